Context: an optimization exercise on an open-source flow, tuned for a short achievable clock period and few clock cycles. The choices shown serve that exercise and are no tape-out recipe. RTL that was checked went through simulation tests only; none was proved equivalent to the original. The runs stand in the order in which they began. Some may have run side by side, so a run need not build on the results above it, and the first need not be the original design. Some runs may be left out. An edit can pass the tests and still lose a function that they never use. Only the layout flow was run in runs 1 to 6, 8, 9 and 11 to 13; the RTL was not checked for function there. Power figures rest on the tool's default switching activity, not on a simulated workload.

### design.v
`timescale 1ns/100ps
`default_nettype none
module BUF    (input wire I, output wire O); assign O = I; endmodule
module INV    (input wire I, output wire O); assign O = ~I; endmodule
module AND2   (input wire I0, I1, output wire O); assign O = I0 & I1; endmodule
module AND2B1 (input wire I0, I1, output wire O); assign O = ~I0 & I1; endmodule
module AND4   (input wire I0, I1, I2, I3, output wire O); assign O = I0 & I1 & I2 & I3; endmodule
module AND4B1 (input wire I0, I1, I2, I3, output wire O); assign O = ~I0 & I1 & I2 & I3; endmodule
module AND4B2 (input wire I0, I1, I2, I3, output wire O); assign O = ~I0 & ~I1 & I2 & I3; endmodule
module AND4B3 (input wire I0, I1, I2, I3, output wire O); assign O = ~I0 & ~I1 & ~I2 & I3; endmodule
module OR2    (input wire I0, I1, output wire O); assign O = I0 | I1; endmodule
module OR2B1  (input wire I0, I1, output wire O); assign O = ~I0 | I1; endmodule
module OR3    (input wire I0, I1, I2, output wire O); assign O = I0 | I1 | I2; endmodule
module OR4    (input wire I0, I1, I2, I3, output wire O); assign O = I0 | I1 | I2 | I3; endmodule
module FDC (input wire C, CLR, D, output reg Q);
  always @(posedge C or posedge CLR)
    if (CLR) Q <= 1'b0;
    else     Q <= D;
endmodule
`default_nettype wire
`timescale 1ns/100ps
`default_nettype none
module MU0_Alu (
               input  wire [15:0]  X, 
               input  wire [15:0]  Y, 
               input  wire [1:0]   M, 
               output reg  [15:0]  Q
	       );
always @ (*)
begin
    case(M)
        2'b00: Q <= Y;   
        2'b01: Q <= X + Y;  
        2'b10: Q <= X + 1;   
        2'b11: Q <= X + (~Y) + 1;  
        default: Q <= 16'hxxxx;
    endcase
end
endmodule 
`default_nettype wire
`timescale 1ns/100ps
`default_nettype none
module MU0_Flags (
input  wire [15:0]  Acc, 
output reg          N, 
output reg          Z
);
always @(*)
 begin
   Z = ~|Acc;      
   N = Acc[15];    
 end
endmodule 
`default_nettype wire
`timescale 1ns/100ps
`default_nettype none
module MU0_Mux12 (
input  wire [11:0] A, 
input  wire [11:0] B, 
input  wire        S, 
output reg  [11:0] Q);
always @ (*)
begin
    case(S)
        0: Q <= A;   
        1: Q <= B;   
        default: Q <= 12'dx;     
    endcase
end
endmodule 
`default_nettype wire
`timescale 1ns/100ps
`default_nettype none
module MU0_Mux16 (
input  wire  [15:0] A, 
input  wire  [15:0] B, 
input  wire         S, 
output reg  [15:0]  Q
);
always @ (*)
begin
    case(S)
        0: Q <= A;   
        1: Q <= B;   
        default: Q <= 16'dx;
    endcase
end
endmodule 
`default_nettype wire
`timescale 1ns/100ps
`default_nettype none
module MU0_Reg12 (
input  wire        Clk, 
input  wire        Reset,     
input  wire        En, 
input  wire [11:0] D, 
output reg  [11:0] Q
);
always @ (posedge Clk, posedge Reset)
begin
    if(Reset)
        Q <= 12'h000;    
    else if(En)
        Q <= D;  
end
endmodule 
`default_nettype wire
`timescale 1ns/100ps
`default_nettype none
module MU0_Reg16 (
input  wire        Clk, 
input  wire        Reset,     
input  wire        En, 
input  wire [15:0] D, 
output reg  [15:0] Q
 );
always @ (posedge Clk, posedge Reset)
begin
    if(Reset)
        Q <= 16'h0000;   
    else if(En)
        Q <= D;  
end
endmodule 
`default_nettype wire
`timescale 1ns/100ps
`default_nettype none
module MU0_Datapath(
input  wire        Clk,
input  wire        Reset,
input  wire [15:0] Din,
input  wire        X_sel,
input  wire        Y_sel,
input  wire        Addr_sel,
input  wire        PC_En,
input  wire        IR_En,
input  wire        Acc_En,
input  wire [1:0]  M,
output wire [3:0]  F,			 
output wire [11:0] Address,
output wire [15:0] Dout,
output wire        N,
output wire        Z,
output wire [15:0] PC,
output wire [15:0] Acc);
wire [15:0] X;
wire [15:0] Y;
wire [15:0] ALU;
wire [15:0] IR;
MU0_Reg12 PCReg(.D(ALU[11:0]), .En(PC_En), .Reset(Reset), .Clk(Clk), .Q(PC[11:0]));  
MU0_Reg16 ACCReg(.D(ALU), .En(Acc_En), .Reset(Reset), .Clk(Clk), .Q(Acc));  
MU0_Reg16 IRReg(.D(Din), .En(IR_En), .Reset(Reset), .Clk(Clk), .Q(IR));  
MU0_Mux12 AddrMux(.S(Addr_sel), .A(PC[11:0]), .B(IR[11:0]), .Q(Address));    
MU0_Mux16 XMux(.S(X_sel), .A(Acc), .B(PC), .Q(X));   
MU0_Mux16 YMux(.S(Y_sel), .A(Din), .B(IR), .Q(Y));   
MU0_Alu MU0_ALU(.X(X), .Y(Y), .M(M), .Q(ALU));
MU0_Flags FLAGS(.Acc(Acc), .N(N), .Z(Z));
assign Dout = X;
assign F = IR[15:12];
assign PC[15:12] = 4'b0;
endmodule 
`default_nettype wire
`timescale 1ns/100ps
`default_nettype none
module MU0_Control(
                   input  wire         Clk,       
                   input  wire         Reset,     
                   input  wire  [3:0]  F,         
                   input  wire         N,         
                   input  wire         Z,         
                   output wire          fetch,     
                   output wire          PC_En,     
                   output wire          IR_En,     
                   output wire          Acc_En,    
                   output wire          X_sel,     
                   output wire          Y_sel,     
                   output wire          Addr_sel,  
                   output wire   [1:0]  M,         
                   output wire          Rd,        
                   output wire          Wr,        
                   output wire          Halted);   
wire net103, net110, net120, net123, net126;
wire lda, sta, add, sub, jmp, jge, jne, stp; 
wire execute;
AND4B3  ID4 ( .I0(F[2]), .I1(F[1]), .I2(F[0]), .I3(execute), .O(lda));
AND4B1  ID1 ( .I0(F[0]), .I1(F[2]), .I2(F[1]), .I3(execute), .O(jne));
AND4B1  ID2 ( .I0(F[1]), .I1(F[2]), .I2(F[0]), .I3(execute), .O(jge));
AND4B1  ID7 ( .I0(F[2]), .I1(F[1]), .I2(F[0]), .I3(execute), .O(sub));
AND4    ID0 ( .I0(F[2]), .I1(F[1]), .I2(F[0]), .I3(execute), .O(stp));
AND4B2  ID3 ( .I0(F[1]), .I1(F[0]), .I2(F[2]), .I3(execute), .O(jmp));
AND4B2  ID5 ( .I0(F[2]), .I1(F[1]), .I2(F[0]), .I3(execute), .O(sta));
AND4B2  ID6 ( .I0(F[2]), .I1(F[0]), .I2(F[1]), .I3(execute), .O(add));
BUF     ID8 ( .I(execute), .O(Addr_sel));
BUF  I10 ( .I(F[2]), .O(Y_sel));
BUF  I8 ( .I(stp), .O(Halted));
FDC  I0 ( .C(Clk), .CLR(Reset), .Q(execute), .D(net110));
AND2  I12 ( .I0(net120), .I1(execute), .O(M[0]));
AND2  I9 ( .I0(net103), .I1(execute), .O(Acc_En));
AND2  I4 ( .I0(sta), .I1(execute), .O(Wr));
INV  I3 ( .I(execute), .O(X_sel));
INV  I11 ( .I(execute), .O(IR_En));
INV  I5 ( .I(execute), .O(fetch));
AND2B1  I15 ( .I0(Z), .I1(jne), .O(net123));
AND2B1  I17 ( .I0(N), .I1(jge), .O(net126));
OR4  I16 ( .I0(net123), .I1(net126), .I2(jmp), .I3(fetch), .O(PC_En));
OR2B1  I14 ( .I0(execute), .I1(sub), .O(M[1]));
OR2B1  I1 ( .I0(execute), .I1(stp), .O(net110));
OR2B1  I6 ( .I0(execute), .I1(net103), .O(Rd));
OR2  I13 ( .I0(sub), .I1(add), .O(net120));
OR3  I7 ( .I0(add), .I1(sub), .I2(lda), .O(net103));
endmodule 
`default_nettype wire
`timescale 1ns/100ps
`default_nettype none
module MU0 (
           input  wire         Clk,
           input  wire         Reset,
           input  wire [15:0]  Din,
           output wire         Rd,
           output wire         Wr,
           output wire [11:0]  Addr,
           output wire [15:0]  Dout,
           output wire         Halted
	   );
wire N;
wire Z;
wire fetch;
wire [3:0] F;
wire IR_En;
wire PC_En;
wire Acc_En;
wire X_sel;
wire Y_sel;
wire Addr_sel;
wire [1:0] M;
wire [15:0] PC;
wire [15:0] Acc;
MU0_Datapath Datapath (.Clk(Clk), .Reset(Reset), .Din(Din), .X_sel(X_sel),
  			.Y_sel(Y_sel), .Addr_sel(Addr_sel), .PC_En(PC_En),
			.IR_En(IR_En), .Acc_En(Acc_En), .M(M), .F(F),
                        .Address(Addr), .Dout(Dout), .N(N), .Z(Z), .PC(PC), .Acc(Acc));
MU0_Control Control (.Clk(Clk), .Reset(Reset), .F(F),  .N(N), .Z(Z),
                      .fetch(fetch), .PC_En(PC_En), .IR_En(IR_En), .Acc_En(Acc_En),
                      .X_sel(X_sel), .Y_sel(Y_sel), .Addr_sel(Addr_sel),
                      .M(M), .Rd(Rd), .Wr(Wr), .Halted(Halted));
endmodule 
`default_nettype wire
### run.sh
#!/bin/bash
# synth_recipe.tcl (not shown) runs the flow's synth.tcl, then flattens the netlist and writes it again
# the make line also repeats each setting of config.mk as NAME=value (left out here)
make -C /OpenROAD-flow-scripts/flow DESIGN_CONFIG=/design/flow/config.mk WORK_HOME=/design/flow/orfs CLKGATE_MAP_FILE= SYNTH_SCRIPT=/design/flow/synth_recipe.tcl finish
### config.mk
export PLATFORM = sky130hd
export DESIGN_NAME = MU0
export DESIGN_NICKNAME = MU0
export VERILOG_FILES = /design/flow/design.v
export SDC_FILE = /design/flow/constraint.sdc
export NUM_CORES = 4
export LEC_CHECK = 0
export CAP_MARGIN = 20
export CORE_MARGIN = 2
export CORE_UTILIZATION = 40
export SLEW_MARGIN = 20
### constraint.sdc
create_clock -name core_clock -period 4.0 [get_ports {Clk}]
set_input_delay 0.8000 -clock core_clock [delete_from_list [all_inputs] [get_ports {Clk}]]
set_output_delay 0.8000 -clock core_clock [all_outputs]
set_load 0.01 [all_outputs]
==> summary.md, run 1 <==
| Metric | Value |
|---|---|
| Outcome | timing/DRC/antenna clean |
| Latest clock arrival within the worst-skew pair | 310 ps |
| Largest net degree at the start of global routing | 46 |
| Top cells by area, synth | dfrtp_1 (27%), ha_1 (9.8%), nand2_1 (7.6%) |
| Post-DR vias/cell | 5.62 |
| Mapped Area | 4100 sq um |
| Reg-to-Reg Start | Datapath.IRReg.Q[13]$_DFFE_PP0N_ |
| Root Buffer | clkbuf_8 |
| Post-route ant nets | 0 |
| Initial antenna violation count | 0 |
| Post-Syn Instances | 503 |
| Fin Clk Skew | 8.55 ps |
| Actual slew at the worst max-slew pin | 1010 ps |
| Worst setup startpoint | Datapath.IRReg.Q[13]$_DFFE_PP0N_ |
| Total Routed Length | 12,000 microns |
| WP depth | 14 |
| Clk sinks | 45 |
| Fmax | 277 MHz |
| Die H | 105 microns |
| Pre-Repair DR Iteration Count | 5 |
| Hold path startpoint | Datapath.ACCReg.Q[1]$_DFFE_PP0P_ |
| # port buffers | 48 |
| Synth Register Bits | 45 |
| Largest family of logic cells by synthesized area | compound AO/OA/AOI/OAI gates |
| Final setup violation count | 0 |
| Layout cells sized above 1 | 0.0936 |
| Top Family by Delay on Critical Path | compound AO/OA/AOI/OAI gates |
| Number of synthesized flops with an enable pin | 0 |
| Final net count | 596 |
| Area of placed instances | 4710 sq um |
| Yosys warns | 7 |
| Final Cell Area | 4820 sq um |
| Post-synthesis async set-or-reset flop share | 1.00 |
| Mux contribution to synthesized area | 0.0965 |
| M3 GR Usage | 0.0324 |
| Detailed Place HPWL | 9180 microns |
| Max stage delay on crit path | 470 ps |
| Routed vias | 3,812 |
| Post-synthesis compound-gate area fraction | 0.213 |
| Die ar. | 11,100 sq um |
| Simple-Gate Fraction of Synth Area | 0.209 |
| Bufs and invs on worst path | 1 |
| Drc violations | 0 |
| R2R depth | 14 |
| Register area share after synthesis | 0.275 |
| Share of the synthesized area in the top cell type | 0.275 |
| Initial core utilization | 0.415 |
| Core area | 9860 sq um |
| Leading area contributor after synthesis | dfrtp_1 |
| Synth Area in Adders | 0.108 |
| Final GP Congestion | 0.958 |
| CP arrival | 3760 ps |
| Busiest metal layer after global routing | met2 |
| Clock Tree Buf Depth | 2 |
| CTS resizes | 0 |
| Global Route met2 Usage | 0.403 |
| TritonCTS clock tree | done |
| Htree depth | 2 |
| First-pass GRT wire length | 19,800 microns |
| Crit-path cells | and2b_1, nand2_1, nand2_1, ha_1, or2_2, inv_1, ha_1, a211oi_1, o211a_1, o31ai_4, o211ai_1, o31ai_1, a2111oi_0, a311oi_1 |
| Final setup TNS | 0 ps |
| Initial DRC count | 176 |
| CP Max Fanout | 8 |
| Required time worst endpoint | 4150 ps |
| Crit start category | flop |
| Wire length per cell | 17.8 microns |
| FILL cells | 955 |
| CP endpoint kind | flop |
| Clock transition at path regs | 100 ps |
| Max_slew headroom | 0.325 |
| Total track usage | 0.224 |
| Slew Limit Fails | 0 |
| Max stage delay cell, worst path | dfrtp_1 |
| Worst Hold Depth | 2 |
| Gr ovfl total | 0 |
| Rows | 36 |
| N_diodes | 0 |
| Area grow syn2layout | 17.7% |
| Die W | 105 microns |
| Synth unique cells | 61 |
| Ports | 49 |
| Kind of critical path | flop to flop |
| Worst Hold Class | flop to flop |
| Synth Flop Type | dfrtp_1 |
| Inserted Clock Buffers | 5 |
| Post-CTS Hold Buffers | 0 |
| Vias in the first global route | 3,804 |
| RSZ-0062 raised after global routing | no |
| Global routing usage on met1 | 0.279 |
| XOR/XNOR Fraction of Synth Area | 0.0492 |
| Final hold vios | 0 |
| Max-cap violations | 0 |
| Post-Syn Nets | 555 |
| Synthesized area per cell | 8.14 sq um |
| Postcts setup bufs | 0 |
| Final min period | 3610 ps |
| Final period utilization | 0.903 |
area by class of cell:
cell class,instances,area [sq um],share of cell area
Multi-Input combinational cell,408,2770,0.574
Sequential cell,45,1130,0.234
Timing Repair Buffer,56,541,0.112
Tap cell,133,166,0.0345
Inverter,28,106,0.0221
Clock buffer,6,72.6,0.0151
Clock inverter,2,38.8,0.00805
cell families (layout without fill, tap and decap cells):
family,count (synthesis),in the layout
buffers and inverters,50,92
AO/OA/AOI/OAI,128,128
multiplexers,37,37
flip-flops,45,45
AND/OR/NAND/NOR,186,186
adder cells (fa/ha/maj),34,34
XOR/XNOR,23,23
Yosys cell counts, types with 2 or more instances:
| cell type | instances |
|---|---|
| a211oi_1 | 4 |
| a21o_1 | 2 |
| a21oi_1 | 31 |
| a21oi_2 | 3 |
| a221oi_1 | 6 |
| a22oi_1 | 2 |
| a31oi_1 | 8 |
| a31oi_2 | 2 |
| a41oi_1 | 3 |
| and2_1 | 8 |
| and3b_1 | 2 |
| buf_2 | 5 |
| buf_4 | 2 |
| clkbuf_1 | 14 |
| clkinv_1 | 2 |
| dfrtp_1 | 45 |
| fa_1 | 2 |
| ha_1 | 32 |
| inv_1 | 26 |
| mux2_2 | 20 |
| mux2i_1 | 17 |
| nand2_1 | 83 |
| nand2b_1 | 18 |
| nand3_1 | 7 |
| nand3b_1 | 2 |
| nand4_1 | 3 |
| nor2_1 | 40 |
| nor2b_1 | 4 |
| nor3_1 | 4 |
| nor4_1 | 8 |
| o211ai_1 | 5 |
| o21a_1 | 6 |
| o21ai_0 | 31 |
| o21ai_1 | 3 |
| o22ai_1 | 2 |
| o31ai_1 | 3 |
| o31ai_4 | 2 |
| or2_2 | 2 |
| xnor2_1 | 15 |
| xor2_1 | 8 |
layer usage:
metal,vias up,part of all wire
li1,1870,-
met1,1814,0.44
met2,107,0.50
met3,21,0.038
met4,0,0.021
met5,-,0
flip-flops by register name, summed over array words and instances (netlist names):
name               count
Control.I0.Q           1
Datapath.ACCReg.Q     16
Datapath.IRReg.Q      16
Datapath.PCReg.Q      12
metrics by stage:
stage	hold slack, ps	utilization	setup WS (ps)	instances
after global placement	486	0.477	211	670
after CTS	516	0.488	377	678
after detailed placement	493	0.477	184	670
after global routing	533	0.488	218	678
final	515	0.488	390	678
after floorplan	468	-	658	503
placed cells by master (no fill, tap or decap), types with 4 or more instances in the layout:
cell type,Yosys,layout
a221oi_1,6,6
dfrtp_1,45,44
nor2b_1,4,4
a21oi_1,31,31
o211ai_1,5,5
clkbuf_8,0,5
xnor2_1,15,15
ha_1,32,32
nor3_1,4,4
a211oi_1,4,4
nand3_1,7,7
and2_1,8,8
nor2_1,40,40
xor2_1,8,8
nand2b_1,18,18
o21ai_0,31,31
nor4_1,8,8
mux2i_1,17,17
o21a_1,6,6
clkdlybuf4s50_1,0,48
nand2_1,83,83
a31oi_1,8,8
inv_1,26,25
buf_4,2,8
mux2_2,20,20
worst paths after layout:
kind	slack, ps	end
setup / recovery	390	Datapath.ACCReg.Q[13]$_DFFE_PP0P_
min in group asynchronous	950	Datapath.IRReg.Q[3]$_DFFE_PP0N_
max in group asynchronous	2520	Control.I0.Q$_DFF_PP0_
hold reg to reg	510	Datapath.ACCReg.Q[1]$_DFFE_PP0P_
setup reg to reg	390	Datapath.ACCReg.Q[13]$_DFFE_PP0P_
hold / removal	510	Datapath.ACCReg.Q[1]$_DFFE_PP0P_
worst min-delay path, delay by kind of cell (launching register included):
family        cells  cell delay, ps
simple gates      2             120
flops             1             370
Power of run 1 is left out: the tool's default activity adds up to more than one toggle a clock period on the data nets, which glitch-free logic cannot reach.
==> run 2: changes to the inputs <==
==> design.v (replaced) <==
`timescale 1ns/100ps
`default_nettype none
module MU0 (
           input  wire         Clk,
           input  wire         Reset,
           input  wire [15:0]  Din,
           output wire         Rd,
           output wire         Wr,
           output wire [11:0]  Addr,
           output wire [15:0]  Dout,
           output wire         Halted
	   );
localparam S_FETCH = 2'd0;   
localparam S_OPER  = 2'd1;   
localparam S_STORE = 2'd2;   
localparam S_HALT  = 2'd3;   
reg [1:0]  state;
reg [11:0] pc;        
reg [11:0] addr_r;
reg        rd_r, wr_r, halted_r;
reg [15:0] acc;
reg        op_lda, op_sub;   
wire [2:0]  op = Din[14:12];
wire [11:0] s  = Din[11:0];
wire [11:0] pc_inc = pc + 12'd1;
wire taken = (op == 3'd4) |
             (op == 3'd5 & ~acc[15]) |
             (op == 3'd6 & (|acc));
wire [15:0] sum = acc + (Din ^ {16{op_sub}}) + {15'd0, op_sub};
always @(posedge Clk or posedge Reset)
  if (Reset) begin
    state    <= S_FETCH;
    pc       <= 12'd0;
    addr_r   <= 12'd0;
    rd_r     <= 1'b1;
    wr_r     <= 1'b0;
    halted_r <= 1'b0;
    acc      <= 16'd0;
    op_lda   <= 1'b0;
    op_sub   <= 1'b0;
  end else begin
    case (state)
      S_FETCH: begin
        op_lda <= (op == 3'd0);
        op_sub <= (op == 3'd3);
        case (op)
          3'd0, 3'd2, 3'd3: begin
            state  <= S_OPER;
            addr_r <= s;
            pc     <= pc_inc;
            rd_r   <= 1'b1;
            wr_r   <= 1'b0;
          end
          3'd1: begin
            state  <= S_STORE;
            addr_r <= s;
            pc     <= pc_inc;
            rd_r   <= 1'b0;
            wr_r   <= 1'b1;
          end
          3'd7: begin
            state    <= S_HALT;
            rd_r     <= 1'b0;
            wr_r     <= 1'b0;
            halted_r <= 1'b1;
          end
          default: begin
            addr_r <= taken ? s : pc_inc;
            pc     <= taken ? s : pc_inc;
            rd_r   <= 1'b1;
            wr_r   <= 1'b0;
          end
        endcase
      end
      S_OPER: begin
        acc    <= op_lda ? Din : sum;
        state  <= S_FETCH;
        addr_r <= pc;
        rd_r   <= 1'b1;
        wr_r   <= 1'b0;
      end
      S_STORE: begin
        state  <= S_FETCH;
        addr_r <= pc;
        rd_r   <= 1'b1;
        wr_r   <= 1'b0;
      end
      default: ;
    endcase
  end
assign Addr   = addr_r;
assign Rd     = rd_r;
assign Wr     = wr_r;
assign Dout   = acc;
assign Halted = halted_r;
endmodule
`default_nettype wire
--- a/config.mk
+++ b/config.mk
@@ -5,7 +5,9 @@
 export SDC_FILE = /design/flow/constraint.sdc
 export NUM_CORES = 4
 export LEC_CHECK = 0
+export ABC_CLOCK_PERIOD_IN_PS = 1000
 export CAP_MARGIN = 20
 export CORE_MARGIN = 2
 export CORE_UTILIZATION = 40
+export SETUP_SLACK_MARGIN = 2.5
 export SLEW_MARGIN = 20
==> run 2 against run 1 <==
  * Sequential share of layout area increased by 0.61 points
  * Routed wire length decreased by 11%
  * Die area decreased by 16%
  * Register-to-register slack improved by 700 ps
  * Via count decreased by 7.0%
  * Sequential cell count increased by 2
  * Critical path type is now input port to flop
  * Highest routed layer unchanged
==> summary.md, run 2 <==
| Metric | Value |
|---|---|
| Final setup violation count | 0 (unchanged) |
| Synth Register Bits | 47 (+4.4%) |
| Die H | 96.5 microns (-8.2%) |
| CP endpoint kind | flop |
| Initial antenna violation count | 0 (unchanged) |
| Largest Register | acc |
| Hold path startpoint | halted_r$_DFFE_PP0P_ |
| Final period utilization | 0.735 (-0.168) |
| Worst Hold Class | flop to flop |
| First-pass GRT wire length | 16,500 microns (-17%) |
| Total Routed Length | 10,700 microns (-11%) |
| Post-Syn Instances | 424 (-16%) |
| Slew Limit Fails | 0 (unchanged) |
| Actual slew at the worst max-slew pin | 837 ps (-174 ps) |
| Flop2flop setup slack | 1090 ps (+700 ps) |
| Register area share after synthesis | 0.344 (+0.0690) |
| Required time worst endpoint | 4200 ps (+50 ps) |
| Number of synthesized flops with an enable pin | 0 (unchanged) |
| Total track usage | 0.229 (+0.00418) |
| Final GP Congestion | 0.865 (-9.7%) |
| N_diodes | 0 (unchanged) |
| Yosys warns | 1 (-6) |
| Crit start category | input port |
| Share of the synthesized area in the top cell type | 0.336 (+0.0613) |
| Layout cells sized above 1 | 0.336 (+0.243) |
| Initial DRC count | 190 (+8.0%) |
| Clock Tree Buf Depth | 2 (unchanged) |
| Top cells by area, synth | dfrtp_1 (34%), a21oi_1 (7.9%), ha_1 (7.3%) |
| Core area | 8260 sq um (-16%) |
| CP Max Fanout | 2 (-6) |
| Post-synthesis async set-or-reset flop share | 1.00 (unchanged) |
| Post-Syn Nets | 463 (-17%) |
| Latest clock arrival within the worst-skew pair | 310 ps (about the same) |
| RSZ-0062 raised after global routing | yes |
| Synth Flop Type | dfrtp_1 |
| Top-count cell post-synth | a21oi_1 |
| Leading area contributor after synthesis | dfrtp_1 |
| Wire length per cell | 16.6 microns (-6.4%) |
| Fmax | 340 MHz (+23%) |
| WHS | 468 ps (-47.1 ps) |
| Kind of critical path | input port to flop |
| # port buffers | 48 (unchanged) |
| Detailed Place HPWL | 6750 microns (-26%) |
| Initial core utilization | 0.415 (-0.000599) |
| Worst setup startpoint | Din[3] |
| Die W | 96.5 microns (-8.2%) |
| Final hold vios | 0 (unchanged) |
| Top cells by instance count after synthesis | a21oi_1 (54), nor2_1 (48), dfrtp_1 (46), nand2_1 (33), o21ai_0 (31) |
| Gr ovfl total | 0 (unchanged) |
| Drc violations | 0 (unchanged) |
| Routed vias | 3,547 (-7.0%) |
| Max-cap violations | 0 (unchanged) |
| Fin Clk Skew | 11.4 ps (+2.84 ps) |
| Synthesized area per cell | 8.07 sq um (-0.83%) |
| Post-DR vias/cell | 5.52 (-1.9%) |
| Clk sinks | 47 (+4.4%) |
| Pre-CTS setup slack | 226 ps (+41.9 ps) |
| Clock transition at path regs | 100 ps (about the same) |
| Area grow syn2layout | 44.2% |
| Synth unique cells | 44 (-28%) |
| Die ar. | 9310 sq um (-16%) |
| CP arrival | 3140 ps (-620 ps) |
| Inserted Clock Buffers | 5 (unchanged) |
| Worst Hold Depth | 1 (-1) |
| R2R depth | 12 (-2) |
| Commonest non-fill, non-tap cell in the layout | buf_4 |
| Final setup TNS | 0 ps (unchanged) |
| Vias in the first global route | 3,319 (-13%) |
| Post-route setup slack | 1060 ps (+670 ps) |
| Outcome | timing/DRC/antenna clean |
| Core Util, Final | 0.598 (+0.109) |
| Htree depth | 2 (unchanged) |
| Ports | 49 (unchanged) |
| Root Buffer | clkbuf_8 |
| Largest net degree at the start of global routing | 36 (-22%) |
| Post-route ant nets | 0 (unchanged) |
| TritonCTS clock tree | done |
| Mapped Area | 3420 sq um (-16%) |
| Final min period | 2940 ps (-670 ps) |
| Max FFs per register | 16 |
| Reg-to-Reg Start | op_sub$_DFFE_PP0P_ |
| Most frequent cells in the layout | buf_4 (58), a21oi_1 (48), nor2_1 (47), dfrtp_1 (40), buf_6 (37) |
| Max_slew headroom | 0.442 (+0.117) |
| Final net count | 576 (-3.4%) |
| Post-CTS Hold Buffers | 0 (unchanged) |
| Rows | 33 (-8.3%) |
| Pre-Repair DR Iteration Count | 4 (-1) |
run 2: cell types whose count changed after synthesis, sizes merged, moves of 12 or more:
| cell | before | now |
|---|---|---|
| a21oi | 34 | 54 |
| ha | 32 | 20 |
| inv | 26 | 10 |
| mux2 | 20 | 4 |
| nand2 | 83 | 33 |
| nand2b | 18 | 5 |
| nand3 | 7 | 26 |
run 2: layout make-up:
class | instances | area (sq um)
fill | 765 | 3320
inverter | 11 | 45.0
timing repair inverter | 1 | 5.00
timing repair buffer | 131 | 1120
clock buffer | 5 | 68.8
multi-input combinational | 340 | 2360
clock inverter | 3 | 18.8
tap | 105 | 131
sequential | 47 | 1180
run 2: per-stage QoR:
step                      instances  cell area [sq um]
after floorplan                 424               3570
after CTS                       624               4700
after global placement          568               4130
final                           643               4930
after global routing            643               4930
after detailed placement        569               4150
run 2: logic make-up (layout without fill, tap and decap cells):
family / Yosys count / after routing / share of synthesized area
simple gates: 144 / 144 / 0.196
xor+xnor: 28 / 28 / 0.0716
fa+ha+maj: 21 / 21 / 0.0789
flops: 47 / 47 / 0.344
compound gates: 134 / 134 / 0.229
buf+inv: 37 / 151 / 0.0413
mux: 13 / 13 / 0.0395
run 2: critical path, cell delays in order:
cell and delay, ps:
buf_2 120, xor2_1 160, ha_1 350, nor3_2 60, o311a_1 380, a2111oi_4 220, a211oi_2 100, a221oi_2 350
xnor2_2 160, buf_4 150, mux2i_1 190, nand4b_1 100
run 2: final timing paths:
check / endpoint
max reg2reg: acc[15]$_DFFE_PP0N_
min in group asynchronous: pc[2]$_DFFE_PP0P_
min: halted_r$_DFFE_PP0P_
min reg2reg: halted_r$_DFFE_PP0P_
max: acc[15]$_DFFE_PP0N_
max in group asynchronous: rd_r$_DFFE_PP1P_
run 2: per-layer routing:
metal	vias to the layer above	GRT usage	wire, microns
met5	-	0	0
met4	0	0.0880	317
met3	25	0.0318	368
met2	87	0.380	5140
met1	1691	0.301	4860
li1	1744	-	-
run 2: repair_timing:
action,4_1_cts,5_1_grt
pin swaps,30,21
gates resized for setup,203,26
cloned,0,1
hold endpoints to repair,0,0
setup buffers,47,18
endpoints found under the setup margin,78,102
Power of run 2 is not shown: the default activity estimate is doubtful for this run.
==> run 3: changes to the inputs <==
==> config.mk (replaced) <==
export PLATFORM = sky130hd
export DESIGN_NAME = MU0
export DESIGN_NICKNAME = MU0
export VERILOG_FILES = /design/flow/design.v
export SDC_FILE = /design/flow/constraint.sdc
export NUM_CORES = 4
export LEC_CHECK = 0
export CAP_MARGIN = 20
export CORE_MARGIN = 2
export CORE_UTILIZATION = 40
export SLEW_MARGIN = 20
==> run 3 against run 2 <==
  * Still clean
  * Die area unchanged
  * Count of clock-buffer cells in the layout increased by 1
  * Design area is 15% lower
  * Area after synthesis did not move
  * Synthesized cell count is the same
  * Critical path type unchanged
  * Largest cell class unchanged
==> summary.md, run 3 <==
| Metric | Value |
|---|---|
| Outcome | timing/DRC/antenna clean |
| Final GP Congestion | 0.894 (+3.4%) |
| Top-count cell post-synth | a21oi_1 |
| Register area share after synthesis | 0.344 (unchanged) |
| Synth Flop Type | dfrtp_1 |
| Synth unique cells | 44 (unchanged) |
| Final min period | 3560 ps (+624 ps) |
| Max stage delay cell, worst path | clkdlybuf4s50_1 |
| Synthesized area per cell | 8.07 sq um (unchanged) |
| Latest clock arrival within the worst-skew pair | 310 ps (about the same) |
| N_diodes | 0 (unchanged) |
| Gr ovfl total | 0 (unchanged) |
| Flop2flop setup slack | 860 ps (-230 ps) |
| Initial DRC count | 243 (+28%) |
| Clk sinks | 47 (unchanged) |
| Final hold vios | 0 (unchanged) |
| R2R depth | 11 (-1) |
| Max FFs per register | 16 (unchanged) |
| Initial antenna violation count | 0 (unchanged) |
| Crit-path cells | clkdlybuf4s50_1, xor2_1, ha_1, nand2_1, o311a_1, a2111oi_2, a211oi_1, buf_4, a221oi_2, xnor2_1, or4_1, nand4b_1 |
| Core area | 8260 sq um (unchanged) |
| Die H | 96.5 microns (unchanged) |
| Post-Syn Instances | 424 (unchanged) |
| Synth Register Bits | 47 (unchanged) |
| Largest Register | acc |
| Final setup TNS | 0 ps (unchanged) |
| Initial core utilization | 0.415 (unchanged) |
| Clock Tree Buf Depth | 2 (unchanged) |
| Share of the synthesized area in the top cell type | 0.336 (unchanged) |
| Max_slew headroom | 0.413 (-0.0296) |
| CP arrival | 3810 ps (+670 ps) |
| Largest net degree at the start of global routing | 48 (+33%) |
| Final setup violation count | 0 (unchanged) |
| Routed vias | 3,240 (-8.7%) |
| Crit start category | input port |
| Drc violations | 0 (unchanged) |
| Top cells by area, synth | dfrtp_1 (34%), a21oi_1 (7.9%), ha_1 (7.3%) |
| Bufs and invs on worst path | 2 (unchanged) |
| Reg-to-Reg Start | op_sub$_DFFE_PP0P_ |
| Total track usage | 0.211 (-0.0177) |
| Vias in the first global route | 3,011 (-9.3%) |
| Kind of critical path | input port to flop |
| R2R Path End | acc[15]$_DFFE_PP0N_ |
| TritonCTS clock tree | done |
| Post-CTS Hold Buffers | 0 (unchanged) |
| Detailed Place HPWL | 6790 microns (+0.52%) |
| Yosys warns | 1 (unchanged) |
| Final net count | 511 (-11%) |
| Crit path capture | acc[15]$_DFFE_PP0N_ |
| Root Buffer | clkbuf_8 |
| CP Max Fanout | 4 (+2) |
| Die ar. | 9310 sq um (unchanged) |
| Layout cells sized above 1 | 0.0782 (-0.258) |
| FILL cells | 831 (+8.6%) |
| Post-route ant nets | 0 (unchanged) |
| Clock transition at path regs | 100 ps (about the same) |
| Max stage delay on crit path | 430 ps (+50 ps) |
| Leading area contributor after synthesis | dfrtp_1 |
| Top cells by instance count after synthesis | a21oi_1 (54), nor2_1 (48), dfrtp_1 (46), nand2_1 (33), o21ai_0 (31) |
| WP depth | 12 (unchanged) |
| Post-DR vias/cell | 5.61 (+1.6%) |
| Ports | 49 (unchanged) |
| Worst setup startpoint | Din[6] |
| Fmax | 281 MHz (-18%) |
| # port buffers | 48 (unchanged) |
| Number of synthesized flops with an enable pin | 0 (unchanged) |
| CTS resizes | 0 (-100%) |
| Commonest non-fill, non-tap cell in the layout | a21oi_1 |
| Area grow syn2layout | 22.0% |
| Top Family by Delay on Critical Path | compound AO/OA/AOI/OAI gates |
| Inserted Clock Buffers | 5 (unchanged) |
| Mapped Area | 3420 sq um (unchanged) |
| Most frequent cells in the layout | a21oi_1 (54), nor2_1 (48), clkdlybuf4s50_1 (48), dfrtp_1 (46), nand2_1 (33) |
| Required time worst endpoint | 4250 ps (+50 ps) |
| Actual slew at the worst max-slew pin | 880 ps (+43.3 ps) |
| Htree depth | 2 (unchanged) |
| Post-synthesis async set-or-reset flop share | 1.00 (unchanged) |
| Pre-Repair DR Iteration Count | 5 (+1) |
| Postcts setup bufs | 0 (-100%) |
| CP endpoint kind | flop |
| Final period utilization | 0.891 (+0.156) |
| Worst Hold Class | flop to flop |
| Slew Limit Fails | 0 (unchanged) |
| First-pass GRT wire length | 15,100 microns (-8.3%) |
| Max-cap violations | 0 (unchanged) |
| RSZ-0062 raised after global routing | no |
| Post-Syn Nets | 463 (unchanged) |
| Fin Clk Skew | 7.31 ps (-4.07 ps) |
| Die W | 96.5 microns (unchanged) |
| Total Routed Length | 9390 microns (-12%) |
| Rows | 33 (unchanged) |
| Wire length per cell | 16.2 microns (-2.3%) |
[run 3: cell counts after synthesis]
No cell type changed its count.
[run 3: metrics by stage]
stage | area [sq um] | utilization | hold slack, ps | std cells | setup slack [ps]
6_report | 4180 | 0.506 | 471 | 578 | 436
2_1_floorplan | 3420 | - | 472 | 424 | 804
4_1_cts | 4180 | 0.506 | 478 | 578 | 439
5_1_grt | 4180 | 0.506 | 493 | 578 | 249
3_3_place_gp | 4080 | 0.494 | 449 | 570 | 215
3_5_place_dp | 4080 | 0.494 | 454 | 570 | 124
[run 3: layer usage]
layer | GRT usage | vias to the layer above | routed length [microns] | part of all wire
met5 | 0 | - | 0 | 0
met4 | 0.0587 | 0 | 132 | 0.014
met3 | 0.0310 | 11 | 363 | 0.039
met2 | 0.338 | 75 | 4360 | 0.46
met1 | 0.297 | 1531 | 4530 | 0.48
li1 | - | 1623 | - | -
[run 3: final cells by class]
| type | count | area, sq um | area share |
|---|---|---|---|
| multi-input combinational | 340 | 2100 | 0.504 |
| sequential | 47 | 1180 | 0.282 |
| timing repair buffer | 67 | 623 | 0.149 |
| tap | 105 | 131 | 0.0314 |
| clock buffer | 6 | 82.6 | 0.0198 |
| inverter | 11 | 42.5 | 0.0102 |
| clock inverter | 2 | 16.3 | 0.00389 |
[run 3: how the worst min path moves through the flow]
stage / start / end / slack [ps] / cells past startpoint
4_1_cts: halted_r$_DFFE_PP0P_ / halted_r$_DFFE_PP0P_ / 480 / 1
3_5_place_dp: halted_r$_DFFE_PP0P_ / halted_r$_DFFE_PP0P_ / 450 / 1
2_1_floorplan: rd_r$_DFFE_PP1P_ / rd_r$_DFFE_PP1P_ / 470 / 2
3_3_place_gp: halted_r$_DFFE_PP0P_ / halted_r$_DFFE_PP0P_ / 450 / 1
5_1_grt: rd_r$_DFFE_PP1P_ / rd_r$_DFFE_PP1P_ / 490 / 2
6_report: halted_r$_DFFE_PP0P_ / halted_r$_DFFE_PP0P_ / 470 / 1
[run 3: kinds of logic (layout without fill, tap and decap cells)]
| group | after synthesis | in the layout | share of synthesized area |
|---|---|---|---|
| and+or+nand+nor | 144 | 144 | 0.196 |
| AOI/OAI and AO/OA | 134 | 134 | 0.229 |
| DFF | 47 | 47 | 0.344 |
| buffers and inverters | 37 | 86 | 0.0413 |
| xor gates and xnor gates | 28 | 28 | 0.0716 |
| adders and majority gates | 21 | 21 | 0.0789 |
| muxes | 13 | 13 | 0.0395 |
Power of run 3 is not shown: the default activity estimate is doubtful for this run.
==> run 4: changes to the inputs <==
--- a/design.v
+++ b/design.v
@@ -26,7 +26,42 @@
 wire taken = (op == 3'd4) |
              (op == 3'd5 & ~acc[15]) |
              (op == 3'd6 & (|acc));
-wire [15:0] sum = acc + (Din ^ {16{op_sub}}) + {15'd0, op_sub};
+wire [15:0] x = op_lda ? 16'd0 : (acc ^ {16{op_sub}});
+wire [15:0] g0 = x & Din;
+wire [15:0] p0 = x ^ Din;
+wire [15:0] g1, p1, g2, p2, g3, p3, g4;
+genvar i;
+generate
+  for (i = 0; i < 16; i = i + 1) begin : pfx
+    if (i >= 1) begin
+      assign g1[i] = g0[i] | (p0[i] & g0[i-1]);
+      assign p1[i] = p0[i] & p0[i-1];
+    end else begin
+      assign g1[i] = g0[i];
+      assign p1[i] = p0[i];
+    end
+    if (i >= 2) begin
+      assign g2[i] = g1[i] | (p1[i] & g1[i-2]);
+      assign p2[i] = p1[i] & p1[i-2];
+    end else begin
+      assign g2[i] = g1[i];
+      assign p2[i] = p1[i];
+    end
+    if (i >= 4) begin
+      assign g3[i] = g2[i] | (p2[i] & g2[i-4]);
+      assign p3[i] = p2[i] & p2[i-4];
+    end else begin
+      assign g3[i] = g2[i];
+      assign p3[i] = p2[i];
+    end
+    if (i >= 8) begin
+      assign g4[i] = g3[i] | (p3[i] & g3[i-8]);
+    end else begin
+      assign g4[i] = g3[i];
+    end
+  end
+endgenerate
+wire [15:0] sum = p0 ^ {g4[14:0], 1'b0};
 always @(posedge Clk or posedge Reset)
   if (Reset) begin
     state    <= S_FETCH;
@@ -73,7 +108,7 @@
         endcase
       end
       S_OPER: begin
-        acc    <= op_lda ? Din : sum;
+        acc    <= sum ^ {16{op_sub}};
         state  <= S_FETCH;
         addr_r <= pc;
         rd_r   <= 1'b1;
--- a/config.mk
+++ b/config.mk
@@ -5,7 +5,9 @@
 export SDC_FILE = /design/flow/constraint.sdc
 export NUM_CORES = 4
 export LEC_CHECK = 0
+export ABC_CLOCK_PERIOD_IN_PS = 1000
 export CAP_MARGIN = 20
 export CORE_MARGIN = 2
 export CORE_UTILIZATION = 40
+export SETUP_SLACK_MARGIN = 2.5
 export SLEW_MARGIN = 20
==> run 4 against run 3 <==
  * Count of clock-buffer cells in the layout stayed put
  * Via count increased by 15%
  * Synthesized cell count increased by 2.1%
  * Sequential cell count unchanged
  * Final cell count up 12%
  * Setup slack better by 590 ps
  * Maximum frequency up 20%
==> summary.md, run 4 <==
| Metric | Value |
|---|---|
| Largest Register | acc |
| Vias in the first global route | 3,711 (+23%) |
| Clock transition at path regs | 100 ps (about the same) |
| Area of placed instances | 4270 sq um (+4.7%) |
| Root Buffer | clkbuf_8 |
| Number of synthesized flops with an enable pin | 0 (unchanged) |
| Actual slew at the worst max-slew pin | 664 ps (-217 ps) |
| Share of the synthesized area in the top cell type | 0.311 (-0.0249) |
| Rows | 35 (+6.1%) |
| Routed vias | 3,725 (+15%) |
| Final net count | 575 (+13%) |
| Yosys warns | 1 (unchanged) |
| Synth Area in Adders | 0.0697 (-0.00924) |
| Final setup TNS | 0 ps (unchanged) |
| Post-Syn Nets | 471 (+1.7%) |
| R2R Path End | acc[15]$_DFFE_PP0N_ |
| Leading area contributor after synthesis | dfrtp_1 |
| Final min period | 2970 ps (-594 ps) |
| Post-synthesis async set-or-reset flop share | 1.00 (unchanged) |
| Final period utilization | 0.742 (-0.149) |
| Slew Limit Fails | 0 (unchanged) |
| Wire length per cell | 17.9 microns (+10%) |
| Post-route ant nets | 0 (unchanged) |
| Gr ovfl total | 0 (unchanged) |
| Post-CTS Hold Buffers | 0 (unchanged) |
| Initial DRC count | 270 (+11%) |
| Simple-Gate Fraction of Synth Area | 0.166 (-0.0301) |
| Max FFs per register | 16 (unchanged) |
| Max-cap violations | 0 (unchanged) |
| Pre-CTS setup slack | 507 ps (+383 ps) |
| Total Routed Length | 11,600 microns (+23%) |
| Initial antenna violation count | 0 (unchanged) |
| Crit start category | flop |
| Synthesized area per cell | 8.54 sq um (+5.8%) |
| Most frequent cells in the layout | a21oi_1 (40), buf_4 (38), nor2_1 (37), dfrtp_1 (36), buf_6 (34) |
| N_diodes | 0 (unchanged) |
| Detailed Place HPWL | 6520 microns (-4.0%) |
| Required time worst endpoint | 4200 ps (-50 ps) |
| XOR/XNOR Fraction of Synth Area | 0.114 (+0.0421) |
| CP Max Fanout | 6 (+2) |
| Top-count cell post-synth | a21oi_1 |
| Drc violations | 0 (unchanged) |
| Fin Clk Skew | 4.63 ps (-2.68 ps) |
| Mux contribution to synthesized area | 0.0403 (+0.000797) |
| Total track usage | 0.223 (+0.0124) |
| Mapped Area | 3700 sq um (+8.0%) |
| Final GP Congestion | 0.936 (+4.7%) |
| Post-Syn Instances | 433 (+2.1%) |
| Final hold vios | 0 (unchanged) |
| Latest clock arrival within the worst-skew pair | 310 ps (about the same) |
| Post-DR vias/cell | 5.74 (+2.4%) |
| Max_slew headroom | 0.555 (+0.143) |
| Pre-Repair DR Iteration Count | 5 (unchanged) |
| Largest net degree at the start of global routing | 33 (-31%) |
| Ports | 49 (unchanged) |
| Top cells by instance count after synthesis | a21oi_1 (58), dfrtp_1 (46), nor2_1 (44), xnor2_1 (41), o21ai_0 (33) |
| Die H | 100 microns (+3.8%) |
| Worst Hold Class | flop to flop |
| Area grow syn2layout | 50.6% |
| Kind of critical path | flop to flop |
| Inserted Clock Buffers | 5 (unchanged) |
| Core area | 9110 sq um (+10%) |
| Post-synthesis compound-gate area fraction | 0.229 (+0.000302) |
| Outcome | timing/DRC/antenna clean |
| FILL cells | 745 (-10%) |
| Clock Tree Buf Depth | 2 (unchanged) |
| CP endpoint kind | flop |
| RSZ-0062 raised after global routing | yes |
| Flop2flop setup slack | 1030 ps (+170 ps) |
| Reg area | 1190 sq um (+1.3%) |
| Final Cell Area | 5570 sq um (+33%) |
| Multi-input logic area | 2940 sq um (+40%) |
| Layout cells sized above 1 | 0.424 (+0.346) |
| Worst Hold Depth | 2 (+1) |
| Clk sinks | 47 (unchanged) |
| Top cells by area, synth | dfrtp_1 (31%), xnor2_1 (9.7%), a21oi_1 (7.9%) |
| Reg-to-Reg Start | op_sub$_DFFE_PP0P_ |
| TritonCTS clock tree | done |
| Post-route setup slack | 1030 ps (+594 ps) |
| Final setup violation count | 0 (unchanged) |
| Die W | 100 microns (+3.8%) |
| Synth Flop Type | dfrtp_1 |
| # port buffers | 48 (unchanged) |
| Htree depth | 2 (unchanged) |
| R2R depth | 12 (+1) |
| Die ar. | 10,000 sq um (+7.7%) |
| Initial core utilization | 0.406 (-0.00864) |
| Synth Register Bits | 47 (unchanged) |
| Largest family of logic cells by synthesized area | compound AO/OA/AOI/OAI gates |
| Hold path startpoint | addr_r[11]$_DFFE_PP0P_ |
| Register area share after synthesis | 0.318 (-0.0255) |
| First-pass GRT wire length | 18,100 microns (+19%) |
| Hold endpoint | addr_r[11]$_DFFE_PP0P_ |
| CP arrival | 3170 ps (-640 ps) |
| Fmax | 337 MHz (+20%) |
| Synth unique cells | 64 (+45%) |
| Commonest non-fill, non-tap cell in the layout | a21oi_1 |
run 4: cell count changes after synthesis, sizes merged, moves of 6 or more:
cell | before | now
xor2 | 18 | 7
o21ai | 31 | 38
xnor2 | 10 | 41
a31oi | 16 | 4
clkbuf | 19 | 13
nand3 | 26 | 14
and3 | 11 | 3
run 4: per-layer routing:
layer	up-vias	share of wire	GRT usage	routed length, microns
met4	0	0.028	0.0875	326
met3	30	0.047	0.0265	549
met1	1809	0.43	0.286	4950
li1	1760	-	-	-
met5	-	0	0	0
met2	126	0.50	0.385	5780
run 4: area by class of cell:
type,count,share of cell area
multi-input cells,349,0.528
flip-flops and latches,47,0.214
repair buffers,119,0.198
well taps,111,0.0249
clock buffers,6,0.0130
clock inverters,2,0.0108
inverters,13,0.00944
repair inverters,2,0.00225
run 4: worst max path at each step:
stage | endpoint | from | slack (ps)
floorplan | acc[15]$_DFFE_PP0N_ | op_sub$_DFFE_PP0P_ | 1000
global placement | acc[15]$_DFFE_PP0N_ | Din[11] | 550
detailed placement | acc[15]$_DFFE_PP0N_ | Din[6] | 510
CTS | acc[15]$_DFFE_PP0N_ | op_sub$_DFFE_PP0P_ | 1120
global route | acc[15]$_DFFE_PP0N_ | op_sub$_DFFE_PP0P_ | 950
finish | acc[15]$_DFFE_PP0N_ | op_sub$_DFFE_PP0P_ | 1030
run 4: logic make-up after synthesis:
family | Yosys count
compound gates | 140
xor+xnor | 48
fa+ha+maj | 20
buf+inv | 40
flops | 47
mux | 14
simple gates | 124
run 4: per-stage QoR:
| stage | utilization | cells | hold slack [ps] |
|---|---|---|---|
| 4_1_cts | 0.559 | 634 | 494 |
| 3_5_place_dp | 0.469 | 571 | 456 |
| 2_1_floorplan | - | 433 | 470 |
| 6_report | 0.611 | 649 | 489 |
| 3_3_place_gp | 0.469 | 571 | 453 |
| 5_1_grt | 0.611 | 649 | 510 |
run 4: worst max-delay path: stages (launching register included):
cell	delay, ps
dfrtp_4	510
buf_12	160
buf_12	130
xnor2_2	110
nor2_1	60
ha_1	340
o21a_1	170
o21a_4	150
o21ai_4	80
o41a_2	490
o311ai_2	90
mux2_1	350
o221a_2	220
run 4: repair_timing:
item,4_1_cts,5_1_grt
cloned,4,1
setup endpoints to repair,125,85
setup buffers,51,14
pin swaps,41,54
resized for setup,215,79
Power of run 4 is not shown: the default activity estimate is doubtful for this run.
==> run 5: changes to the inputs <==
--- a/design.v
+++ b/design.v
@@ -19,14 +19,14 @@
 reg [11:0] addr_r;
 reg        rd_r, wr_r, halted_r;
 reg [15:0] acc;
-reg        op_lda, op_sub;   
 wire [2:0]  op = Din[14:12];
 wire [11:0] s  = Din[11:0];
 wire [11:0] pc_inc = pc + 12'd1;
 wire taken = (op == 3'd4) |
              (op == 3'd5 & ~acc[15]) |
              (op == 3'd6 & (|acc));
-wire [15:0] x = op_lda ? 16'd0 : (acc ^ {16{op_sub}});
+reg  [15:0] x_r, y_r;
+wire [15:0] x = x_r;
 wire [15:0] g0 = x & Din;
 wire [15:0] p0 = x ^ Din;
 wire [15:0] g1, p1, g2, p2, g3, p3, g4;
@@ -61,7 +61,11 @@
     end
   end
 endgenerate
-wire [15:0] sum = p0 ^ {g4[14:0], 1'b0};
+wire [15:0] sum = y_r ^ Din ^ {g4[14:0], 1'b0};
+always @(posedge Clk) begin
+  x_r <= (op == 3'd0) ? 16'd0 : (op == 3'd3) ? ~acc : acc;
+  y_r <= (op == 3'd0) ? 16'd0 : acc;
+end
 always @(posedge Clk or posedge Reset)
   if (Reset) begin
     state    <= S_FETCH;
@@ -71,13 +75,9 @@
     wr_r     <= 1'b0;
     halted_r <= 1'b0;
     acc      <= 16'd0;
-    op_lda   <= 1'b0;
-    op_sub   <= 1'b0;
   end else begin
     case (state)
       S_FETCH: begin
-        op_lda <= (op == 3'd0);
-        op_sub <= (op == 3'd3);
         case (op)
           3'd0, 3'd2, 3'd3: begin
             state  <= S_OPER;
@@ -108,7 +108,7 @@
         endcase
       end
       S_OPER: begin
-        acc    <= sum ^ {16{op_sub}};
+        acc    <= sum;
         state  <= S_FETCH;
         addr_r <= pc;
         rd_r   <= 1'b1;
==> run 5 against run 4 <==
  * Clock skew is 9.1 ps higher
  * First-iteration DRC count decreased by 55%
  * Count of clock-buffer cells in the layout rose by 6
  * Non-clock buffer count is 17 higher
  * Global-route usage shrank 0.90 points
  * Critical path depth decreased by 4
  * Utilization is 1.2 points higher
  * Die area grew 15%
==> summary.md, run 5 <==
| Metric | Value |
|---|---|
| Outcome | timing/DRC/antenna clean |
| Layout cells sized above 1 | 0.425 (+0.000866) |
| Mapped Area | 4270 sq um (+15%) |
| P_leak | 2.67 nW |
| Reg area | 1770 sq um (+48%) |
| Total track usage | 0.214 (-0.00901) |
| Die H | 107 microns (+7.1%) |
| Core area | 10,300 sq um (+13%) |
| Initial antenna violation count | 0 (unchanged) |
| Yosys warns | 1 (unchanged) |
| Top cells by instance count after synthesis | dfrtp_1 (44), nor2_1 (38), nand2_1 (37), dfxtp_1 (31), xor2_1 (28) |
| Actual slew at the worst max-slew pin | 623 ps (-40.4 ps) |
| Total Routed Length | 12,500 microns (+7.8%) |
| CP arrival | 2250 ps (-920 ps) |
| Clk sinks | 76 (+62%) |
| Crit-path cells | buf_6, ha_4, and3_4, o221ai_4, buf_12, a211oi_4, a311o_1, o221ai_1 |
| Synth unique cells | 61 (-4.7%) |
| Largest net degree at the start of global routing | 28 (-15%) |
| Area of placed instances | 5130 sq um (+20%) |
| Die W | 107 microns (+7.1%) |
| Multi-input logic area | 2890 sq um (-1.7%) |
| Gr ovfl total | 0 (unchanged) |
| Die ar. | 11,500 sq um (+15%) |
| Fin Clk Skew | 13.7 ps (+9.05 ps) |
| Max-cap violations | 0 (unchanged) |
| Inserted Clock Buffers | 9 (+4) |
| Final min period | 2030 ps (-937 ps) |
| Post-DR vias/cell | 5.29 (-7.9%) |
| Final setup TNS | 0 ps (unchanged) |
| Initial DRC count | 121 (-55%) |
| Vias in the first global route | 3,709 (-0.054%) |
| RSZ-0062 raised after global routing | yes |
| Wire length per cell | 17.4 microns (-2.8%) |
| Worst Hold Class | flop to flop |
| TritonCTS clock tree | done |
| Final GP Congestion | 0.783 (-16%) |
| Final period utilization | 0.508 (-0.234) |
| Most frequent cells in the layout | buf_4 (64), nor2_1 (37), nand2_1 (34), buf_6 (32), dfxtp_1 (31) |
| Max_slew headroom | 0.582 (+0.0271) |
| FILL cells | 865 (+16%) |
| Initial core utilization | 0.413 (+0.00738) |
| Synth Register Bits | 76 (+62%) |
| Core Util, Final | 0.623 (+0.0117) |
| PwrDens | 845 nW/um^2 |
| Crit start category | input port |
| Final hold vios | 0 (unchanged) |
| Htree depth | 3 (+1) |
| Post-Syn Instances | 453 (+4.6%) |
| Final net count | 615 (+7.0%) |
| CP Max Fanout | 6 (unchanged) |
| Top cells by area, synth | dfrtp_1 (26%), dfxtp_1 (15%), xor2_1 (5.7%) |
| Post-route ant nets | 0 (unchanged) |
| Top-count cell post-synth | dfrtp_1 |
| Max stage delay cell, worst path | ha_4 |
| VDD IR max | 0.337 mV |
| Final setup violation count | 0 (unchanged) |
| Detailed Place HPWL | 7420 microns (+14%) |
| First-pass GRT wire length | 19,200 microns (+6.3%) |
| Pre-Repair DR Iteration Count | 4 (-1) |
| Root Buffer | clkbuf_8 |
| Slew Limit Fails | 0 (unchanged) |
| Required time worst endpoint | 4210 ps (about the same) |
| Leading area contributor after synthesis | dfrtp_1 |
| Latest clock arrival within the worst-skew pair | 350 ps (+40 ps) |
| Number of synthesized flops with an enable pin | 0 (unchanged) |
| Final Cell Area | 6430 sq um (+16%) |
| Clock Tree Buf Depth | 2 (unchanged) |
| Clock transition at path regs | 90 ps (about the same) |
| CP endpoint kind | flop |
| Rows | 37 (+5.7%) |
| Top Family by Delay on Critical Path | compound AO/OA/AOI/OAI gates |
| Synthesized area per cell | 9.42 sq um (+10%) |
| Drc violations | 0 (unchanged) |
| Routed vias | 3,807 (+2.2%) |
| Post-synthesis async set-or-reset flop share | 0.592 (-0.408) |
| Max stage delay on crit path | 280 ps (-230 ps) |
| Synth Flop Type | dfrtp_1 |
| Register area share after synthesis | 0.410 (+0.0912) |
| Share of the synthesized area in the top cell type | 0.258 (-0.0533) |
| Bufs and invs on worst path | 2 (unchanged) |
| Fmax | 492 MHz (+46%) |
| Ports | 49 (unchanged) |
| Kind of critical path | input port to flop |
| Area grow syn2layout | 50.7% (about the same) |
| Post-Syn Nets | 489 (+3.8%) |
| Commonest non-fill, non-tap cell in the layout | buf_4 |
| # port buffers | 48 (unchanged) |
| N_diodes | 0 (unchanged) |
-- run 5: cell count changes after synthesis, sizes merged, moves of 6 or more --
cell	delta
xnor2	-20
nor2b	+16
o211ai	+11
xor2	+21
nor3	+6
a21oi	-34
dfxtp	+31
mux2i	+16
nand3	+7
o21ai	-18
nor2	-6
mux2	-6
-- run 5: worst paths after layout --
| path | to | depth (start not counted) | startpoint | slack (ps) |
|---|---|---|---|---|
| setup / recovery | acc[15]$_DFFE_PP0N_ | 8 | Din[4] | 1970 |
| hold / removal | halted_r$_DFFE_PP0P_ | 1 | halted_r$_DFFE_PP0P_ | 470 |
| setup reg to reg | pc[2]$_DFFE_PP0P_ | 7 | acc[10]$_DFFE_PP0N_ | 1970 |
| hold reg to reg | halted_r$_DFFE_PP0P_ | 1 | halted_r$_DFFE_PP0P_ | 470 |
| max in group asynchronous | rd_r$_DFFE_PP1P_ | 2 | Reset | 2580 |
| min in group asynchronous | acc[0]$_DFFE_PP0N_ | 2 | Reset | 990 |
-- run 5: cell type report --
class                           instances  share of cell area
Multi-Input combinational cell        337               0.449
Sequential cell                        76               0.275
Timing Repair Buffer                  136               0.199
Tap cell                              136              0.0265
Clock buffer                           12              0.0226
Clock inverter                          4              0.0152
Inverter                               17              0.0117
Timing Repair inverter                  2             0.00195
-- run 5: logic make-up (layout without fill, tap and decap cells) --
family          after synthesis  after routing  synth area share
compound gates               95             95             0.152
xor+xnor                     49             49             0.101
fa+ha+maj                    18             18            0.0528
mux                          24             24            0.0575
flops                        76             76             0.410
buf+inv                      40            171            0.0496
simple gates                151            151             0.178
-- run 5: per-layer routing --
layer	up-vias	track usage	wire length (microns)
met2	69	0.361	6280
met3	13	0.0291	615
met1	1879	0.287	5480
li1	1846	-	-
met4	0	0.0631	129
met5	-	0	0
-- run 5: power by group --
part	switching, mW	internal, mW
registers	0.297	1.16
clock network	0.298	0.433
logic	1.56	1.68
-- run 5: what timing repair did --
item                       4_1_cts  5_1_grt
setup buffers                   48       33
pin swaps                       37       47
resized for setup              267       52
cloned                           1        3
hold buffers                     0        0
setup endpoints to repair      151       88
-- run 5: stage by stage --
step / instances / hold slack (ps) / power, mW / worst slack, ps
2_1_floorplan: 453 / 470 / 3.14 / 1910
6_report: 720 / 465 / 5.44 / 1970
4_1_cts: 684 / 472 / 4.96 / 1990
3_5_place_dp: 619 / 451 / 3.81 / 811
3_3_place_gp: 619 / 450 / 3.78 / 878
5_1_grt: 720 / 488 / 5.80 / 1920
==> run 6: changes to the inputs <==
==> design.v (replaced) <==
`timescale 1ns/100ps
`default_nettype none
module MU0 (
           input  wire         Clk,
           input  wire         Reset,
           input  wire [15:0]  Din,
           output wire         Rd,
           output wire         Wr,
           output wire [11:0]  Addr,
           output wire [15:0]  Dout,
           output wire         Halted
	   );
localparam S_FETCH = 2'd0;   
localparam S_OPER  = 2'd1;   
localparam S_STORE = 2'd2;   
localparam S_HALT  = 2'd3;   
reg [1:0]  state;
reg [11:0] addr_r;    
reg [11:0] ret_r;     
reg        rd_r, wr_r, halted_r;
reg [15:0] acc;
reg        nz_r;      
wire [2:0]  op = Din[14:12];
wire [11:0] s  = Din[11:0];
wire [11:0] addr_inc = addr_r + 12'd1;
wire to_s = ~op[2] | (op == 3'd4) |
            (op == 3'd5 & ~acc[15]) |
            (op == 3'd6 & nz_r);
reg  [15:0] x_r, y_r;
wire [15:0] g0 = x_r & Din;
wire [15:0] p0 = x_r ^ Din;
wire [15:0] g1, p1, g2, p2, g3, p3, g4;
genvar i;
generate
  for (i = 0; i < 16; i = i + 1) begin : pfx
    if (i >= 1) begin
      assign g1[i] = g0[i] | (p0[i] & g0[i-1]);
      assign p1[i] = p0[i] & p0[i-1];
    end else begin
      assign g1[i] = g0[i];
      assign p1[i] = p0[i];
    end
    if (i >= 2) begin
      assign g2[i] = g1[i] | (p1[i] & g1[i-2]);
      assign p2[i] = p1[i] & p1[i-2];
    end else begin
      assign g2[i] = g1[i];
      assign p2[i] = p1[i];
    end
    if (i >= 4) begin
      assign g3[i] = g2[i] | (p2[i] & g2[i-4]);
      assign p3[i] = p2[i] & p2[i-4];
    end else begin
      assign g3[i] = g2[i];
      assign p3[i] = p2[i];
    end
    if (i >= 8) begin
      assign g4[i] = g3[i] | (p3[i] & g3[i-8]);
    end else begin
      assign g4[i] = g3[i];
    end
  end
endgenerate
wire [15:0] h   = y_r ^ Din;
wire [15:0] sum = h ^ {g4[14:0], 1'b0};
wire [14:0] carry_ok;
generate
  for (i = 0; i < 15; i = i + 1) begin : zchk
    assign carry_ok[i] = h[i+1] == ((x_r[i] & Din[i]) | (x_r[i] & h[i]) | (Din[i] & h[i]));
  end
endgenerate
wire sum_zero = ~h[0] & (&carry_ok);
always @(posedge Clk) begin
  x_r   <= (op == 3'd0) ? 16'd0 : (op == 3'd3) ? ~acc : acc;
  y_r   <= (op == 3'd0) ? 16'd0 : acc;
  ret_r <= addr_inc;
end
always @(posedge Clk or posedge Reset)
  if (Reset) begin
    state    <= S_FETCH;
    addr_r   <= 12'd0;
    rd_r     <= 1'b1;
    wr_r     <= 1'b0;
    halted_r <= 1'b0;
    acc      <= 16'd0;
    nz_r     <= 1'b0;
  end else begin
    case (state)
      S_FETCH: begin
        addr_r   <= to_s ? s : addr_inc;
        state    <= (op == 3'd1) ? S_STORE :
                    ~op[2]       ? S_OPER  :
                    (op == 3'd7) ? S_HALT  : S_FETCH;
        rd_r     <= ~((op == 3'd1) | (op == 3'd7));
        wr_r     <= (op == 3'd1);
        halted_r <= (op == 3'd7);
      end
      S_OPER: begin
        acc    <= sum;
        nz_r   <= ~sum_zero;
        state  <= S_FETCH;
        addr_r <= ret_r;
        rd_r   <= 1'b1;
        wr_r   <= 1'b0;
      end
      S_STORE: begin
        state  <= S_FETCH;
        addr_r <= ret_r;
        rd_r   <= 1'b1;
        wr_r   <= 1'b0;
      end
      default: ;
    endcase
  end
assign Addr   = addr_r;
assign Rd     = rd_r;
assign Wr     = wr_r;
assign Dout   = acc;
assign Halted = halted_r;
endmodule
`default_nettype wire
==> run 6 against run 5 <==
  * Still clean
  * Utilization decreased by 3.2 points
  * Combinational power decreased by 14%
  * Area after synthesis decreased by 2.7%
  * Routed wire length decreased by 7.6%
  * Critical path depth unchanged
  * Total power decreased by 9.7%
  * Non-clock buffer count decreased by 24
  * First-iteration DRC count decreased by 9.9%
  * Register-to-register slack about the same
  * Synthesized cell count decreased by 5.7%
  * Critical endpoint is now acc[13]$_DFFE_PP0N_
  * Largest cell class unchanged
==> summary.md, run 6 <==
| Metric | Value |
|---|---|
| Outcome | timing/DRC/antenna clean |
| Synth unique cells | 56 (-8.2%) |
| Post-DR vias/cell | 5.09 (-3.7%) |
| Final setup violation count | 0 (unchanged) |
| Max stage delay on crit path | 350 ps (+70 ps) |
| Multi-input logic area | 2810 sq um (-2.6%) |
| Fmax | 458 MHz (-7.0%) |
| Total track usage | 0.195 (-0.0198) |
| Max-cap violations | 0 (unchanged) |
| Latest clock arrival within the worst-skew pair | 350 ps (about the same) |
| Total Routed Length | 11,600 microns (-7.6%) |
| Fin Clk Skew | 11.4 ps (-2.24 ps) |
| Routed vias | 3,438 (-9.7%) |
| P_leak | 2.57 nW (-3.6%) |
| Rows | 37 (unchanged) |
| Post-synthesis async set-or-reset flop share | 0.442 (-0.151) |
| Largest net degree at the start of global routing | 37 (+32%) |
| Clock transition at path regs | 90 ps (about the same) |
| # port buffers | 48 (unchanged) |
| Max_slew headroom | 0.634 (+0.0519) |
| Synth Flop Type | dfxtp_1 |
| Pre-Repair DR Iteration Count | 5 (+1) |
| Clk pwr share | 0.132 (-0.002) |
| Crit-path cells | buf_4, ha_4, a21oi_4, a21oi_1, a211o_1, a41oi_4, o21ai_2, a221o_1 |
| Post-CTS Hold Buffers | 0 (unchanged) |
| CP arrival | 2420 ps (+170 ps) |
| Worst Hold Class | flop to flop |
| Gr ovfl total | 0 (unchanged) |
| Final setup TNS | 0 ps (unchanged) |
| Layout cells sized above 1 | 0.404 (-0.0202) |
| Final min period | 2180 ps (+153 ps) |
| Max stage delay cell, worst path | a41oi_4 |
| Actual slew at the worst max-slew pin | 549 ps (-74.4 ps) |
| Post-Syn Instances | 427 (-5.7%) |
| Final hold vios | 0 (unchanged) |
| Top cells by area, synth | dfxtp_1 (21%), dfrtp_1 (20%), xor2_1 (6.7%) |
| Crit start category | input port |
| Mapped Area | 4150 sq um (-2.7%) |
| Die H | 106 microns (-1.3%) |
| Clock Tree Buf Depth | 2 (unchanged) |
| Commonest non-fill, non-tap cell in the layout | buf_4 |
| Die ar. | 11,200 sq um (-2.6%) |
| Inserted Clock Buffers | 9 (unchanged) |
| Global Route met2 Usage | 0.312 (-0.0488) |
| Final GP Congestion | 0.839 (+7.1%) |
| Area grow syn2layout | 45.0% |
| Drc violations | 0 (unchanged) |
| Synth Register Bits | 77 (+1.3%) |
| Sw Ratio | 0.392 (-0.00477) |
| VDD IR max | 0.300 mV (-11%) |
| Internal power | 2.98 mW (-9.0%) |
| Vias in the first global route | 3,290 (-11%) |
| Flop pwr share | 0.296 (+0.028) |
| Leading area contributor after synthesis | dfxtp_1 |
| Initial antenna violation count | 0 (unchanged) |
| Post-Syn Nets | 463 (-5.3%) |
| Number of synthesized flops with an enable pin | 0 (unchanged) |
| Htree depth | 3 (unchanged) |
| WHS | 477 ps (+12.0 ps) |
| CP endpoint kind | flop |
| Required time worst endpoint | 4240 ps (+30 ps) |
| Die W | 106 microns (-1.3%) |
| Final period utilization | 0.546 (+0.0382) |
| Post-route ant nets | 0 (unchanged) |
| CP Max Fanout | 6 (unchanged) |
| Share of the synthesized area in the top cell type | 0.207 (-0.0508) |
| Share of total power in combinational logic | 0.573 (-0.025) |
| N_diodes | 0 (unchanged) |
| Yosys warns | 1 (unchanged) |
| Wire length per cell | 17.1 microns (-1.5%) |
| Initial DRC count | 109 (-9.9%) |
| Slew Limit Fails | 0 (unchanged) |
| Register area share after synthesis | 0.412 (+0.00280) |
| Reg area | 1730 sq um (-2.2%) |
| Top cells by instance count after synthesis | dfxtp_1 (43), dfrtp_1 (33), nor2_1 (32), xor2_1 (32), xnor2_1 (30) |
| Final net count | 570 (-7.3%) |
| M3 GR Usage | 0.0392 (+0.0102) |
| PwrDens | 815 nW/um^2 (-3.6%) |
| Synthesized area per cell | 9.73 sq um (+3.3%) |
| Ports | 49 (unchanged) |
| Core area | 10,200 sq um (-1.3%) |
| Most frequent cells in the layout | buf_4 (46), dfxtp_1 (43), buf_6 (32), nor2_1 (31), xor2_1 (27) |
| TritonCTS clock tree | done |
| Busiest metal layer after global routing | met2 |
| First-pass GRT wire length | 17,000 microns (-11%) |
| FILL cells | 902 (+4.3%) |
| Clk sinks | 77 (+1.3%) |
| Top-count cell post-synth | dfxtp_1 |
| Detailed Place HPWL | 6740 microns (-9.2%) |
| Kind of critical path | input port to flop |
| Sw Pwr | 1.93 mW (-11%) |
| Root Buffer | clkbuf_8 |
| Initial core utilization | 0.408 (-0.00554) |
| Global routing usage on met1 | 0.274 (-0.0138) |
| RSZ-0062 raised after global routing | yes |
[run 6: cell types whose count changed after synthesis, moves of 11 or more]
cell,change
dfrtp_1,-11
dfxtp_1,+12
mux2_2,+13
nand3_1,-11
o21ai_0,+11
o21ai_1,-12
[run 6: final cells by class]
class                           instances  area share
Clock buffer                           10      0.0212
Clock inverter                          6      0.0143
Inverter                               15     0.00998
Multi-Input combinational cell        318       0.467
Sequential cell                        77       0.287
Tap cell                              136      0.0283
Timing Repair Buffer                  112       0.171
Timing Repair inverter                  1     0.00125
[run 6: cells by family (layout without fill, tap and decap cells)]
group	count (synthesis)	after routing	synth area share
adders and majority gates	18	18	0.0542
DFF	77	77	0.412
muxes	34	34	0.0862
AOI/OAI and AO/OA	84	84	0.137
buffers and inverters	33	144	0.0362
xor gates and xnor gates	62	62	0.131
and+or+nand+nor	119	120	0.143
[run 6: what timing repair did]
item / 4_1_cts / 5_1_grt
endpoints found under the hold margin: 0 / 0
pin swaps: 44 / 36
setup endpoints to repair: 96 / 116
gates cloned: 1 / 3
gates resized for setup: 261 / 52
buffers inserted: 41 / 16
[run 6: routing by layer]
metal / vias to the layer above / part of all wire
li1: 1697 / -
met1: 1676 / 0.48
met2: 55 / 0.47
met3: 10 / 0.036
met4: 0 / 0.011
met5: - / 0
[run 6: power groups by stage]
stage / Clock, mW / Combinational, mW / Sequential [mW]
after floorplan: 0 / 1.38 / 1.51
after global placement: 0 / 1.98 / 1.52
after detailed placement: 0 / 2.02 / 1.53
after CTS: 0.662 / 2.47 / 1.44
after global routing: 0.696 / 3.04 / 1.50
final: 0.646 / 2.81 / 1.45
[run 6: final timing paths]
kind / start / endpoint / slack [ps] / cells past startpoint
hold reg to reg: rd_r$_DFFE_PP1P_ / rd_r$_DFFE_PP1P_ / 480 / 2
setup reg to reg: x_r[6]$_SDFF_PN0_ / acc[13]$_DFFE_PP0N_ / 1980 / 8
min in group asynchronous: Reset / addr_r[9]$_DFFE_PP0P_ / 940 / 2
max in group asynchronous: Reset / acc[10]$_DFFE_PP0N_ / 2690 / 2
hold / removal: rd_r$_DFFE_PP1P_ / rd_r$_DFFE_PP1P_ / 480 / 2
setup / recovery: Din[7] / acc[13]$_DFFE_PP0N_ / 1820 / 8
[run 6: metrics by stage]
stage	setup WS (ps)	util	power, mW	area (sq um)	instances
after CTS	1750	0.554	4.57	5640	656
final	1820	0.591	4.91	6020	675
after global placement	917	0.484	3.50	4930	598
after detailed placement	843	0.484	3.54	4930	598
after global routing	1770	0.591	5.23	6020	675
after floorplan	1700	-	2.89	4410	427
[run 6: worst max-delay path, delay by kind of cell]
kind                       cells  cell delay, ps
AOI/OAI and AO/OA              6            1230
adders and majority gates      1             240
buffers and inverters          1             150
==> run 7: changes to the inputs <==
--- a/design.v
+++ b/design.v
@@ -1,3 +1,12 @@
+`timescale 1ns/100ps
+`default_nettype none
+module MU0_inv   (input wire a, output wire y);           assign y = ~a; endmodule
+module MU0_nand2 (input wire a, b, output wire y);        assign y = ~(a & b); endmodule
+module MU0_nor2  (input wire a, b, output wire y);        assign y = ~(a | b); endmodule
+module MU0_aoi21 (input wire a1, a2, b1, output wire y);  assign y = ~((a1 & a2) | b1); endmodule
+module MU0_oai21 (input wire a1, a2, b1, output wire y);  assign y = ~((a1 | a2) & b1); endmodule
+module MU0_mux2  (input wire a0, a1, s, output wire y);   assign y = s ? a1 : a0; endmodule
+`default_nettype wire
 `timescale 1ns/100ps
 `default_nettype none
 module MU0 (
@@ -27,42 +36,61 @@
             (op == 3'd5 & ~acc[15]) |
             (op == 3'd6 & nz_r);
 reg  [15:0] x_r, y_r;
-wire [15:0] g0 = x_r & Din;
-wire [15:0] p0 = x_r ^ Din;
-wire [15:0] g1, p1, g2, p2, g3, p3, g4;
+wire [15:0] gn0, pn0, g1, p1, gn2, pn2, g3, p3, gn4;
 genvar i;
 generate
   for (i = 0; i < 16; i = i + 1) begin : pfx
-    if (i >= 1) begin
-      assign g1[i] = g0[i] | (p0[i] & g0[i-1]);
-      assign p1[i] = p0[i] & p0[i-1];
-    end else begin
-      assign g1[i] = g0[i];
-      assign p1[i] = p0[i];
+    MU0_nand2 l0g (.a(x_r[i]), .b(Din[i]), .y(gn0[i]));
+    MU0_nor2  l0p (.a(x_r[i]), .b(Din[i]), .y(pn0[i]));
+    if (i >= 1) begin : l1
+      MU0_oai21 g (.a1(pn0[i]), .a2(gn0[i-1]), .b1(gn0[i]), .y(g1[i]));
+    end else begin : l1
+      MU0_inv   g (.a(gn0[i]), .y(g1[i]));
     end
-    if (i >= 2) begin
-      assign g2[i] = g1[i] | (p1[i] & g1[i-2]);
-      assign p2[i] = p1[i] & p1[i-2];
-    end else begin
-      assign g2[i] = g1[i];
-      assign p2[i] = p1[i];
+    if (i >= 2) begin : l1p
+      MU0_nor2  p (.a(pn0[i]), .b(pn0[i-1]), .y(p1[i]));
+    end else begin : l1p
+      assign p1[i] = 1'b0;
     end
-    if (i >= 4) begin
-      assign g3[i] = g2[i] | (p2[i] & g2[i-4]);
-      assign p3[i] = p2[i] & p2[i-4];
-    end else begin
-      assign g3[i] = g2[i];
-      assign p3[i] = p2[i];
+    if (i >= 2) begin : l2
+      MU0_aoi21 g (.a1(p1[i]), .a2(g1[i-2]), .b1(g1[i]), .y(gn2[i]));
+    end else begin : l2
+      MU0_inv   g (.a(g1[i]), .y(gn2[i]));
     end
-    if (i >= 8) begin
-      assign g4[i] = g3[i] | (p3[i] & g3[i-8]);
-    end else begin
-      assign g4[i] = g3[i];
+    if (i >= 4) begin : l2p
+      MU0_nand2 p (.a(p1[i]), .b(p1[i-2]), .y(pn2[i]));
+    end else begin : l2p
+      assign pn2[i] = 1'b1;
+    end
+    if (i >= 4) begin : l3
+      MU0_oai21 g (.a1(pn2[i]), .a2(gn2[i-4]), .b1(gn2[i]), .y(g3[i]));
+    end else begin : l3
+      MU0_inv   g (.a(gn2[i]), .y(g3[i]));
+    end
+    if (i >= 8) begin : l3p
+      MU0_nor2  p (.a(pn2[i]), .b(pn2[i-4]), .y(p3[i]));
+    end else begin : l3p
+      assign p3[i] = 1'b0;
+    end
+    if (i >= 8) begin : l4
+      MU0_aoi21 g (.a1(p3[i]), .a2(g3[i-8]), .b1(g3[i]), .y(gn4[i]));
+    end else begin : l4
+      MU0_inv   g (.a(g3[i]), .y(gn4[i]));
     end
   end
 endgenerate
 wire [15:0] h   = y_r ^ Din;
-wire [15:0] sum = h ^ {g4[14:0], 1'b0};
+wire [15:0] sum = h ^ ~{gn4[14:0], 1'b1};
+wire        en = (state == S_OPER);
+wire [15:0] nc = en ? h  : acc;    
+wire [15:0] wc = en ? ~h : acc;    
+wire [15:0] acc_next;
+assign acc_next[0] = nc[0];
+generate
+  for (i = 1; i < 16; i = i + 1) begin : fin
+    MU0_mux2 m (.a0(wc[i]), .a1(nc[i]), .s(gn4[i-1]), .y(acc_next[i]));
+  end
+endgenerate
 wire [14:0] carry_ok;
 generate
   for (i = 0; i < 15; i = i + 1) begin : zchk
@@ -85,6 +113,7 @@
     acc      <= 16'd0;
     nz_r     <= 1'b0;
   end else begin
+    acc <= acc_next;
     case (state)
       S_FETCH: begin
         addr_r   <= to_s ? s : addr_inc;
@@ -96,7 +125,6 @@
         halted_r <= (op == 3'd7);
       end
       S_OPER: begin
-        acc    <= sum;
         nz_r   <= ~sum_zero;
         state  <= S_FETCH;
         addr_r <= ret_r;
--- a/config.mk
+++ b/config.mk
@@ -5,9 +5,10 @@
 export SDC_FILE = /design/flow/constraint.sdc
 export NUM_CORES = 4
 export LEC_CHECK = 0
-export ABC_CLOCK_PERIOD_IN_PS = 1000
 export CAP_MARGIN = 20
 export CORE_MARGIN = 2
 export CORE_UTILIZATION = 40
 export SETUP_SLACK_MARGIN = 2.5
 export SLEW_MARGIN = 20
+export SYNTH_HIERARCHICAL = 1
+export SYNTH_MINIMUM_KEEP_SIZE = 0
==> run 7 against run 6 <==
  * Area after synthesis rose by 5.1%
  * Via count rose by 22%
  * Count of clock-buffer cells in the layout rose by 2
  * Die area rose by 4.9%
  * Critical path depth fell by 2
  * Clock skew fell by 3.4 ps
  * Critical endpoint is now nz_r$_DFFE_PP0N_
  * Largest cell class unchanged
  * Register-to-register slack improved by 190 ps
  * Hold slack improved by 6.3 ps
==> summary.md, run 7 <==
| Metric | Value |
|---|---|
| Synth Register Bits | 77 (unchanged) |
| Final Power | 5.65 mW (+15%) |
| Kind of critical path | input port to flop |
| Hold endpoint | rd_r$_DFFE_PP1P_ |
| Max stage delay on crit path | 500 ps (+150 ps) |
| Rows | 38 (+2.7%) |
| Wire length per cell | 18.1 microns (+5.8%) |
| Initial antenna violation count | 0 (unchanged) |
| Inserted Clock Buffers | 9 (unchanged) |
| Number of synthesized flops with an enable pin | 0 (unchanged) |
| Clk sinks | 77 (unchanged) |
| Htree depth | 3 (unchanged) |
| Fmax | 523 MHz (+14%) |
| Final setup violation count | 0 (unchanged) |
| Top cells by instance count after synthesis | nand2_1 (64), nor2_1 (56), dfxtp_1 (43), inv_1 (41), xnor2_1 (35) |
| Required time worst endpoint | 4250 ps (about the same) |
| CP Max Fanout | 4 (-2) |
| Initial DRC count | 200 (+83%) |
| Reg-to-Reg Start | y_r[14]$_SDFF_PN0_ |
| Gr ovfl total | 0 (unchanged) |
| VDD IR max | 0.373 mV (+24%) |
| Met3 Routed Length | 603 microns (+44%) |
| PwrDens | 826 nW/um^2 (+1.3%) |
| Most frequent cells in the layout | buf_4 (59), nand2_1 (41), dfxtp_1 (40), nor2_4 (29), buf_6 (29) |
| Flop2flop setup slack | 2170 ps (+190 ps) |
| Post-route ant nets | 0 (unchanged) |
| R2R Path End | nz_r$_DFFE_PP0N_ |
| Worst Hold Depth | 2 (unchanged) |
| Crit-path cells | buf_12, xnor2_4, xnor2_2, nand4_1, or4_1, o32a_1 |
| Layout cells sized above 1 | 0.511 (+0.106) |
| Die ar. | 11,800 sq um (+4.9%) |
| Final setup TNS | 0 ps (unchanged) |
| RSZ-0062 raised after global routing | yes |
| Core area | 10,700 sq um (+5.5%) |
| Largest net degree at the start of global routing | 31 (-16%) |
| Final period utilization | 0.478 (-0.0685) |
| Max-cap violations | 0 (unchanged) |
| Max stage delay cell, worst path | or4_1 |
| Max_slew headroom | 0.630 (-0.00454) |
| Mapped Area | 4360 sq um (+5.1%) |
| Post-DR vias/cell | 5.35 (+5.1%) |
| Commonest non-fill, non-tap cell in the layout | buf_4 |
| Fin Clk Skew | 8.02 ps (-3.42 ps) |
| First-pass GRT wire length | 21,300 microns (+25%) |
| Post-synthesis async set-or-reset flop share | 0.442 (unchanged) |
| Final GP Congestion | 0.890 (+6.1%) |
| TritonCTS clock tree | done |
| R2R depth | 5 (-3) |
| Met2 Routed Length | 6870 microns (+27%) |
| Die W | 108 microns (+2.4%) |
| Register area share after synthesis | 0.392 (-0.0200) |
| Actual slew at the worst max-slew pin | 554 ps (+5.65 ps) |
| Initial core utilization | 0.406 (-0.00159) |
| Pre-Repair DR Iteration Count | 4 (-1) |
| # port buffers | 48 (unchanged) |
| N_diodes | 0 (unchanged) |
| Slew Limit Fails | 0 (unchanged) |
| Worst Hold Class | flop to flop |
| Met1 Wirelength | 6510 microns (+17%) |
| Highest metal used | met4 |
| Leading area contributor after synthesis | dfxtp_1 |
| Total Routed Length | 14,200 microns (+23%) |
| Post-Syn Nets | 539 (+16%) |
| Drc violations | 0 (unchanged) |
| Post-Syn Instances | 517 (+21%) |
| Latest clock arrival within the worst-skew pair | 360 ps (about the same) |
| Die H | 108 microns (+2.4%) |
| Area grow syn2layout | 56.8% |
| Synthesized area per cell | 8.44 sq um (-13%) |
| Final net count | 663 (+16%) |
| Synth unique cells | 47 (-16%) |
| Final min period | 1910 ps (-274 ps) |
| Top cells by area, synth | dfxtp_1 (20%), dfrtp_1 (19%), xnor2_1 (7.0%) |
| Detailed Place HPWL | 8500 microns (+26%) |
| Routed vias | 4,206 (+22%) |
| Final hold vios | 0 (unchanged) |
| Top-count cell post-synth | nand2_1 |
| Share of the synthesized area in the top cell type | 0.197 (-0.0100) |
| Outcome | timing/DRC/antenna clean |
| Synth Flop Type | dfxtp_1 |
| Clock Tree Buf Depth | 2 (unchanged) |
| P_leak | 2.89 nW (+12%) |
| CP endpoint kind | flop |
| Crit start category | input port |
| Hold path startpoint | rd_r$_DFFE_PP1P_ |
| Vias in the first global route | 4,026 (+22%) |
| CP arrival | 2160 ps (-260 ps) |
| Yosys warns | 7 (+6) |
| Ports | 49 (unchanged) |
| Clock transition at path regs | 80 ps (about the same) |
| Total track usage | 0.239 (+0.0444) |
| Root Buffer | clkbuf_8 |
| Bufs and invs on worst path | 1 (unchanged) |
| Top Family by Delay on Critical Path | simple AND/OR/NAND/NOR gates |
run 7: cell count changes after synthesis, sizes merged, moves of 5 or more:
cell and change:
xnor2 +5, nor2 +24, mux2i -7, o21a +11, ha -14, a21oi +16
nand3 -7, nand2 +37, xor2 -25, inv +26, o21ai +36, nor2b -7
run 7: routing by layer:
layer	global-route usage	vias to the layer above
met5	0	-
li1	-	2023
met4	0.0641	0
met1	0.334	2075
met3	0.0392	17
met2	0.383	91
run 7: cell families (layout without fill, tap and decap cells):
logic type               Yosys count  count (layout)  share of synthesized area
multiplexers                      30              30                     0.0866
adder cells (fa/ha/maj)            4               4                     0.0115
XOR/XNOR                          42              42                     0.0843
AO/OA/AOI/OAI                    147             148                      0.216
flip-flops                        77              77                      0.392
buffers and inverters             61             188                     0.0539
AND/OR/NAND/NOR                  156             157                      0.155
run 7: per-module statistics from Yosys (local to each module, per instance):
module	cells inside	flip-flops and latches	times used
MU0_mux2	1	0	15
MU0_nor2	1	0	34
MU0_aoi21	1	0	20
MU0_nand2	1	0	26
MU0_inv	1	0	15
MU0_oai21	1	0	25
MU0	382	77	1
run 7: metrics by stage:
step / hold WS, ps / instances / utilization / setup WS, ps / cell area, sq um
3_5_place_dp: 466 / 690 / 0.492 / 949 / 5290
2_1_floorplan: 460 / 517 / - / 1930 / 4750
3_3_place_gp: 468 / 690 / 0.492 / 963 / 5290
6_report: 483 / 786 / 0.637 / 2090 / 6840
4_1_cts: 489 / 772 / 0.588 / 2110 / 6320
5_1_grt: 512 / 786 / 0.637 / 2080 / 6840
run 7: area by class of cell:
cell class              count  area (sq um)
repair buffers            130          1220
multi-input cells         381          3350
clock buffers              12           135
flip-flops and latches     77          1720
repair inverters            1          7.51
inverters                  41           164
clock inverters             4          72.6
well taps                 140           175
fillers                   906          3900
run 7: what timing repair did:
item                       4_1_cts  5_1_grt
gates resized for setup        324       97
setup endpoints to repair      129       95
pin swaps                       57       45
hold buffers                     0        0
buffers inserted                62       13
gates cloned                     4        1
run 7: where the power goes:
part	leakage (nW)	switching, mW	total, mW	internal (mW)
Clock	0.101	0.302	0.653	0.352
Sequential	0.755	0.339	1.51	1.17
Combinational	2.04	1.72	3.49	1.77
Total	2.89	2.36	5.65	3.29
run 7: worst max path at each step:
stage	to	cells past startpoint	slack [ps]	start
after floorplan	nz_r$_DFFE_PP0N_	5	1930	Din[4]
after global placement	nz_r$_DFFE_PP0N_	6	960	Din[14]
after detailed placement	nz_r$_DFFE_PP0N_	6	950	Din[12]
after CTS	nz_r$_DFFE_PP0N_	6	2110	Din[1]
after global routing	nz_r$_DFFE_PP0N_	7	2080	Din[13]
final	nz_r$_DFFE_PP0N_	6	2090	Din[1]
run 7: worst reg2reg max path, delay by kind of cell (launching register included):
kind / cells / cell delay (ps)
AOI/OAI and AO/OA: 1 / 330
xor gates and xnor gates: 1 / 170
muxes: 1 / 270
DFF: 1 / 420
and+or+nand+nor: 2 / 530
Testbench counts for the RTL of run 7, summed over its fixed seeds: cycles 83,782.
==> run 8: changes to the inputs <==
--- a/design.v
+++ b/design.v
@@ -19,23 +19,24 @@
            output wire [15:0]  Dout,
            output wire         Halted
 	   );
-localparam S_FETCH = 2'd0;   
-localparam S_OPER  = 2'd1;   
-localparam S_STORE = 2'd2;   
-localparam S_HALT  = 2'd3;   
-reg [1:0]  state;
+reg        oper_r, store_r, halt_r;
 reg [11:0] addr_r;    
 reg [11:0] ret_r;     
-reg        rd_r, wr_r, halted_r;
+reg        nrd_r, wr_r;
 reg [15:0] acc;
 reg        nz_r;      
+reg        lda_r;     
+reg [15:0] x_r;       
+reg [15:0] k_r;       
 wire [2:0]  op = Din[14:12];
 wire [11:0] s  = Din[11:0];
 wire [11:0] addr_inc = addr_r + 12'd1;
+wire        is_lda = (op == 3'd0);
+wire        is_sub = (op == 3'd3);
+wire        fetch  = ~(oper_r | store_r | halt_r);
 wire to_s = ~op[2] | (op == 3'd4) |
             (op == 3'd5 & ~acc[15]) |
             (op == 3'd6 & nz_r);
-reg  [15:0] x_r, y_r;
 wire [15:0] gn0, pn0, g1, p1, gn2, pn2, g3, p3, gn4;
 genvar i;
 generate
@@ -79,11 +80,9 @@
     end
   end
 endgenerate
-wire [15:0] h   = y_r ^ Din;
-wire [15:0] sum = h ^ ~{gn4[14:0], 1'b1};
-wire        en = (state == S_OPER);
-wire [15:0] nc = en ? h  : acc;    
-wire [15:0] wc = en ? ~h : acc;    
+wire [15:0] h = acc ^ Din;
+wire [15:0] nc = ~oper_r ? acc : lda_r ? Din : h;    
+wire [15:0] wc = ~oper_r ? acc : lda_r ? Din : ~h;   
 wire [15:0] acc_next;
 assign acc_next[0] = nc[0];
 generate
@@ -91,59 +90,47 @@
     MU0_mux2 m (.a0(wc[i]), .a1(nc[i]), .s(gn4[i-1]), .y(acc_next[i]));
   end
 endgenerate
-wire [14:0] carry_ok;
-generate
-  for (i = 0; i < 15; i = i + 1) begin : zchk
-    assign carry_ok[i] = h[i+1] == ((x_r[i] & Din[i]) | (x_r[i] & h[i]) | (Din[i] & h[i]));
-  end
-endgenerate
-wire sum_zero = ~h[0] & (&carry_ok);
+wire        res_nz = |(Din ^ k_r);
+wire [15:0] acc_neg = ~acc + 16'd1;
 always @(posedge Clk) begin
-  x_r   <= (op == 3'd0) ? 16'd0 : (op == 3'd3) ? ~acc : acc;
-  y_r   <= (op == 3'd0) ? 16'd0 : acc;
+  x_r   <= acc ^ {16{is_sub}};
+  k_r   <= is_lda ? 16'd0 : is_sub ? acc : acc_neg;
+  lda_r <= fetch & is_lda;
   ret_r <= addr_inc;
 end
 always @(posedge Clk or posedge Reset)
   if (Reset) begin
-    state    <= S_FETCH;
-    addr_r   <= 12'd0;
-    rd_r     <= 1'b1;
-    wr_r     <= 1'b0;
-    halted_r <= 1'b0;
-    acc      <= 16'd0;
-    nz_r     <= 1'b0;
+    oper_r  <= 1'b0;
+    store_r <= 1'b0;
+    halt_r  <= 1'b0;
+    addr_r  <= 12'd0;
+    nrd_r   <= 1'b0;
+    wr_r    <= 1'b0;
+    acc     <= 16'd0;
+    nz_r    <= 1'b0;
   end else begin
     acc <= acc_next;
-    case (state)
-      S_FETCH: begin
-        addr_r   <= to_s ? s : addr_inc;
-        state    <= (op == 3'd1) ? S_STORE :
-                    ~op[2]       ? S_OPER  :
-                    (op == 3'd7) ? S_HALT  : S_FETCH;
-        rd_r     <= ~((op == 3'd1) | (op == 3'd7));
-        wr_r     <= (op == 3'd1);
-        halted_r <= (op == 3'd7);
-      end
-      S_OPER: begin
-        nz_r   <= ~sum_zero;
-        state  <= S_FETCH;
-        addr_r <= ret_r;
-        rd_r   <= 1'b1;
-        wr_r   <= 1'b0;
-      end
-      S_STORE: begin
-        state  <= S_FETCH;
-        addr_r <= ret_r;
-        rd_r   <= 1'b1;
-        wr_r   <= 1'b0;
-      end
-      default: ;
-    endcase
+    if (oper_r)
+      nz_r <= res_nz;
+    if (fetch) begin
+      addr_r  <= to_s ? s : addr_inc;
+      oper_r  <= ~op[2] & (op != 3'd1);
+      store_r <= (op == 3'd1);
+      halt_r  <= (op == 3'd7);
+      nrd_r   <= (op == 3'd1) | (op == 3'd7);
+      wr_r    <= (op == 3'd1);
+    end else if (~halt_r) begin
+      addr_r  <= ret_r;
+      oper_r  <= 1'b0;
+      store_r <= 1'b0;
+      nrd_r   <= 1'b0;
+      wr_r    <= 1'b0;
+    end
   end
 assign Addr   = addr_r;
-assign Rd     = rd_r;
+assign Rd     = ~nrd_r;
 assign Wr     = wr_r;
 assign Dout   = acc;
-assign Halted = halted_r;
+assign Halted = halt_r;
 endmodule
 `default_nettype wire
==> run 8 against run 7 <==
  * Still clean on timing, DRC and antenna
  * Count of clock-buffer cells in the layout fell by 3
  * Register-to-register slack got worse by 110 ps
  * Routed wire length rose by 16%
  * Clock skew fell by 1.1 ps
  * Maximum frequency fell by 1.4%
  * Design area rose by 7.1%
  * Final cell count rose by 5.7%
  * Utilization rose by 0.78 points
  * Global-route usage fell by 0.20 points
  * Area after synthesis rose by 6.5%
  * Sequential power barely moved
  * Largest power group unchanged
==> summary.md, run 8 <==
| Metric | Value |
|---|---|
| Kind of critical path | flop to flop |
| FILL cells | 904 (-0.22%) |
| Crit start category | flop |
| Die ar. | 12,500 sq um (+6.3%) |
| Fin cells | 831 (+5.7%) |
| Crit path capture | k_r[14]$_SDFF_PN0_ |
| Layout cells sized above 1 | 0.496 (-0.0152) |
| Worst setup startpoint | acc[10]$_DFF_PP0_ |
| Clock Tree Buf Depth | 2 (unchanged) |
| Top-count cell post-synth | nor2_1 |
| Post-synthesis compound-gate area fraction | 0.231 (+0.0145) |
| Mux contribution to synthesized area | 0.0657 (-0.0209) |
| Root Buffer | clkbuf_16 |
| Max stage delay cell, worst path | or4_4 |
| Clk sinks | 77 (unchanged) |
| Final Cell Area | 7330 sq um (+7.1%) |
| Final net count | 703 (+6.0%) |
| Rows | 39 (+2.6%) |
| Sw Ratio | 0.416 (-0.00185) |
| Final min period | 1940 ps (+27.8 ps) |
| Simple-Gate Fraction of Synth Area | 0.176 (+0.0207) |
| Sw Pwr | 2.52 mW (+6.9%) |
| Max-cap violations | 0 (unchanged) |
| Commonest non-fill, non-tap cell in the layout | buf_4 |
| Bufs and invs on worst path | 1 (unchanged) |
| Area grow syn2layout | 57.7% |
| Core area | 11,400 sq um (+5.8%) |
| Synthesized area per cell | 8.33 sq um (-1.3%) |
| Top cells by instance count after synthesis | nor2_1 (57), o21ai_0 (56), xnor2_1 (47), dfxtp_1 (44), nand2_1 (42) |
| Register area share after synthesis | 0.367 (-0.0253) |
| Share of total power in combinational logic | 0.626 (+0.008) |
| R2R Path End | k_r[14]$_SDFF_PN0_ |
| Clk pwr share | 0.127 (+0.011) |
| P_leak | 3.00 nW (+3.7%) |
| Share of the synthesized area in the top cell type | 0.190 (-0.00775) |
| Post-route ant nets | 0 (unchanged) |
| Total Routed Length | 16,500 microns (+16%) |
| Flop pwr share | 0.247 (-0.020) |
| Post-Syn Instances | 558 (+7.9%) |
| Slew Limit Fails | 0 (unchanged) |
| Clock transition at path regs | 60 ps (-20 ps) |
| Die H | 112 microns (+3.1%) |
| CP arrival | 2180 ps (+20 ps) |
| Die W | 112 microns (+3.1%) |
| Latest clock arrival within the worst-skew pair | 340 ps (-20 ps) |
| Synth Register Bits | 77 (unchanged) |
| Synth Area in Adders | 0.00538 (-0.00608) |
| WP depth | 6 (unchanged) |
| Final setup TNS | 0 ps (unchanged) |
| CP endpoint kind | flop |
| XOR/XNOR Fraction of Synth Area | 0.102 (+0.0175) |
| Final period utilization | 0.485 (+0.00696) |
| Largest family of logic cells by synthesized area | compound AO/OA/AOI/OAI gates |
| Post-CTS Hold Buffers | 0 (unchanged) |
| Initial core utilization | 0.409 (+0.00268) |
| Reg-to-Reg Start | acc[10]$_DFF_PP0_ |
| Drc violations | 0 (unchanged) |
| Mapped Area | 4650 sq um (+6.5%) |
| Leading area contributor after synthesis | dfxtp_1 |
| Ports | 49 (unchanged) |
| Required time worst endpoint | 4240 ps (about the same) |
| R2R depth | 6 (+1) |
| Internal power | 3.54 mW (+7.7%) |
| Synth unique cells | 44 (-6.4%) |
| Outcome | timing/DRC/antenna clean |
| Area of placed instances | 5420 sq um (+2.4%) |
| First-pass GRT wire length | 23,400 microns (+9.6%) |
| Detailed Place HPWL | 8740 microns (+2.9%) |
| Wire length per cell | 19.8 microns (+9.5%) |
| Max stage delay on crit path | 530 ps (+30 ps) |
| Crit-path cells | buf_6, or4_4, or4_4, o21ai_2, xor2_1, nor2_1 |
| Initial DRC count | 340 (+70%) |
| CP most frequent cell | or4_4 |
| Flop2flop setup slack | 2060 ps (-110 ps) |
| Final Power | 6.07 mW (+7.4%) |
| Post-synthesis async set-or-reset flop share | 0.429 (-0.0130) |
| PwrDens | 828 nW/um^2 (+0.25%) |
| CP Max Fanout | 2 (-2) |
| Fmax | 516 MHz (-1.4%) |
| Inserted Clock Buffers | 9 (unchanged) |
| TritonCTS clock tree | done |
| Largest net degree at the start of global routing | 63 (+100%) |
| Yosys warns | 7 (unchanged) |
| Number of synthesized flops with an enable pin | 0 (unchanged) |
| Htree depth | 3 (unchanged) |
| Total track usage | 0.237 (-0.00204) |
| Vias in the first global route | 4,373 (+8.6%) |
| RSZ-0062 raised after global routing | yes |
| Top cells by area, synth | dfxtp_1 (19%), dfrtp_1 (18%), xnor2_1 (8.9%) |
| Most frequent cells in the layout | buf_4 (63), buf_6 (52), o21ai_0 (47), dfxtp_1 (44), xnor2_1 (35) |
| Worst Hold Class | flop to flop |
| Synth Flop Type | dfxtp_1 |
| Post-DR vias/cell | 5.72 (+7.0%) |
| Final setup violation count | 0 (unchanged) |
| Actual slew at the worst max-slew pin | 535 ps (-19.5 ps) |
| N_diodes | 0 (unchanged) |
| Routed vias | 4,757 (+13%) |
| WHS | 521 ps (+38.1 ps) |
| # port buffers | 48 (unchanged) |
| Post-Syn Nets | 578 (+7.2%) |
| VDD IR max | 0.469 mV (+26%) |
| Max_slew headroom | 0.643 (+0.0130) |
| Final GP Congestion | 0.920 (+3.4%) |
| Pre-Repair DR Iteration Count | 5 (+1) |
| Initial antenna violation count | 0 (unchanged) |
| Final hold vios | 0 (unchanged) |
| Number of instances in the placed design | 714 (+3.5%) |
| Top Family by Delay on Critical Path | simple AND/OR/NAND/NOR gates |
| Fin Clk Skew | 6.97 ps (-1.05 ps) |
| Gr ovfl total | 0 (unchanged) |
run 8: modules after synthesis (local to each module, per instance):
module,cells inside,flops+latches,area [sq um]
MU0,423,77,3840
MU0_nand2,1,0,3.75
MU0_inv,1,0,3.75
MU0_oai21,1,0,5.00
MU0_aoi21,1,0,8.76
MU0_nor2,1,0,3.75
MU0_mux2,1,0,15.0
run 8: per-stage QoR:
step | worst slack (ps) | utilization
2_1_floorplan | 2080 | -
3_3_place_gp | 1190 | 0.476
3_5_place_dp | 1150 | 0.476
4_1_cts | 2070 | 0.570
5_1_grt | 2000 | 0.645
6_report | 2060 | 0.645
run 8: timing repair:
action	in CTS	in global routing
endpoints found under the setup margin	96	124
gates resized for setup	344	102
setup buffers	61	32
hold endpoints to repair	0	0
gates cloned	1	7
pin swaps	30	61
run 8: layout make-up:
cell class                      instances  area, sq um  area share
Multi-Input combinational cell        420         3380       0.461
Clock buffer                            9          225      0.0307
Sequential cell                        77         1740       0.237
Clock inverter                          7         51.3     0.00700
Tap cell                              143          179      0.0244
Inverter                               21         92.6      0.0126
Timing Repair Buffer                  152         1650       0.225
Timing Repair inverter                  2         15.0     0.00205
run 8: layer usage:
layer	share of wire	global-route usage
met1	0.41	0.300
met2	0.51	0.414
met3	0.047	0.0408
met4	0.030	0.0700
met5	0	0
run 8: kinds of logic after synthesis:
family,after synthesis
xor+xnor,54
mux,23
simple gates,170
fa+ha+maj,2
compound gates,171
flops,77
buf+inv,61
run 8: worst min path at each step:
stage                      start                      to  slack [ps]  cells after the start
2_1_floorplan  nrd_r$_DFFE_PP0P_       nrd_r$_DFFE_PP0P_         460                      1
4_1_cts         ret_r[6]$_DFF_P_   addr_r[6]$_DFFE_PP0P_         520                      2
3_5_place_dp    ret_r[6]$_DFF_P_   addr_r[6]$_DFFE_PP0P_         500                      2
3_3_place_gp    ret_r[7]$_DFF_P_   addr_r[7]$_DFFE_PP0P_         480                      2
6_report        ret_r[6]$_DFF_P_   addr_r[6]$_DFFE_PP0P_         520                      2
5_1_grt        ret_r[11]$_DFF_P_  addr_r[11]$_DFFE_PP0P_         560                      2
run 8: worst reg2reg max path: cells and delay by family (launching register included):
kind / cells / cell delay, ps
AOI/OAI and AO/OA: 1 / 140
and+or+nand+nor: 3 / 1020
xor gates and xnor gates: 1 / 160
buffers and inverters: 1 / 120
DFF: 1 / 400
run 8: power by group through the flow:
stage	registers [mW]	logic, mW	clock network (mW)
2_1_floorplan	1.51	1.89	0
3_3_place_gp	1.67	2.37	0
3_5_place_dp	1.69	2.42	0
4_1_cts	1.47	3.24	0.779
5_1_grt	1.53	4.06	0.815
6_report	1.50	3.80	0.769
==> run 9: changes to the inputs <==
--- a/design.v
+++ b/design.v
@@ -24,6 +24,7 @@
 reg [11:0] ret_r;     
 reg        nrd_r, wr_r;
 reg [15:0] acc;
+reg [15:0] dout_r;    
 reg        nz_r;      
 reg        lda_r;     
 reg [15:0] x_r;       
@@ -91,7 +92,32 @@
   end
 endgenerate
 wire        res_nz = |(Din ^ k_r);
-wire [15:0] acc_neg = ~acc + 16'd1;
+wire [15:0] on1, o2, on3, o4;
+generate
+  for (i = 0; i < 16; i = i + 1) begin : nor_pfx
+    if (i >= 1) begin : l1
+      MU0_nor2  g (.a(acc[i]), .b(acc[i-1]), .y(on1[i]));
+    end else begin : l1
+      MU0_inv   g (.a(acc[i]), .y(on1[i]));
+    end
+    if (i >= 2) begin : l2
+      MU0_nand2 g (.a(on1[i]), .b(on1[i-2]), .y(o2[i]));
+    end else begin : l2
+      MU0_inv   g (.a(on1[i]), .y(o2[i]));
+    end
+    if (i >= 4) begin : l3
+      MU0_nor2  g (.a(o2[i]), .b(o2[i-4]), .y(on3[i]));
+    end else begin : l3
+      MU0_inv   g (.a(o2[i]), .y(on3[i]));
+    end
+    if (i >= 8) begin : l4
+      MU0_nand2 g (.a(on3[i]), .b(on3[i-8]), .y(o4[i]));
+    end else begin : l4
+      MU0_inv   g (.a(on3[i]), .y(o4[i]));
+    end
+  end
+endgenerate
+wire [15:0] acc_neg = acc ^ {o4[14:0], 1'b0};
 always @(posedge Clk) begin
   x_r   <= acc ^ {16{is_sub}};
   k_r   <= is_lda ? 16'd0 : is_sub ? acc : acc_neg;
@@ -107,9 +133,11 @@
     nrd_r   <= 1'b0;
     wr_r    <= 1'b0;
     acc     <= 16'd0;
+    dout_r  <= 16'd0;
     nz_r    <= 1'b0;
   end else begin
-    acc <= acc_next;
+    acc    <= acc_next;
+    dout_r <= acc_next;
     if (oper_r)
       nz_r <= res_nz;
     if (fetch) begin
@@ -130,7 +158,7 @@
 assign Addr   = addr_r;
 assign Rd     = ~nrd_r;
 assign Wr     = wr_r;
-assign Dout   = acc;
+assign Dout   = dout_r;
 assign Halted = halt_r;
 endmodule
 `default_nettype wire
==> run 9 against run 8 <==
  * Sequential share of layout area shrank 0.11 points
  * Non-clock buffer count shrank 16
  * Design area up 0.63%
  * Via count about the same
  * Sequential cell count unchanged
  * Total power rose by 2.1%
  * Utilization shrank 2.5 points
  * Clock power grew 9.6%
  * Clock skew rose by 0.51 ps
  * Register-to-register slack better by 330 ps
  * Area after synthesis rose by 3.9%
  * Sequential power about the same
  * Critical path type is now input port to flop
  * Critical endpoint is now acc[15]$_DFF_PP0_
==> summary.md, run 9 <==
| Metric | Value |
|---|---|
| Reg area | 1740 sq um (+0.14%) |
| Max_slew headroom | 0.646 (+0.00329) |
| Detailed Place HPWL | 9610 microns (+9.9%) |
| Crit start category | input port |
| Core area | 11,900 sq um (+4.8%) |
| Post-DR vias/cell | 5.46 (-4.5%) |
| Leading area contributor after synthesis | dfxtp_1 |
| Final period utilization | 0.454 (-0.0306) |
| CP Max Fanout | 4 (+2) |
| Inserted Clock Buffers | 9 (unchanged) |
| Final setup TNS | 0 ps (unchanged) |
| Clk pwr share | 0.136 (+0.009) |
| Post-synthesis async set-or-reset flop share | 0.429 (unchanged) |
| Final hold vios | 0 (unchanged) |
| PwrDens | 840 nW/um^2 (+1.5%) |
| Initial DRC count | 282 (-17%) |
| Worst Hold Depth | 2 (unchanged) |
| Synthesized area per cell | 8.11 sq um (-2.7%) |
| P_leak | 3.07 nW (+2.4%) |
| CP endpoint kind | flop |
| Top-count cell post-synth | nor2_1 |
| Multi-input logic area | 3550 sq um (+5.0%) |
| R2R Path End | acc[12]$_DFF_PP0_ |
| Initial antenna violation count | 0 (unchanged) |
| Share of total power in combinational logic | 0.623 (-0.003) |
| Initial core utilization | 0.406 (-0.00326) |
| Final setup violation count | 0 (unchanged) |
| Number of synthesized flops with an enable pin | 0 (unchanged) |
| Yosys warns | 7 (unchanged) |
| N_diodes | 0 (unchanged) |
| Die ar. | 13,000 sq um (+3.8%) |
| Kind of critical path | input port to flop |
| Post-Syn Instances | 596 (+6.8%) |
| RSZ-0062 raised after global routing | yes |
| FILL cells | 976 (+8.0%) |
| Worst Hold Class | flop to flop |
| Reg-to-Reg Start | x_r[5]$_DFF_P_ |
| Commonest non-fill, non-tap cell in the layout | buf_4 |
| First-pass GRT wire length | 23,600 microns (+0.86%) |
| Synth Flop Type | dfxtp_1 |
| Fmax | 551 MHz (+6.7%) |
| Rows | 40 (+2.6%) |
| Root Buffer | clkbuf_16 |
| Vias in the first global route | 4,525 (+3.5%) |
| Routed vias | 4,760 (+0.063%) |
| Area grow syn2layout | 52.7% |
| XOR/XNOR Fraction of Synth Area | 0.0995 (-0.00229) |
| Outcome | timing/DRC/antenna clean |
| Synth unique cells | 45 (+2.3%) |
| Gr ovfl total | 0 (unchanged) |
| Total Routed Length | 15,900 microns (-3.5%) |
| Clk sinks | 77 (unchanged) |
| Drc violations | 0 (unchanged) |
| Final GP Congestion | 0.964 (+4.8%) |
| Hold path startpoint | nz_r$_DFFE_PP0P_ |
| Flop2flop setup slack | 2390 ps (+330 ps) |
| Area of placed instances | 5590 sq um (+3.3%) |
| Top cells by area, synth | dfxtp_1 (18%), dfrtp_1 (17%), xnor2_1 (6.3%) |
| Final Cell Area | 7370 sq um (+0.63%) |
| Final net count | 738 (+5.0%) |
| Register area share after synthesis | 0.353 (-0.0139) |
| Mapped Area | 4830 sq um (+3.9%) |
| Post-Syn Nets | 615 (+6.4%) |
| VDD IR max | 0.341 mV (-27%) |
| Clock transition at path regs | 60 ps (about the same) |
| Die H | 114 microns (+1.9%) |
| Most frequent cells in the layout | buf_4 (60), buf_6 (47), dfxtp_1 (44), nand2_1 (43), nor2_1 (41) |
| Ports | 49 (unchanged) |
| Share of the synthesized area in the top cell type | 0.182 (-0.00717) |
| Latest clock arrival within the worst-skew pair | 340 ps (about the same) |
| Largest family of logic cells by synthesized area | compound AO/OA/AOI/OAI gates |
| Largest net degree at the start of global routing | 63 (unchanged) |
| Flop pwr share | 0.241 (-0.006) |
| Actual slew at the worst max-slew pin | 530 ps (-4.93 ps) |
| TritonCTS clock tree | done |
| Final min period | 1820 ps (-123 ps) |
| Fin Clk Skew | 7.48 ps (+0.512 ps) |
| Htree depth | 3 (unchanged) |
| Required time worst endpoint | 4220 ps (-20 ps) |
| Simple-Gate Fraction of Synth Area | 0.211 (+0.0353) |
| Post-synthesis compound-gate area fraction | 0.216 (-0.0149) |
| Total track usage | 0.235 (-0.00174) |
| Mux contribution to synthesized area | 0.0632 (-0.00248) |
| Internal power | 3.60 mW (+1.6%) |
| Sw Pwr | 2.59 mW (+2.8%) |
| Top cells by instance count after synthesis | nor2_1 (81), nand2_1 (74), dfxtp_1 (44), o21ai_0 (40) |
| Hold endpoint | nz_r$_DFFE_PP0P_ |
| Clock Tree Buf Depth | 2 (unchanged) |
| Pre-Repair DR Iteration Count | 6 (+1) |
| Max-cap violations | 0 (unchanged) |
| Post-route ant nets | 0 (unchanged) |
| Layout cells sized above 1 | 0.481 (-0.0150) |
| R2R depth | 6 (unchanged) |
| Synth Area in Adders | 0.00259 (-0.00279) |
| CP arrival | 2040 ps (-140 ps) |
| Synth Register Bits | 77 (unchanged) |
| Slew Limit Fails | 0 (unchanged) |
| Wire length per cell | 18.2 microns (-8.0%) |
| # port buffers | 48 (unchanged) |
| Sw Ratio | 0.419 (+0.00271) |
| Die W | 114 microns (+1.9%) |
## run 9: cell count changes after synthesis, sizes merged, moves of 12 or more
| cell | change |
|---|---|
| nor2 | +24 |
| nand2 | +32 |
| clkbuf | -18 |
| inv | +14 |
| xnor2 | -12 |
| xor2 | +12 |
## run 9: critical path: stages
cell     delay (ps)
buf_12          110
nor2_4          170
o21ai_4          90
a21oi_2         210
o21ai_2         130
a21oi_2         210
mux2_4          320
## run 9: metrics by stage
stage	power [mW]	hold WS [ps]	worst slack [ps]	cells	util
after global routing	6.55	548	2180	871	0.619
final	6.19	525	2180	871	0.619
after CTS	5.75	527	2220	844	0.567
after floorplan	3.49	463	2210	596	-
after detailed placement	4.30	486	1070	769	0.470
after global placement	4.23	487	1120	769	0.470
## run 9: per-layer routing
metal	global-route usage	share of wire
met1	0.284	0.41
met5	0	0
met4	0.0951	0.024
met2	0.420	0.52
met3	0.0340	0.040
## run 9: worst max path at each step
stage	start	to	slack [ps]
after detailed placement	Din[12]	acc[13]$_DFF_PP0_	1070
after CTS	Din[4]	acc[15]$_DFF_PP0_	2220
after floorplan	Din[4]	acc[15]$_DFF_PP0_	2210
after global placement	Din[12]	acc[13]$_DFF_PP0_	1120
final	Din[4]	acc[15]$_DFF_PP0_	2180
after global routing	Din[4]	acc[15]$_DFF_PP0_	2180
## run 9: final cells by class
cell class | instances | share of cell area
Timing Repair Buffer | 136 | 0.196
Clock buffer | 12 | 0.0348
Timing Repair inverter | 2 | 0.00204
Tap cell | 147 | 0.0249
Inverter | 35 | 0.0188
Multi-Input combinational cell | 458 | 0.481
Sequential cell | 77 | 0.236
Clock inverter | 4 | 0.00645
## run 9: modules after synthesis (local to each module, per instance)
module,cells,copies in the design,flip-flops and latches,cell area [sq um]
MU0_oai21,1,25,0,5.00
MU0_nand2,1,46,0,3.75
MU0_inv,1,30,0,3.75
MU0_nor2,1,59,0,3.75
MU0_mux2,1,15,0,15.0
MU0_aoi21,1,20,0,8.76
MU0,401,1,77,3800
## run 9: power groups by stage
stage          clock, mW  combinational (mW)  sequential (mW)
3_5_place_dp           0                2.61             1.69
5_1_grt            0.887                4.14             1.53
2_1_floorplan          0                1.86             1.62
6_report           0.843                3.86             1.49
4_1_cts            0.855                3.42             1.47
3_3_place_gp           0                2.55             1.68
## run 9: cells by family (layout without fill, tap and decap cells)
kind of cell               count (synthesis)  in the layout
muxes                                     23             23
xor gates and xnor gates                  54             54
DFF                                       77             77
buffers and inverters                     62            189
AOI/OAI and AO/OA                        158            158
adders and majority gates                  1              1
and+or+nand+nor                          221            222
## run 9: what timing repair did
item / 4_1_cts / 5_1_grt
endpoints found under the setup margin: 96 / 109
buffers inserted: 55 / 23
pin swaps: 38 / 61
cloned: 4 / 4
hold buffers: 0 / 0
gates resized for setup: 364 / 94
==> run 10: changes to the inputs <==
--- a/design.v
+++ b/design.v
@@ -5,6 +5,7 @@
 module MU0_nor2  (input wire a, b, output wire y);        assign y = ~(a | b); endmodule
 module MU0_aoi21 (input wire a1, a2, b1, output wire y);  assign y = ~((a1 & a2) | b1); endmodule
 module MU0_oai21 (input wire a1, a2, b1, output wire y);  assign y = ~((a1 | a2) & b1); endmodule
+module MU0_xnor2 (input wire a, b, output wire y);        assign y = ~(a ^ b); endmodule
 module MU0_mux2  (input wire a0, a1, s, output wire y);   assign y = s ? a1 : a0; endmodule
 `default_nettype wire
 `timescale 1ns/100ps
@@ -22,7 +23,7 @@
 reg        oper_r, store_r, halt_r;
 reg [11:0] addr_r;    
 reg [11:0] ret_r;     
-reg        nrd_r, wr_r;
+reg        rd_r, wr_r;
 reg [15:0] acc;
 reg [15:0] dout_r;    
 reg        nz_r;      
@@ -82,13 +83,12 @@
   end
 endgenerate
 wire [15:0] h = acc ^ Din;
-wire [15:0] nc = ~oper_r ? acc : lda_r ? Din : h;    
-wire [15:0] wc = ~oper_r ? acc : lda_r ? Din : ~h;   
+wire [15:0] a = ~oper_r ? acc : lda_r ? Din : h;
 wire [15:0] acc_next;
-assign acc_next[0] = nc[0];
+assign acc_next[0] = a[0];
 generate
   for (i = 1; i < 16; i = i + 1) begin : fin
-    MU0_mux2 m (.a0(wc[i]), .a1(nc[i]), .s(gn4[i-1]), .y(acc_next[i]));
+    MU0_xnor2 x (.a(a[i]), .b(gn4[i-1]), .y(acc_next[i]));
   end
 endgenerate
 wire        res_nz = |(Din ^ k_r);
@@ -119,44 +119,49 @@
 endgenerate
 wire [15:0] acc_neg = acc ^ {o4[14:0], 1'b0};
 always @(posedge Clk) begin
-  x_r   <= acc ^ {16{is_sub}};
-  k_r   <= is_lda ? 16'd0 : is_sub ? acc : acc_neg;
-  lda_r <= fetch & is_lda;
-  ret_r <= addr_inc;
+  k_r    <= is_lda ? 16'd0 : is_sub ? acc : acc_neg;
+  lda_r  <= fetch & is_lda;
+  ret_r  <= addr_inc;
+  dout_r <= acc;
+end
+always @(posedge Clk) begin
+  x_r <= (~Reset & fetch & ~op[2] & op[1]) ? acc ^ {16{is_sub}} : 16'd0;
+  if (Reset) begin
+    addr_r <= 12'd0;
+    rd_r   <= 1'b1;
+  end else if (fetch) begin
+    addr_r <= to_s ? s : addr_inc;
+    rd_r   <= ~((op == 3'd1) | (op == 3'd7));
+  end else if (~halt_r) begin
+    addr_r <= ret_r;
+    rd_r   <= 1'b1;
+  end
 end
 always @(posedge Clk or posedge Reset)
   if (Reset) begin
     oper_r  <= 1'b0;
     store_r <= 1'b0;
     halt_r  <= 1'b0;
-    addr_r  <= 12'd0;
-    nrd_r   <= 1'b0;
     wr_r    <= 1'b0;
     acc     <= 16'd0;
-    dout_r  <= 16'd0;
     nz_r    <= 1'b0;
   end else begin
-    acc    <= acc_next;
-    dout_r <= acc_next;
+    acc <= acc_next;
     if (oper_r)
       nz_r <= res_nz;
     if (fetch) begin
-      addr_r  <= to_s ? s : addr_inc;
       oper_r  <= ~op[2] & (op != 3'd1);
       store_r <= (op == 3'd1);
       halt_r  <= (op == 3'd7);
-      nrd_r   <= (op == 3'd1) | (op == 3'd7);
       wr_r    <= (op == 3'd1);
     end else if (~halt_r) begin
-      addr_r  <= ret_r;
       oper_r  <= 1'b0;
       store_r <= 1'b0;
-      nrd_r   <= 1'b0;
       wr_r    <= 1'b0;
     end
   end
 assign Addr   = addr_r;
-assign Rd     = ~nrd_r;
+assign Rd     = rd_r;
 assign Wr     = wr_r;
 assign Dout   = dout_r;
 assign Halted = halt_r;
==> run 10 against run 9 <==
  * Still clean on timing, DRC and antenna
  * Utilization is 0.66 points lower
  * Design area shrank 4.8%
  * Sequential cell count rose by 16
  * Count of clock-buffer cells in the layout decreased by 3
  * Sequential power up 4%
  * Global-route usage shrank 0.43 points
  * Sequential share of layout area grew 5.1 points
  * Critical path depth decreased by 6
  * Hold slack got worse by 13 ps
  * First-iteration DRC count is 2.5% lower
  * Setup slack better by 130 ps
  * Largest power group is now registers
==> summary.md, run 10 <==
| Metric | Value |
|---|---|
| Worst Hold Depth | 0 (-2) |
| Synth unique cells | 48 (+6.7%) |
| Root Buffer | clkbuf_16 |
| VDD IR max | 0.415 mV (+22%) |
| Final net count | 687 (-6.9%) |
| Register area share after synthesis | 0.414 (+0.0608) |
| Gr ovfl total | 0 (unchanged) |
| Layout cells sized above 1 | 0.421 (-0.0602) |
| Top Family by Delay on Critical Path | flip-flops |
| Initial core utilization | 0.413 (+0.00764) |
| Yosys warns | 7 (unchanged) |
| Synth Register Bits | 93 (+21%) |
| Post-DR vias/cell | 5.38 (-1.6%) |
| Total Routed Length | 15,200 microns (-4.5%) |
| Post-route ant nets | 0 (unchanged) |
| Fin Clk Skew | 4.23 ps (-3.25 ps) |
| Initial antenna violation count | 0 (unchanged) |
| Final min period | 1680 ps (-132 ps) |
| Vias in the first global route | 4,184 (-7.5%) |
| Worst Hold Class | flop to flop |
| Post-route setup slack | 2320 ps (+132 ps) |
| CP endpoint kind | output pin |
| Final GP Congestion | 0.842 (-13%) |
| Bufs and invs on worst path | 1 (unchanged) |
| Post-CTS Hold Buffers | 0 (unchanged) |
| Ports | 49 (unchanged) |
| Final period utilization | 0.421 (-0.0331) |
| Clock Tree Buf Depth | 2 (unchanged) |
| Drc violations | 0 (unchanged) |
| Pre-Repair DR Iteration Count | 5 (-1) |
| Max-cap violations | 0 (unchanged) |
| Max_slew headroom | 0.596 (-0.0502) |
| N_diodes | 0 (unchanged) |
| # port buffers | 48 (unchanged) |
| WHS | 512 ps (-12.9 ps) |
| Area of placed instances | 5580 sq um (-0.31%) |
| RSZ-0062 raised after global routing | yes |
| Top cells by instance count after synthesis | nor2_1 (98), dfxtp_1 (73), nand2_1 (67), inv_1 (43), xnor2_1 (38) |
| Fin cells | 816 (-6.3%) |
| Slew Limit Fails | 0 (unchanged) |
| Post-synthesis async set-or-reset flop share | 0.215 (-0.214) |
| R2R depth | 6 (unchanged) |
| Die ar. | 12,700 sq um (-1.8%) |
| Die H | 113 microns (-0.93%) |
| Number of instances in the placed design | 745 (-3.1%) |
| Leading area contributor after synthesis | dfxtp_1 |
| Required time worst endpoint | 3200 ps (-1020 ps) |
| Clk sinks | 93 (+21%) |
| Crit-path cells | buf_2 |
| Synthesized area per cell | 8.28 sq um (+2.2%) |
| Number of synthesized flops with an enable pin | 0 (unchanged) |
| Latest clock arrival within the worst-skew pair | 350 ps (about the same) |
| CP Max Fanout | 2 (-2) |
| CP arrival | 880 ps (-1160 ps) |
| Core area | 11,500 sq um (-3.7%) |
| Most frequent cells in the layout | nor2_1 (64), dfxtp_1 (53), nand2_1 (43), inv_1 (39), buf_4 (37) |
| Largest net degree at the start of global routing | 33 (-48%) |
| WP depth | 1 (-6) |
| Detailed Place HPWL | 9410 microns (-2.1%) |
| Area grow syn2layout | 48.2% |
| Final setup TNS | 0 ps (unchanged) |
| PwrDens | 539 nW/um^2 (-36%) |
| Kind of critical path | flop to output pin |
| Actual slew at the worst max-slew pin | 604 ps (+74.4 ps) |
| Pre-CTS setup slack | 1030 ps (-39.2 ps) |
| Routed vias | 4,387 (-7.8%) |
| Final Cell Area | 7020 sq um (-4.8%) |
| TritonCTS clock tree | done |
| Crit start category | flop |
| Wire length per cell | 18.6 microns (+2.0%) |
| Final setup violation count | 0 (unchanged) |
| Mapped Area | 4740 sq um (-1.9%) |
| Top-count cell post-synth | nor2_1 |
| Rows | 39 (-2.5%) |
| Max stage delay cell, worst path | dfrtp_1 |
| Die W | 113 microns (-0.93%) |
| Initial DRC count | 275 (-2.5%) |
| Post-Syn Nets | 591 (-3.9%) |
| Max stage delay on crit path | 390 ps (+70 ps) |
| Post-Syn Instances | 572 (-4.0%) |
| Synth Flop Type | dfxtp_1 |
| Final hold vios | 0 (unchanged) |
| Inserted Clock Buffers | 9 (unchanged) |
| Share of the synthesized area in the top cell type | 0.308 (+0.126) |
| Clock transition at path regs | 70 ps (about the same) |
| P_leak | 2.86 nW (-7.0%) |
| Outcome | timing/DRC/antenna clean |
| Htree depth | 3 (unchanged) |
| Total track usage | 0.231 (-0.00433) |
| First-pass GRT wire length | 22,700 microns (-3.8%) |
| Fmax | 594 MHz (+7.9%) |
| Commonest non-fill, non-tap cell in the layout | nor2_1 |
| Top cells by area, synth | dfxtp_1 (31%), dfrtp_1 (11%), nor2_1 (7.8%) |
-- run 10: cell types whose count changed in the layout (fill, tap and decap cells not counted), sizes merged, moves of 13 or more --
cell and delta:
dfxtp +29, dfrtp -13, nor2 +18, xor2 +15, o21ai -32, mux2 -14, buf -32
-- run 10: final timing paths --
| check | from | to | slack, ps |
|---|---|---|---|
| min in group asynchronous | Reset | oper_r$_DFFE_PP0P_ | 600 |
| worst max-delay path | halt_r$_DFFE_PP0P_ | Halted | 2320 |
| worst min register to register | acc[2]$_DFF_PP0_ | dout_r[2]$_DFF_P_ | 510 |
| worst max register to register | halt_r$_DFFE_PP0P_ | addr_r[9]$_SDFFE_PP0P_ | 2340 |
| worst min-delay path | acc[2]$_DFF_PP0_ | dout_r[2]$_DFF_P_ | 510 |
| max in group asynchronous | Reset | acc[2]$_DFF_PP0_ | 3120 |
-- run 10: area by class of cell --
| class | count | area, sq um |
|---|---|---|
| clock buffer | 9 | 225 |
| clock inverter | 7 | 83.8 |
| fill | 974 | 4440 |
| inverter | 43 | 165 |
| multi-input combinational | 414 | 3190 |
| sequential | 93 | 2010 |
| tap | 143 | 179 |
| timing repair buffer | 107 | 1170 |
-- run 10: kinds of logic (layout without fill, tap and decap cells) --
| family | after synthesis | count (layout) | share of synthesized area |
|---|---|---|---|
| compound gates | 109 | 109 | 0.172 |
| xor+xnor | 72 | 72 | 0.133 |
| fa+ha+maj | 1 | 1 | 0.00264 |
| buf+inv | 65 | 166 | 0.0560 |
| flops | 93 | 93 | 0.414 |
| mux | 2 | 2 | 0.00449 |
| simple gates | 230 | 230 | 0.218 |
-- run 10: through the flow --
stage | power, mW | util
2_1_floorplan | 2.27 | -
3_3_place_gp | 2.71 | 0.486
3_5_place_dp | 2.72 | 0.486
4_1_cts | 3.64 | 0.558
5_1_grt | 4.00 | 0.613
6_report | 3.79 | 0.613
-- run 10: what timing repair did --
item | in CTS | in global routing
resized for setup | 311 | 104
setup endpoints to repair | 117 | 90
setup buffers | 35 | 13
pin swaps | 40 | 49
gates cloned | 2 | 5
-- run 10: per-module statistics from Yosys (local to each module, per instance) --
module     flops+latches  area, sq um  cells  copies in the design
MU0_nor2               0         3.75      1                    59
MU0_aoi21              0         8.76      1                    20
MU0_inv                0         3.75      1                    30
MU0                   93         3800    377                     1
MU0_xnor2              0         8.76      1                    15
MU0_oai21              0         5.00      1                    25
MU0_nand2              0         3.75      1                    46
-- run 10: where the power goes --
group / switching (mW) / internal, mW / total [mW]
sequential: 0.334 / 1.22 / 1.55
combinational: 0.664 / 0.685 / 1.35
clock: 0.394 / 0.494 / 0.888
total: 1.39 / 2.39 / 3.79
-- run 10: per-layer routing --
layer,wire (microns),GRT usage
met5,0,0
met4,377,0.0650
met3,857,0.0370
met2,7740,0.406
met1,6200,0.294
Testbench counts for the RTL of run 10, summed over its fixed seeds: cycles 83,782.
==> run 11: changes to the inputs <==
--- a/design.v
+++ b/design.v
@@ -20,7 +20,8 @@
            output wire [15:0]  Dout,
            output wire         Halted
 	   );
-reg        oper_r, store_r, halt_r;
+reg        fetch_r, oper_r, stop_r;
+reg        halt_r;
 reg [11:0] addr_r;    
 reg [11:0] ret_r;     
 reg        rd_r, wr_r;
@@ -35,7 +36,7 @@
 wire [11:0] addr_inc = addr_r + 12'd1;
 wire        is_lda = (op == 3'd0);
 wire        is_sub = (op == 3'd3);
-wire        fetch  = ~(oper_r | store_r | halt_r);
+wire        fetch  = fetch_r;
 wire to_s = ~op[2] | (op == 3'd4) |
             (op == 3'd5 & ~acc[15]) |
             (op == 3'd6 & nz_r);
@@ -132,15 +133,23 @@
   end else if (fetch) begin
     addr_r <= to_s ? s : addr_inc;
     rd_r   <= ~((op == 3'd1) | (op == 3'd7));
-  end else if (~halt_r) begin
+  end else if (~stop_r) begin
     addr_r <= ret_r;
     rd_r   <= 1'b1;
   end
 end
+always @(posedge Clk)
+  if (Reset) begin
+    fetch_r <= 1'b1;
+    oper_r  <= 1'b0;
+    stop_r  <= 1'b0;
+  end else begin
+    fetch_r <= fetch_r ? (op[2] & (op != 3'd7)) : ~stop_r;
+    oper_r  <= fetch_r & ~op[2] & (op != 3'd1);
+    stop_r  <= stop_r | (fetch_r & (op == 3'd7));
+  end
 always @(posedge Clk or posedge Reset)
   if (Reset) begin
-    oper_r  <= 1'b0;
-    store_r <= 1'b0;
     halt_r  <= 1'b0;
     wr_r    <= 1'b0;
     acc     <= 16'd0;
@@ -149,16 +158,8 @@
     acc <= acc_next;
     if (oper_r)
       nz_r <= res_nz;
-    if (fetch) begin
-      oper_r  <= ~op[2] & (op != 3'd1);
-      store_r <= (op == 3'd1);
-      halt_r  <= (op == 3'd7);
-      wr_r    <= (op == 3'd1);
-    end else if (~halt_r) begin
-      oper_r  <= 1'b0;
-      store_r <= 1'b0;
-      wr_r    <= 1'b0;
-    end
+    wr_r   <= fetch & (op == 3'd1);
+    halt_r <= halt_r | (fetch & (op == 3'd7));
   end
 assign Addr   = addr_r;
 assign Rd     = rd_r;
==> run 11 against run 10 <==
  * Via count increased by 1.3%
  * Hold slack got worse by 75 ps
  * Critical path depth unchanged
  * Combinational power increased by 3%
  * Utilization increased by 1.8 points
  * Clock skew increased by 3.9 ps
  * Setup slack improved by 16 ps
  * Register-to-register slack improved by 60 ps
  * Maximum frequency increased by 0.95%
  * Global-route usage decreased by 0.26 points
  * Design area increased by 3.3%
==> summary.md, run 11 <==
| Metric | Value |
|---|---|
| Outcome | timing/DRC/antenna clean |
| First-pass GRT wire length | 22,500 microns (-0.82%) |
| Post-Syn Nets | 597 (+1.0%) |
| Number of synthesized flops with an enable pin | 0 (unchanged) |
| Reg-to-Reg Start | addr_r[3]$_SDFFE_PP0P_ |
| Root Buffer | clkbuf_16 |
| CP endpoint kind | output pin |
| Drc violations | 0 (unchanged) |
| R2R Path End | addr_r[7]$_SDFFE_PP0P_ |
| Post-route ant nets | 0 (unchanged) |
| Bufs and invs on worst path | 1 (unchanged) |
| Max stage delay on crit path | 370 ps (-20 ps) |
| Core Util, Final | 0.630 (+0.0177) |
| Final setup violation count | 0 (unchanged) |
| Pre-CTS setup slack | 1260 ps (+229 ps) |
| Commonest non-fill, non-tap cell in the layout | nor2_1 |
| WHS | 438 ps (-74.9 ps) |
| Htree depth | 3 (unchanged) |
| CP Max Fanout | 2 (unchanged) |
| Post-DR vias/cell | 5.34 (-0.65%) |
| Flop2flop setup slack | 2400 ps (+60 ps) |
| VDD IR max | 0.330 mV (-20%) |
| Mapped Area | 4770 sq um (+0.63%) |
| Layout cells sized above 1 | 0.448 (+0.0280) |
| Die W | 113 microns (+0.30%) |
| FILL cells | 953 (-2.2%) |
| Share of the synthesized area in the top cell type | 0.319 (+0.0107) |
| Top cells by instance count after synthesis | nor2_1 (94), nand2_1 (82), dfxtp_1 (76), inv_1 (37), xnor2_1 (36) |
| Most frequent cells in the layout | nor2_1 (64), dfxtp_1 (56), buf_4 (50), nand2_1 (47), inv_1 (34) |
| Synth unique cells | 44 (-8.3%) |
| Final net count | 703 (+2.3%) |
| Max_slew headroom | 0.659 (+0.0629) |
| Pre-Repair DR Iteration Count | 16 (+11) |
| Synth Flop Type | dfxtp_1 |
| Final GP Congestion | 0.933 (+11%) |
| Initial antenna violation count | 0 (unchanged) |
| Post-synthesis async set-or-reset flop share | 0.200 (-0.0151) |
| Required time worst endpoint | 3200 ps (about the same) |
| Final setup TNS | 0 ps (unchanged) |
| Synth Register Bits | 95 (+2.2%) |
| R2R depth | 6 (unchanged) |
| Slew Limit Fails | 0 (unchanged) |
| Initial DRC count | 297 (+8.0%) |
| Final hold vios | 0 (unchanged) |
| Latest clock arrival within the worst-skew pair | 360 ps (about the same) |
| Detailed Place HPWL | 9670 microns (+2.8%) |
| Crit-path cells | buf_2 |
| Leading area contributor after synthesis | dfxtp_1 |
| Routed vias | 4,444 (+1.3%) |
| Inserted Clock Buffers | 9 (unchanged) |
| Worst Hold Class | input port to async pin |
| TritonCTS clock tree | done |
| Kind of critical path | flop to output pin |
| Initial core utilization | 0.414 (+0.000857) |
| Vias in the first global route | 4,231 (+1.1%) |
| Max stage delay cell, worst path | dfrtp_1 |
| Wire length per cell | 18.0 microns (-3.4%) |
| Post-Syn Instances | 578 (+1.0%) |
| Post-CTS Hold Buffers | 0 (unchanged) |
| Largest net degree at the start of global routing | 35 (+6.1%) |
| Yosys warns | 7 (unchanged) |
| Crit start category | flop |
| PwrDens | 560 nW/um^2 (+3.8%) |
| Final period utilization | 0.417 (-0.00397) |
| P_leak | 2.98 nW (+4.2%) |
| Total Routed Length | 15,000 microns (-1.5%) |
| Die H | 113 microns (+0.30%) |
| Top-count cell post-synth | nor2_1 |
| Actual slew at the worst max-slew pin | 512 ps (-92.4 ps) |
| Area grow syn2layout | 52.2% |
| CP arrival | 870 ps (about the same) |
| Ports | 49 (unchanged) |
| Top cells by area, synth | dfxtp_1 (32%), dfrtp_1 (10%), nor2_1 (7.4%) |
| Final min period | 1670 ps (-15.9 ps) |
| Clock transition at path regs | 70 ps (about the same) |
| Core area | 11,500 sq um (+0.43%) |
| Top Family by Delay on Critical Path | flip-flops |
| Gr ovfl total | 0 (unchanged) |
| Clk sinks | 95 (+2.2%) |
| Fmax | 600 MHz (+0.95%) |
| Total track usage | 0.228 (-0.00259) |
| Synthesized area per cell | 8.25 sq um (-0.41%) |
| Max-cap violations | 0 (unchanged) |
| Clock Tree Buf Depth | 2 (unchanged) |
| Fin Clk Skew | 8.16 ps (+3.93 ps) |
| Post-route setup slack | 2330 ps (+15.9 ps) |
| Die ar. | 12,800 sq um (+0.60%) |
| # port buffers | 48 (unchanged) |
| N_diodes | 0 (unchanged) |
| Rows | 39 (unchanged) |
| RSZ-0062 raised after global routing | yes |
| Register area share after synthesis | 0.419 (+0.00474) |
-- run 11: report_power, final --
part	total, mW	switching (mW)	internal, mW
clock network	1.09	0.381	0.708
registers	1.59	0.326	1.26
logic	1.39	0.642	0.743
-- run 11: metal layers --
layer	wire length, microns	share of wire	track usage	up-vias
met5	0	0	0	-
met4	381	0.025	0.100	0
met3	674	0.045	0.0332	25
met2	7610	0.51	0.379	121
met1	6290	0.42	0.296	2154
li1	-	-	-	2144
-- run 11: worst max-delay path by stage --
stage / slack [ps] / depth (start not counted) / startpoint / endpoint
4_1_cts: 2320 / 1 / halt_r$_DFF_PP0_ / Halted
5_1_grt: 2310 / 1 / halt_r$_DFF_PP0_ / Halted
2_1_floorplan: 2110 / 5 / Din[13] / addr_r[10]$_SDFFE_PP0P_
6_report: 2330 / 1 / halt_r$_DFF_PP0_ / Halted
3_3_place_gp: 1280 / 5 / Din[13] / addr_r[10]$_SDFFE_PP0P_
3_5_place_dp: 1260 / 5 / Din[13] / addr_r[10]$_SDFFE_PP0P_
-- run 11: worst reg2reg max path, delay by kind of cell (launching register included) --
kind                   cells  cell delay, ps
AND/OR/NAND/NOR            3             660
flip-flops                 1             360
buffers and inverters      2             300
AO/OA/AOI/OAI              1             190
-- run 11: through the flow --
step / instance area [sq um] / power, mW / instances
after detailed placement: 5630 / 2.69 / 752
after CTS: 6540 / 3.82 / 806
after global routing: 7260 / 4.27 / 832
after floorplan: 5100 / 2.26 / 578
final: 7260 / 4.06 / 832
after global placement: 5630 / 2.67 / 752
-- run 11: Yosys stat by module, one instance, submodules excluded --
module     times used  flops+latches  cells inside
MU0                 1             95           383
MU0_aoi21          20              0             1
MU0_xnor2          15              0             1
MU0_oai21          25              0             1
MU0_inv            30              0             1
MU0_nand2          46              0             1
MU0_nor2           59              0             1
-- run 11: cell type report --
cell class                      count  area, sq um  area share
Clock buffer                       11          253      0.0348
Clock inverter                      5          128      0.0176
Inverter                           38          155      0.0214
Multi-Input combinational cell    424         3330       0.459
Sequential cell                    95         2060       0.284
Tap cell                          143          179      0.0247
Timing Repair Buffer              115         1150       0.158
Timing Repair inverter              1         8.76     0.00121
-- run 11: cell families after synthesis --
logic type | share of synthesized area
AOI/OAI and AO/OA | 0.158
buffers and inverters | 0.0496
adders and majority gates | 0.00262
DFF | 0.419
and+or+nand+nor | 0.225
xor gates and xnor gates | 0.127
muxes | 0.0197
-- run 11: repair_timing --
item                                    in CTS  in global routing
endpoints found under the setup margin      98                 75
gates resized for setup                    325                106
pin swaps                                   49                 53
gates cloned                                 3                  3
buffers inserted                            35                 23
==> run 12: changes to the inputs <==
--- a/config.mk
+++ b/config.mk
@@ -7,7 +7,8 @@
 export LEC_CHECK = 0
 export CAP_MARGIN = 20
 export CORE_MARGIN = 2
-export CORE_UTILIZATION = 40
+export CORE_UTILIZATION = 65
+export PLACE_DENSITY = 0.75
 export SETUP_SLACK_MARGIN = 2.5
 export SLEW_MARGIN = 20
 export SYNTH_HIERARCHICAL = 1
==> run 12 against run 11 <==
  * Area after synthesis unchanged
  * Synthesized cell count unchanged
  * The flow now stops in global routing
==> summary.md, run 12 <==
| Metric | Value |
|---|---|
| Top-count cell post-synth | nor2_1 |
| Top cells by instance count after synthesis | nor2_1 (94), nand2_1 (82), dfxtp_1 (76), inv_1 (37), xnor2_1 (36) |
| Clock Tree Buf Depth | 2 (unchanged) |
| Die W | 89.7 microns (-21%) |
| Top cells by area, synth | dfxtp_1 (32%), dfrtp_1 (10%), nor2_1 (7.4%) |
| Inserted Clock Buffers | 9 (unchanged) |
| Post-Syn Instances | 578 (unchanged) |
| Leading area contributor after synthesis | dfxtp_1 |
| Synth Flop Type | dfxtp_1 |
| Post-synthesis async set-or-reset flop share | 0.200 (unchanged) |
| Worst EP Category | output port |
| # port buffers | 48 (unchanged) |
| Synthesized area per cell | 8.25 sq um (unchanged) |
| Number of instances in the placed design | 705 (-6.3%) |
| Post-Syn Nets | 597 (unchanged) |
| Initial core utilization | 0.665 (+0.250) |
| Yosys warns | 7 (unchanged) |
| Post-CTS Hold Buffers | 0 (unchanged) |
| Gr ovfl total | 373 |
| Die H | 89.7 microns (-21%) |
| Synth unique cells | 44 (unchanged) |
| Htree depth | 3 (unchanged) |
| Error message | [ERROR GRT-0232] Routing congestion too high. Check the congestion heatmap in the GUI. |
| Total track usage | 0.886 |
| Detailed Place HPWL | 9170 microns (-5.1%) |
| Last step reached | global routing |
| Register area share after synthesis | 0.419 (unchanged) |
| Final GP Congestion | 0.958 (+2.7%) |
| Largest net degree at the start of global routing | 35 |
| Synth Register Bits | 95 (unchanged) |
| Mapped Area | 4770 sq um (unchanged) |
| Worst_ep grt | Halted |
| Area of placed instances | 5560 sq um (-1.4%) |
| Rows | 31 (-21%) |
| Root Buffer | clkbuf_8 |
| Number of synthesized flops with an enable pin | 0 (unchanged) |
| Ports | 49 (unchanged) |
| Outcome | did not finish |
| Clk sinks | 95 (unchanged) |
| Share of the synthesized area in the top cell type | 0.319 (unchanged) |
-- run 12: routing by layer --
metal / GRT usage / GRT overflow
met1: 0.835 / 1
met2: 1.13 / 261
met3: 0.642 / 3
met4: 1.03 / 108
met5: 0.117 / 0
-- run 12: stage by stage --
stage	setup WS, ps	utilization
detailed placement	1070	0.774
CTS	2320	0.842
global placement	1130	0.774
floorplan	2110	-
-- run 12: what timing repair did --
item / CTS
pin swaps: 22
setup buffers: 26
gates resized for setup: 291
endpoints found under the setup margin: 98
hold endpoints to repair: 0
-- run 12: logic make-up after synthesis --
logic type	count (synthesis)	synth area share
compound gates	106	0.158
xor+xnor	69	0.127
fa+ha+maj	1	0.00262
buf+inv	60	0.0496
flops	95	0.419
mux	9	0.0197
simple gates	238	0.225
-- run 12: worst max path at each step --
stage	slack, ps	end	cells past startpoint	startpoint
3_3_place_gp	1130	addr_r[10]$_SDFFE_PP0P_	5	Din[14]
3_5_place_dp	1070	addr_r[10]$_SDFFE_PP0P_	5	Din[14]
4_1_cts	2320	Halted	1	halt_r$_DFF_PP0_
2_1_floorplan	2110	addr_r[10]$_SDFFE_PP0P_	5	Din[13]
-- run 12: per-module statistics from Yosys (local to each module, per instance) --
module,cells,flip-flops and latches,copies in the design,cell area (sq um)
MU0_aoi21,1,0,20,8.76
MU0_inv,1,0,30,3.75
MU0,383,95,1,3830
MU0_nand2,1,0,46,3.75
MU0_xnor2,1,0,15,8.76
MU0_nor2,1,0,59,3.75
MU0_oai21,1,0,25,5.00
==> run 13: changes to the inputs <==
--- a/config.mk
+++ b/config.mk
@@ -7,8 +7,9 @@
 export LEC_CHECK = 0
 export CAP_MARGIN = 20
 export CORE_MARGIN = 2
-export CORE_UTILIZATION = 65
-export PLACE_DENSITY = 0.75
+export CORE_UTILIZATION = 40
+export CTS_CLUSTER_DIAMETER = 150
+export CTS_CLUSTER_SIZE = 40
 export SETUP_SLACK_MARGIN = 2.5
 export SLEW_MARGIN = 20
 export SYNTH_HIERARCHICAL = 1
==> run 13 against run 12 <==
  * The run now finishes clean
  * Synthesized cell count unchanged
  * Area after synthesis unchanged
==> summary.md, run 13 <==
| Metric | Value |
|---|---|
| N_diodes | 0 |
| Drc violations | 0 |
| Pre-Repair DR Iteration Count | 16 |
| CP endpoint kind | output pin |
| Reg area | 2060 sq um |
| Actual slew at the worst max-slew pin | 512 ps |
| Clk sinks | 95 (unchanged) |
| Max stage delay on crit path | 370 ps |
| Post-Syn Nets | 597 (unchanged) |
| Routed vias | 4,444 |
| Clock Tree Buf Depth | 2 (unchanged) |
| Post-Syn Instances | 578 (unchanged) |
| Required time worst endpoint | 3200 ps |
| Share of the synthesized area in the top cell type | 0.319 (unchanged) |
| Crit start category | flop |
| Top cells by area, synth | dfxtp_1 (32%), dfrtp_1 (10%), nor2_1 (7.4%) |
| Max stage delay cell, worst path | dfrtp_1 |
| Max-cap violations | 0 |
| Root Buffer | clkbuf_16 |
| Inserted Clock Buffers | 9 (unchanged) |
| Final net count | 703 |
| Final hold vios | 0 |
| CP arrival | 870 ps |
| Most frequent cells in the layout | nor2_1 (64), dfxtp_1 (56), buf_4 (50), nand2_1 (47), inv_1 (34) |
| Die W | 113 microns (+26%) |
| Top cells by instance count after synthesis | nor2_1 (94), nand2_1 (82), dfxtp_1 (76), inv_1 (37), xnor2_1 (36) |
| Commonest non-fill, non-tap cell in the layout | nor2_1 |
| Slew Limit Fails | 0 |
| Core area | 11,500 sq um |
| Layout cells sized above 1 | 0.448 |
| Initial core utilization | 0.414 (-0.250) |
| Top-count cell post-synth | nor2_1 |
| P_leak | 2.98 nW |
| Synth unique cells | 44 (unchanged) |
| Ports | 49 (unchanged) |
| Final min period | 1670 ps |
| Wire length per cell | 18.0 microns |
| PwrDens | 560 nW/um^2 |
| Register area share after synthesis | 0.419 (unchanged) |
| Post-CTS Hold Buffers | 0 (unchanged) |
| Total track usage | 0.228 |
| Die H | 113 microns (+26%) |
| Clock transition at path regs | 70 ps |
| Detailed Place HPWL | 9670 microns (+5.4%) |
| Rows | 39 (+26%) |
| Top Family by Delay on Critical Path | flip-flops |
| Post-DR vias/cell | 5.34 |
| Post-route ant nets | 0 |
| Leading area contributor after synthesis | dfxtp_1 |
| Largest net degree at the start of global routing | 35 |
| Fmax | 600 MHz |
| Yosys warns | 7 (unchanged) |
| Synth Register Bits | 95 (unchanged) |
| Crit-path cells | buf_2 |
| Post-synthesis async set-or-reset flop share | 0.200 (unchanged) |
| Vias in the first global route | 4,231 |
| Number of synthesized flops with an enable pin | 0 (unchanged) |
| Kind of critical path | flop to output pin |
| Outcome | timing/DRC/antenna clean |
| Max_slew headroom | 0.659 |
| Final period utilization | 0.417 |
| Area grow syn2layout | 52.2% |
| Initial DRC count | 297 |
| Pre-CTS setup slack | 1260 ps (+187 ps) |
| Bufs and invs on worst path | 1 |
| FILL cells | 953 |
| Synth Flop Type | dfxtp_1 |
| Die ar. | 12,800 sq um |
| Fin Clk Skew | 8.16 ps |
| Final GP Congestion | 0.933 (-2.6%) |
| Final setup TNS | 0 ps |
| CP Max Fanout | 2 |
| Total Routed Length | 15,000 microns |
| Mapped Area | 4770 sq um (unchanged) |
| RSZ-0062 raised after global routing | yes |
| Synthesized area per cell | 8.25 sq um (unchanged) |
| VDD IR max | 0.330 mV |
| Final setup violation count | 0 |
| Multi-input logic area | 3330 sq um |
| # port buffers | 48 (unchanged) |
| Htree depth | 3 (unchanged) |
| Latest clock arrival within the worst-skew pair | 360 ps |
| First-pass GRT wire length | 22,500 microns |
| Initial antenna violation count | 0 |
| Gr ovfl total | 0 |
| Worst Hold Class | input port to async pin |
| Post-route setup slack | 2330 ps |
| TritonCTS clock tree | done |
-- run 13: power breakdown --
part,internal [mW],switching (mW),total (mW)
Combinational,0.743,0.642,1.39
Sequential,1.26,0.326,1.59
Clock,0.708,0.381,1.09
Total,2.71,1.35,4.06
-- run 13: metal layers --
metal	vias to the layer above	track usage	wire length, microns
li1	2144	-	-
met1	2154	0.296	6290
met2	121	0.379	7610
met3	25	0.0332	674
met4	0	0.100	381
met5	-	0	0
-- run 13: cell type report --
class,count,share of cell area
clock buffers,11,0.0348
clock inverters,5,0.0176
inverters,38,0.0214
multi-input cells,424,0.459
flip-flops and latches,95,0.284
well taps,143,0.0247
repair buffers,115,0.158
repair inverters,1,0.00121
-- run 13: path summary, 6_finish.rpt --
| path | endpoint | startpoint | slack [ps] | depth (start not counted) |
|---|---|---|---|---|
| worst max-delay path | Halted | halt_r$_DFF_PP0_ | 2330 | 1 |
| worst max register to register | addr_r[7]$_SDFFE_PP0P_ | addr_r[3]$_SDFFE_PP0P_ | 2400 | 6 |
| max in group asynchronous | acc[6]$_DFF_PP0_ | Reset | 3370 | 2 |
| min in group core_clock | halt_r$_DFF_PP0_ | halt_r$_DFF_PP0_ | 470 | 1 |
| worst min register to register | halt_r$_DFF_PP0_ | halt_r$_DFF_PP0_ | 470 | 1 |
| worst min-delay path | acc[14]$_DFF_PP0_ | Reset | 440 | 2 |
-- run 13: repair_timing --
| action | in CTS | in global routing |
|---|---|---|
| gates cloned | 3 | 3 |
| buffers inserted | 35 | 23 |
| pin swaps | 49 | 53 |
| resized for setup | 325 | 106 |
| endpoints found under the setup margin | 98 | 75 |
-- run 13: kinds of logic after synthesis --
| family | share of synthesized area |
|---|---|
| flip-flops | 0.419 |
| AND/OR/NAND/NOR | 0.225 |
| XOR/XNOR | 0.127 |
| multiplexers | 0.0197 |
| AO/OA/AOI/OAI | 0.158 |
| buffers and inverters | 0.0496 |
| adder cells (fa/ha/maj) | 0.00262 |
-- run 13: modules after synthesis, one instance, submodules excluded --
module | area, sq um | times used
MU0 | 3830 | 1
MU0_aoi21 | 8.76 | 20
MU0_xnor2 | 8.76 | 15
MU0_oai21 | 5.00 | 25
MU0_inv | 3.75 | 30
MU0_nand2 | 3.75 | 46
MU0_nor2 | 3.75 | 59
-- run 13: metrics by stage --
stage / utilization / cells / power, mW / cell area [sq um] / hold WS, ps
6_report: 0.630 / 832 / 4.06 / 7260 / 438
5_1_grt: 0.630 / 832 / 4.27 / 7260 / 440
4_1_cts: 0.568 / 806 / 3.82 / 6540 / 424
3_5_place_dp: 0.489 / 752 / 2.69 / 5630 / 443
3_3_place_gp: 0.489 / 752 / 2.67 / 5630 / 434
2_1_floorplan: - / 578 / 2.26 / 5100 / 425
==> run 14: changes to the inputs <==
--- a/design.v
+++ b/design.v
@@ -23,6 +23,7 @@
 reg        fetch_r, oper_r, stop_r;
 reg        halt_r;
 reg [11:0] addr_r;    
+reg [11:0] pc_r;      
 reg [11:0] ret_r;     
 reg        rd_r, wr_r;
 reg [15:0] acc;
@@ -33,13 +34,16 @@
 reg [15:0] k_r;       
 wire [2:0]  op = Din[14:12];
 wire [11:0] s  = Din[11:0];
-wire [11:0] addr_inc = addr_r + 12'd1;
+wire [11:0] addr_inc = pc_r + 12'd1;
 wire        is_lda = (op == 3'd0);
 wire        is_sub = (op == 3'd3);
 wire        fetch  = fetch_r;
-wire to_s = ~op[2] | (op == 3'd4) |
+wire to_s;
+wire [11:0] addr_next;
+assign to_s = ~op[2] | (op == 3'd4) |
             (op == 3'd5 & ~acc[15]) |
             (op == 3'd6 & nz_r);
+assign addr_next = fetch ? (to_s ? s : addr_inc) : ret_r;
 wire [15:0] gn0, pn0, g1, p1, gn2, pn2, g3, p3, gn4;
 genvar i;
 generate
@@ -130,27 +134,29 @@
   if (Reset) begin
     addr_r <= 12'd0;
     rd_r   <= 1'b1;
-  end else if (fetch) begin
-    addr_r <= to_s ? s : addr_inc;
-    rd_r   <= ~((op == 3'd1) | (op == 3'd7));
-  end else if (~stop_r) begin
-    addr_r <= ret_r;
-    rd_r   <= 1'b1;
+    halt_r <= 1'b0;
+  end else begin
+    if (~stop_r)
+      addr_r <= addr_next;
+    if (fetch)
+      rd_r <= ~((op == 3'd1) | (op == 3'd7));
+    else if (~stop_r)
+      rd_r <= 1'b1;
+    halt_r <= halt_r | (fetch & (op == 3'd7));
   end
 end
 always @(posedge Clk)
   if (Reset) begin
     fetch_r <= 1'b1;
     oper_r  <= 1'b0;
-    stop_r  <= 1'b0;
   end else begin
     fetch_r <= fetch_r ? (op[2] & (op != 3'd7)) : ~stop_r;
     oper_r  <= fetch_r & ~op[2] & (op != 3'd1);
-    stop_r  <= stop_r | (fetch_r & (op == 3'd7));
   end
 always @(posedge Clk or posedge Reset)
   if (Reset) begin
-    halt_r  <= 1'b0;
+    stop_r  <= 1'b0;
+    pc_r    <= 12'd0;
     wr_r    <= 1'b0;
     acc     <= 16'd0;
     nz_r    <= 1'b0;
@@ -159,7 +165,9 @@
     if (oper_r)
       nz_r <= res_nz;
     wr_r   <= fetch & (op == 3'd1);
-    halt_r <= halt_r | (fetch & (op == 3'd7));
+    stop_r <= stop_r | (fetch & (op == 3'd7));
+    if (~stop_r)
+      pc_r <= addr_next;
   end
 assign Addr   = addr_r;
 assign Rd     = rd_r;
--- a/config.mk
+++ b/config.mk
@@ -8,9 +8,8 @@
 export CAP_MARGIN = 20
 export CORE_MARGIN = 2
 export CORE_UTILIZATION = 40
-export CTS_CLUSTER_DIAMETER = 150
-export CTS_CLUSTER_SIZE = 40
-export SETUP_SLACK_MARGIN = 2.5
+export SETUP_SLACK_MARGIN = 3.0
 export SLEW_MARGIN = 20
 export SYNTH_HIERARCHICAL = 1
 export SYNTH_MINIMUM_KEEP_SIZE = 0
+export TNS_END_PERCENT = 100
==> run 14 against run 13 <==
  * Synthesized cell count grew 11%
  * Via count increased by 17%
  * Largest cell class unchanged
  * Highest routed layer unchanged
  * Hold slack better by 32 ps
  * Combinational power hardly changed
  * Critical path type unchanged
==> summary.md, run 14 <==
| Metric | Value |
|---|---|
| Crit-path cells | buf_2 |
| Rows | 42 (+7.7%) |
| Kind of critical path | flop to output pin |
| VDD IR max | 0.346 mV (+4.9%) |
| Share of the synthesized area in the top cell type | 0.284 (-0.0351) |
| Detailed Place HPWL | 10,900 microns (+12%) |
| Die H | 120 microns (+5.8%) |
| Pre-CTS setup slack | 987 ps (-270 ps) |
| PwrDens | 457 nW/um^2 (-18%) |
| Fmax | 604 MHz (+0.80%) |
| Synthesized area per cell | 8.33 sq um (+1.0%) |
| Die W | 120 microns (+5.8%) |
| Clock transition at path regs | 70 ps (about the same) |
| Post-Syn Nets | 662 (+11%) |
| Final setup TNS | 0 ps (unchanged) |
| Top cells by instance count after synthesis | nor2_1 (105), nand2_1 (86), dfxtp_1 (76), inv_1 (38), xnor2_1 (36) |
| Clock Tree Buf Depth | 2 (unchanged) |
| Most frequent cells in the layout | nor2_1 (68), buf_6 (62), nand2_1 (53), buf_4 (49), dfxtp_1 (43) |
| Core area | 13,100 sq um (+14%) |
| CP arrival | 850 ps (-20 ps) |
| Gr ovfl total | 0 (unchanged) |
| Post-DR vias/cell | 5.47 (+2.3%) |
| Synth unique cells | 62 (+41%) |
| Final period utilization | 0.414 (-0.00332) |
| Yosys warns | 7 (unchanged) |
| Layout cells sized above 1 | 0.530 (+0.0817) |
| Worst Hold Class | input port to async pin |
| Top-count cell post-synth | nor2_1 |
| Actual slew at the worst max-slew pin | 458 ps (-54.1 ps) |
| Ports | 49 (unchanged) |
| TritonCTS clock tree | done |
| RSZ-0062 raised after global routing | yes |
| Final min period | 1650 ps (-13.3 ps) |
| Total track usage | 0.268 (+0.0397) |
| Synth Flop Type | dfxtp_1 |
| Fin Clk Skew | 10.5 ps (+2.36 ps) |
| Vias in the first global route | 5,089 (+20%) |
| Initial antenna violation count | 0 (unchanged) |
| Leading area contributor after synthesis | dfxtp_1 |
| Largest net degree at the start of global routing | 33 (-5.7%) |
| Die ar. | 14,300 sq um (+12%) |
| CP Max Fanout | 1 (-1) |
| Drc violations | 0 (unchanged) |
| Clk sinks | 107 (+13%) |
| Sw Ratio | 0.346 (+0.0136) |
| Share of total power in combinational logic | 0.345 (+0.004) |
| Synth Register Bits | 107 (+13%) |
| Top Family by Delay on Critical Path | flip-flops |
| CP endpoint kind | output pin |
| Register area share after synthesis | 0.429 (+0.00998) |
| Post-synthesis async set-or-reset flop share | 0.290 (+0.0897) |
| Sw Pwr | 1.37 mW (+1.6%) |
| Max stage delay on crit path | 360 ps (about the same) |
| Root Buffer | clkbuf_16 |
| Number of synthesized flops with an enable pin | 0 (unchanged) |
| Post-Syn Instances | 643 (+11%) |
| Max stage delay cell, worst path | dfrtp_1 |
| # port buffers | 48 (unchanged) |
| Internal power | 2.59 mW (-4.4%) |
| Crit start category | flop |
| Clk pwr share | 0.230 (-0.038) |
| Wire length per cell | 20.0 microns (+11%) |
| Flop pwr share | 0.425 (+0.034) |
| Initial core utilization | 0.408 (-0.00625) |
| Final setup violation count | 0 (unchanged) |
| Routed vias | 5,220 (+17%) |
| Bufs and invs on worst path | 1 (unchanged) |
| Outcome | timing/DRC/antenna clean |
| Required time worst endpoint | 3200 ps (about the same) |
| Commonest non-fill, non-tap cell in the layout | nor2_1 |
| Top cells by area, synth | dfxtp_1 (28%), dfrtp_1 (14%), nor2_1 (7.4%) |
| Post-route setup slack | 2350 ps (+13.3 ps) |
| Final GP Congestion | 0.889 (-4.7%) |
| Total Routed Length | 19,100 microns (+28%) |
| Pre-Repair DR Iteration Count | 5 (-11) |
| Latest clock arrival within the worst-skew pair | 360 ps (about the same) |
| Final Power | 3.96 mW (-2.4%) |
| N_diodes | 0 (unchanged) |
| Final net count | 794 (+13%) |
| First-pass GRT wire length | 28,800 microns (+28%) |
| Final hold vios | 0 (unchanged) |
| Mapped Area | 5360 sq um (+12%) |
| Initial DRC count | 366 (+23%) |
| Max-cap violations | 0 (unchanged) |
| Slew Limit Fails | 0 (unchanged) |
| Htree depth | 3 (unchanged) |
| P_leak | 3.50 nW (+17%) |
| Post-route ant nets | 0 (unchanged) |
| Inserted Clock Buffers | 9 (unchanged) |
| Core Util, Final | 0.660 (+0.0299) |
| Max_slew headroom | 0.692 (+0.0332) |
| Area grow syn2layout | 61.9% |
run 14: worst paths after layout:
check                                   from                    to  slack (ps)  cells past startpoint
max                           wr_r$_DFF_PP0_                    Wr        2350                      1
min                                    Reset  pc_r[11]$_DFFE_PP0N_         470                      2
max reg2reg                acc[15]$_DFF_PP0_   pc_r[1]$_DFFE_PP0N_        2450                      5
min reg2reg                halt_r$_SDFF_PP0_     halt_r$_SDFF_PP0_         470                      2
max in group asynchronous              Reset   pc_r[2]$_DFFE_PP0N_        3260                      2
min in group core_clock    halt_r$_SDFF_PP0_     halt_r$_SDFF_PP0_         470                      2
run 14: what timing repair did:
| action | 4_1_cts | 5_1_grt |
|---|---|---|
| pin swaps | 88 | 52 |
| gates resized for setup | 425 | 89 |
| hold buffers | 0 | 0 |
| gates cloned | 7 | 0 |
| buffers inserted | 61 | 23 |
| endpoints found under the setup margin | 149 | 119 |
run 14: metal layers:
| layer | GRT usage | part of all wire | vias up |
|---|---|---|---|
| met3 | 0.0575 | 0.049 | 43 |
| li1 | - | - | 2432 |
| met2 | 0.446 | 0.48 | 152 |
| met1 | 0.340 | 0.43 | 2593 |
| met5 | 0 | 0 | - |
| met4 | 0.103 | 0.039 | 0 |
run 14: per-module statistics from Yosys, one instance, submodules excluded:
module	cell area, sq um	cells
MU0	4420	448
MU0_aoi21	8.76	1
MU0_inv	3.75	1
MU0_nand2	3.75	1
MU0_nor2	3.75	1
MU0_oai21	5.00	1
MU0_xnor2	8.76	1
run 14: power by group through the flow:
stage | clock network, mW | logic, mW | registers (mW)
after global routing | 0.971 | 1.47 | 1.72
after CTS | 0.922 | 1.19 | 1.68
after detailed placement | 0 | 1.01 | 1.67
after global placement | 0 | 0.994 | 1.67
after floorplan | 0 | 0.683 | 1.60
final | 0.911 | 1.37 | 1.69
run 14: per-stage QoR:
stage                     area [sq um]  hold slack [ps]  std cells
after floorplan                   5870              443        643
after global placement            6390              437        849
after detailed placement          6390              455        849
after CTS                         8090              447        932
after global routing              8670              461        955
final                             8670              469        955
run 14: final cells by class:
type | count | area (sq um)
Fill cell | 1014 | 4460
Multi-Input combinational cell | 474 | 3900
Sequential cell | 107 | 2370
Timing Repair Buffer | 142 | 1680
Clock buffer | 11 | 243
Tap cell | 176 | 220
Inverter | 39 | 191
Clock inverter | 4 | 52.6
Timing Repair inverter | 2 | 17.5
run 14: kinds of logic (layout without fill, tap and decap cells):
family,after synthesis,after routing,synth area share
buf+inv,62,198,0.0474
simple gates,270,270,0.231
xor+xnor,67,67,0.110
fa+ha+maj,1,1,0.00233
flops,107,107,0.429
compound gates,134,134,0.177
mux,2,2,0.00397
Testbench counts for the RTL of run 14, summed over its fixed seeds: cycles 83,782.
==> run 15: changes to the inputs <==
--- a/config.mk
+++ b/config.mk
@@ -8,8 +8,7 @@
 export CAP_MARGIN = 20
 export CORE_MARGIN = 2
 export CORE_UTILIZATION = 40
-export SETUP_SLACK_MARGIN = 3.0
+export SETUP_SLACK_MARGIN = 2.5
 export SLEW_MARGIN = 20
 export SYNTH_HIERARCHICAL = 1
 export SYNTH_MINIMUM_KEEP_SIZE = 0
-export TNS_END_PERCENT = 100
==> run 15 against run 14 <==
  * Still clean on timing, DRC and antenna
  * Hold slack lost 20 ps
  * Final cell count decreased by 4.7%
  * Via count fell by 5.8%
  * Sequential share of layout area is 3.4 points higher
  * Non-clock buffer count shrank 47
  * Count of clock-buffer cells in the layout fell by 1
  * Combinational power down 23%
  * Routed wire length shrank 13%
  * Sequential power barely moved
  * Clock power barely moved
  * Design area fell by 12%
  * Critical path type unchanged
==> summary.md, run 15 <==
| Metric | Value |
|---|---|
| Max stage delay cell, worst path | dfrtp_1 |
| Total track usage | 0.230 (-0.0382) |
| Initial DRC count | 407 (+11%) |
| Detailed Place HPWL | 10,400 microns (-4.5%) |
| Fin cells | 910 (-4.7%) |
| Ports | 49 (unchanged) |
| FILL cells | 1,141 (+13%) |
| Actual slew at the worst max-slew pin | 520 ps (+62.7 ps) |
| Drc violations | 0 (unchanged) |
| CP endpoint kind | output pin |
| Total Routed Length | 16,600 microns (-13%) |
| Gr ovfl total | 0 (unchanged) |
| TritonCTS clock tree | done |
| Core Util, Final | 0.580 (-0.0800) |
| Slew Limit Fails | 0 (unchanged) |
| PwrDens | 477 nW/um^2 (+4.3%) |
| WHS | 449 ps (-19.8 ps) |
| Area grow syn2layout | 42.3% |
| Bufs and invs on worst path | 1 (unchanged) |
| Rows | 42 (unchanged) |
| Post-Syn Nets | 662 (unchanged) |
| Number of synthesized flops with an enable pin | 0 (unchanged) |
| Wire length per cell | 18.2 microns (-8.9%) |
| Fin Clk Skew | 6.74 ps (-3.78 ps) |
| Pre-Repair DR Iteration Count | 5 (unchanged) |
| Core area | 13,100 sq um (unchanged) |
| Leading area contributor after synthesis | dfxtp_1 |
| Die W | 120 microns (unchanged) |
| Most frequent cells in the layout | nor2_1 (77), nand2_1 (58), dfxtp_1 (56), inv_1 (34), buf_4 (34) |
| Initial antenna violation count | 0 (unchanged) |
| Largest net degree at the start of global routing | 35 (+6.1%) |
| Post-route ant nets | 0 (unchanged) |
| Share of total power in combinational logic | 0.293 (-0.052) |
| Yosys warns | 7 (unchanged) |
| Clk sinks | 107 (unchanged) |
| Worst Hold Class | input port to async pin |
| VDD IR max | 0.540 mV (+56%) |
| Final setup TNS | 0 ps (unchanged) |
| Top Family by Delay on Critical Path | flip-flops |
| Crit-path cells | buf_2 |
| Post-synthesis async set-or-reset flop share | 0.290 (unchanged) |
| # port buffers | 48 (unchanged) |
| Synthesized area per cell | 8.33 sq um (unchanged) |
| Post-CTS Hold Buffers | 0 (unchanged) |
| Flop pwr share | 0.457 (+0.032) |
| P_leak | 3.09 nW (-12%) |
| Top cells by area, synth | dfxtp_1 (28%), dfrtp_1 (14%), nor2_1 (7.4%) |
| First-pass GRT wire length | 25,200 microns (-12%) |
| CP Max Fanout | 1 (unchanged) |
| Post-DR vias/cell | 5.40 (-1.1%) |
| Htree depth | 3 (unchanged) |
| Final net count | 748 (-5.8%) |
| Sw Ratio | 0.345 (-0.00114) |
| Outcome | timing/DRC/antenna clean |
| Mapped Area | 5360 sq um (unchanged) |
| R2R Path End | addr_r[11]$_SDFFE_PP0N_ |
| Crit start category | flop |
| Layout cells sized above 1 | 0.411 (-0.119) |
| CP arrival | 850 ps (about the same) |
| Die ar. | 14,300 sq um (unchanged) |
| Commonest non-fill, non-tap cell in the layout | nor2_1 |
| Latest clock arrival within the worst-skew pair | 350 ps (about the same) |
| Synth Register Bits | 107 (unchanged) |
| Clk pwr share | 0.250 (+0.020) |
| N_diodes | 0 (unchanged) |
| Number of instances in the placed design | 848 (-0.12%) |
| Register area share after synthesis | 0.429 (unchanged) |
| Top cells by instance count after synthesis | nor2_1 (105), nand2_1 (86), dfxtp_1 (76), inv_1 (38), xnor2_1 (36) |
| Kind of critical path | flop to output pin |
| Final min period | 1650 ps (-6.95 ps) |
| Post-Syn Instances | 643 (unchanged) |
| Initial core utilization | 0.408 (unchanged) |
| Final hold vios | 0 (unchanged) |
| Inserted Clock Buffers | 9 (unchanged) |
| Clock Tree Buf Depth | 2 (unchanged) |
| RSZ-0062 raised after global routing | yes |
| Final setup violation count | 0 (unchanged) |
| Max_slew headroom | 0.653 (-0.0390) |
| Clock transition at path regs | 70 ps (about the same) |
| Share of the synthesized area in the top cell type | 0.284 (unchanged) |
| Top-count cell post-synth | nor2_1 |
| Sw Pwr | 1.25 mW (-8.7%) |
| Final period utilization | 0.412 (-0.00174) |
| Reg-to-Reg Start | pc_r[1]$_DFFE_PP0N_ |
| Final GP Congestion | 0.872 (-2.0%) |
| Max stage delay on crit path | 360 ps (about the same) |
| Internal power | 2.38 mW (-8.2%) |
| Synth unique cells | 62 (unchanged) |
| Synth Flop Type | dfxtp_1 |
| Fmax | 607 MHz (+0.42%) |
| Flop2flop setup slack | 2490 ps (+40 ps) |
| Max-cap violations | 0 (unchanged) |
| Die H | 120 microns (unchanged) |
| Root Buffer | clkbuf_16 |
| Routed vias | 4,917 (-5.8%) |
| R2R depth | 6 (+1) |
| Required time worst endpoint | 3200 ps (about the same) |
| Vias in the first global route | 4,720 (-7.3%) |
-- run 15: cells by family (layout without fill, tap and decap cells) --
kind of cell / Yosys count / in the layout / synth area share
DFF: 107 / 107 / 0.429
adders and majority gates: 1 / 1 / 0.00233
muxes: 2 / 2 / 0.00397
and+or+nand+nor: 270 / 271 / 0.231
AOI/OAI and AO/OA: 134 / 134 / 0.177
buffers and inverters: 62 / 152 / 0.0474
xor gates and xnor gates: 67 / 67 / 0.110
-- run 15: what timing repair did --
action | in CTS | in global routing
resized for setup | 317 | 92
pin swaps | 44 | 49
buffers inserted | 21 | 18
gates cloned | 3 | 4
endpoints found under the setup margin | 145 | 93
-- run 15: power by group through the flow --
stage	clock (mW)	sequential (mW)	combinational (mW)
after CTS	0.933	1.65	0.987
after floorplan	0	1.58	0.677
after global placement	0	1.66	0.982
after detailed placement	0	1.66	0.998
final	0.909	1.66	1.06
after global routing	0.973	1.70	1.18
-- run 15: per-stage QoR --
stage | area (sq um) | power (mW) | setup WS (ps)
6_report | 7620 | 3.63 | 2350
3_5_place_dp | 6260 | 2.66 | 1090
3_3_place_gp | 6260 | 2.64 | 1130
4_1_cts | 7000 | 3.57 | 2330
2_1_floorplan | 5730 | 2.26 | 2280
5_1_grt | 7620 | 3.85 | 2330
-- run 15: cell type report --
class / instances / area, sq um / share of cell area
multi-input combinational: 475 / 3580 / 0.469
clock inverter: 6 / 63.8 / 0.00837
sequential: 107 / 2340 / 0.307
timing repair buffer: 95 / 986 / 0.129
inverter: 39 / 176 / 0.0231
clock buffer: 10 / 239 / 0.0314
tap: 176 / 220 / 0.0289
timing repair inverter: 2 / 17.5 / 0.00230
-- run 15: metal layers --
layer,up-vias,part of all wire,routed length (microns),track usage
met1,2412,0.43,7100,0.293
met2,147,0.50,8250,0.391
met4,0,0.026,430,0.0662
li1,2329,-,-,-
met5,-,0,0,0
met3,29,0.049,807,0.0509
-- run 15: Yosys stat by module (local to each module, per instance) --
module	cells	flops+latches	cell area [sq um]	copies in the design
MU0_aoi21	1	0	8.76	20
MU0_nor2	1	0	3.75	59
MU0	448	107	4420	1
MU0_nand2	1	0	3.75	46
MU0_xnor2	1	0	8.76	15
MU0_inv	1	0	3.75	30
MU0_oai21	1	0	5.00	25
-- run 15: worst max-delay path by stage --
stage / from / to / slack, ps / depth (start not counted)
after floorplan: Din[13] / addr_r[2]$_SDFFE_PP0N_ / 2280 / 4
after global placement: Din[13] / addr_r[0]$_SDFFE_PP0N_ / 1130 / 5
after detailed placement: Din[13] / addr_r[1]$_SDFFE_PP0N_ / 1090 / 5
after CTS: wr_r$_DFF_PP0_ / Wr / 2330 / 1
after global routing: wr_r$_DFF_PP0_ / Wr / 2330 / 1
final: wr_r$_DFF_PP0_ / Wr / 2350 / 1
==> run 16: changes to the inputs <==
--- a/config.mk
+++ b/config.mk
@@ -10,5 +10,3 @@
 export CORE_UTILIZATION = 40
 export SETUP_SLACK_MARGIN = 2.5
 export SLEW_MARGIN = 20
-export SYNTH_HIERARCHICAL = 1
-export SYNTH_MINIMUM_KEEP_SIZE = 0
==> run 16 against run 15 <==
  * Still clean
  * Setup slack lost 690 ps
  * Sequential cell count did not move
  * Combinational power increased by 62%
  * Final cell count shrank 11%
  * Critical endpoint is now acc[15]$_DFF_PP0_
==> summary.md, run 16 <==
| Metric | Value |
|---|---|
| Final Power | 4.29 mW (+18%) |
| Fmax | 428 MHz (-30%) |
| Top-count cell post-synth | dfxtp_1 |
| Required time worst endpoint | 4240 ps (+1040 ps) |
| Wire length per cell | 17.7 microns (-3.0%) |
| Die ar. | 13,000 sq um (-9.0%) |
| Die W | 114 microns (-4.6%) |
| FILL cells | 929 (-19%) |
| Top cells by instance count after synthesis | dfxtp_1 (76), nor2_1 (70), xnor2_1 (56), a21oi_1 (51), dfrtp_1 (31) |
| Worst Hold Class | flop to flop |
| Core area | 11,900 sq um (-9.3%) |
| Ports | 49 (unchanged) |
| Root Buffer | clkbuf_16 |
| Inserted Clock Buffers | 9 (unchanged) |
| Gr ovfl total | 0 (unchanged) |
| Clock transition at path regs | 80 ps (about the same) |
| Most frequent cells in the layout | nor2_1 (60), dfxtp_1 (60), buf_4 (60), buf_6 (49) |
| Synthesized area per cell | 9.04 sq um (+8.4%) |
| Post-route setup slack | 1660 ps (-691 ps) |
| Fin cells | 808 (-11%) |
| Clk sinks | 107 (unchanged) |
| Outcome | timing/DRC/antenna clean |
| Pre-CTS setup slack | 582 ps (-507 ps) |
| Number of synthesized flops with an enable pin | 0 (unchanged) |
| Synth Register Bits | 107 (unchanged) |
| Share of the synthesized area in the top cell type | 0.313 (+0.0290) |
| Core Util, Final | 0.635 (+0.0552) |
| Pre-Repair DR Iteration Count | 4 (-1) |
| RSZ-0062 raised after global routing | yes |
| Fin Clk Skew | 8.67 ps (+1.93 ps) |
| Final setup TNS | 0 ps (unchanged) |
| First-pass GRT wire length | 21,400 microns (-15%) |
| Final period utilization | 0.585 (+0.173) |
| Actual slew at the worst max-slew pin | 491 ps (-29.4 ps) |
| CP arrival | 2580 ps (+1730 ps) |
| Post-Syn Nets | 558 (-16%) |
| Initial core utilization | 0.408 (about the same) |
| # port buffers | 48 (unchanged) |
| Max_slew headroom | 0.673 (+0.0196) |
| Final setup violation count | 0 (unchanged) |
| Slew Limit Fails | 0 (unchanged) |
| Routed vias | 4,312 (-12%) |
| Total Routed Length | 14,300 microns (-14%) |
| CP Max Fanout | 4 (+3) |
| Kind of critical path | input port to flop |
| Final min period | 2340 ps (+691 ps) |
| Latest clock arrival within the worst-skew pair | 360 ps (about the same) |
| Initial antenna violation count | 0 (unchanged) |
| Layout cells sized above 1 | 0.492 (+0.0802) |
| Final GP Congestion | 0.862 (-1.2%) |
| TritonCTS clock tree | done |
| Largest net degree at the start of global routing | 33 (-5.7%) |
| Post-route ant nets | 0 (unchanged) |
| Crit start category | input port |
| CP endpoint kind | flop |
| Post-synthesis async set-or-reset flop share | 0.290 (unchanged) |
| VDD IR max | 0.322 mV (-40%) |
| PwrDens | 567 nW/um^2 (+19%) |
| Total track usage | 0.215 (-0.0146) |
| Register area share after synthesis | 0.473 (+0.0438) |
| Synth Flop Type | dfxtp_1 |
| Vias in the first global route | 4,132 (-12%) |
| Htree depth | 3 (unchanged) |
| P_leak | 3.04 nW (-1.5%) |
| Post-Syn Instances | 538 (-16%) |
| Synth unique cells | 47 (-24%) |
| Area grow syn2layout | 55.7% |
| Initial DRC count | 208 (-49%) |
| Top cells by area, synth | dfxtp_1 (31%), dfrtp_1 (16%), xnor2_1 (10%) |
| Drc violations | 0 (unchanged) |
| Max-cap violations | 0 (unchanged) |
| Die H | 114 microns (-4.6%) |
| Final hold vios | 0 (unchanged) |
| WHS | 464 ps (+14.4 ps) |
| Leading area contributor after synthesis | dfxtp_1 |
| Mapped Area | 4860 sq um (-9.3%) |
| Number of instances in the placed design | 701 (-17%) |
| Detailed Place HPWL | 8300 microns (-20%) |
| Clock Tree Buf Depth | 2 (unchanged) |
| Final net count | 676 (-9.6%) |
| Area of placed instances | 5750 sq um (-8.2%) |
| Rows | 40 (-4.8%) |
| Final Cell Area | 7570 sq um (-0.71%) |
| Post-DR vias/cell | 5.34 (-1.2%) |
| Yosys warns | 1 (-6) |
| N_diodes | 0 (unchanged) |
-- run 16: worst max-delay path, cell delays in order --
cell	delay, ps
buf_12	110
o211a_4	260
nor3_4	160
o221ai_2	130
nor3b_4	260
o31ai_4	90
maj3_2	330
maj3_2	310
xnor2_1	120
-- run 16: cells by family (layout without fill, tap and decap cells) --
| group | Yosys count | in the layout | synth area share |
|---|---|---|---|
| compound gates | 108 | 108 | 0.140 |
| mux | 13 | 13 | 0.0275 |
| fa+ha+maj | 7 | 7 | 0.0162 |
| xor+xnor | 67 | 67 | 0.121 |
| buf+inv | 60 | 180 | 0.0497 |
| simple gates | 176 | 179 | 0.173 |
| flops | 107 | 107 | 0.473 |
-- run 16: final timing paths --
path / start / endpoint / slack (ps) / depth (start not counted)
setup / recovery: Din[7] / acc[15]$_DFF_PP0_ / 1660 / 9
hold / removal: halt_r$_SDFF_PP0_ / halt_r$_SDFF_PP0_ / 460 / 2
setup reg to reg: x_r[0]$_SDFF_PN0_ / acc[14]$_DFF_PP0_ / 1830 / 9
hold reg to reg: halt_r$_SDFF_PP0_ / halt_r$_SDFF_PP0_ / 460 / 2
max in group asynchronous: Reset / acc[9]$_DFF_PP0_ / 2950 / 4
min in group asynchronous: Reset / pc_r[5]$_DFFE_PP0N_ / 780 / 4
-- run 16: repair_timing --
| action | CTS | global route |
|---|---|---|
| pin swaps | 68 | 51 |
| hold buffers | 0 | 0 |
| cloned | 4 | 1 |
| buffers inserted | 60 | 26 |
| setup endpoints to repair | 145 | 99 |
| resized for setup | 323 | 96 |
| endpoints found under the hold margin | 0 | 0 |
-- run 16: final cells by class --
| class | instances | area, sq um | share of cell area |
|---|---|---|---|
| clock buffer | 9 | 225 | 0.0298 |
| multi-input combinational | 374 | 3330 | 0.440 |
| timing repair buffer | 144 | 1360 | 0.180 |
| tap | 147 | 184 | 0.0243 |
| inverter | 20 | 78.8 | 0.0104 |
| sequential | 107 | 2330 | 0.308 |
| clock inverter | 7 | 53.8 | 0.00711 |
-- run 16: layer usage --
layer | track usage | vias up | part of all wire | wire, microns
met5 | 0 | - | 0 | 0
met4 | 0.0667 | 0 | 0.018 | 251
met3 | 0.0524 | 21 | 0.038 | 545
met2 | 0.369 | 83 | 0.51 | 7250
met1 | 0.268 | 2143 | 0.44 | 6240
li1 | - | 2065 | - | -
-- run 16: report_power, final --
part	total (mW)	switching (mW)	leakage (nW)	internal [mW]
logic	1.72	0.804	1.93	0.912
clock network	0.845	0.419	0.128	0.426
registers	1.73	0.316	0.984	1.42
total	4.29	1.54	3.04	2.75
==> run 17: changes to the inputs <==
--- a/config.mk
+++ b/config.mk
@@ -8,5 +8,8 @@
 export CAP_MARGIN = 20
 export CORE_MARGIN = 2
 export CORE_UTILIZATION = 40
+export PLACE_DENSITY = 0.8
 export SETUP_SLACK_MARGIN = 2.5
 export SLEW_MARGIN = 20
+export SYNTH_HIERARCHICAL = 1
+export SYNTH_MINIMUM_KEEP_SIZE = 0
==> run 17 against run 16 <==
  * Synthesized cell count grew 20%
  * Sequential share of layout area is 0.34 points lower
  * Non-clock buffer count down 41
  * Area after synthesis increased by 10%
  * Count of clock-buffer cells in the layout is 5 higher
  * Largest cell class unchanged
  * Sequential power down 4%
  * Critical path depth is 3 lower
  * Still clean
  * Register-to-register slack improved by 500 ps
  * Critical path type unchanged
  * Clock power rose by 7.3%
  * First-iteration DRC count grew 100%
  * Final cell count is 13% higher
==> summary.md, run 17 <==
| Metric | Value |
|---|---|
| Share of the synthesized area in the top cell type | 0.284 (-0.0290) |
| Flop pwr share | 0.449 (+0.046) |
| Total track usage | 0.218 (+0.00245) |
| Root Buffer | clkbuf_16 |
| Leading area contributor after synthesis | dfxtp_1 |
| Wire length per cell | 18.5 microns (+4.9%) |
| Commonest non-fill, non-tap cell in the layout | nor2_1 |
| Crit start category | input port |
| Register area share after synthesis | 0.429 (-0.0438) |
| Latest clock arrival within the worst-skew pair | 360 ps (about the same) |
| Inserted Clock Buffers | 9 (unchanged) |
| Final hold vios | 0 (unchanged) |
| Post-synthesis async set-or-reset flop share | 0.290 (unchanged) |
| Largest net degree at the start of global routing | 35 (+6.1%) |
| Fin Clk Skew | 8.71 ps (+0.0385 ps) |
| First-pass GRT wire length | 24,400 microns (+14%) |
| Top cells by area, synth | dfxtp_1 (28%), dfrtp_1 (14%), nor2_1 (7.4%) |
| Die H | 120 microns (+4.8%) |
| Core Util, Final | 0.586 (-0.0497) |
| Worst Hold Class | flop to flop |
| Mapped Area | 5360 sq um (+10%) |
| Rows | 42 (+5.0%) |
| Internal power | 2.43 mW (-12%) |
| Clock Tree Buf Depth | 2 (unchanged) |
| Initial antenna violation count | 0 (unchanged) |
| Share of total power in combinational logic | 0.307 (-0.093) |
| Clk sinks | 107 (unchanged) |
| Top cells by instance count after synthesis | nor2_1 (105), nand2_1 (86), dfxtp_1 (76), inv_1 (38), xnor2_1 (36) |
| Ports | 49 (unchanged) |
| Core area | 13,100 sq um (+10%) |
| Gr ovfl total | 0 (unchanged) |
| FILL cells | 1,074 (+16%) |
| RSZ-0062 raised after global routing | yes |
| Initial DRC count | 423 (+100%) |
| Max-cap violations | 0 (unchanged) |
| Number of synthesized flops with an enable pin | 0 (unchanged) |
| Final period utilization | 0.427 (-0.158) |
| Sw Ratio | 0.345 (-0.0132) |
| Drc violations | 0 (unchanged) |
| Final min period | 1710 ps (-631 ps) |
| Total Routed Length | 17,000 microns (+19%) |
| Die W | 120 microns (+4.8%) |
| CP most frequent cell | buf_12 |
| CP arrival | 1940 ps (-640 ps) |
| Crit-path cells | buf_12, o21a_4, o21ai_4, buf_12, nor3_4, o31ai_1 |
| Kind of critical path | input port to flop |
| Post-Syn Nets | 662 (+19%) |
| Final GP Congestion | 0.880 (+2.1%) |
| Final setup TNS | 0 ps (unchanged) |
| Most frequent cells in the layout | nor2_1 (76), nand2_1 (65), dfxtp_1 (51), buf_6 (44), inv_1 (36) |
| TritonCTS clock tree | done |
| Clock transition at path regs | 70 ps (about the same) |
| Max_slew headroom | 0.667 (-0.00555) |
| Synth Register Bits | 107 (unchanged) |
| Final net count | 755 (+12%) |
| Yosys warns | 7 (+6) |
| Area grow syn2layout | 43.6% |
| Fmax | 586 MHz (+37%) |
| N_diodes | 0 (unchanged) |
| Sw Pwr | 1.28 mW (-17%) |
| Htree depth | 3 (unchanged) |
| P_leak | 3.11 nW (+2.3%) |
| Final Power | 3.71 mW (-14%) |
| Clk pwr share | 0.245 (+0.048) |
| CP endpoint kind | flop |
| VDD IR max | 0.371 mV (+15%) |
| Final setup violation count | 0 (unchanged) |
| Required time worst endpoint | 4230 ps (about the same) |
| Synthesized area per cell | 8.33 sq um (-7.8%) |
| Die ar. | 14,300 sq um (+9.9%) |
| # port buffers | 48 (unchanged) |
| Max stage delay on crit path | 350 ps (+20 ps) |
| Routed vias | 5,094 (+18%) |
| Post-Syn Instances | 643 (+20%) |
| Detailed Place HPWL | 9570 microns (+15%) |
| Vias in the first global route | 4,772 (+15%) |
| Slew Limit Fails | 0 (unchanged) |
| Actual slew at the worst max-slew pin | 495 ps (+4.20 ps) |
| Max stage delay cell, worst path | o31ai_1 |
| Initial core utilization | 0.408 (about the same) |
| Post-DR vias/cell | 5.56 (+4.1%) |
| Outcome | timing/DRC/antenna clean |
| PwrDens | 482 nW/um^2 (-15%) |
| CP Max Fanout | 7 (+3) |
| Pre-Repair DR Iteration Count | 5 (+1) |
| Post-route ant nets | 0 (unchanged) |
| Layout cells sized above 1 | 0.402 (-0.0895) |
| Top-count cell post-synth | nor2_1 |
| Synth unique cells | 62 (+32%) |
| Synth Flop Type | dfxtp_1 |
## run 17: what timing repair did
action | CTS | global route
hold buffers | 0 | 0
endpoints found under the setup margin | 113 | 74
gates cloned | 4 | 1
gates resized for setup | 316 | 100
pin swaps | 45 | 58
setup buffers | 26 | 22
## run 17: layout make-up
type	instances	area, sq um	area share
clock inverters	2	13.8	0.00179
inverters	39	171	0.0223
multi-input cells	474	3530	0.459
repair inverters	2	17.5	0.00228
repair buffers	103	1110	0.145
well taps	176	220	0.0286
flip-flops and latches	107	2340	0.305
clock buffers	14	287	0.0372
## run 17: logic make-up after synthesis
family	count (synthesis)	synth area share
muxes	2	0.00397
buffers and inverters	62	0.0474
xor gates and xnor gates	67	0.110
DFF	107	0.429
adders and majority gates	1	0.00233
and+or+nand+nor	270	0.231
AOI/OAI and AO/OA	134	0.177
## run 17: final timing paths
path | from | depth (start not counted) | slack [ps] | end
worst max-delay path | Din[13] | 6 | 2290 | addr_r[10]$_SDFFE_PP0N_
worst min-delay path | halt_r$_SDFF_PP0_ | 2 | 450 | halt_r$_SDFF_PP0_
worst max register to register | pc_r[2]$_DFFE_PP0N_ | 5 | 2330 | addr_r[10]$_SDFFE_PP0N_
worst min register to register | halt_r$_SDFF_PP0_ | 2 | 450 | halt_r$_SDFF_PP0_
max in group asynchronous | Reset | 4 | 2910 | acc[15]$_DFF_PP0_
min in group asynchronous | Reset | 4 | 800 | pc_r[3]$_DFFE_PP0N_
## run 17: worst max-delay path: cells and delay by family
family	cells	cell delay, ps
compound gates	3	780
buf+inv	2	290
simple gates	1	50
## run 17: routing by layer
metal | routed length, microns | vias to the layer above | global-route usage | share of wire
met1 | 6680 | 2485 | 0.266 | 0.39
met5 | 0 | - | 0 | 0
met3 | 956 | 56 | 0.0385 | 0.056
met2 | 8710 | 203 | 0.384 | 0.51
li1 | - | 2350 | - | -
met4 | 664 | 0 | 0.0779 | 0.039
## run 17: through the flow
step | std cells | setup WS (ps) | hold WS [ps] | instance area [sq um]
after floorplan | 643 | 2280 | 443 | 5730
after global placement | 848 | 1130 | 434 | 6260
after detailed placement | 848 | 1080 | 435 | 6260
after CTS | 894 | 2340 | 450 | 7060
after global routing | 917 | 2260 | 489 | 7690
final | 917 | 2290 | 454 | 7690
## run 17: power by group through the flow
stage	clock (mW)	combinational, mW	sequential (mW)
3_5_place_dp	0	1.01	1.63
3_3_place_gp	0	0.986	1.64
5_1_grt	0.959	1.24	1.70
6_report	0.907	1.14	1.66
4_1_cts	0.901	1.01	1.63
2_1_floorplan	0	0.677	1.58
## run 17: modules after synthesis, one instance, submodules excluded
module	area, sq um	times used	cells
MU0_xnor2	8.76	15	1
MU0_nor2	3.75	59	1
MU0_nand2	3.75	46	1
MU0_oai21	5.00	25	1
MU0_aoi21	8.76	20	1
MU0_inv	3.75	30	1
MU0	4420	1	448
==> run 18: changes to the inputs <==
--- a/config.mk
+++ b/config.mk
@@ -7,8 +7,7 @@
 export LEC_CHECK = 0
 export CAP_MARGIN = 20
 export CORE_MARGIN = 2
-export CORE_UTILIZATION = 40
-export PLACE_DENSITY = 0.8
+export CORE_UTILIZATION = 50
 export SETUP_SLACK_MARGIN = 2.5
 export SLEW_MARGIN = 20
 export SYNTH_HIERARCHICAL = 1
==> run 18 against run 17 <==
  * Still clean on timing, DRC and antenna
  * Sequential power barely moved
  * Clock skew barely moved
  * Via count fell by 4.0%
  * Design area fell by 6.5%
  * First-iteration DRC count fell by 32%
  * Critical endpoint is now Wr
  * Largest power group unchanged
==> summary.md, run 18 <==
| Metric | Value |
|---|---|
| Post-synthesis async set-or-reset flop share | 0.290 (unchanged) |
| Commonest non-fill, non-tap cell in the layout | nor2_1 |
| Max-cap violations | 0 (unchanged) |
| Synth Flop Type | dfxtp_1 |
| Top cells by instance count after synthesis | nor2_1 (105), nand2_1 (86), dfxtp_1 (76), inv_1 (38), xnor2_1 (36) |
| Core area | 10,400 sq um (-21%) |
| Outcome | timing/DRC/antenna clean |
| CP arrival | 910 ps (-1030 ps) |
| CP endpoint kind | output pin |
| Max stage delay on crit path | 370 ps (+20 ps) |
| Kind of critical path | flop to output pin |
| Clk sinks | 107 (unchanged) |
| Clk pwr share | 0.205 (-0.040) |
| Layout cells sized above 1 | 0.392 (-0.0101) |
| Crit path capture | Wr |
| Final GP Congestion | 0.884 (+0.44%) |
| Required time worst endpoint | 3200 ps (-1030 ps) |
| Inserted Clock Buffers | 9 (unchanged) |
| Flop pwr share | 0.477 (+0.028) |
| Final min period | 1710 ps (+0.860 ps) |
| Initial core utilization | 0.517 (+0.109) |
| Fmax | 585 MHz (about the same) |
| Final Cell Area | 7190 sq um (-6.5%) |
| N_diodes | 0 (unchanged) |
| Vias in the first global route | 4,620 (-3.2%) |
| Drc violations | 0 (unchanged) |
| Total Routed Length | 16,100 microns (-5.6%) |
| Die H | 108 microns (-10%) |
| Top Family by Delay on Critical Path | flip-flops |
| Reg area | 2350 sq um (+0.11%) |
| Share of the synthesized area in the top cell type | 0.284 (unchanged) |
| Sw Pwr | 1.24 mW (-2.8%) |
| Most frequent cells in the layout | nor2_1 (77), nand2_1 (64), dfxtp_1 (56), buf_4 (37), inv_1 (35) |
| VDD IR max | 0.489 mV (+32%) |
| P_leak | 2.89 nW (-7.1%) |
| WP depth | 1 (-5) |
| Latest clock arrival within the worst-skew pair | 400 ps (+40 ps) |
| Synth unique cells | 62 (unchanged) |
| Final hold vios | 0 (unchanged) |
| R2R Path End | addr_r[10]$_SDFFE_PP0N_ |
| Fin Clk Skew | 8.23 ps (-0.477 ps) |
| Area of placed instances | 6210 sq um (-0.80%) |
| Ports | 49 (unchanged) |
| Post-Syn Nets | 662 (unchanged) |
| First-pass GRT wire length | 24,300 microns (-0.28%) |
| RSZ-0062 raised after global routing | yes |
| TritonCTS clock tree | done |
| Max stage delay cell, worst path | dfrtp_1 |
| Final setup TNS | 0 ps (unchanged) |
| Sw Ratio | 0.364 (+0.0182) |
| FILL cells | 825 (-23%) |
| Initial DRC count | 286 (-32%) |
| Largest net degree at the start of global routing | 35 (unchanged) |
| Worst setup startpoint | wr_r$_DFF_PP0_ |
| Mapped Area | 5360 sq um (unchanged) |
| Register area share after synthesis | 0.429 (unchanged) |
| Slew Limit Fails | 0 (unchanged) |
| Internal power | 2.18 mW (-10%) |
| Root Buffer | clkbuf_8 |
| Top-count cell post-synth | nor2_1 |
| Crit-path cells | buf_2 |
| Final setup violation count | 0 (unchanged) |
| Synthesized area per cell | 8.33 sq um (unchanged) |
| Bufs and invs on worst path | 1 (-1) |
| Post-Syn Instances | 643 (unchanged) |
| Post-DR vias/cell | 5.63 (+1.4%) |
| CP Max Fanout | 1 (-6) |
| Total track usage | 0.278 (+0.0607) |
| Flop2flop setup slack | 2460 ps (+130 ps) |
| Wire length per cell | 18.5 microns (-0.28%) |
| R2R depth | 5 (unchanged) |
| WHS | 463 ps (+9.32 ps) |
| Crit start category | flop |
| Number of synthesized flops with an enable pin | 0 (unchanged) |
| # port buffers | 48 (unchanged) |
| Reg-to-Reg Start | pc_r[3]$_DFFE_PP0N_ |
| Die ar. | 11,600 sq um (-19%) |
| Yosys warns | 7 (unchanged) |
| Worst Hold Class | flop to flop |
| Routed vias | 4,888 (-4.0%) |
| Rows | 37 (-12%) |
| Clock Tree Buf Depth | 2 (unchanged) |
| Worst Hold Depth | 2 (unchanged) |
| Share of total power in combinational logic | 0.317 (+0.010) |
| Synth Register Bits | 107 (unchanged) |
| Pre-Repair DR Iteration Count | 7 (+2) |
| Multi-input logic area | 3430 sq um (-2.7%) |
| Detailed Place HPWL | 10,500 microns (+9.3%) |
| Final net count | 746 (-1.2%) |
| Area grow syn2layout | 34.3% |
| Actual slew at the worst max-slew pin | 513 ps (+17.5 ps) |
| Gr ovfl total | 0 (unchanged) |
| PwrDens | 475 nW/um^2 (-1.3%) |
| Die W | 108 microns (-10%) |
| Leading area contributor after synthesis | dfxtp_1 |
| Max_slew headroom | 0.658 (-0.00891) |
| Post-route ant nets | 0 (unchanged) |
| Htree depth | 3 (unchanged) |
| Initial antenna violation count | 0 (unchanged) |
| Clock transition at path regs | 100 ps (+30 ps) |
| Top cells by area, synth | dfxtp_1 (28%), dfrtp_1 (14%), nor2_1 (7.4%) |
| Final period utilization | 0.427 (about the same) |
[run 18: per-layer routing]
layer | vias to the layer above | wire [microns] | GRT usage
li1 | 2344 | - | -
met1 | 2375 | 6910 | 0.341
met2 | 134 | 7970 | 0.474
met3 | 35 | 703 | 0.0623
met4 | 0 | 473 | 0.111
met5 | - | 0 | 0
[run 18: modules after synthesis, one instance, submodules excluded]
module     area, sq um  flops+latches
MU0               4420            107
MU0_aoi21         8.76              0
MU0_inv           3.75              0
MU0_nand2         3.75              0
MU0_nor2          3.75              0
MU0_oai21         5.00              0
MU0_xnor2         8.76              0
[run 18: worst min-delay path by stage]
stage                                  from                    to  slack, ps
final                     halt_r$_SDFF_PP0_     halt_r$_SDFF_PP0_        460
after global routing                  Reset      acc[3]$_DFF_PP0_        480
after CTS                             Reset      acc[3]$_DFF_PP0_        460
after detailed placement  halt_r$_SDFF_PP0_     halt_r$_SDFF_PP0_        440
after global placement    halt_r$_SDFF_PP0_     halt_r$_SDFF_PP0_        430
after floorplan           ret_r[10]$_DFF_P_  pc_r[10]$_DFFE_PP0N_        440
[run 18: power by group through the flow]
stage	Combinational, mW	Sequential, mW	Clock (mW)
after global placement	0.985	1.65	0
final	1.09	1.63	0.702
after global routing	1.19	1.67	0.756
after detailed placement	1.00	1.66	0
after CTS	0.985	1.64	0.712
after floorplan	0.677	1.58	0
[run 18: area by class of cell]
class	count	area share
Multi-Input combinational cell	476	0.477
Sequential cell	107	0.326
Timing Repair Buffer	93	0.119
Inverter	39	0.0242
Tap cell	136	0.0237
Clock buffer	9	0.0172
Clock inverter	7	0.0110
Timing Repair inverter	1	0.00122
[run 18: what timing repair did]
| action | CTS | global route |
|---|---|---|
| buffers inserted | 21 | 20 |
| pin swaps | 16 | 49 |
| setup endpoints to repair | 146 | 87 |
| gates cloned | 1 | 2 |
| hold buffers | 0 | 0 |
| gates resized for setup | 288 | 81 |
[run 18: logic make-up (layout without fill, tap and decap cells)]
group / Yosys count / count (layout) / synth area share
fa+ha+maj: 1 / 1 / 0.00233
compound gates: 134 / 134 / 0.177
xor+xnor: 67 / 67 / 0.110
simple gates: 270 / 272 / 0.231
flops: 107 / 107 / 0.429
buf+inv: 62 / 149 / 0.0474
mux: 2 / 2 / 0.00397
[run 18: per-stage QoR]
step	setup slack (ps)	instances	total power [mW]	util
floorplan	2280	643	2.26	-
global placement	1170	808	2.64	0.598
detailed placement	1080	808	2.67	0.598
CTS	2290	846	3.33	0.645
global route	2260	868	3.61	0.694
finish	2290	868	3.42	0.694

-- what the ideal ports hide --
The flow's constraints put no driver on any port. The routed layouts listed below were extracted and timed again, unchanged, in two steps.
Step 1 (the two cells are an assumption about what drives the block):
set clk [get_ports {Clk}]
set_driving_cell -lib_cell sky130_fd_sc_hd__clkbuf_16 $clk
set_driving_cell -lib_cell sky130_fd_sc_hd__buf_2 [delete_from_list [all_inputs] $clk]
Step 2 adds t to the input delays and takes it off the output delays; t is the mean of the earliest and latest rising clock arrival at the registers after step 1. Input paths then give back, and output paths get back, about the clock's delay inside the block.
Slacks: ideal ports / drivers / drivers and shift; pairs: ideal ports / drivers.
| run | t, ns | setup WS [ns] | worst setup path at the end | worst slew at a driven data input, ns |
|---|---|---|---|---|
| run 1 | 0.331 | 0.390 / 0.390 / 0.155 | input to register | 0.04 |
| run 2 | 0.337 | 1.060 / 1.066 / 0.729 | input to register | 0.04 |
| run 3 | 0.342 | 0.436 / 0.448 / 0.106 | input to register | 0.03 |
| run 4 | 0.336 | 1.030 / 1.030 / 0.857 | input to register | 0.05 |
| run 5 | 0.379 | 1.968 / 1.961 / 1.582 | input to register | 0.06 |
| run 6 | 0.381 | 1.815 / 1.801 / 1.420 | input to register | 0.06 |
| run 7 | 0.396 | 2.089 / 2.075 / 1.680 | input to register | 0.06 |
| run 8 | 0.383 | 2.061 / 2.046 / 1.864 | input to register | 0.13 |
| run 9 | 0.379 | 2.184 / 2.166 / 1.787 | input to register | 0.08 |
| run 10 | 0.380 | 2.316 / 2.280 / 2.018 | input to register | 0.13 |
| run 11 | 0.391 | 2.332 / 2.294 / 1.973 | input to register | 0.07 |
| run 13 | 0.391 | 2.332 / 2.294 / 1.973 | input to register | 0.07 |
| run 14 | 0.398 | 2.345 / 2.306 / 1.980 | input to register | 0.09 |
| run 15 | 0.392 | 2.352 / 2.312 / 1.992 | input to register | 0.08 |
| run 16 | 0.396 | 1.661 / 1.654 / 1.258 | input to register | 0.06 |
| run 17 | 0.396 | 2.292 / 2.286 / 1.890 | input to register | 0.07 |
| run 18 | 0.437 | 2.291 / 2.253 / 2.047 | input to register | 0.06 |
After both steps setup and hold are still met in every run listed. The setup slack of run 7, which loses most, moves by -0.014 ns with the drivers and by -0.409 ns with both steps.
